This design comes from an exercise in tuning for small area on the open sky130 flow, not from production work. At most, simulation tests tie the RTL to the original design; equivalence was not proved. Runs are listed by start time; runs that overlapped did not see each other's results, and the first one shown may already differ from the original design. The series may have gaps, and a smaller design here may also do less where the tests do not look. No functional check of the RTL was part of runs 1, 2 and 13.

**flow/config.mk**
```make
export PLATFORM = sky130hd
export DESIGN_NAME = rv_core
export DESIGN_NICKNAME = rv_core
export VERILOG_FILES = /design/flow/design.v
export SDC_FILE = /design/flow/constraint.sdc
export NUM_CORES = 8
export LEC_CHECK = 0
export CAP_MARGIN = 20
export CORE_MARGIN = 2
export CORE_UTILIZATION = 30
export SLEW_MARGIN = 20
```
**flow/constraint.sdc**
```tcl
create_clock -name core_clock -period 36.0 [get_ports {clk}]
set_input_delay 7.2000 -clock core_clock [delete_from_list [all_inputs] [get_ports {clk}]]
set_output_delay 7.2000 -clock core_clock [all_outputs]
set_load 0.01 [all_outputs]
```
**flow/design.v**
```verilog
 typedef logic [1:0]         u2_t;
 typedef logic [2:0]         u3_t;
 typedef logic signed [2:0]  s3_t;
 typedef logic [3:0]         u4_t;
 typedef logic signed [3:0]  s4_t;
 typedef logic [4:0]         u5_t;
 typedef logic [5:0]         u6_t;
 typedef logic [6:0]         u7_t;
 typedef logic [7:0]         u8_t;
 typedef logic signed [7:0]  s8_t;
 typedef logic [8:0]         u9_t;
 typedef logic signed [8:0]  s9_t;
 typedef logic [9:0]         u10_t;
 typedef logic signed [9:0]  s10_t;
 typedef logic [10:0]        u11_t;
 typedef logic signed [10:0] s11_t;
 typedef logic [11:0]        u12_t;
 typedef logic signed [11:0] s12_t;
 typedef logic [15:0]        u16_t;
 typedef logic signed [15:0] s16_t;
 typedef logic [16:0]        u17_t;
 typedef logic signed [16:0] s17_t;
 typedef logic [17:0]        u18_t;
 typedef logic signed [17:0] s18_t;
 typedef logic [19:0]        u20_t;
 typedef logic signed [19:0] s20_t;
 typedef logic [21:0]        u22_t;
 typedef logic signed [21:0] s22_t;
 typedef logic [22:0]        u23_t;
 typedef logic [23:0]        u24_t;
 typedef logic signed [23:0] s24_t;
 typedef logic [24:0]        u25_t;
 typedef logic [25:0]        u26_t;
 typedef logic [26:0]        u27_t;
 typedef logic [27:0]        u28_t;
 typedef logic signed [27:0] s28_t;
 typedef logic [28:0]        u29_t;
 typedef logic signed [28:0] s29_t;
 typedef logic [31:0]        u32_t;
 typedef logic signed [31:0] s32_t;
 typedef logic [32:0]        u33_t;
 typedef logic signed [32:0] s33_t;
 typedef logic [33:0]        u34_t;
 typedef logic signed [33:0] s34_t;
 typedef logic [39:0]        u40_t;
 typedef logic [47:0]        u48_t;
 typedef logic signed [47:0] s48_t;
 typedef logic [63:0]        u64_t;
 typedef logic signed [63:0] s64_t;
typedef enum logic [2:0] {
  type_U, type_UJ, type_I, type_SB, type_S, type_R, type_RF
} itype_t;
typedef enum logic [2:0] {
  ex_I, ex_M, ex_F, ex_E, ex_C, ex_R
} ex_t;
typedef enum logic [2:0] {
  SI, HI, QI, SHI, SQI
} wmode_t;
typedef enum logic [5:0] {
  A_NA, S2, ADD, SLT,  SLTU, XOR, OR, AND,  SLL, SRL, SRA, SUB,
  MUL, MULH, MULHSU, MULHU,  DIV, DIVU, REM, REMU, CSR,
  FADD, FSUB, FMUL, FDIV, FLOAT, FEQ, FLT, FLE, FIX, FSGNJ, FSGNJN, FSGNJX, FMIN, FMAX
} alu_t;
typedef enum logic [3:0] {
  R_NA, X0, RS1, RS2, RD, IMM, PC, WE, RE, MDR, ALU, INC, JMP, BRA, SHAMT
} regs_t;
typedef struct packed {
  itype_t itype;
  ex_t    ex;
  alu_t   alu;
  wmode_t mode;
  regs_t  mar;
  regs_t  ofs;
  regs_t  mwe;
  regs_t  rrd1;
  regs_t  rrd2;
  regs_t  rwa;
  regs_t  rwd;
  regs_t  pc;
  logic [4:0]    excyc;
} f_insn_t;
typedef enum logic [3:0] {
  type_CR, type_CI, type_CSS, type_CIW, type_CL, type_CS, type_CB, type_CJ
} citype_t;
typedef enum logic [3:0] {
  CX_NA, CX0, CX1, CX2, CRS1, CRS2, CRS1D, CRS2D, CRS2I
} cregs_t;
typedef enum logic [3:0] {
  CIMM_NA, CIMM0, CIMM1, CIMM2, CIMM3, CIMM4, CIMM5, CIMM6, CIMM7, CIMM8, CIMM9, CIMM10
} cimm_t;
typedef struct packed {
  citype_t itype;
  cimm_t   imm;
  cregs_t  rs2;
  cregs_t  rs1;
  cregs_t  rd;
  logic [6:0] func7;
  logic [2:0] func3;
  logic [6:0] opc;
} c_insn_t;
function logic [63:0] exp_cinsn (input logic [15:0] ir);
  logic [31:0] exir, c_imm;
  c_insn_t c_dec;
  casez (ir[15:0])
  16'b000???????????00 : c_dec = {type_CIW,   CIMM9,   CX_NA,     CX2,   CRS2D,    7'h0,    3'h0,   7'h13 };   
  16'b010???????????00 : c_dec = { type_CL,   CIMM8,   CX_NA,   CRS1D,   CRS2D,    7'h0,    3'h2,   7'h03 };   
  16'b011???????????00 : c_dec = { type_CL,   CIMM8,   CX_NA,   CRS1D,   CRS2D,    7'h0,    3'h2,   7'h07 };   
  16'b110???????????00 : c_dec = { type_CS,   CIMM8,   CRS2D,   CRS1D,   CX_NA,    7'h0,    3'h2,   7'h23 };   
  16'b111???????????00 : c_dec = { type_CS,   CIMM8,   CRS2D,   CRS1D,   CX_NA,    7'h0,    3'h2,   7'h27 };   
  16'b0000000000000001 : c_dec = { type_CR,   CIMM0,   CX_NA,     CX0,     CX0,    7'h0,    3'h0,   7'h13 };   
  16'b000???????????01 : c_dec = { type_CI,  CIMM10,   CX_NA,    CRS1,    CRS1,    7'h0,    3'h0,   7'h13 };   
  16'b001???????????01 : c_dec = { type_CJ,   CIMM5,   CX_NA,   CX_NA,     CX1,    7'h0,    3'h0,   7'h6F };   
  16'b010???????????01 : c_dec = { type_CI,  CIMM10,   CX_NA,     CX0,    CRS1,    7'h0,    3'h0,   7'h13 };   
  16'b011?00010?????01 : c_dec = { type_CI,   CIMM7,   CX_NA,     CX2,     CX2,    7'h0,    3'h0,   7'h13 };   
  16'b011???????????01 : c_dec = { type_CI,   CIMM6,   CX_NA,   CX_NA,    CRS1,    7'h0,    3'h0,   7'h37 };   
  16'b100?00????????01 : c_dec = { type_CI,   CIMM4,   CRS2I,   CRS1D,   CRS1D,   7'h00,    3'h5,   7'h13 };   
  16'b100?01????????01 : c_dec = { type_CI,   CIMM4,   CRS2I,   CRS1D,   CRS1D,   7'h20,    3'h5,   7'h13 };   
  16'b100?10????????01 : c_dec = { type_CI,  CIMM10,   CX_NA,   CRS1D,   CRS1D,    7'h0,    3'h7,   7'h13 };   
  16'b100011???00???01 : c_dec = { type_CL, CIMM_NA,   CRS2D,   CRS1D,   CRS1D,   7'h20,    3'h0,   7'h33 };   
  16'b100011???01???01 : c_dec = { type_CL, CIMM_NA,   CRS2D,   CRS1D,   CRS1D,   7'h00,    3'h4,   7'h33 };   
  16'b100011???10???01 : c_dec = { type_CL, CIMM_NA,   CRS2D,   CRS1D,   CRS1D,   7'h00,    3'h6,   7'h33 };   
  16'b100011???11???01 : c_dec = { type_CL, CIMM_NA,   CRS2D,   CRS1D,   CRS1D,   7'h00,    3'h7,   7'h33 };   
  16'b101???????????01 : c_dec = { type_CJ,   CIMM5,   CX_NA,   CX_NA,     CX0,    7'h0,    3'h0,   7'h6F };   
  16'b110???????????01 : c_dec = { type_CB,   CIMM3,   CX_NA,   CRS1D,     CX0,    7'h0,    3'h0,   7'h63 };   
  16'b111???????????01 : c_dec = { type_CB,   CIMM3,   CX_NA,   CRS1D,     CX0,    7'h0,    3'h1,   7'h63 };   
  16'b000???????????10 : c_dec = { type_CI,   CIMM4,   CRS2I,    CRS1,    CRS1,   7'h00,    3'h1,   7'h13 };   
  16'b010???????????10 : c_dec = { type_CI,   CIMM2,   CX_NA,     CX2,    CRS1,    7'h0,    3'h2,   7'h03 };   
  16'b011???????????10 : c_dec = { type_CI,   CIMM2,   CX_NA,     CX2,    CRS1,    7'h0,    3'h2,   7'h07 };   
  16'b1000?????0000010 : c_dec = { type_CI, CIMM_NA,   CX_NA,    CRS1,     CX0,    7'h0,    3'h0,   7'h67 };   
  16'b1000??????????10 : c_dec = { type_CR, CIMM_NA,    CRS2,     CX0,    CRS1,   7'h00,    3'h0,   7'h33 };   
  16'b1001000000000010 : c_dec = { type_CI, CIMM_NA,     CX1,   CX_NA,   CX_NA,    7'h0,    3'h0,   7'h73 };   
  16'b1001?????0000010 : c_dec = { type_CR,   CIMM0,   CX_NA,    CRS1,     CX1,    7'h0,    3'h0,   7'h67 };   
  16'b1001??????????10 : c_dec = { type_CR, CIMM_NA,    CRS2,    CRS1,    CRS1,   7'h00,    3'h0,   7'h33 };   
  16'b110???????????10 : c_dec = {type_CSS,   CIMM1,    CRS2,     CX2,   CX_NA,    7'h0,    3'h2,   7'h23 };   
  16'b111???????????10 : c_dec = {type_CSS,   CIMM1,    CRS2,     CX2,   CX_NA,    7'h0,    3'h2,   7'h27 };   
  default :              c_dec = {type_CR,  CIMM_NA,   CX_NA,   CX_NA,   CX_NA,    7'h0,    3'h0,   7'h00 };
  endcase
  case (c_dec.imm)
  CIMM0:  c_imm = 'h00000000;
  CIMM1:  c_imm = 32'({ir[8:7],ir[12:9],2'b0});
  CIMM2:  c_imm = 32'({ir[3:2],ir[12],ir[6:4],2'b0});
  CIMM3:  c_imm = 32'(signed'({ir[12],ir[6:5],ir[2],ir[11:10],ir[4:3],1'b0}));
  CIMM4:  c_imm = 32'({ir[12],ir[6:2]});
  CIMM5:  c_imm = 32'(signed'({ir[12],ir[8],ir[10:9],ir[6],ir[7],ir[2],ir[11],ir[5:3],1'b0}));
  CIMM6:  c_imm = 32'(signed'({ir[12],ir[6:2],12'b0}));
  CIMM7:  c_imm = 32'(signed'({ir[12],ir[4:3],ir[5],ir[2],ir[6],4'b0}));
  CIMM8:  c_imm = 32'({ir[5],ir[12:10],ir[6],2'b0});
  CIMM9:  c_imm = 32'({ir[10:7],ir[12],ir[11],ir[5],ir[6],2'b0});
  CIMM10: c_imm = 32'(signed'({ir[12],ir[6:2]}));
  default: c_imm = 'h00000000;
  endcase
  case (c_dec.rs1)
  CX0:   exir[19:15] = 5'h0;
  CX2:   exir[19:15] = 5'h2;
  CRS1D: exir[19:15] = {2'h1,ir[9:7]};
  CRS1:  exir[19:15] = ir[11:7];
  default: exir[19:15] = 5'h0;
  endcase
  case (c_dec.rs2)
  CX0:   exir[24:20] = 5'h0;
  CX1:   exir[24:20] = 5'h1;
  CX2:   exir[24:20] = 5'h2;
  CRS2D: exir[24:20] = {2'h1,ir[4:2]};
  CRS2:  exir[24:20] = ir[6:2];
  CRS2I: exir[24:20] = c_imm[4:0];
  default: exir[24:20] = 5'h0;
  endcase
  case (c_dec.rd)
  CX0:   exir[11:7] = 5'h0;
  CX1:   exir[11:7] = 5'h1;
  CX2:   exir[11:7] = 5'h2;
  CRS1:  exir[11:7] = ir[11:7];
  CRS1D: exir[11:7] = {2'h1,ir[9:7]};
  CRS2D: exir[11:7] = {2'h1,ir[4:2]};
  CRS2:  exir[11:7] = ir[11:7];
  default: exir[11:7] = 5'h0;
  endcase
  exir[31:25] = c_dec.func7;
  exir[14:12] = c_dec.func3;
  exir[6:0] = c_dec.opc;
  exp_cinsn = {exir, c_imm};
endfunction
function f_insn_t dec_insn(input logic [31:0] ir);
  f_insn_t f_dec;
  casez ({ir[31:25],ir[22:20],ir[14:12],ir[6:0]})
  20'b??????????0000000011 : f_dec = { type_I,   ex_I,   A_NA,    SQI,    RS1,    IMM,     RE,    RS1,   R_NA,     RD,    MDR,   R_NA,   5'd0 };  
  20'b??????????0010000011 : f_dec = { type_I,   ex_I,   A_NA,    SHI,    RS1,    IMM,     RE,    RS1,   R_NA,     RD,    MDR,   R_NA,   5'd0 };  
  20'b??????????0100000011 : f_dec = { type_I,   ex_I,   A_NA,     SI,    RS1,    IMM,     RE,    RS1,   R_NA,     RD,    MDR,   R_NA,   5'd0 };  
  20'b??????????1000000011 : f_dec = { type_I,   ex_I,   A_NA,     QI,    RS1,    IMM,     RE,    RS1,   R_NA,     RD,    MDR,   R_NA,   5'd0 };  
  20'b??????????1010000011 : f_dec = { type_I,   ex_I,   A_NA,     HI,    RS1,    IMM,     RE,    RS1,   R_NA,     RD,    MDR,   R_NA,   5'd0 };  
  20'b??????????0000001111 : f_dec = { type_I,   ex_I,   A_NA,     SI,   R_NA,   R_NA,   R_NA,   R_NA,   R_NA,   R_NA,   R_NA,   R_NA,   5'd0 };  
  20'b??????????0010001111 : f_dec = { type_I,   ex_I,   A_NA,     SI,   R_NA,   R_NA,   R_NA,   R_NA,   R_NA,   R_NA,   R_NA,   R_NA,   5'd0 };  
  20'b??????????0000010011 : f_dec = { type_I,   ex_I,    ADD,     SI,   R_NA,   R_NA,   R_NA,    RS1,    IMM,     RD,    ALU,   R_NA,   5'd0 };  
  20'b??????????0100010011 : f_dec = { type_I,   ex_I,    SLT,     SI,   R_NA,   R_NA,   R_NA,    RS1,    IMM,     RD,    ALU,   R_NA,   5'd0 };  
  20'b??????????0110010011 : f_dec = { type_I,   ex_I,   SLTU,     SI,   R_NA,   R_NA,   R_NA,    RS1,    IMM,     RD,    ALU,   R_NA,   5'd0 };  
  20'b??????????1000010011 : f_dec = { type_I,   ex_I,    XOR,     SI,   R_NA,   R_NA,   R_NA,    RS1,    IMM,     RD,    ALU,   R_NA,   5'd0 };  
  20'b??????????1100010011 : f_dec = { type_I,   ex_I,     OR,     SI,   R_NA,   R_NA,   R_NA,    RS1,    IMM,     RD,    ALU,   R_NA,   5'd0 };  
  20'b??????????1110010011 : f_dec = { type_I,   ex_I,    AND,     SI,   R_NA,   R_NA,   R_NA,    RS1,    IMM,     RD,    ALU,   R_NA,   5'd0 };  
  20'b0000000???0010010011 : f_dec = { type_R,   ex_I,    SLL,     SI,   R_NA,   R_NA,   R_NA,    RS1,  SHAMT,     RD,    ALU,   R_NA,   5'd0 };  
  20'b0000000???1010010011 : f_dec = { type_R,   ex_I,    SRL,     SI,   R_NA,   R_NA,   R_NA,    RS1,  SHAMT,     RD,    ALU,   R_NA,   5'd0 };  
  20'b0100000???1010010011 : f_dec = { type_R,   ex_I,    SRA,     SI,   R_NA,   R_NA,   R_NA,    RS1,  SHAMT,     RD,    ALU,   R_NA,   5'd0 };  
  20'b?????????????0010111 : f_dec = { type_U,   ex_I,    ADD,     SI,   R_NA,    IMM,   R_NA,     PC,    IMM,     RD,    ALU,   R_NA,   5'd0 };  
  20'b??????????0000100011 : f_dec = { type_S,   ex_I,   A_NA,     QI,    RS1,    IMM,     WE,    RS1,    RS2,   R_NA,   R_NA,   R_NA,   5'd0 };  
  20'b??????????0010100011 : f_dec = { type_S,   ex_I,   A_NA,     HI,    RS1,    IMM,     WE,    RS1,    RS2,   R_NA,   R_NA,   R_NA,   5'd0 };  
  20'b??????????0100100011 : f_dec = { type_S,   ex_I,   A_NA,     SI,    RS1,    IMM,     WE,    RS1,    RS2,   R_NA,   R_NA,   R_NA,   5'd0 };  
  20'b0000000???0000110011 : f_dec = { type_R,   ex_I,    ADD,     SI,   R_NA,   R_NA,   R_NA,    RS1,    RS2,     RD,    ALU,   R_NA,   5'd0 };  
  20'b0100000???0000110011 : f_dec = { type_R,   ex_I,    SUB,     SI,   R_NA,   R_NA,   R_NA,    RS1,    RS2,     RD,    ALU,   R_NA,   5'd0 };  
  20'b0000000???0010110011 : f_dec = { type_R,   ex_I,    SLL,     SI,   R_NA,   R_NA,   R_NA,    RS1,    RS2,     RD,    ALU,   R_NA,   5'd0 };  
  20'b0000000???0100110011 : f_dec = { type_R,   ex_I,    SLT,     SI,   R_NA,   R_NA,   R_NA,    RS1,    RS2,     RD,    ALU,   R_NA,   5'd0 };  
  20'b0000000???0110110011 : f_dec = { type_R,   ex_I,   SLTU,     SI,   R_NA,   R_NA,   R_NA,    RS1,    RS2,     RD,    ALU,   R_NA,   5'd0 };  
  20'b0000000???1000110011 : f_dec = { type_R,   ex_I,    XOR,     SI,   R_NA,   R_NA,   R_NA,    RS1,    RS2,     RD,    ALU,   R_NA,   5'd0 };  
  20'b0000000???1010110011 : f_dec = { type_R,   ex_I,    SRL,     SI,   R_NA,   R_NA,   R_NA,    RS1,    RS2,     RD,    ALU,   R_NA,   5'd0 };  
  20'b0100000???1010110011 : f_dec = { type_R,   ex_I,    SRA,     SI,   R_NA,   R_NA,   R_NA,    RS1,    RS2,     RD,    ALU,   R_NA,   5'd0 };  
  20'b0000000???1100110011 : f_dec = { type_R,   ex_I,     OR,     SI,   R_NA,   R_NA,   R_NA,    RS1,    RS2,     RD,    ALU,   R_NA,   5'd0 };  
  20'b0000000???1110110011 : f_dec = { type_R,   ex_I,    AND,     SI,   R_NA,   R_NA,   R_NA,    RS1,    RS2,     RD,    ALU,   R_NA,   5'd0 };  
  20'b0000001???0000110011 : f_dec = { type_R,   ex_M,    MUL,     SI,   R_NA,   R_NA,   R_NA,    RS1,    RS2,     RD,    ALU,   R_NA,   5'd0 };  
  20'b0000001???0010110011 : f_dec = { type_R,   ex_M,   MULH,     SI,   R_NA,   R_NA,   R_NA,    RS1,    RS2,     RD,    ALU,   R_NA,   5'd0 };  
  20'b0000001???0100110011 : f_dec = { type_R,   ex_M, MULHSU,     SI,   R_NA,   R_NA,   R_NA,    RS1,    RS2,     RD,    ALU,   R_NA,   5'd0 };  
  20'b0000001???0110110011 : f_dec = { type_R,   ex_M,  MULHU,     SI,   R_NA,   R_NA,   R_NA,    RS1,    RS2,     RD,    ALU,   R_NA,   5'd0 };  
  20'b0000001???1000110011 : f_dec = { type_R,   ex_M,    DIV,     SI,   R_NA,   R_NA,   R_NA,    RS1,    RS2,     RD,    ALU,   R_NA,  5'd16 };  
  20'b0000001???1010110011 : f_dec = { type_R,   ex_M,   DIVU,     SI,   R_NA,   R_NA,   R_NA,    RS1,    RS2,     RD,    ALU,   R_NA,  5'd16 };  
  20'b0000001???1100110011 : f_dec = { type_R,   ex_M,    REM,     SI,   R_NA,   R_NA,   R_NA,    RS1,    RS2,     RD,    ALU,   R_NA,  5'd16 };  
  20'b0000001???1110110011 : f_dec = { type_R,   ex_M,   REMU,     SI,   R_NA,   R_NA,   R_NA,    RS1,    RS2,     RD,    ALU,   R_NA,  5'd16 };  
  20'b?????????????0110111 : f_dec = { type_U,   ex_I,    ADD,     SI,   R_NA,    IMM,   R_NA,     X0,    IMM,     RD,    ALU,   R_NA,   5'd0 };  
  20'b0000000??????1010011 : f_dec = { type_R,   ex_M,   FADD,     SI,   R_NA,   R_NA,   R_NA,    RS1,    RS2,     RD,    ALU,   R_NA,   5'd1 };  
  20'b0000100??????1010011 : f_dec = { type_R,   ex_M,   FSUB,     SI,   R_NA,   R_NA,   R_NA,    RS1,    RS2,     RD,    ALU,   R_NA,   5'd1 };  
  20'b0001000??????1010011 : f_dec = { type_R,   ex_M,   FMUL,     SI,   R_NA,   R_NA,   R_NA,    RS1,    RS2,     RD,    ALU,   R_NA,   5'd0 };  
  20'b0001100??????1010011 : f_dec = { type_R,   ex_M,   FDIV,     SI,   R_NA,   R_NA,   R_NA,    RS1,    RS2,     RD,    ALU,   R_NA,  5'd16 };  
  20'b1100000??????1010011 : f_dec = { type_R,   ex_M,    FIX,     SI,   R_NA,   R_NA,   R_NA,    RS1,  SHAMT,     RD,    ALU,   R_NA,   5'd0 };  
  20'b1010000???0101010011 : f_dec = { type_R,   ex_M,    FEQ,     SI,   R_NA,   R_NA,   R_NA,    RS1,    RS2,     RD,    ALU,   R_NA,   5'd0 };  
  20'b1010000???0011010011 : f_dec = { type_R,   ex_M,    FLT,     SI,   R_NA,   R_NA,   R_NA,    RS1,    RS2,     RD,    ALU,   R_NA,   5'd0 };  
  20'b1010000???0001010011 : f_dec = { type_R,   ex_M,    FLE,     SI,   R_NA,   R_NA,   R_NA,    RS1,    RS2,     RD,    ALU,   R_NA,   5'd0 };  
  20'b1101000??????1010011 : f_dec = { type_R,   ex_M,  FLOAT,     SI,   R_NA,   R_NA,   R_NA,    RS1,  SHAMT,     RD,    ALU,   R_NA,   5'd0 };  
  20'b0010000???0001010011 : f_dec = { type_R,   ex_M,  FSGNJ,     SI,   R_NA,   R_NA,   R_NA,    RS1,    RS2,     RD,    ALU,   R_NA,   5'd0 };  
  20'b0010000???0011010011 : f_dec = { type_R,   ex_M, FSGNJN,     SI,   R_NA,   R_NA,   R_NA,    RS1,    RS2,     RD,    ALU,   R_NA,   5'd0 };  
  20'b0010000???0101010011 : f_dec = { type_R,   ex_M, FSGNJX,     SI,   R_NA,   R_NA,   R_NA,    RS1,    RS2,     RD,    ALU,   R_NA,   5'd0 };  
  20'b0010100???0001010011 : f_dec = { type_R,   ex_M,   FMIN,     SI,   R_NA,   R_NA,   R_NA,    RS1,    RS2,     RD,    ALU,   R_NA,   5'd0 };  
  20'b0010100???0011010011 : f_dec = { type_R,   ex_M,   FMAX,     SI,   R_NA,   R_NA,   R_NA,    RS1,    RS2,     RD,    ALU,   R_NA,   5'd0 };  
  20'b??????????0001100011 : f_dec = {type_SB,   ex_I,   A_NA,     SI,   R_NA,    IMM,   R_NA,    RS1,    RS2,   R_NA,   R_NA,    BRA,   5'd0 };  
  20'b??????????0011100011 : f_dec = {type_SB,   ex_I,   A_NA,     SI,   R_NA,    IMM,   R_NA,    RS1,    RS2,   R_NA,   R_NA,    BRA,   5'd0 };  
  20'b??????????1001100011 : f_dec = {type_SB,   ex_I,   A_NA,     SI,   R_NA,    IMM,   R_NA,    RS1,    RS2,   R_NA,   R_NA,    BRA,   5'd0 };  
  20'b??????????1011100011 : f_dec = {type_SB,   ex_I,   A_NA,     SI,   R_NA,    IMM,   R_NA,    RS1,    RS2,   R_NA,   R_NA,    BRA,   5'd0 };  
  20'b??????????1101100011 : f_dec = {type_SB,   ex_I,   A_NA,     SI,   R_NA,    IMM,   R_NA,    RS1,    RS2,   R_NA,   R_NA,    BRA,   5'd0 };  
  20'b??????????1111100011 : f_dec = {type_SB,   ex_I,   A_NA,     SI,   R_NA,    IMM,   R_NA,    RS1,    RS2,   R_NA,   R_NA,    BRA,   5'd0 };  
  20'b??????????0001100111 : f_dec = { type_I,   ex_I,     S2,     SI,   R_NA,    IMM,   R_NA,    RS1,    INC,     RD,    ALU,    JMP,   5'd0 };  
  20'b?????????????1101111 : f_dec = {type_UJ,   ex_I,     S2,     SI,   R_NA,    IMM,   R_NA,   R_NA,    INC,     RD,    ALU,    JMP,   5'd0 };  
  20'b00000000000001110011 : f_dec = { type_I,   ex_E,   A_NA,     SI,   R_NA,   R_NA,   R_NA,   R_NA,   R_NA,   R_NA,   R_NA,    JMP,   5'd0 };  
  20'b00000000010001110011 : f_dec = { type_I,   ex_E,   A_NA,     SI,   R_NA,   R_NA,   R_NA,   R_NA,   R_NA,   R_NA,   R_NA,    JMP,   5'd0 };  
  20'b00000000100001110011 : f_dec = { type_R,   ex_R,   A_NA,     SI,   R_NA,   R_NA,   R_NA,   R_NA,   R_NA,   R_NA,   R_NA,    JMP,   5'd0 };  
  20'b00010000100001110011 : f_dec = { type_R,   ex_R,   A_NA,     SI,   R_NA,   R_NA,   R_NA,   R_NA,   R_NA,   R_NA,   R_NA,    JMP,   5'd0 };  
  20'b00110000100001110011 : f_dec = { type_R,   ex_R,   A_NA,     SI,   R_NA,   R_NA,   R_NA,   R_NA,   R_NA,   R_NA,   R_NA,    JMP,   5'd0 };  
  20'b??????????0011110011 : f_dec = { type_I,   ex_C,    CSR,     SI,   R_NA,   R_NA,   R_NA,    RS1,   R_NA,     RD,    ALU,   R_NA,   5'd0 };  
  20'b??????????0101110011 : f_dec = { type_I,   ex_C,    CSR,     SI,   R_NA,   R_NA,   R_NA,    RS1,   R_NA,     RD,    ALU,   R_NA,   5'd0 };  
  20'b??????????0111110011 : f_dec = { type_I,   ex_C,    CSR,     SI,   R_NA,   R_NA,   R_NA,    RS1,   R_NA,     RD,    ALU,   R_NA,   5'd0 };  
  20'b??????????1011110011 : f_dec = { type_I,   ex_C,    CSR,     SI,   R_NA,   R_NA,   R_NA,  SHAMT,   R_NA,     RD,    ALU,   R_NA,   5'd0 };  
  20'b??????????1101110011 : f_dec = { type_I,   ex_C,    CSR,     SI,   R_NA,   R_NA,   R_NA,  SHAMT,   R_NA,     RD,    ALU,   R_NA,   5'd0 };  
  20'b??????????1111110011 : f_dec = { type_I,   ex_C,    CSR,     SI,   R_NA,   R_NA,   R_NA,  SHAMT,   R_NA,     RD,    ALU,   R_NA,   5'd0 };  
  default                  : f_dec = { type_I,   ex_I,   A_NA,     SI,   R_NA,   R_NA,   R_NA,   R_NA,   R_NA,   R_NA,   R_NA,   R_NA,   5'd0 };
  endcase
  dec_insn = f_dec;
endfunction
`timescale 1ns/1ns
module rv_regf 
  # (parameter Nregs = 16)
  (
  input  logic clk,
  input  u5_t  ars1,	 
  input  u5_t  ars2,	 
  output u32_t rs1,	 
  output u32_t rs2,	 
  input  u5_t  awd,	 
  input  logic we,	 
  input  u32_t wd	 
  );
  u32_t regf[Nregs];	 
  always @(posedge clk) begin
    if(awd > 0 && we)
      regf[awd] <= wd;
  end
  always_comb begin
    if(ars1 == 5'd0)
      rs1 <= 32'd0;
    else
      rs1 <= regf[ars1];
    if(ars2 == 5'd0)
      rs2 <= 32'd0;
    else
      rs2 <= regf[ars2];
  end
endmodule
module rv_muldiv (
  input  logic clk,
  input  logic xreset,
  input  logic rdy,
  input  alu_t alu,
  input  u32_t rrd1,
  input  u32_t rrd2,
  output u32_t rwdat,    
  output u32_t rwdatx,   
  output logic cmpl,
  output logic mulop   
  );
  typedef struct packed {
    u32_t A, B;
    u64_t R;
  } div_t;
  logic sgn, msgn;
  div_t Q;
  alu_t alu1;
  u64_t umul;
  s32_t smul, sumul;
  always_ff@(posedge clk) begin
    alu1 <= alu;
    umul[31:0]  <= 32'(rrd1 * rrd2);
    umul[63:32] <= 64'(rrd1 * rrd2) >>> 32;
    smul        <= 64'(signed'(rrd1) * signed'(rrd2)) >>> 32;         
    sumul       <= 64'(signed'(rrd1) * signed'({1'b0,rrd2})) >>> 32;  
  end
  always_comb begin
    case(alu)	 
    MUL,MULH,MULHSU,MULHU: mulop = 1'b1;
    default: mulop = 1'b0;
    endcase
    case(alu1)	 
    MUL:    rwdatx = umul[31:0];   
    MULH:   rwdatx = smul;         
    MULHSU: rwdatx = sumul;        
    MULHU:  rwdatx = umul[63:32];  
    default: rwdatx = 'd0;
    endcase
  end
  function div_t div_sub(div_t Q);
    div_t q;
    q = Q;
    for(int i = 0; i < 2; i++) begin
      q.R = {1'b0, q.R[63:1]};
      if((q.R[63:32] == 'd0) && (q.B >= q.R[31:0])) begin
        q.B = q.B - q.R[31:0];
        q.A = {q.A[30:0], 1'b1};
      end else begin
        q.A = {q.A[30:0], 1'b0};
      end
    end
    div_sub = q;
  endfunction
  typedef enum logic {Idle, Calc} state_t;
  state_t st;
  u5_t exc;
  div_t vQ;
  assign vQ = div_sub(Q);
  always_ff@(posedge clk) begin
    if(!xreset) begin
      st <= Idle;
      exc <= 'd0;
      cmpl <= 1'b0;
    end else begin
      if(rdy && st == Idle) begin
        exc <= 'd16;
        cmpl <= 1'b0;
        case (alu)
        DIV,REM : begin
            sgn <= rrd1[31] ^ rrd2[31];
            msgn <= rrd1[31];
            Q.R <= {32'((rrd2[31] ? (32'd0 - rrd2) : rrd2)), 32'd0};
            Q.B <= rrd1[31] ? (32'd0 - rrd1) : rrd1;
            Q.A <= 'd0;
            st <= Calc;
          end
        DIVU,REMU : begin
            sgn <= 1'b0;
            msgn <= 1'b0;
            Q.R <= {rrd2, 32'd0};
            Q.B <= rrd1;
            Q.A <= 'd0;
            st <= Calc;
          end
        default: begin
            st <= Idle;
          end
        endcase
      end else if(st == Calc) begin
        Q <= vQ;
        case(alu)	 
        DIV:    rwdat <= sgn ? 32'd0 - vQ.A : vQ.A;	 
        DIVU:   rwdat <= vQ.A;
        REM:    rwdat <= msgn ? 2'd0 - vQ.B : vQ.B;	 
        REMU:   rwdat <= vQ.B;
        default: rwdat <= 'd0;
        endcase
        exc <= exc - 'd1;
        if(exc == 0) begin
          st <= Idle;
        end
        cmpl <= exc == 2 ? 1'b1 : 1'b0;
      end
    end
  end
endmodule
`timescale 1ns/1ns
module rv_fpu #(parameter divfen = 1) (
    input logic clk,   
    input logic xreset,   
    input logic rdy,   
    input alu_t alu,   
    input u32_t rrd1,   
    input u32_t rrd2,   
    output u32_t rwdat,   
    output u32_t rwdatx,   
    output logic cmpl,
    output logic mulop   
    );
  logic sgns;  
  u9_t  exps;  
  u26_t sigs;  
  logic nan, inf, rfz;  
  u26_t R, A, B;  
  function logic is_nan(u32_t flt);
      is_nan = (flt[30:23] == 'd255) && (flt[22:0] != 'd0);
  endfunction
  function logic is_fzero(u32_t flt);
      is_fzero = (flt[30:23] == 'd0) && (flt[22:0] == 0);
  endfunction
  function logic is_inf(u32_t flt);
      is_inf = (flt[30:23] == 'd255) && (flt[22:0] == 'd0);
  endfunction
  function u8_t leadingzero(u32_t ud, int nb);
      u8_t zr;
      logic fnd;
      zr = 'd0;
      fnd = 1'b0;
      for(int i = 31;  i >= 0; i--) begin
          if(i < nb) begin
              if(ud[i]) fnd = 1'b1;
              if(!fnd) zr = zr + 'd1;
          end
      end
      leadingzero = zr;
  endfunction
  function u33_t sgned(u32_t rd);
  u33_t rv;
      rv = {rd[31], rd};
      if(rd[30:0] == 'd0) begin
          rv = 'd0;
      end else if(rd[31]) begin
          rv[30:0] = ~rv[30:0];
      end
      sgned = rv;
  endfunction
  function u3_t grsg(u26_t sig, int d);
    u3_t rv;
    rv = '0;
    if(d-1 >= 0) rv[2] = sig[d-1]; 
    if(d-2 >= 0) rv[1] = sig[d-2]; 
    if(d-3 >= 0) rv[0] = (sig & ((1'b1 << d-2) - 'd1)) != 'd0;
    grsg = rv;
  endfunction
  function u4_t rndup(u4_t d);
    logic ulp, g, r, s;
    {ulp,g,r,s} = d;
    rndup = g & (ulp|r|s) ? 4'b1000 : 4'b0000;
  endfunction
  typedef enum logic {Idle, Calc} state_t;
  state_t st;
  u5_t exc;
  logic nan1r, nan2r, inf1r, inf2r, fz1r, fz2r;    
  bit nan1, nan2, inf1, inf2, fz1, fz2;
  logic sgn1, sgn2, vsgns;
  u3_t grs1, grs2;
  u8_t exp1, exp2;  
  u8_t d	;  
  u9_t vexps ;  
  u26_t sig1, sig2 ;  
  u26_t vsigs;  
  u29_t sums, vsums;
  u32_t fsigs;  
  u48_t msigs;  
  u33_t rd	;  
  u32_t cc	; 
  u26_t vR, vA, vB;  
  always_comb begin
    case (alu)
    FLOAT,FMUL,FIX,FEQ,FLT,FLE,FMIN,FMAX,FSGNJ,FSGNJN,FSGNJX: mulop <= 1'b1;
    default:  mulop <= 1'b0;
    endcase
  end
  always_ff@(posedge clk) begin
    sgn1 = rrd1[31];
    sgn2 = rrd2[31];
    exp1 = rrd1[30:23];
    exp2 = rrd2[30:23];
    sig1 = {3'b001, rrd1[22:0]};
    sig2 = {3'b001, rrd2[22:0]};
    nan1 = is_nan(rrd1);
    fz1  = is_fzero(rrd1);
    inf1 = is_inf(rrd1);
    nan2 = is_nan(rrd2);
    fz2  = is_fzero(rrd2);
    inf2 = is_inf(rrd2);
    cc  = '0;
    if(!xreset) begin
    end else begin
      if(rdy) begin
        case (alu)
        FADD,FSUB : begin  
                nan <= nan1 | nan2 | inf1 | inf2;
                inf <= inf1 | inf2;
                if(alu == FSUB) begin  
                    sgn2 = ~sgn2;
                end
                grs1 = '0;
                grs2 = '0;
                if(exp1 > exp2) begin
                    d = exp1 - exp2;
                    vexps = {1'b0, exp1};
                    if(fz2 || d > 'd24) begin
                        sig2 = 'd0;
                    end else begin
                        grs2 = grsg(sig2, d);
                        sig2 = sig2 >> d;
                    end
                end else begin
                    d = exp2 - exp1;
                    vexps = {1'b0, exp2};
                    if(fz1 || d > 'd24) begin
                        sig1 = '0;
                    end else begin
                        if(d > 0) begin
                            grs1 = grsg(sig1, d);
                        end
                        sig1 = sig1 >> d;
                    end
                end
                if(sgn1 != sgn2) begin   
                    vsums = {sig1,grs1} - {sig2,grs2};
                end else begin   
                    vsums = {sig1,grs1} + {sig2,grs2};
                end
                if(vsums[28]) begin  
                    vsums = 'd0 - vsums;
                    vsgns = ~sgn1;
                end else begin
                    vsgns = sgn1;
                end
                sgns <= vsgns;
                exps <= vexps;
                sums <= vsums;
                vsgns = sgns;
                vexps = exps;
                vsums = sums;
                if(!vsums) begin
                    vexps = '0;
                end else if(vsums[27]) begin	 
                    vsums = {1'b0, vsums[28:1]};   
                    vexps = vexps + 'd1;
                end else begin
                    d = leadingzero(vsums, 29) - 'd2;
                    vexps = vexps - d;
                    vsums = vsums << d;
                    if(vexps[8]) begin	 
                        vexps = '0;
                        vsums = '0;
                    end
                end
                vsigs = (vsums + rndup(vsums[3:0])) >> 3;    
                if(nan) begin
                    vexps = 8'hff;
                end
                if(inf) begin
                    vsigs[22:0] = '0;
                end
                rwdat[31] <= vsgns;
                rwdat[30:23] <= vexps[7:0];
                rwdat[22:0] <= vsigs[22:0];
        end
        FDIV : begin	 
            if(divfen) begin
                vB = B;
                vA = A;
                vR = R;
                if(st == Idle) begin
                  vR = sig2;
                  vB = sig1;
                  vA = '0;
                  exps <= 'd254 + exp1 - exp2;
                  sgns <= sgn1 ^ sgn2;
                  nan1r <= nan1;
                  nan2r <= nan2;
                  inf1r <= inf1;
                  inf2r <= inf2;
                  fz1r <= fz1;
                  fz2r <= fz2; 
                end else if(exc > 'd3) begin
                    for(int i = 0; i < 2; i++) begin
                        if(vB >= vR) begin
                                vB = vB - vR;
                                vA = {vA[24:0], 1'b1};
                        end else begin
                                vA = {vA[24:0], 1'b0};
                        end
                        vB = {vB[24:0], 1'b0};
                    end
                end
                B <= vB;
                A <= vA;	 
                R <= vR;
                if(exc == 'd1) begin
                    if(A[25]) begin	 
                        vsigs = A[25:2] + A[1];
                        vexps = exps;
                    end else begin			 
                        vsigs = A[25:1] + A[0];
                        vexps = exps - 'd1;
                    end
                    if(vexps < 'd128) begin	 
                        vexps = '0;
                        vsigs[22:0] = 'd0;
                    end else if(vexps > 'd254+'d127) begin	 
                        vexps = 8'hff;
                        vsigs[22:0] = 'd0;
                    end else begin
                        vexps = vexps - 'd127;
                    end
                    if((fz2r && fz1r) || (inf1r && inf2r)) begin
                        vexps = 8'hff;	 
                        vsigs[22:0] = {1'b1, 22'd0};
                    end else if(fz1r || inf2r) begin
                        vexps = '0;	 
                        vsigs[22:0] = '0;
                    end else if(fz2r || inf1r) begin
                        vexps = 8'hff;	 
                        vsigs[22:0] = '0;
                    end
                    if(nan1r || nan2r) begin
                        vexps = 8'hff;
                        vsigs[22:0] = {1'b1, 22'd0};
                    end
                    rwdat[31] <= sgns;
                    rwdat[30:23] <= vexps[7:0];
                    rwdat[22:0] <= vsigs[22:0];
                end
            end
        end
        FLOAT : begin  
            fsigs = rrd1;
            vsgns = '0;
            if(rrd2 == '0) begin     
                if(rrd1[31]) begin
                    fsigs = 'd0 - rrd1;
                    vsgns = 1'b1;
                end
            end
            d = leadingzero(fsigs, 32);
            vexps = 9'('d127+'d31) - d;
            if(d < 9) begin
                d = 'd8 - d;	
                fsigs = (fsigs >> d);
            end else begin
                d = d - 'd8;
                fsigs = (fsigs << d);
            end
            if(fz1) begin
                vexps = '0;
            end
            rwdatx[31] <= vsgns;
            rwdatx[30:23] <= vexps[7:0];
            rwdatx[22:0] <= fsigs[22:0];
        end
        FMUL : begin   
            msigs = sig1[23:0] * sig2[23:0];
            if(msigs[47]) begin
                vsigs[22:0] = msigs[46:24] + msigs[23];
                vexps = {1'b0, exp1} + exp2 + 1;
            end else if(msigs[45:22] == 24'hffffff) begin	 
                vsigs[22:0] = '0;
                vexps = {1'b0, exp1} + exp2 + 'd1;
            end else begin
                vsigs[22:0] = msigs[45:23] + msigs[22];
                vexps = {1'b0, exp1} + exp2;
            end
            if(vexps < 128) begin	 
                vexps = '0;
            end else if(vexps > 'd254+'d127) begin	 
                vexps = 8'hff;
            end else begin
                vexps = vexps - 'd127;
            end
            vsgns = sgn1 ^ sgn2;
            if(fz1 || fz2) begin
                vexps = '0;
                vsigs[22:0] ='0;
            end
            if(inf1 || inf2) begin
                vsigs[22:0] = '0;
            end
            if(nan1 || nan2 || inf1 || inf2) begin
                vexps = 8'hff;
            end 
            rwdatx[31] <= vsgns;
            rwdatx[30:23] <= vexps[7:0];
            rwdatx[22:0] <= vsigs[22:0];
        end
        FIX : begin  
            fsigs = sig1;
            d = ('d23 + 'd127) - exp1;
            if(!d[7]) begin	 
                fsigs = (fsigs >> d);
            end else begin
                fsigs = fsigs << (0-d);
            end
            if(sgn1) begin
                    fsigs = 'd0 - fsigs;
            end
            rwdatx <= fsigs;
        end
        FEQ,FLT,FLE,FMIN,FMAX : begin  
            rd = sgned(rrd1) - sgned(rrd2);
            case(alu) 
            FEQ : cc = rd[31:0] == '0;   
            FLT : cc = rd[32];   
            FLE : cc = rd[32] || (rd[31:0] == '0);   
            FMIN: cc = rd[32] ? rrd1 : rrd2;
            FMAX: cc = rd[32] ? rrd2 : rrd1;
            default : cc = '0;
            endcase
            rwdatx <= cc;
        end
        FSGNJ,FSGNJN,FSGNJX: begin    
            cc = rrd1;
            case(alu)
            FSGNJ:  cc[31] = rrd2[31];
            FSGNJN: cc[31] = ~rrd2[31];
            FSGNJX: cc[31] = rrd1[31] ^ rrd2[31];
            default: ;
            endcase
            rwdatx <= cc;
        end
        default : begin
            rwdatx <= '0;
            rwdat <= '0;
        end
        endcase
      end
    end
    if(!xreset) begin
      st <= Idle;
      cmpl <= 1'b0;
      exc <= 'd0;
    end else if(rdy) begin
        if(st == Idle) begin
          case(alu)
          FADD,FSUB: begin
            st <= Calc;
            exc <= 'd1;
            cmpl <= 1'b1;
          end
          FDIV: begin
            st <= Calc;
            exc <= 'd16;
          end
          default: begin
            exc <= 'd0;
          end
          endcase
        end else begin   
          case(alu)
          FADD,FSUB: begin
            cmpl <= 1'b0;
          end
          FDIV: begin
            if(exc == 'd2) begin
              cmpl <= 1'b1;
            end else begin
              cmpl <= 1'b0;
            end
          end
          default: begin
            cmpl <= 1'b0;
          end
          endcase
          if(exc > 'd0) begin
            exc <= exc - 'd1;
          end else if(exc == '0) begin
            st <= Idle;
          end
        end
    end
  end
endmodule
module rv_alu #(parameter fpuen = 1) (
  input  logic clk,
  input  logic xreset,
  input  logic rdy,
  input  alu_t alu,
  input  u32_t rrd1,
  input  u32_t rrd2,
  input  u32_t csr_rd,
  output u32_t rwdat,
  output u32_t rwdatx,
  output logic cmpl,
  output logic mulop
  );
  u32_t rwd, rwdx;
  logic cmplm, mulopm;
  rv_muldiv u_rv_muldiv(	 
    .clk(clk),   .xreset(xreset), .rdy(rdy),
    .alu(alu),
    .rrd1(rrd1), .rrd2(rrd2),
    .rwdat(rwd), .rwdatx(rwdx),
    .cmpl(cmplm), .mulop(mulopm)
  );
  u32_t rwdatf, rwdatxf;
  logic cmplf, mulopf;
  generate
    if(fpuen) begin
      rv_fpu #(.divfen(1)) u_rv_fpu (
        .clk    (clk),     
        .xreset (xreset),  
        .rdy    (rdy),     
        .alu    (alu),     
        .rrd1   (rrd1),    
        .rrd2   (rrd2),    
        .rwdat  (rwdatf),  
        .rwdatx (rwdatxf),  
        .cmpl   (cmplf),   
        .mulop  (mulopf)   
        );
    end else begin
      assign rwdatf  = 'd0;
      assign rwdatxf = 'd0;
      assign cmplf  = 1'b0;
      assign mulopf = 1'b0;
    end
  endgenerate
  assign mulop = mulopm | mulopf;
  assign cmpl = cmplm | cmplf;
  assign rwdatx = rwdx | rwdatxf;
  always_comb begin
  case(alu)	 
  ADD:    rwdat = rrd1 + rrd2;  
  S2:     rwdat = rrd2;	
  SLT:    rwdat = $signed(rrd1) < $signed(rrd2);	
  SLTU:   rwdat = rrd1 < rrd2;	
  XOR:    rwdat = rrd1 ^ rrd2;	
  OR:     rwdat = rrd1 | rrd2;	
  AND:    rwdat = rrd1 & rrd2;	
  SLL:    rwdat = rrd1 << (rrd2 & 6'h3f);	
  SRL:    rwdat = rrd1 >> (rrd2 & 6'h3f);	
  SRA:    rwdat = $signed(rrd1) >>> (rrd2 & 6'h3f);	
  SUB:    rwdat = rrd1 - rrd2;	
  CSR:    rwdat = csr_rd;
  DIV:    rwdat = rwd;
  DIVU:   rwdat = rwd;
  REM:    rwdat = rwd;
  REMU:   rwdat = rwd;
  default: rwdat = rwdatf;
  endcase
  end
endmodule
`timescale 1ns/1ns
module rv_core #(parameter Nregs = 16,
                 parameter debug = 0,
                 parameter fpuen = 1 ) (
  input  logic clk,
  input  logic xreset,
  output u32_t i_adr,	 
  input  u32_t i_dr,	 
  output logic i_re,	 
  input  logic i_rdy,	 
  output u32_t d_adr,	 
  input  u32_t d_dr,	 
  output logic d_re,	 
  output u32_t d_dw,	 
  output u4_t  d_we,	 
  input  logic d_rdy,	 
  input  logic d_be,	 
  input  logic irq   
  );
function logic [63:0] exp_cinsn (input logic [15:0] ir);
  logic [31:0] exir, c_imm;
  c_insn_t c_dec;
  casez (ir[15:0])
  16'b000???????????00 : c_dec = {type_CIW,   CIMM9,   CX_NA,     CX2,   CRS2D,    7'h0,    3'h0,   7'h13 };   
  16'b010???????????00 : c_dec = { type_CL,   CIMM8,   CX_NA,   CRS1D,   CRS2D,    7'h0,    3'h2,   7'h03 };   
  16'b011???????????00 : c_dec = { type_CL,   CIMM8,   CX_NA,   CRS1D,   CRS2D,    7'h0,    3'h2,   7'h07 };   
  16'b110???????????00 : c_dec = { type_CS,   CIMM8,   CRS2D,   CRS1D,   CX_NA,    7'h0,    3'h2,   7'h23 };   
  16'b111???????????00 : c_dec = { type_CS,   CIMM8,   CRS2D,   CRS1D,   CX_NA,    7'h0,    3'h2,   7'h27 };   
  16'b0000000000000001 : c_dec = { type_CR,   CIMM0,   CX_NA,     CX0,     CX0,    7'h0,    3'h0,   7'h13 };   
  16'b000???????????01 : c_dec = { type_CI,  CIMM10,   CX_NA,    CRS1,    CRS1,    7'h0,    3'h0,   7'h13 };   
  16'b001???????????01 : c_dec = { type_CJ,   CIMM5,   CX_NA,   CX_NA,     CX1,    7'h0,    3'h0,   7'h6F };   
  16'b010???????????01 : c_dec = { type_CI,  CIMM10,   CX_NA,     CX0,    CRS1,    7'h0,    3'h0,   7'h13 };   
  16'b011?00010?????01 : c_dec = { type_CI,   CIMM7,   CX_NA,     CX2,     CX2,    7'h0,    3'h0,   7'h13 };   
  16'b011???????????01 : c_dec = { type_CI,   CIMM6,   CX_NA,   CX_NA,    CRS1,    7'h0,    3'h0,   7'h37 };   
  16'b100?00????????01 : c_dec = { type_CI,   CIMM4,   CRS2I,   CRS1D,   CRS1D,   7'h00,    3'h5,   7'h13 };   
  16'b100?01????????01 : c_dec = { type_CI,   CIMM4,   CRS2I,   CRS1D,   CRS1D,   7'h20,    3'h5,   7'h13 };   
  16'b100?10????????01 : c_dec = { type_CI,  CIMM10,   CX_NA,   CRS1D,   CRS1D,    7'h0,    3'h7,   7'h13 };   
  16'b100011???00???01 : c_dec = { type_CL, CIMM_NA,   CRS2D,   CRS1D,   CRS1D,   7'h20,    3'h0,   7'h33 };   
  16'b100011???01???01 : c_dec = { type_CL, CIMM_NA,   CRS2D,   CRS1D,   CRS1D,   7'h00,    3'h4,   7'h33 };   
  16'b100011???10???01 : c_dec = { type_CL, CIMM_NA,   CRS2D,   CRS1D,   CRS1D,   7'h00,    3'h6,   7'h33 };   
  16'b100011???11???01 : c_dec = { type_CL, CIMM_NA,   CRS2D,   CRS1D,   CRS1D,   7'h00,    3'h7,   7'h33 };   
  16'b101???????????01 : c_dec = { type_CJ,   CIMM5,   CX_NA,   CX_NA,     CX0,    7'h0,    3'h0,   7'h6F };   
  16'b110???????????01 : c_dec = { type_CB,   CIMM3,   CX_NA,   CRS1D,     CX0,    7'h0,    3'h0,   7'h63 };   
  16'b111???????????01 : c_dec = { type_CB,   CIMM3,   CX_NA,   CRS1D,     CX0,    7'h0,    3'h1,   7'h63 };   
  16'b000???????????10 : c_dec = { type_CI,   CIMM4,   CRS2I,    CRS1,    CRS1,   7'h00,    3'h1,   7'h13 };   
  16'b010???????????10 : c_dec = { type_CI,   CIMM2,   CX_NA,     CX2,    CRS1,    7'h0,    3'h2,   7'h03 };   
  16'b011???????????10 : c_dec = { type_CI,   CIMM2,   CX_NA,     CX2,    CRS1,    7'h0,    3'h2,   7'h07 };   
  16'b1000?????0000010 : c_dec = { type_CI, CIMM_NA,   CX_NA,    CRS1,     CX0,    7'h0,    3'h0,   7'h67 };   
  16'b1000??????????10 : c_dec = { type_CR, CIMM_NA,    CRS2,     CX0,    CRS1,   7'h00,    3'h0,   7'h33 };   
  16'b1001000000000010 : c_dec = { type_CI, CIMM_NA,     CX1,   CX_NA,   CX_NA,    7'h0,    3'h0,   7'h73 };   
  16'b1001?????0000010 : c_dec = { type_CR,   CIMM0,   CX_NA,    CRS1,     CX1,    7'h0,    3'h0,   7'h67 };   
  16'b1001??????????10 : c_dec = { type_CR, CIMM_NA,    CRS2,    CRS1,    CRS1,   7'h00,    3'h0,   7'h33 };   
  16'b110???????????10 : c_dec = {type_CSS,   CIMM1,    CRS2,     CX2,   CX_NA,    7'h0,    3'h2,   7'h23 };   
  16'b111???????????10 : c_dec = {type_CSS,   CIMM1,    CRS2,     CX2,   CX_NA,    7'h0,    3'h2,   7'h27 };   
  default :              c_dec = {type_CR,  CIMM_NA,   CX_NA,   CX_NA,   CX_NA,    7'h0,    3'h0,   7'h00 };
  endcase
  case (c_dec.imm)
  CIMM0:  c_imm = 'h00000000;
  CIMM1:  c_imm = 32'({ir[8:7],ir[12:9],2'b0});
  CIMM2:  c_imm = 32'({ir[3:2],ir[12],ir[6:4],2'b0});
  CIMM3:  c_imm = 32'(signed'({ir[12],ir[6:5],ir[2],ir[11:10],ir[4:3],1'b0}));
  CIMM4:  c_imm = 32'({ir[12],ir[6:2]});
  CIMM5:  c_imm = 32'(signed'({ir[12],ir[8],ir[10:9],ir[6],ir[7],ir[2],ir[11],ir[5:3],1'b0}));
  CIMM6:  c_imm = 32'(signed'({ir[12],ir[6:2],12'b0}));
  CIMM7:  c_imm = 32'(signed'({ir[12],ir[4:3],ir[5],ir[2],ir[6],4'b0}));
  CIMM8:  c_imm = 32'({ir[5],ir[12:10],ir[6],2'b0});
  CIMM9:  c_imm = 32'({ir[10:7],ir[12],ir[11],ir[5],ir[6],2'b0});
  CIMM10: c_imm = 32'(signed'({ir[12],ir[6:2]}));
  default: c_imm = 'h00000000;
  endcase
  case (c_dec.rs1)
  CX0:   exir[19:15] = 5'h0;
  CX2:   exir[19:15] = 5'h2;
  CRS1D: exir[19:15] = {2'h1,ir[9:7]};
  CRS1:  exir[19:15] = ir[11:7];
  default: exir[19:15] = 5'h0;
  endcase
  case (c_dec.rs2)
  CX0:   exir[24:20] = 5'h0;
  CX1:   exir[24:20] = 5'h1;
  CX2:   exir[24:20] = 5'h2;
  CRS2D: exir[24:20] = {2'h1,ir[4:2]};
  CRS2:  exir[24:20] = ir[6:2];
  CRS2I: exir[24:20] = c_imm[4:0];
  default: exir[24:20] = 5'h0;
  endcase
  case (c_dec.rd)
  CX0:   exir[11:7] = 5'h0;
  CX1:   exir[11:7] = 5'h1;
  CX2:   exir[11:7] = 5'h2;
  CRS1:  exir[11:7] = ir[11:7];
  CRS1D: exir[11:7] = {2'h1,ir[9:7]};
  CRS2D: exir[11:7] = {2'h1,ir[4:2]};
  CRS2:  exir[11:7] = ir[11:7];
  default: exir[11:7] = 5'h0;
  endcase
  exir[31:25] = c_dec.func7;
  exir[14:12] = c_dec.func3;
  exir[6:0] = c_dec.opc;
  exp_cinsn = {exir, c_imm};
endfunction
function f_insn_t dec_insn(input logic [31:0] ir);
  f_insn_t f_dec;
  casez ({ir[31:25],ir[22:20],ir[14:12],ir[6:0]})
  20'b??????????0000000011 : f_dec = { type_I,   ex_I,   A_NA,    SQI,    RS1,    IMM,     RE,    RS1,   R_NA,     RD,    MDR,   R_NA,   5'd0 };  
  20'b??????????0010000011 : f_dec = { type_I,   ex_I,   A_NA,    SHI,    RS1,    IMM,     RE,    RS1,   R_NA,     RD,    MDR,   R_NA,   5'd0 };  
  20'b??????????0100000011 : f_dec = { type_I,   ex_I,   A_NA,     SI,    RS1,    IMM,     RE,    RS1,   R_NA,     RD,    MDR,   R_NA,   5'd0 };  
  20'b??????????1000000011 : f_dec = { type_I,   ex_I,   A_NA,     QI,    RS1,    IMM,     RE,    RS1,   R_NA,     RD,    MDR,   R_NA,   5'd0 };  
  20'b??????????1010000011 : f_dec = { type_I,   ex_I,   A_NA,     HI,    RS1,    IMM,     RE,    RS1,   R_NA,     RD,    MDR,   R_NA,   5'd0 };  
  20'b??????????0000001111 : f_dec = { type_I,   ex_I,   A_NA,     SI,   R_NA,   R_NA,   R_NA,   R_NA,   R_NA,   R_NA,   R_NA,   R_NA,   5'd0 };  
  20'b??????????0010001111 : f_dec = { type_I,   ex_I,   A_NA,     SI,   R_NA,   R_NA,   R_NA,   R_NA,   R_NA,   R_NA,   R_NA,   R_NA,   5'd0 };  
  20'b??????????0000010011 : f_dec = { type_I,   ex_I,    ADD,     SI,   R_NA,   R_NA,   R_NA,    RS1,    IMM,     RD,    ALU,   R_NA,   5'd0 };  
  20'b??????????0100010011 : f_dec = { type_I,   ex_I,    SLT,     SI,   R_NA,   R_NA,   R_NA,    RS1,    IMM,     RD,    ALU,   R_NA,   5'd0 };  
  20'b??????????0110010011 : f_dec = { type_I,   ex_I,   SLTU,     SI,   R_NA,   R_NA,   R_NA,    RS1,    IMM,     RD,    ALU,   R_NA,   5'd0 };  
  20'b??????????1000010011 : f_dec = { type_I,   ex_I,    XOR,     SI,   R_NA,   R_NA,   R_NA,    RS1,    IMM,     RD,    ALU,   R_NA,   5'd0 };  
  20'b??????????1100010011 : f_dec = { type_I,   ex_I,     OR,     SI,   R_NA,   R_NA,   R_NA,    RS1,    IMM,     RD,    ALU,   R_NA,   5'd0 };  
  20'b??????????1110010011 : f_dec = { type_I,   ex_I,    AND,     SI,   R_NA,   R_NA,   R_NA,    RS1,    IMM,     RD,    ALU,   R_NA,   5'd0 };  
  20'b0000000???0010010011 : f_dec = { type_R,   ex_I,    SLL,     SI,   R_NA,   R_NA,   R_NA,    RS1,  SHAMT,     RD,    ALU,   R_NA,   5'd0 };  
  20'b0000000???1010010011 : f_dec = { type_R,   ex_I,    SRL,     SI,   R_NA,   R_NA,   R_NA,    RS1,  SHAMT,     RD,    ALU,   R_NA,   5'd0 };  
  20'b0100000???1010010011 : f_dec = { type_R,   ex_I,    SRA,     SI,   R_NA,   R_NA,   R_NA,    RS1,  SHAMT,     RD,    ALU,   R_NA,   5'd0 };  
  20'b?????????????0010111 : f_dec = { type_U,   ex_I,    ADD,     SI,   R_NA,    IMM,   R_NA,     PC,    IMM,     RD,    ALU,   R_NA,   5'd0 };  
  20'b??????????0000100011 : f_dec = { type_S,   ex_I,   A_NA,     QI,    RS1,    IMM,     WE,    RS1,    RS2,   R_NA,   R_NA,   R_NA,   5'd0 };  
  20'b??????????0010100011 : f_dec = { type_S,   ex_I,   A_NA,     HI,    RS1,    IMM,     WE,    RS1,    RS2,   R_NA,   R_NA,   R_NA,   5'd0 };  
  20'b??????????0100100011 : f_dec = { type_S,   ex_I,   A_NA,     SI,    RS1,    IMM,     WE,    RS1,    RS2,   R_NA,   R_NA,   R_NA,   5'd0 };  
  20'b0000000???0000110011 : f_dec = { type_R,   ex_I,    ADD,     SI,   R_NA,   R_NA,   R_NA,    RS1,    RS2,     RD,    ALU,   R_NA,   5'd0 };  
  20'b0100000???0000110011 : f_dec = { type_R,   ex_I,    SUB,     SI,   R_NA,   R_NA,   R_NA,    RS1,    RS2,     RD,    ALU,   R_NA,   5'd0 };  
  20'b0000000???0010110011 : f_dec = { type_R,   ex_I,    SLL,     SI,   R_NA,   R_NA,   R_NA,    RS1,    RS2,     RD,    ALU,   R_NA,   5'd0 };  
  20'b0000000???0100110011 : f_dec = { type_R,   ex_I,    SLT,     SI,   R_NA,   R_NA,   R_NA,    RS1,    RS2,     RD,    ALU,   R_NA,   5'd0 };  
  20'b0000000???0110110011 : f_dec = { type_R,   ex_I,   SLTU,     SI,   R_NA,   R_NA,   R_NA,    RS1,    RS2,     RD,    ALU,   R_NA,   5'd0 };  
  20'b0000000???1000110011 : f_dec = { type_R,   ex_I,    XOR,     SI,   R_NA,   R_NA,   R_NA,    RS1,    RS2,     RD,    ALU,   R_NA,   5'd0 };  
  20'b0000000???1010110011 : f_dec = { type_R,   ex_I,    SRL,     SI,   R_NA,   R_NA,   R_NA,    RS1,    RS2,     RD,    ALU,   R_NA,   5'd0 };  
  20'b0100000???1010110011 : f_dec = { type_R,   ex_I,    SRA,     SI,   R_NA,   R_NA,   R_NA,    RS1,    RS2,     RD,    ALU,   R_NA,   5'd0 };  
  20'b0000000???1100110011 : f_dec = { type_R,   ex_I,     OR,     SI,   R_NA,   R_NA,   R_NA,    RS1,    RS2,     RD,    ALU,   R_NA,   5'd0 };  
  20'b0000000???1110110011 : f_dec = { type_R,   ex_I,    AND,     SI,   R_NA,   R_NA,   R_NA,    RS1,    RS2,     RD,    ALU,   R_NA,   5'd0 };  
  20'b0000001???0000110011 : f_dec = { type_R,   ex_M,    MUL,     SI,   R_NA,   R_NA,   R_NA,    RS1,    RS2,     RD,    ALU,   R_NA,   5'd0 };  
  20'b0000001???0010110011 : f_dec = { type_R,   ex_M,   MULH,     SI,   R_NA,   R_NA,   R_NA,    RS1,    RS2,     RD,    ALU,   R_NA,   5'd0 };  
  20'b0000001???0100110011 : f_dec = { type_R,   ex_M, MULHSU,     SI,   R_NA,   R_NA,   R_NA,    RS1,    RS2,     RD,    ALU,   R_NA,   5'd0 };  
  20'b0000001???0110110011 : f_dec = { type_R,   ex_M,  MULHU,     SI,   R_NA,   R_NA,   R_NA,    RS1,    RS2,     RD,    ALU,   R_NA,   5'd0 };  
  20'b0000001???1000110011 : f_dec = { type_R,   ex_M,    DIV,     SI,   R_NA,   R_NA,   R_NA,    RS1,    RS2,     RD,    ALU,   R_NA,  5'd16 };  
  20'b0000001???1010110011 : f_dec = { type_R,   ex_M,   DIVU,     SI,   R_NA,   R_NA,   R_NA,    RS1,    RS2,     RD,    ALU,   R_NA,  5'd16 };  
  20'b0000001???1100110011 : f_dec = { type_R,   ex_M,    REM,     SI,   R_NA,   R_NA,   R_NA,    RS1,    RS2,     RD,    ALU,   R_NA,  5'd16 };  
  20'b0000001???1110110011 : f_dec = { type_R,   ex_M,   REMU,     SI,   R_NA,   R_NA,   R_NA,    RS1,    RS2,     RD,    ALU,   R_NA,  5'd16 };  
  20'b?????????????0110111 : f_dec = { type_U,   ex_I,    ADD,     SI,   R_NA,    IMM,   R_NA,     X0,    IMM,     RD,    ALU,   R_NA,   5'd0 };  
  20'b0000000??????1010011 : f_dec = { type_R,   ex_M,   FADD,     SI,   R_NA,   R_NA,   R_NA,    RS1,    RS2,     RD,    ALU,   R_NA,   5'd1 };  
  20'b0000100??????1010011 : f_dec = { type_R,   ex_M,   FSUB,     SI,   R_NA,   R_NA,   R_NA,    RS1,    RS2,     RD,    ALU,   R_NA,   5'd1 };  
  20'b0001000??????1010011 : f_dec = { type_R,   ex_M,   FMUL,     SI,   R_NA,   R_NA,   R_NA,    RS1,    RS2,     RD,    ALU,   R_NA,   5'd0 };  
  20'b0001100??????1010011 : f_dec = { type_R,   ex_M,   FDIV,     SI,   R_NA,   R_NA,   R_NA,    RS1,    RS2,     RD,    ALU,   R_NA,  5'd16 };  
  20'b1100000??????1010011 : f_dec = { type_R,   ex_M,    FIX,     SI,   R_NA,   R_NA,   R_NA,    RS1,  SHAMT,     RD,    ALU,   R_NA,   5'd0 };  
  20'b1010000???0101010011 : f_dec = { type_R,   ex_M,    FEQ,     SI,   R_NA,   R_NA,   R_NA,    RS1,    RS2,     RD,    ALU,   R_NA,   5'd0 };  
  20'b1010000???0011010011 : f_dec = { type_R,   ex_M,    FLT,     SI,   R_NA,   R_NA,   R_NA,    RS1,    RS2,     RD,    ALU,   R_NA,   5'd0 };  
  20'b1010000???0001010011 : f_dec = { type_R,   ex_M,    FLE,     SI,   R_NA,   R_NA,   R_NA,    RS1,    RS2,     RD,    ALU,   R_NA,   5'd0 };  
  20'b1101000??????1010011 : f_dec = { type_R,   ex_M,  FLOAT,     SI,   R_NA,   R_NA,   R_NA,    RS1,  SHAMT,     RD,    ALU,   R_NA,   5'd0 };  
  20'b0010000???0001010011 : f_dec = { type_R,   ex_M,  FSGNJ,     SI,   R_NA,   R_NA,   R_NA,    RS1,    RS2,     RD,    ALU,   R_NA,   5'd0 };  
  20'b0010000???0011010011 : f_dec = { type_R,   ex_M, FSGNJN,     SI,   R_NA,   R_NA,   R_NA,    RS1,    RS2,     RD,    ALU,   R_NA,   5'd0 };  
  20'b0010000???0101010011 : f_dec = { type_R,   ex_M, FSGNJX,     SI,   R_NA,   R_NA,   R_NA,    RS1,    RS2,     RD,    ALU,   R_NA,   5'd0 };  
  20'b0010100???0001010011 : f_dec = { type_R,   ex_M,   FMIN,     SI,   R_NA,   R_NA,   R_NA,    RS1,    RS2,     RD,    ALU,   R_NA,   5'd0 };  
  20'b0010100???0011010011 : f_dec = { type_R,   ex_M,   FMAX,     SI,   R_NA,   R_NA,   R_NA,    RS1,    RS2,     RD,    ALU,   R_NA,   5'd0 };  
  20'b??????????0001100011 : f_dec = {type_SB,   ex_I,   A_NA,     SI,   R_NA,    IMM,   R_NA,    RS1,    RS2,   R_NA,   R_NA,    BRA,   5'd0 };  
  20'b??????????0011100011 : f_dec = {type_SB,   ex_I,   A_NA,     SI,   R_NA,    IMM,   R_NA,    RS1,    RS2,   R_NA,   R_NA,    BRA,   5'd0 };  
  20'b??????????1001100011 : f_dec = {type_SB,   ex_I,   A_NA,     SI,   R_NA,    IMM,   R_NA,    RS1,    RS2,   R_NA,   R_NA,    BRA,   5'd0 };  
  20'b??????????1011100011 : f_dec = {type_SB,   ex_I,   A_NA,     SI,   R_NA,    IMM,   R_NA,    RS1,    RS2,   R_NA,   R_NA,    BRA,   5'd0 };  
  20'b??????????1101100011 : f_dec = {type_SB,   ex_I,   A_NA,     SI,   R_NA,    IMM,   R_NA,    RS1,    RS2,   R_NA,   R_NA,    BRA,   5'd0 };  
  20'b??????????1111100011 : f_dec = {type_SB,   ex_I,   A_NA,     SI,   R_NA,    IMM,   R_NA,    RS1,    RS2,   R_NA,   R_NA,    BRA,   5'd0 };  
  20'b??????????0001100111 : f_dec = { type_I,   ex_I,     S2,     SI,   R_NA,    IMM,   R_NA,    RS1,    INC,     RD,    ALU,    JMP,   5'd0 };  
  20'b?????????????1101111 : f_dec = {type_UJ,   ex_I,     S2,     SI,   R_NA,    IMM,   R_NA,   R_NA,    INC,     RD,    ALU,    JMP,   5'd0 };  
  20'b00000000000001110011 : f_dec = { type_I,   ex_E,   A_NA,     SI,   R_NA,   R_NA,   R_NA,   R_NA,   R_NA,   R_NA,   R_NA,    JMP,   5'd0 };  
  20'b00000000010001110011 : f_dec = { type_I,   ex_E,   A_NA,     SI,   R_NA,   R_NA,   R_NA,   R_NA,   R_NA,   R_NA,   R_NA,    JMP,   5'd0 };  
  20'b00000000100001110011 : f_dec = { type_R,   ex_R,   A_NA,     SI,   R_NA,   R_NA,   R_NA,   R_NA,   R_NA,   R_NA,   R_NA,    JMP,   5'd0 };  
  20'b00010000100001110011 : f_dec = { type_R,   ex_R,   A_NA,     SI,   R_NA,   R_NA,   R_NA,   R_NA,   R_NA,   R_NA,   R_NA,    JMP,   5'd0 };  
  20'b00110000100001110011 : f_dec = { type_R,   ex_R,   A_NA,     SI,   R_NA,   R_NA,   R_NA,   R_NA,   R_NA,   R_NA,   R_NA,    JMP,   5'd0 };  
  20'b??????????0011110011 : f_dec = { type_I,   ex_C,    CSR,     SI,   R_NA,   R_NA,   R_NA,    RS1,   R_NA,     RD,    ALU,   R_NA,   5'd0 };  
  20'b??????????0101110011 : f_dec = { type_I,   ex_C,    CSR,     SI,   R_NA,   R_NA,   R_NA,    RS1,   R_NA,     RD,    ALU,   R_NA,   5'd0 };  
  20'b??????????0111110011 : f_dec = { type_I,   ex_C,    CSR,     SI,   R_NA,   R_NA,   R_NA,    RS1,   R_NA,     RD,    ALU,   R_NA,   5'd0 };  
  20'b??????????1011110011 : f_dec = { type_I,   ex_C,    CSR,     SI,   R_NA,   R_NA,   R_NA,  SHAMT,   R_NA,     RD,    ALU,   R_NA,   5'd0 };  
  20'b??????????1101110011 : f_dec = { type_I,   ex_C,    CSR,     SI,   R_NA,   R_NA,   R_NA,  SHAMT,   R_NA,     RD,    ALU,   R_NA,   5'd0 };  
  20'b??????????1111110011 : f_dec = { type_I,   ex_C,    CSR,     SI,   R_NA,   R_NA,   R_NA,  SHAMT,   R_NA,     RD,    ALU,   R_NA,   5'd0 };  
  default                  : f_dec = { type_I,   ex_I,   A_NA,     SI,   R_NA,   R_NA,   R_NA,   R_NA,   R_NA,   R_NA,   R_NA,   R_NA,   5'd0 };
  endcase
  dec_insn = f_dec;
endfunction
function logic [32:0] bra_dest(logic bra_stall, f_insn_t f_dec, u3_t func3,
                               u32_t rs1, u32_t rs2, u32_t imm, u32_t bdst, u32_t pc, u4_t pcinc,
                               u32_t vec, u32_t epc);
  logic bra;
  u32_t pc_nxt;
  bra = 1'b0;
  if(bra_stall) begin
    pc_nxt = pc + pcinc;
    bra_dest = {bra,pc_nxt};
  end else if(f_dec.pc == BRA) begin
    case(func3)
    3'd0: if(rs1 == rs2) bra = 1'b1;    
    3'd1: if(rs1 != rs2) bra = 1'b1;    
    3'd4: if($signed(rs1) < $signed(rs2)) bra = 1'b1;   
    3'd5: if($signed(rs1) >= $signed(rs2)) bra = 1'b1;  
    3'd6: if(rs1 < rs2)  bra = 1'b1;    
    3'd7: if(rs1 >= rs2) bra = 1'b1;    
    endcase
    if(bra) begin
      pc_nxt = bdst;
    end else begin
      pc_nxt = pc + pcinc;
    end
  end else if(f_dec.pc == JMP) begin
    if(f_dec.ex == ex_E) begin   
      pc_nxt = vec;
    end else if(f_dec.ex == ex_R) begin  
      pc_nxt = epc;
    end else begin
      pc_nxt = f_dec.rrd1 == RS1 ? (rs1 + imm) : bdst;
    end
    bra = 1'b1;
  end else begin
    pc_nxt = pc + pcinc;
  end
  bra_dest = {bra,pc_nxt};         
endfunction
function logic [32:0] Reg_fwd(u5_t ix, u32_t rd, u32_t mdr,
                              u5_t rwa_0, u5_t rwa_1, u5_t rwa_2, regs_t rwd_0, regs_t rwd_1, regs_t rwd_2,
                              logic rwdx_0, u32_t rwdat_0, u32_t rwdat_1, u32_t rwdat_2);  
  logic d_stall;
  u32_t rdi;
  rdi = rd;
  d_stall = 1'b0;
  if(ix == 5'd0) rdi = 'd0;
  else if(rwa_0 == ix) begin
    if(rwd_0 == ALU && rwdx_0) d_stall = 1'b1;
    else if(rwd_0 == ALU) rdi = rwdat_0;
    else if(rwd_0 == MDR) d_stall = 1'b1;
  end else if(rwa_1 == ix) begin
    if(rwd_1 == ALU) rdi = rwdat_1;
    else if(rwd_1 == MDR) d_stall = 1'b1;
  end else if(rwa_2 == ix) begin
    if(rwd_2 == ALU) rdi = rwdat_2;
    else if(rwd_2 == MDR) rdi = mdr;
  end
  Reg_fwd = {d_stall,rdi};
endfunction
function u32_t dec_imm(f_insn_t f_dec, u32_t insn);
  u32_t f_imm;
  case (f_dec.itype)
  type_I  : f_imm = u32_t'(signed'(insn[31:20]));
  type_S  : f_imm = u32_t'(signed'({insn[31:25],insn[11:7]}));
  type_SB : f_imm = u32_t'(signed'({insn[31],insn[7],insn[30:25],insn[11:8],1'b0}));
  type_U  : f_imm = {insn[31:12],12'h0};
  type_UJ : f_imm = u32_t'(signed'({insn[31],insn[19:12],insn[20],insn[30:21],1'b0}));
  type_R  : f_imm = 'h00000000;
  type_RF : f_imm = 'h00000000;
  default : f_imm = 'h00000000;
  endcase
  dec_imm = f_imm;
endfunction
logic   rdy, cmpl, mulop;
logic   bstall, ds1, ds2;  
u3_t    issue_int;
assign rdy = i_rdy & d_rdy;
assign i_re = 1'b1;
  u5_t    ars1, ars2, awd;
  u32_t   wd, rs1, rs2;
  logic   we;
  rv_regf #(.Nregs(Nregs)) u_rv_regf (
    .clk   (clk),
    .ars1  (ars1),   .ars2  (ars2),  .rs1   (rs1),    .rs2   (rs2),
    .awd   (rwa[2]), .we    (we),    .wd    (wd)
  );
  u32_t   IR, ir, irh;	 
  u32_t   pc,  pca, pc1, bdst;
  u32_t   mar, mdr, mdr1, mdw;
  u2_t    mar1[2];
  wmode_t mmd, mmd1[2];	 
  regs_t  mwe, mwe1[2];	 
  u32_t   rrd1, rrd2;	 
  u5_t    rwa[3];	 
  regs_t  rwd[3];	 
  logic   rwdx_s0, rwdx_s1, rwdx_s2;	 
  u32_t   rwdat_s0, rwdat_s1, rwdat_s2;	 
  u32_t   rwdat1;	 
  u32_t   rwdatx;	 
  alu_t   alu;		 
  logic   bra_stall;	 
  logic   d_stall;	 
  logic   ex_stall;	 
  logic   stall;
  u32_t   mtvec, mepc;
  u16_t   mip, mie;
  u32_t   mcause;
  assign stall = bra_stall | d_stall | ex_stall;
  logic   rdy1;
  u4_t    pcinc, pcinca;
  u32_t   ira, irah;
  assign  ira = rdy1 ? i_dr : irah;
  assign  i_adr = pca;
  always_ff @ (posedge clk) begin
    if(!xreset) begin
      ir <= 'd0;
      irh <= 'd0;
    end else if(rdy) begin
      ir <= ira;
      if(!(ex_stall || d_stall))
        irh <= ir;
    end
    rdy1 <= rdy;
    if(rdy1) begin
      irah <= ira;
    end
  end
  assign IR = (ex_stall || d_stall) ? irh : ir;
  logic c_insn, c_insna;
  f_insn_t f_dec;
  u32_t c_imm, f_imm, imm;
  u32_t exir, eir;
  u3_t func3;
  parameter ECALL = 32'h00000073;
  assign c_insn = IR[1:0] != 2'b11;
  assign c_insna = ira[1:0] != 2'b11;
  assign pcinc = c_insn ? 'd2 : 'd4;
  assign pcinca = c_insna ? 'd2 : 'd4;
  assign {eir, c_imm} = exp_cinsn(IR[15:0]);
  assign f_imm = dec_imm(f_dec, IR);
  assign imm  = c_insn ? c_imm : f_imm;
  assign exir = issue_int ? ECALL : (c_insn ? eir : IR);  
  assign f_dec = dec_insn(exir);
  assign func3 = exir[14:12];
  assign ars1 = f_dec.rrd1 == RS1 ? exir[19:15] : 'd0;
  assign ars2 = f_dec.rrd2 == RS2 ? exir[24:20] : 'd0;
  assign awd  = exir[10:7];
  u32_t rrd1a, rrd2a, bdsta;
  u32_t rs1f, rs2f;
  assign {ds1,rs1f} = Reg_fwd(ars1, rs1, mdr, rwa[0], rwa[1], rwa[2], rwd[0], rwd[1], rwd[2], rwdx_s0, rwdat_s0, rwdat_s1, rwdat_s2) & ~{bra_stall, 32'd0};
  assign {ds2,rs2f} = Reg_fwd(ars2, rs2, mdr, rwa[0], rwa[1], rwa[2], rwd[0], rwd[1], rwd[2], rwdx_s0, rwdat_s0, rwdat_s1, rwdat_s2) & ~{bra_stall, 32'd0};
  assign rrd1a = f_dec.rrd1 == PC ? pc1 :
                (f_dec.rrd1 == X0 ? 'd0 :
                (f_dec.rrd1 == SHAMT ? exir[19:15] : rs1f));
  assign rrd2a = f_dec.rrd2 == IMM ? imm :
                (f_dec.rrd2 == INC ? pc1 + (d_stall ? 'd0 : pcinc) :   
                (f_dec.rrd2 == SHAMT ? exir[24:20] : rs2f));
  assign bdsta = d_stall ? bdst : pc1 + imm;
  assign {bstall,pca} = xreset ? 
          (ds1|ds2|(ex_stall&!cmpl) ? {1'b0,pc} : 
                  bra_dest(bra_stall, f_dec, func3, rs1f, rs2f, imm, bdsta, pc, pcinca, mtvec, mepc)) : 'd0;
  u32_t csr_rd;
  rv_alu #(.fpuen(fpuen)) u_rv_alu (
    .clk    (clk),
    .xreset (xreset),
    .rdy    (rdy),
    .alu    (alu),
    .rrd1   (rrd1),
    .rrd2   (rrd2),
    .csr_rd (csr_rd),
    .rwdat  (rwdat_s0),	 
    .rwdatx (rwdatx),	 
    .cmpl   (cmpl),	   
    .mulop  (mulop)	   
  );
parameter MTIME    = 32'hffff8000;
parameter MTIMECMP = 32'hffff8008;
  u64_t   mtime, mtimecmp;
  logic   mtirq;
  logic [1:0] irq_s;
  typedef enum logic [1:0] { RW, SET, CLR, NOP } csrmd_t;
  logic   csren;
  u12_t   csr_adr;
  csrmd_t csrmd;
  logic   mret;
  logic   zmip;
  function csrmd_t csr_mode(logic csren, u3_t func3);
    if(csren)
      case(func3)
      3'd1: csr_mode = RW;
      3'd2: csr_mode = SET;
      3'd3: csr_mode = CLR;
      3'd5: csr_mode = RW;
      3'd6: csr_mode = SET;
      3'd7: csr_mode = CLR;
      default: csr_mode = NOP;
      endcase
    else 
      csr_mode = NOP;
  endfunction
  function u32_t csr_wsc(csrmd_t csrmd, u32_t csr, u32_t rrd1);
    case(csrmd)
    RW:  csr_wsc = rrd1;
    SET: csr_wsc = csr | rrd1;
    CLR: csr_wsc = csr & ~rrd1;
    default: csr_wsc = csr;
    endcase
  endfunction
  function u32_t csr_rd_sel(csrmd_t md, u12_t adr);
    u32_t csr_rd;
    if(md != NOP)
      case(adr)
      12'h305: csr_rd = mtvec;
      12'h304: csr_rd = mie;
      12'h344: csr_rd = mip;
      12'h341: csr_rd = mepc;
      12'h342: csr_rd = mcause;
      12'hc01: csr_rd = mtime[31:0];   
      12'hc81: csr_rd = mtime[63:32];  
      default: csr_rd = 'd0;
      endcase
    else
      csr_rd = 'd0;
    csr_rd_sel = csr_rd;
  endfunction
  assign csren = f_dec.ex == ex_C;
  always_ff @ (posedge clk) begin
    if(!xreset) begin
      mtvec <= 'd0;
      mepc  <= 'd0;
      mie   <= 'd0;
      mip   <= 'd0;
      zmip  <= 1'b1;
      mcause<= 'd0;
    end else if(rdy) begin
      csrmd   <= csr_mode(csren, func3);
      csr_adr <= IR[31:20];
      csr_rd  <= csr_rd_sel(csr_mode(csren, func3), IR[31:20]);
      mtirq <= $signed(32'(mtimecmp - mtime)) < 0;   
      irq_s <= {irq_s[0], irq};
      mret  <= f_dec.ex == ex_R;
      if(csr_adr == 12'h304 && csrmd != NOP)   
        mie <= csr_wsc(csrmd, mie, rrd1) & 32'b100010001000;
      else begin
        mie[7] <= mie[7] & ~issue_int[1];
        mie[11] <= mie[11] & ~issue_int[2];
      end
      if(csr_adr == 12'h344 && csrmd != NOP) begin  
        mip <= csr_wsc(csrmd, mip, rrd1) & 32'b100010001000;
        zmip <= (csr_wsc(csrmd, mip, rrd1) & 32'b100010001000) == 'd0;
      end else begin
        mip[7] <= (mip[7] | issue_int[1]) & ~mret; 
        mip[11] <= (mip[11] | issue_int[2]) & ~mret; 
        zmip <= ~((mip[7] | issue_int[1]) & ~mret || (mip[11] | issue_int[2]) & ~mret);
      end
      if(csrmd != NOP) begin
        case(csr_adr)
        12'h305: mtvec <= csr_wsc(csrmd, mtvec, rrd1);
        12'h342: mcause<= csr_wsc(csrmd, mcause, rrd1);
        default: ;
        endcase
      end
      if(issue_int) mepc <= pc1;
    end
  end
  assign issue_int[0] = 1'b0;
  assign issue_int[1] = !mip && (mie[7]  && mtirq) && !stall;
  assign issue_int[2] = !mip && (mie[11] && irq_s[1]) && !stall;
  u32_t d_dr1;
  always_ff @ (posedge clk) begin
    if(!xreset) begin
      mtime     <= 'd0;
      mtimecmp  <= 'd0;
      d_dr1     <= 'd0;
    end else begin
      if(rdy && (d_we != 'd0)) begin
        case(d_adr)
        MTIME:        mtime[31:0]   <= d_dw;
        MTIME+'d4:    mtime[63:32]  <= d_dw;
        default:      mtime <= mtime + 'd1;
        endcase
        case(d_adr)
        MTIMECMP:     mtimecmp[31:0]  <= d_dw;
        MTIMECMP+'d4: mtimecmp[63:32] <= d_dw;
        endcase
      end else begin
        mtime <= mtime + 'd1;
      end
      if(rdy) begin
        if(d_re) begin
          case(d_adr)
          MTIME:        d_dr1 <= mtime[31:0];
          MTIME+'d4:    d_dr1 <= mtime[63:32];
          MTIMECMP:     d_dr1 <= mtimecmp[31:0];
          MTIMECMP+'d4: d_dr1 <= mtimecmp[63:32];
          default:      d_dr1 <= 'd0;
          endcase
        end else begin
          d_dr1 <= 'd0;
        end
      end
    end
  end
  logic d_be1[2];
  function u32_t mem_rdata(u32_t mrd, regs_t mwe, wmode_t mmd, u2_t ma, logic be);
    u32_t rd;
    u2_t mar;
    mar = be ? ~ma : ma;
    case(mmd)
    HI:  rd = u32_t'(mar[1] ? mrd[31:16] : mrd[15:0]);
    SHI: rd = u32_t'(signed'((mar[1] ? mrd[31:16] : mrd[15:0])));
    QI:
        case(mar)
        2'd0:  rd = u32_t'(mrd[7:0]);
        2'd1:  rd = u32_t'(mrd[15:8]);
        2'd2:  rd = u32_t'(mrd[23:16]);
        2'd3:  rd = u32_t'(mrd[31:24]);
        endcase
    SQI:
        case(mar)
        2'd0:  rd = u32_t'(signed'(mrd[7:0]));
        2'd1:  rd = u32_t'(signed'(mrd[15:8]));
        2'd2:  rd = u32_t'(signed'(mrd[23:16]));
        2'd3:  rd = u32_t'(signed'(mrd[31:24]));
        endcase
    default: rd = mrd;
    endcase
    mem_rdata = rd;
  endfunction
  function u32_t mem_wdata(u32_t mdw, regs_t mwe, wmode_t mmd, u2_t ma, logic be);
    u32_t wd;
    u2_t mar;
    mar = be ? ~ma : ma;
    case(mmd)
    HI:   wd = mar[1] ? {mdw[15:0], 16'd0} : {16'd0, mdw[15:0]};
    SHI:  wd = mar[1] ? {mdw[15:0], 16'd0} : {16'd0, mdw[15:0]};
    QI:   wd = mdw[7:0] << {mar,3'd0};
    SQI:  wd = mdw[7:0] << {mar,3'd0};
    SI:   wd = mdw;
    endcase
    mem_wdata = wd;
  endfunction
  function u4_t mem_we(regs_t mwe, wmode_t mmd, u2_t ma, logic be);
    u4_t we;
    u2_t mar;
    mar = be ? ~ma : ma;
    case(mmd)
    SI:   we = 4'b1111;
    HI:   we = mar[1] ? 4'b1100 : 4'b0011;
    SHI:  we = mar[1] ? 4'b1100 : 4'b0011;
    QI:   we = 4'b0001 << mar;
    SQI:  we = 4'b0001 << mar;
    endcase
    mem_we = mwe == WE ? we : 'd0;
  endfunction
  assign d_adr = mar;
  assign d_dw = mem_wdata(mdw, mwe, mmd, mar[1:0], d_be);
  assign mdr  = mem_rdata(mdr1, mwe1[1], mmd1[1], mar1[1], d_be1[1]);
  assign d_we = mem_we(mwe, mmd, mar[1:0], d_be);
  assign d_re = mwe == RE;
  always_comb begin
    case(rwd[2])	 
    ALU: begin
         we = 1'b1;
         wd = rwdat_s2;
         end
    MDR: begin
         we = 1'b1;
         wd = mdr;
         end
    default: begin
         we = 1'b0;
         wd = 'd0;
         end
    endcase
  end
  assign rwdat_s1 = rwdx_s1 ? rwdatx : rwdat1;
  assign rwdx_s0 = mulop;
  u32_t marp, mdwp, immp;
  always_ff @ (posedge clk) begin
    if(rdy1) begin
      mdr1 <= d_dr | d_dr1;
    end
    if(rdy || !xreset) begin
      bra_stall <= bra_stall ? 1'b0 : bstall;
      if(!xreset)
        ex_stall <= 1'b0;     
      else if(cmpl)
        ex_stall <= 1'b0;
      else if(!bra_stall && f_dec.excyc > 0)
        ex_stall <= 1'b1;
      d_stall <= (ds1 | ds2);
      if(f_dec.excyc == 0 || cmpl || bra_stall)
              pc  <= pca;
      pc1 <= pc;
      rwdat1   <= rwdat_s0;
      rwdat_s2 <= rwdat_s1;
      rwd[1]   <= rwd[0];
      rwd[2]   <= rwd[1];
      rwdx_s1  <= rwdx_s0;
      rwdx_s2  <= rwdx_s1;
      rwa[1]   <= rwa[0];
      rwa[2]   <= rwa[1];
      mmd1[0] <= mmd;
      mmd1[1] <= mmd1[0];
      mwe1[0] <= mwe;
      mwe1[1] <= mwe1[0];
      mar1[0] <= mar[1:0];
      mar1[1] <= mar1[0];
      d_be1[0] <= d_be;
      d_be1[1] <= d_be1[0];
      if(!(bra_stall)) begin
        if(!(ex_stall && !d_stall)) begin
            rrd1 <= rrd1a;
            rrd2 <= rrd2a;
        end
        bdst <= bdsta;
        mdw    <= (f_dec.mwe == WE ? rs2f : 'd0);
        marp   <= rs1f;
        immp   <= imm;
        rwa[0] <= ds1 | ds2 ? R_NA : (f_dec.rwa == RD ? awd : 'd0);
        mmd    <= ds1 | ds2 ? SI   : f_dec.mode;
        mwe    <= ds1 | ds2 ? R_NA : f_dec.mwe;
        rwd[0] <= ds1 | ds2 ? R_NA : f_dec.rwd;
        alu    <= ds1 | ds2 ? A_NA : f_dec.alu;
      end
    end
  end
  assign mar = marp + immp;
  function void debug_print(u32_t pc, u32_t ir, u32_t mar, u32_t mdr, u32_t rrd1, u32_t rrd2, u32_t rwdat);
    if(ir[1:0] == 2'd3)
      $display("%8h %8h  %8h %8h %8h %8h %8h", pc, ir, mar, mdr, rrd1, rrd2, rwdat);
    else
      $display("%8h     %4h  %8h %8h %8h %8h %8h", pc, ir[15:0], mar, mdr, rrd1, rrd2, rwdat);
  endfunction
  logic [1:0] bst;
  u32_t rrd1h, rrd2h;
  always@(posedge clk) begin
    if(rdy) begin
        bst <= {bst[0]|ex_stall,bra_stall};
        rrd1h <= ex_stall ? rrd1h : rrd1;
        rrd2h <= ex_stall ? rrd2h : rrd2;
        if(debug) debug_print(pc1, IR, mar, mdr, ex_stall?rrd1h:rrd1, ex_stall?rrd2h:rrd2, bst[1]?'d0:rwdat_s1);
    end
  end
endmodule
```
**flow/run.sh**
```bash
#!/bin/bash
# synth_recipe.tcl (not shown) runs the flow's synth.tcl, then flattens the netlist and writes it again
# the make line also repeats each setting of config.mk as NAME=value (left out here)
make -C /OpenROAD-flow-scripts/flow DESIGN_CONFIG=/design/flow/config.mk WORK_HOME=/design/flow/orfs CLKGATE_MAP_FILE= SYNTH_SCRIPT=/design/flow/synth_recipe.tcl finish
```
==> results.json, run 1 <==
{
  "mostFrequentLayoutCell": "inv_1",
  "cts_setup_buffers": 0,
  "numPortBuffers": 170,
  "ys_top_cells_by_area": "fa_1 24%, edfxtp_1 18%, ha_1 7.7%",
  "grt_pass1_vias": 198100,
  "met3_length_um": 150300,
  "cts_tree": "done",
  "die_x_um": 868.5,
  "crit_type": "reg2out",
  "fin_crit_ns": 27.08,
  "max_stage_delay_ns": 0.82,
  "ys_seq_elements": 1813,
  "clkSinkCount": 1813,
  "avgSynthCellArea_sq_um": 8.882,
  "period_share_pct": 75.22,
  "critPathSlowestCell": "nor2_1",
  "netlist_instances": 25250,
  "yosys_warnings": 17,
  "clk_path_buf_depth": 4,
  "cp-start-kind": "flop",
  "max_slew_margin_pct": 7.087,
  "grt_usage_pct": 30.69,
  "setup_tns_ns": 0,
  "final_net_count": 29380,
  "cts_inserted_buffers": 218,
  "rows": 317,
  "async_flop_share_pct": 0,
  "status": "finished clean",
  "synth_top_area_share_pct": 24.37,
  "ctsHoldBuffers": 0,
  "ys.flop_type": "edfxtp_1",
  "cts_resized": 0,
  "cp_num_buf_inv": 9,
  "fmax_ghz": 0.03693,
  "clk-insertion-delay-late_ns": 1.06,
  "endpoint_kind": "output port",
  "drc": 0,
  "wl_per_cell_um": 33.62,
  "core_sq_um": 744900,
  "layout_common_cells": "3870 x inv_1, 2727 x fa_1, 2424 x nor2_1",
  "die-area_sq_um": 754300,
  "fin_skew_ns": 0.1581,
  "synth.distinct_cells": 122,
  "grt_pass1_wl_um": 1623000,
  "worst_slew_pin_slew_ns": 1.394,
  "fill_cells": 76990,
  "vias": 205500,
  "drv_slew": 0,
  "drive_gt1_share_pct": 7.432,
  "wl_met2_um": 495400,
  "start_util_pct": 30.10,
  "critical_path.max_fanout": 54,
  "area_delta_synth_final_pct": 11.09,
  "ant_nets": 0,
  "m1WireLength_um": 455200,
  "io_pins": 172,
  "place_congestion": 1.091,
  "detailed_place_hpwl_um": 923200,
  "synth.largest_area_cell": "fa_1",
  "cp_common_cell": "a21oi_1",
  "cap_violations": 0,
  "crit_family": "compound AO/OA/AOI/OAI gates",
  "viasPerCell": 5.796,
  "clk_pin_slew_worst_paths_ns": 0.07,
  "hold_path.class": "reg2reg",
  "maxUsedRoutingLayer": "met5",
  "synth-seq-area-share_pct": 22.16,
  "cts_max_level": 4,
  "worst_slack_ns": 8.920,
  "rsz0062_at_grt": "false",
  "hold_violations": 0,
  "drt_wl_total_um": 1192000,
  "fp.dieH_um": 868.5,
  "first_iter_violations": 28550,
  "grt_max_degree": 107,
  "crit_required_ns": 28.80,
  "clock-root-buffer": "clkbuf_16",
  "synth.cell_area_sq_um": 224200,
  "drt_pass1_iterations": 14,
  "synth_edf_count": 1338,
  "antenna_found_initial": 201,
  "setup_viol": 0,
  "gr-total-overflow": 0,
  "dpl_worst_slack_ns": 10.79,
  "arrival_ns": 19.88
}
[flip-flops by register name (all words and copies together), names as in the netlist, 64 cells and up]
| signal | cells |
|---|---|
| mtime | 64 |
| mtimecmp | 64 |
| u_rv_alu.u_rv_muldiv.Q | 125 |
| u_rv_alu.u_rv_muldiv.umul | 64 |
| u_rv_regf.regf | 512 |
[layer usage]
layer / track usage (%) / up-vias
met3: 10.82 / 3100
li1: - / 85190
met1: 38.77 / 103200
met5: 0.2604 / -
met4: 19.32 / 80
met2: 44.55 / 13960
[metrics by stage]
stage,util [%],hold slack [ns],instance area [sq um],instances
after CTS,33.36,0.4219,248500,35270
after global placement,32.35,0.4031,241000,34860
after global routing,33.39,0.4347,248700,35310
final,33.44,0.4215,249100,35460
after floorplan,-,0.3462,224300,25280
after detailed placement,32.37,0.4071,241100,34870
[kinds of logic (layout without fill, tap and decap cells)]
logic type	Yosys count	count (layout)	share of synthesized area (%)
XOR/XNOR	1035	1035	4.228
adder cells (fa/ha/maj)	4116	4116	32.10
AND/OR/NAND/NOR	7065	7065	14.03
other	2	211	0.003349
multiplexers	611	611	3.334
AO/OA/AOI/OAI	5331	5331	15.30
buffers and inverters	5273	5386	8.846
flip-flops	1813	1813	22.16
[path summary, 6_finish.rpt]
kind                                 startpoint                                   to  slack (ns)  cells after the start
max                                     d_stall                            i_adr[28]        8.92                     60
min                                  mmd1[0][0]                           mmd1[1][0]        0.42                      0
max reg2reg  u_rv_alu.genblk1.u_rv_fpu.sums[26]  u_rv_alu.genblk1.u_rv_fpu.rwdat[22]       12.66                    113
min reg2reg                          mmd1[0][0]                           mmd1[1][0]        0.42                      0
[cells in the mapped netlist (all sizes together) (60+ instances only)]
cell type,instances
a21o,213
nor2b,151
o221ai,95
xnor2,682
a22o,69
clkbuf,1056
a21oi,1383
dfxtp,475
buf,290
o22ai,258
and3,164
or3,106
nand2b,158
o21a,117
nor4,114
a31oi,258
a22oi,181
nor3,418
mux2i,379
o21bai,115
and2,203
o211ai,176
inv,3905
a221o,71
ha,1380
mux4,95
a21boi,60
nand4,136
edfxtp,1338
a211oi,296
or2,93
nand2,2400
xor2,330
mux2,137
nand3,453
nor2,2475
fa,2729
o31ai,63
a221oi,223
o21ai,1247
[final cells by class]
cell class	instances	area [sq um]	area share [%]
multi-input combinational	18190	155900	62.60
antenna	178	445.4	0.1788
sequential	1813	49690	19.95
timing repair buffer	1054	8528	3.424
clock buffer	293	6148	2.468
inverter	3927	14760	5.925
clock inverter	112	1202	0.4827
tap	9889	12370	4.967
Power of run 1 is not shown: default switching activity piles up to over one toggle a cycle in this logic, so the estimate is an artifact.
==> run 2: too many edits to list; what changed since run 1 <==
flow/design.v: 1483 -> 3416 lines; modules unchanged: 2
  rv_muldiv: edited, 108 -> 103 lines
  rv_mul33: new, 1956 lines, shown in part
  rv_lzc32: new, 16 lines
  rv_fpu: edited, 389 -> 310 lines
  rv_add: new, 16 lines
  rv_inc: new, 15 lines
  rv_cneg: new, 13 lines
  rv_alu: edited, 70 -> 71 lines
==> module rv_muldiv as of run 2 <==
module rv_muldiv (
  input  logic clk,
  input  logic xreset,
  input  logic rdy,
  input  alu_t alu,
  input  u32_t rrd1,
  input  u32_t rrd2,
  input  u64_t prod,     
  output u32_t rwdat,    
  output u32_t rwdatx,   
  output logic cmpl,
  output logic mulop   
  );
  u32_t mres;
  always_ff@(posedge clk) begin
    case(alu)
    MUL:                 mres <= prod[31:0];
    MULH, MULHSU, MULHU: mres <= prod[63:32];
    default:             mres <= 'd0;
    endcase
  end
  assign rwdatx = mres;
  always_comb begin
    case(alu)	 
    MUL,MULH,MULHSU,MULHU: mulop = 1'b1;
    default: mulop = 1'b0;
    endcase
  end
  logic sgn, msgn;
  u32_t QA, QB;
  logic [63:1] QR;	 
  u32_t r1, r2, d1, d2, b1, b2;
  logic c1, c2, t1, t2;
  assign r1 = QR[32:1];
  rv_add #(32) u_sub1 (.a(QB), .b(~r1), .ci(1'b1), .s(d1), .co(c1));
  assign t1 = (QR[63:33] == 'd0) && c1;
  assign b1 = t1 ? d1 : QB;
  assign r2 = QR[33:2];
  rv_add #(32) u_sub2 (.a(b1), .b(~r2), .ci(1'b1), .s(d2), .co(c2));
  assign t2 = (QR[63:34] == 'd0) && c2;
  assign b2 = t2 ? d2 : b1;
  u32_t va, vb, nqa, nqb, nd2, nb1, ra, rb, xa, xb;
  assign va = {QA[29:0], t1, t2};
  assign vb = b2;
  rv_cneg #(32) u_nqa (.a(va), .neg(1'b1), .y(nqa));
  rv_cneg #(32) u_nd2 (.a(d2), .neg(1'b1), .y(nd2));
  rv_cneg #(32) u_nb1 (.a(b1), .neg(1'b1), .y(nb1));
  assign nqb = t2 ? nd2 : nb1;
  rv_cneg #(32) u_xa (.a(rrd1), .neg(rrd1[31]), .y(xa));
  rv_cneg #(32) u_xb (.a(rrd2), .neg(rrd2[31]), .y(xb));
  typedef enum logic {Idle, Calc} state_t;
  state_t st;
  u5_t exc;
  always_ff@(posedge clk) begin
    if(!xreset) begin
      st <= Idle;
      exc <= 'd0;
      cmpl <= 1'b0;
    end else begin
      if(rdy && st == Idle) begin
        exc <= 'd16;
        cmpl <= 1'b0;
        case (alu)
        DIV,REM : begin
            sgn <= rrd1[31] ^ rrd2[31];
            msgn <= rrd1[31];
            QR <= {xb, 31'd0};
            QB <= xa;
            QA <= 'd0;
            st <= Calc;
          end
        DIVU,REMU : begin
            sgn <= 1'b0;
            msgn <= 1'b0;
            QR <= {rrd2, 31'd0};
            QB <= rrd1;
            QA <= 'd0;
            st <= Calc;
          end
        default: begin
            st <= Idle;
          end
        endcase
      end else if(st == Calc) begin
        QA <= va;
        QB <= vb;
        QR <= {2'b00, QR[63:3]};
        case(alu)	 
        DIV:    rwdat <= sgn ? nqa : va;	 
        DIVU:   rwdat <= va;
        REM:    rwdat <= msgn ? nqb : vb;	 
        REMU:   rwdat <= vb;
        default: rwdat <= 'd0;
        endcase
        exc <= exc - 'd1;
        if(exc == 0) begin
          st <= Idle;
        end
        cmpl <= exc == 2 ? 1'b1 : 1'b0;
      end
    end
  end
endmodule
==> module rv_mul33 as of run 2, first 31 of 1956 lines <==
module rv_mul33 (input logic [32:0] a, input logic [32:0] b, output logic [63:0] p);
  wire one0 = b[0] ^ 1'b0;
  wire two0 = (b[1] & ~b[0] & ~1'b0) | (~b[1] & b[0] & 1'b0);
  wire neg0 = b[1];
  wire [34:0] x0;
  assign x0[0] = ((one0 & a[0]) | (two0 & 1'b0)) ^ neg0;
  assign x0[1] = ((one0 & a[1]) | (two0 & a[0])) ^ neg0;
  assign x0[2] = ((one0 & a[2]) | (two0 & a[1])) ^ neg0;
  assign x0[3] = ((one0 & a[3]) | (two0 & a[2])) ^ neg0;
  assign x0[4] = ((one0 & a[4]) | (two0 & a[3])) ^ neg0;
  assign x0[5] = ((one0 & a[5]) | (two0 & a[4])) ^ neg0;
  assign x0[6] = ((one0 & a[6]) | (two0 & a[5])) ^ neg0;
  assign x0[7] = ((one0 & a[7]) | (two0 & a[6])) ^ neg0;
  assign x0[8] = ((one0 & a[8]) | (two0 & a[7])) ^ neg0;
  assign x0[9] = ((one0 & a[9]) | (two0 & a[8])) ^ neg0;
  assign x0[10] = ((one0 & a[10]) | (two0 & a[9])) ^ neg0;
  assign x0[11] = ((one0 & a[11]) | (two0 & a[10])) ^ neg0;
  assign x0[12] = ((one0 & a[12]) | (two0 & a[11])) ^ neg0;
  assign x0[13] = ((one0 & a[13]) | (two0 & a[12])) ^ neg0;
  assign x0[14] = ((one0 & a[14]) | (two0 & a[13])) ^ neg0;
  assign x0[15] = ((one0 & a[15]) | (two0 & a[14])) ^ neg0;
  assign x0[16] = ((one0 & a[16]) | (two0 & a[15])) ^ neg0;
  assign x0[17] = ((one0 & a[17]) | (two0 & a[16])) ^ neg0;
  assign x0[18] = ((one0 & a[18]) | (two0 & a[17])) ^ neg0;
  assign x0[19] = ((one0 & a[19]) | (two0 & a[18])) ^ neg0;
  assign x0[20] = ((one0 & a[20]) | (two0 & a[19])) ^ neg0;
  assign x0[21] = ((one0 & a[21]) | (two0 & a[20])) ^ neg0;
  assign x0[22] = ((one0 & a[22]) | (two0 & a[21])) ^ neg0;
  assign x0[23] = ((one0 & a[23]) | (two0 & a[22])) ^ neg0;
  assign x0[24] = ((one0 & a[24]) | (two0 & a[23])) ^ neg0;
  assign x0[25] = ((one0 & a[25]) | (two0 & a[24])) ^ neg0;
==> module rv_lzc32 as of run 2 <==
module rv_lzc32 (
  input  logic [31:0] a,
  output logic [5:0]  n
  );
  always_comb begin
    logic found;
    n = 6'd32;
    found = 1'b0;
    for (int i = 31; i >= 0; i--) begin
      if (!found && a[i]) begin
        n = 6'(31 - i);
        found = 1'b1;
      end
    end
  end
endmodule
==> module rv_fpu as of run 2 <==
module rv_fpu (
    input logic clk,
    input logic xreset,
    input logic rdy,
    input alu_t alu,
    input u32_t rrd1,
    input u32_t rrd2,
    input logic [47:0] mprod,	 
    output u32_t rwdat,
    output u32_t rwdatx,   
    output logic cmpl,
    output logic mulop   
    );
  logic sgns;
  u9_t  exps;
  u29_t sums;
  logic nan, inf;
  u26_t R, A, B;	 
  typedef enum logic {Idle, Calc} state_t;
  state_t st;
  u5_t exc;
  logic nan1r, nan2r, inf1r, inf2r, fz1r, fz2r;
  always_comb begin
    case (alu)
    FLOAT,FMUL,FIX,FEQ,FLT,FLE,FMIN,FMAX,FSGNJ,FSGNJN,FSGNJX: mulop = 1'b1;
    default:  mulop = 1'b0;
    endcase
  end
  logic sgn1, sgn2;
  u8_t  exp1, exp2;
  logic e1max, e2max, e1z, e2z, f1z, f2z;
  logic nan1, nan2, inf1, inf2, fz1, fz2;
  assign sgn1 = rrd1[31];
  assign sgn2 = rrd2[31];
  assign exp1 = rrd1[30:23];
  assign exp2 = rrd2[30:23];
  assign e1max = &exp1;
  assign e2max = &exp2;
  assign e1z = ~|exp1;
  assign e2z = ~|exp2;
  assign f1z = ~|rrd1[22:0];
  assign f2z = ~|rrd2[22:0];
  assign nan1 = e1max & ~f1z;
  assign nan2 = e2max & ~f2z;
  assign inf1 = e1max & f1z;
  assign inf2 = e2max & f2z;
  assign fz1 = e1z & f1z;
  assign fz2 = e2z & f2z;
  logic isfadd, isfsub, isfix, isfloat, isfdiv;
  assign isfsub  = (alu == FSUB);
  assign isfadd  = (alu == FADD) | isfsub;
  assign isfix   = (alu == FIX);
  assign isfloat = (alu == FLOAT);
  assign isfdiv  = (alu == FDIV);
  u8_t  eb, ediff, dabs;
  logic ecy, gt, ege;
  assign eb = isfix ? 8'd150 : exp2;
  rv_add #(8) u_ediff (.a(exp1), .b(~eb), .ci(1'b1), .s(ediff), .co(ecy));    
  assign gt = ecy & (ediff != 8'd0);
  rv_cneg #(8) u_dabs (.a(ediff), .neg(~ecy), .y(dabs));
  logic [23:0] xsh, ylg;	 
  logic        zsh;		 
  logic [25:0] ext, shr;
  logic        stk;
  assign xsh = gt ? {1'b1, rrd2[22:0]} : {1'b1, rrd1[22:0]};
  assign ylg = gt ? {1'b1, rrd1[22:0]} : {1'b1, rrd2[22:0]};
  assign zsh = (gt ? fz2 : fz1) | (dabs > 8'd24);
  assign ext = {xsh, 2'b00};
  always_comb begin
    logic [25:0] t;
    logic s;
    t = ext;
    s = 1'b0;
    if (dabs[4]) begin s = s | (|t[15:0]); t = {16'd0, t[25:16]}; end
    if (dabs[3]) begin s = s | (|t[7:0]);  t = {8'd0,  t[25:8]};  end
    if (dabs[2]) begin s = s | (|t[3:0]);  t = {4'd0,  t[25:4]};  end
    if (dabs[1]) begin s = s | (|t[1:0]);  t = {2'd0,  t[25:2]};  end
    if (dabs[0]) begin s = s | t[0];       t = {1'd0,  t[25:1]};  end
    shr = zsh ? 26'd0 : t;
    stk = zsh ? 1'b0 : s;
  end
  logic        sub, dneg;
  logic [26:0] lop, sop, sopx, dsum;
  logic        dco;
  logic [27:0] dres, vsums1;
  logic        vsgns1;
  assign sub  = sgn1 ^ sgn2 ^ isfsub;
  assign lop  = {ylg, 3'b000};
  assign sop  = {shr, stk};
  assign sopx = sop ^ {27{sub}};
  rv_add #(27) u_fadd (.a(lop), .b(sopx), .ci(sub), .s(dsum), .co(dco));
  assign dres = {dco ^ sub, dsum};
  assign dneg = sub & ~dco;		 
  rv_cneg #(28) u_fneg (.a(dres), .neg(dneg), .y(vsums1));
  assign vsgns1 = sgn1 ^ (sub & ~gt & dco & (dsum != 27'd0));
  logic [31:0] fsrc, fneg, nin, nout;
  logic [5:0]  lz;
  logic        fsgn;
  assign fsgn = (rrd2 == 'd0) & rrd1[31];
  rv_cneg #(32) u_fltneg (.a(rrd1), .neg(fsgn), .y(fneg));
  assign nin = isfloat ? fneg : {sums[26:0], 5'd0};
  rv_lzc32 u_lzc (.a(nin), .n(lz));
  assign nout = nin << lz[4:0];
  logic [8:0]  vexps2, exps_p1, exps_mlz;
  logic        ecy2;
  logic [28:0] vsums2;
  logic [25:0] vsigs2;
  logic        rnd2;
  rv_inc #(9) u_expp1 (.a(exps), .ci(1'b1), .s(exps_p1), .co());
  rv_add #(9) u_expmlz (.a(exps), .b(~{3'd0, lz}), .ci(1'b1), .s(exps_mlz), .co(ecy2));
  always_comb begin
    if (sums == 'd0) begin
      vexps2 = '0;
      vsums2 = '0;
    end else if (sums[27]) begin
      vexps2 = exps_p1;
      vsums2 = {1'b0, sums[28:1]};
    end else if (exps_mlz[8]) begin    
      vexps2 = '0;
      vsums2 = '0;
    end else begin
      vexps2 = exps_mlz;
      vsums2 = {2'b00, nout[31:5]};
    end
  end
  assign rnd2 = vsums2[2] & (vsums2[3] | vsums2[1] | vsums2[0]);
  rv_inc #(26) u_rnd2 (.a(vsums2[28:3]), .ci(rnd2), .s(vsigs2), .co());
  u32_t fadd_res;
  assign fadd_res = {sgns, nan ? 8'hff : vexps2[7:0], inf ? 23'd0 : vsigs2[22:0]};
  u32_t float_res;
  logic [8:0] fexp;
  assign fexp = 9'd158 - {3'd0, lz};
  assign float_res = {fsgn, fz1 ? 8'd0 : fexp[7:0], nout[30:8]};
  u32_t fixu, fix_res;
  assign fixu = gt ? 32'd0 : {8'd0, shr[25:2]};
  rv_cneg #(32) u_fixneg (.a(fixu), .neg(sgn1), .y(fix_res));
  u32_t fmul_res;
  logic [23:0] mm;
  logic [22:0] msig;
  logic        mco;
  logic [8:0]  mexp, mexp2;
  assign mm = mprod[47] ? mprod[46:23] : mprod[45:22];
  rv_inc #(23) u_mrnd (.a(mm[23:1]), .ci(mm[0]), .s(msig), .co(mco));
  rv_add #(9) u_mexp (.a({1'b0, exp1}), .b({1'b0, exp2}), .ci(mprod[47] | mco), .s(mexp), .co());
  always_comb begin
    logic [7:0] e;
    logic [22:0] f;
    if (mexp < 9'd128) e = 8'd0;
    else if (mexp > 9'd381) e = 8'hff;
    else e = mexp[7:0] - 8'd127;
    f = msig;
    if (fz1 || fz2) begin e = 8'd0; f = 23'd0; end
    if (inf1 || inf2) f = 23'd0;
    if (nan1 || nan2 || inf1 || inf2) e = 8'hff;
    fmul_res = {sgn1 ^ sgn2, e, f};
  end
  u32_t cmp_res;
  logic [32:0] sa1, sb1, cd;
  logic        ccy;
  assign sa1 = (rrd1[30:0] == 'd0) ? 33'd0 : {rrd1[31], rrd1[31], rrd1[30:0] ^ {31{rrd1[31]}}};
  assign sb1 = (rrd2[30:0] == 'd0) ? 33'd0 : {rrd2[31], rrd2[31], rrd2[30:0] ^ {31{rrd2[31]}}};
  rv_add #(33) u_fcmp (.a(sa1), .b(~sb1), .ci(1'b1), .s(cd), .co(ccy));
  always_comb begin
    case (alu)
    FEQ : cmp_res = {31'd0, cd[31:0] == 'd0};
    FLT : cmp_res = {31'd0, cd[32]};
    FLE : cmp_res = {31'd0, cd[32] || (cd[31:0] == 'd0)};
    FMIN: cmp_res = cd[32] ? rrd1 : rrd2;
    default: cmp_res = cd[32] ? rrd2 : rrd1;	 
    endcase
  end
  u32_t sgnj_res;
  always_comb begin
    case (alu)
    FSGNJ:  sgnj_res = {rrd2[31], rrd1[30:0]};
    FSGNJN: sgnj_res = {~rrd2[31], rrd1[30:0]};
    default: sgnj_res = {rrd1[31] ^ rrd2[31], rrd1[30:0]};	 
    endcase
  end
  logic [25:0] q1d, q2d, vB1, vB2;
  logic        q1, q2, q1c, q2c;
  rv_add #(26) u_fdiv1 (.a(B), .b(~R), .ci(1'b1), .s(q1d), .co(q1c));
  assign q1 = q1c;
  assign vB1 = {(q1 ? q1d[24:0] : B[24:0]), 1'b0};
  rv_add #(26) u_fdiv2 (.a(vB1), .b(~R), .ci(1'b1), .s(q2d), .co(q2c));
  assign q2 = q2c;
  assign vB2 = {(q2 ? q2d[24:0] : vB1[24:0]), 1'b0};
  u32_t fdiv_res;
  logic [24:0] dm;
  logic [23:0] dsig;
  logic [8:0]  dexp, exps_m1, dexp0;
  logic [8:0]  fdexp;
  assign dm = A[25] ? A[25:1] : A[24:0];
  rv_inc #(24) u_drnd (.a(dm[24:1]), .ci(dm[0]), .s(dsig), .co());
  rv_add #(9) u_expm1 (.a(exps), .b(9'h1ff), .ci(1'b0), .s(exps_m1), .co());
  assign dexp = A[25] ? exps : exps_m1;
  rv_add #(9) u_fdexp (.a({1'b0, exp1}), .b(~{1'b0, exp2}), .ci(1'b0), .s(fdexp), .co());   
  always_comb begin
    logic [7:0] e;
    logic [22:0] f;
    if (dexp < 9'd128) begin
      e = 8'd0; f = 23'd0;
    end else if (dexp > 9'd381) begin
      e = 8'hff; f = 23'd0;
    end else begin
      e = dexp[7:0] - 8'd127; f = dsig[22:0];
    end
    if ((fz2r && fz1r) || (inf1r && inf2r)) begin
      e = 8'hff; f = {1'b1, 22'd0};
    end else if (fz1r || inf2r) begin
      e = 8'd0; f = 23'd0;
    end else if (fz2r || inf1r) begin
      e = 8'hff; f = 23'd0;
    end
    if (nan1r || nan2r) begin
      e = 8'hff; f = {1'b1, 22'd0};
    end
    fdiv_res = {sgns, e, f};
  end
  always_ff@(posedge clk) begin
    if(!xreset) begin
    end else begin
      if(rdy) begin
        case (alu)
        FADD,FSUB : begin
            nan <= nan1 | nan2 | inf1 | inf2;
            inf <= inf1 | inf2;
            sgns <= vsgns1;
            exps <= {1'b0, gt ? exp1 : exp2};
            sums <= {1'b0, vsums1};
            rwdat <= fadd_res;
        end
        FDIV : begin
            if(st == Idle) begin
              R <= {3'b001, rrd2[22:0]};
              B <= {3'b001, rrd1[22:0]};
              A <= '0;
              exps <= fdexp + 9'd255;
              sgns <= sgn1 ^ sgn2;
              nan1r <= nan1;
              nan2r <= nan2;
              inf1r <= inf1;
              inf2r <= inf2;
              fz1r <= fz1;
              fz2r <= fz2;
            end else if(exc > 'd3) begin
              B <= vB2;
              A <= {A[23:0], q1, q2};
            end
            if(exc == 'd1) begin
              rwdat <= fdiv_res;
            end
        end
        FLOAT : rwdatx <= float_res;
        FMUL  : rwdatx <= fmul_res;
        FIX   : rwdatx <= fix_res;
        FEQ,FLT,FLE,FMIN,FMAX : rwdatx <= cmp_res;
        FSGNJ,FSGNJN,FSGNJX : rwdatx <= sgnj_res;
        default : begin
            rwdatx <= '0;
            rwdat <= '0;
        end
        endcase
      end
    end
    if(!xreset) begin
      st <= Idle;
      cmpl <= 1'b0;
      exc <= 'd0;
    end else if(rdy) begin
        if(st == Idle) begin
          case(alu)
          FADD,FSUB: begin
            st <= Calc;
            exc <= 'd1;
            cmpl <= 1'b1;
          end
          FDIV: begin
            st <= Calc;
            exc <= 'd16;
          end
          default: begin
            exc <= 'd0;
          end
          endcase
        end else begin   
          case(alu)
          FADD,FSUB: begin
            cmpl <= 1'b0;
          end
          FDIV: begin
            if(exc == 'd2) begin
              cmpl <= 1'b1;
            end else begin
              cmpl <= 1'b0;
            end
          end
          default: begin
            cmpl <= 1'b0;
          end
          endcase
          if(exc > 'd0) begin
            exc <= exc - 'd1;
          end else if(exc == '0) begin
            st <= Idle;
          end
        end
    end
  end
endmodule
==> module rv_add as of run 2 <==
module rv_add #(parameter W = 32) (
  input  logic [W-1:0] a,
  input  logic [W-1:0] b,
  input  logic         ci,
  output logic [W-1:0] s,
  output logic         co
  );
  logic [W:0] c;
  assign c[0] = ci;
  genvar i;
  generate for (i = 0; i < W; i++) begin : g
    assign s[i]   = a[i] ^ b[i] ^ c[i];
    assign c[i+1] = (a[i] & b[i]) | (a[i] & c[i]) | (b[i] & c[i]);
  end endgenerate
  assign co = c[W];
endmodule
==> module rv_inc as of run 2 <==
module rv_inc #(parameter W = 32) (
  input  logic [W-1:0] a,
  input  logic         ci,
  output logic [W-1:0] s,
  output logic         co
  );
  logic [W:0] c;
  assign c[0] = ci;
  genvar i;
  generate for (i = 0; i < W; i++) begin : g
    assign s[i]   = a[i] ^ c[i];
    assign c[i+1] = a[i] & c[i];
  end endgenerate
  assign co = c[W];
endmodule
==> module rv_cneg as of run 2 <==
module rv_cneg #(parameter W = 32) (
  input  logic [W-1:0] a,
  input  logic         neg,
  output logic [W-1:0] y
  );
  logic [W:0] o;	 
  assign o[0] = 1'b0;
  genvar i;
  generate for (i = 0; i < W; i++) begin : g
    assign y[i]   = a[i] ^ (neg & o[i]);
    assign o[i+1] = o[i] | a[i];
  end endgenerate
endmodule
==> module rv_alu as of run 2 <==
module rv_alu #(parameter fpuen = 1) (
  input  logic clk,
  input  logic xreset,
  input  logic rdy,
  input  alu_t alu,
  input  u32_t rrd1,
  input  u32_t rrd2,
  input  u32_t csr_rd,
  output u32_t rwdat,
  output u32_t rwdatx,
  output logic cmpl,
  output logic mulop
  );
  logic fm, sa, sb;
  logic [32:0] ma, mb;
  logic [63:0] prod;
  assign fm = (alu == FMUL);
  assign sa = rrd1[31] & (alu == MULH || alu == MULHSU);
  assign sb = rrd2[31] & (alu == MULH);
  assign ma = {sa, rrd1[31:24] & {8{~fm}}, rrd1[23] | fm, rrd1[22:0]};
  assign mb = {sb, rrd2[31:24] & {8{~fm}}, rrd2[23] | fm, rrd2[22:0]};
  rv_mul33 u_rv_mul33 (.a(ma), .b(mb), .p(prod));
  u32_t rwd, rwdx;
  logic cmplm, mulopm;
  rv_muldiv u_rv_muldiv(	 
    .clk(clk),   .xreset(xreset), .rdy(rdy),
    .alu(alu),
    .rrd1(rrd1), .rrd2(rrd2), .prod(prod),
    .rwdat(rwd), .rwdatx(rwdx),
    .cmpl(cmplm), .mulop(mulopm)
  );
  u32_t rwdatf, rwdatxf;
  logic cmplf, mulopf;
  rv_fpu u_rv_fpu (
    .clk    (clk),
    .xreset (xreset),
    .rdy    (rdy),
    .alu    (alu),
    .rrd1   (rrd1),
    .rrd2   (rrd2),
    .mprod  (prod[47:0]),
    .rwdat  (rwdatf),
    .rwdatx (rwdatxf),
    .cmpl   (cmplf),
    .mulop  (mulopf)
    );
  assign mulop = mulopm | mulopf;
  assign cmpl = cmplm | cmplf;
  assign rwdatx = rwdx | rwdatxf;
  always_comb begin
  case(alu)	 
  ADD:    rwdat = rrd1 + rrd2;
  S2:     rwdat = rrd2;
  SLT:    rwdat = $signed(rrd1) < $signed(rrd2);
  SLTU:   rwdat = rrd1 < rrd2;
  XOR:    rwdat = rrd1 ^ rrd2;
  OR:     rwdat = rrd1 | rrd2;
  AND:    rwdat = rrd1 & rrd2;
  SLL:    rwdat = rrd1 << (rrd2 & 6'h3f);
  SRL:    rwdat = rrd1 >> (rrd2 & 6'h3f);
  SRA:    rwdat = $signed(rrd1) >>> (rrd2 & 6'h3f);
  SUB:    rwdat = rrd1 - rrd2;
  CSR:    rwdat = csr_rd;
  DIV:    rwdat = rwd;
  DIVU:   rwdat = rwd;
  REM:    rwdat = rwd;
  REMU:   rwdat = rwd;
  default: rwdat = rwdatf;
  endcase
  end
endmodule
--- a/flow/config.mk
+++ b/flow/config.mk
@@ -7,5 +7,6 @@
 export LEC_CHECK = 0
+export ABC_AREA = 1
 export CAP_MARGIN = 20
 export CORE_MARGIN = 2
-export CORE_UTILIZATION = 30
+export CORE_UTILIZATION = 40
 export SLEW_MARGIN = 20
==> results.json, run 2 <==
{
  "wl_per_cell_um": 33.88,
  "setup_tns_ns": 0,
  "io_pins": 172,
  "die_x_um": 605.9,
  "gr-usage-met2_pct": 59.39,
  "critPathSlowestCell": "fa_1",
  "fin_crit_ns": 35.10,
  "synth.distinct_cells": 90,
  "fill_cells": 36350,
  "endpoint_kind": "flop",
  "ys_seq_elements": 1710,
  "mostFrequentLayoutCell": "nand2_1",
  "numPortBuffers": 170,
  "hold_path.class": "reg2reg",
  "status": "finished clean",
  "area_delta_synth_final_pct": 10.52,
  "drive_gt1_share_pct": 7.520,
  "clock-root-buffer": "clkbuf_16",
  "cp_common_cell": "fa_2",
  "period_share_pct": 97.49,
  "clk-insertion-delay-late_ns": 0.99,
  "layout_common_cells": "3654 x nand2_1, 2083 x inv_1, 1555 x o21ai_0",
  "clk_path_buf_depth": 4,
  "yosys_warnings": 18,
  "antenna_found_initial": 85,
  "cts_max_level": 4,
  "synth.cell_area_sq_um": 144900,
  "grt_busiest_layer": "met2",
  "synth.largest_area_cell": "edfxtp_1",
  "arrival_ns": 35.73,
  "cts_inserted_buffers": 208,
  "cts_setup_buffers": 0,
  "fmax_ghz": 0.02849,
  "ys_top_cells_by_area": "edfxtp_1 28%, fa_1 10%, nand2_1 9.5%",
  "setup_viol": 0,
  "r2r_cells": 107,
  "synth_common_cells": "3666 x nand2_1, 2112 x inv_1, 1578 x o21ai_0",
  "synth_top_area_share_pct": 27.71,
  "viasPerCell": 6.270,
  "met3_usage_pct": 13.35,
  "async_flop_share_pct": 0,
  "drc": 0,
  "first_iter_violations": 21840,
  "drv_slew": 0,
  "die-area_sq_um": 367100,
  "max_stage_delay_ns": 0.48,
  "detailed_place_hpwl_um": 574000,
  "netlist_instances": 18460,
  "start_util_pct": 40.09,
  "grt_max_degree": 92,
  "critical_path.max_fanout": 3,
  "synth_edf_count": 1337,
  "drt_pass1_iterations": 9,
  "cap_violations": 0,
  "grt_use_met1_pct": 51.95,
  "yosysMostFrequentCell": "nand2_1",
  "fin_skew_ns": 0.1115,
  "rows": 221,
  "crit_type": "reg2reg",
  "clk_pin_slew_worst_paths_ns": 0.06,
  "grt_pass1_wl_um": 1073000,
  "avgSynthCellArea_sq_um": 7.848,
  "hold_depth": 0,
  "worst_slew_pin_slew_ns": 1.323,
  "final_net_count": 19570,
  "grt_pass1_vias": 132800,
  "place_congestion": 1.077,
  "synth-seq-area-share_pct": 32.86,
  "crit_required_ns": 36.63,
  "fp.dieH_um": 605.9,
  "gr-total-overflow": 0,
  "vias": 145800,
  "cp-start-kind": "flop",
  "seq_area_sq_um": 47620,
  "multi_input_area_sq_um": 84950,
  "core_sq_um": 361400,
  "hold_violations": 0,
  "grt_usage_pct": 41.72,
  "cts_tree": "done",
  "ant_nets": 0,
  "rsz0062_at_grt": "false",
  "largest_reg_flops": 512,
  "drt_wl_total_um": 787900,
  "clkSinkCount": 1710,
  "ys.flop_type": "edfxtp_1",
  "max_slew_margin_pct": 10.89
}
run 2: cell types whose count changed after synthesis, moves of 315 or more:
cell     delta
nand2_1  +1268
ha_1      -848
fa_1     -2005
nor2_1   -1136
mux2i_1   -338
nand3_1   +464
inv_1    -1782
o22ai_1   +399
a21oi_1   -315
xor2_1    +434
xnor2_1   -612
o21ai_0   +361
run 2: path summary, 6_finish.rpt:
check	start	end	slack (ns)
worst max-delay path	u_rv_alu.u_rv_muldiv.QB[0]	u_rv_alu.u_rv_muldiv.rwdat[31]	0.90
worst min-delay path	mmd1[0][1]	mmd1[1][1]	0.42
worst max register to register	u_rv_alu.u_rv_muldiv.QB[0]	u_rv_alu.u_rv_muldiv.rwdat[31]	0.90
worst min register to register	mmd1[0][1]	mmd1[1][1]	0.42
run 2: logic make-up (layout without fill, tap and decap cells):
| kind of cell | count (synthesis) | in the layout | synth area share (%) |
|---|---|---|---|
| AOI/OAI and AO/OA | 4550 | 4550 | 18.68 |
| xor gates and xnor gates | 824 | 824 | 4.981 |
| adders and majority gates | 1259 | 1259 | 14.62 |
| buffers and inverters | 3419 | 3342 | 9.174 |
| DFF | 1710 | 1710 | 32.86 |
| muxes | 41 | 41 | 0.2832 |
| other | 2 | 78 | 0.005183 |
| and+or+nand+nor | 6658 | 6658 | 19.40 |
run 2: cell type report:
class / count / area share [%]
clock buffers: 274 / 3.569
diodes: 45 / 0.07032
flip-flops and latches: 1710 / 29.74
well taps: 4794 / 3.745
repair buffers: 745 / 3.785
multi-input cells: 13370 / 53.05
clock inverters: 114 / 0.8586
inverters: 2209 / 5.189
run 2: critical path: cells and delay by family (launching register included):
kind,cells,cell delay [ns]
compound gates,3,0.34
xor+xnor,1,0.13
fa+ha+maj,94,32.97
buf+inv,2,0.13
flops,1,0.39
simple gates,7,0.88
run 2: metrics by stage:
step / instances / hold slack (ns) / cell area, sq um / setup WS, ns / util [%]
2_1_floorplan: 18490 / 0.4003 / 145000 / 0.1707 / -
3_3_place_gp: 22820 / 0.4024 / 152700 / -1.631 / 42.25
3_5_place_dp: 22820 / 0.4052 / 152700 / -1.643 / 42.26
4_1_cts: 23210 / 0.4204 / 159900 / 0.02510 / 44.25
5_1_grt: 23210 / 0.4277 / 160000 / 0.03120 / 44.28
6_report: 23260 / 0.4192 / 160100 / 0.9030 / 44.31
run 2: what timing repair did:
action	in CTS	in global routing
gates resized for setup	29	12
hold buffers	0	0
pin swaps	1	0
endpoints found under the setup margin	9	4
run 2: metal layers:
metal  wire length, um  up-vias
met5               514        -
met4             75850       60
met3            102100     2511
met2            320700    10320
met1            288700    70440
li1                  -    62470
Power of run 2 is left out for the same reason.
==> run 3, diff against run 2 <==
--- a/flow/design.v
+++ b/flow/design.v
@@ -274,16 +274,16 @@
   );
-  u32_t regf[Nregs];	 
+  u32_t regf[1:Nregs-1];
   always @(posedge clk) begin
-    if(awd > 0 && we)
-      regf[awd] <= wd;
+    if(awd[3:0] != 'd0 && we)
+      regf[awd[3:0]] <= wd;
   end
   always_comb begin
-    if(ars1 == 5'd0)
-      rs1 <= 32'd0;
+    if(ars1[3:0] == 'd0)
+      rs1 = 32'd0;
     else
-      rs1 <= regf[ars1];
-    if(ars2 == 5'd0)
-      rs2 <= 32'd0;
+      rs1 = regf[ars1[3:0]];
+    if(ars2[3:0] == 'd0)
+      rs2 = 32'd0;
     else
-      rs2 <= regf[ars2];
+      rs2 = regf[ars2[3:0]];
   end
@@ -2459,3 +2459,6 @@
   assign dneg = sub & ~dco;		 
-  rv_cneg #(28) u_fneg (.a(dres), .neg(dneg), .y(vsums1));
+  logic [31:0] ngin, ngout;
+  logic        ngneg;
+  rv_cneg #(32) u_neg (.a(ngin), .neg(ngneg), .y(ngout));
+  assign vsums1 = ngout[27:0];
   assign vsgns1 = sgn1 ^ (sub & ~gt & dco & (dsum != 27'd0));
@@ -2465,3 +2468,3 @@
   assign fsgn = (rrd2 == 'd0) & rrd1[31];
-  rv_cneg #(32) u_fltneg (.a(rrd1), .neg(fsgn), .y(fneg));
+  assign fneg = ngout;
   assign nin = isfloat ? fneg : {sums[26:0], 5'd0};
@@ -2501,3 +2504,5 @@
   assign fixu = gt ? 32'd0 : {8'd0, shr[25:2]};
-  rv_cneg #(32) u_fixneg (.a(fixu), .neg(sgn1), .y(fix_res));
+  assign fix_res = ngout;
+  assign ngin  = isfloat ? rrd1 : isfix ? fixu : {4'd0, dres};
+  assign ngneg = isfloat ? fsgn : isfix ? sgn1 : dneg;
   u32_t fmul_res;
@@ -2720,2 +2725,12 @@
 endmodule
+module rv_pcadd (
+  input  logic [31:0] a,
+  input  logic [1:0]  inc,
+  output logic [31:0] s
+  );
+  logic c;
+  rv_add #(2)  u_lo (.a(a[2:1]), .b(inc), .ci(1'b0), .s(s[2:1]), .co(c));
+  rv_inc #(29) u_hi (.a(a[31:3]), .ci(c), .s(s[31:3]), .co());
+  assign s[0] = a[0];
+endmodule
 module rv_alu #(parameter fpuen = 1) (
@@ -2769,8 +2784,25 @@
   assign rwdatx = rwdx | rwdatxf;
+  logic isub, aco, ltu, lts;
+  u32_t asum;
+  assign isub = (alu == SUB) || (alu == SLT) || (alu == SLTU);
+  rv_add #(32) u_add (.a(rrd1), .b(rrd2 ^ {32{isub}}), .ci(isub), .s(asum), .co(aco));
+  assign ltu = ~aco;
+  assign lts = ltu ^ rrd1[31] ^ rrd2[31];
+  logic sleft, sfill;
+  u32_t sin, sout, srev;
+  logic [32:0] sext;
+  always_comb begin
+    sleft = (alu == SLL);
+    sfill = (alu == SRA) & rrd1[31];
+    for (int i = 0; i < 32; i++) sin[i] = sleft ? rrd1[31-i] : rrd1[i];
+    sext = $signed({sfill, sin}) >>> rrd2[4:0];
+    srev = rrd2[5] ? {32{sfill}} : sext[31:0];
+    for (int i = 0; i < 32; i++) sout[i] = sleft ? srev[31-i] : srev[i];
+  end
   always_comb begin
   case(alu)	 
-  ADD:    rwdat = rrd1 + rrd2;
+  ADD:    rwdat = asum;
   S2:     rwdat = rrd2;
-  SLT:    rwdat = $signed(rrd1) < $signed(rrd2);
-  SLTU:   rwdat = rrd1 < rrd2;
+  SLT:    rwdat = {31'd0, lts};
+  SLTU:   rwdat = {31'd0, ltu};
   XOR:    rwdat = rrd1 ^ rrd2;
@@ -2778,6 +2810,6 @@
   AND:    rwdat = rrd1 & rrd2;
-  SLL:    rwdat = rrd1 << (rrd2 & 6'h3f);
-  SRL:    rwdat = rrd1 >> (rrd2 & 6'h3f);
-  SRA:    rwdat = $signed(rrd1) >>> (rrd2 & 6'h3f);
-  SUB:    rwdat = rrd1 - rrd2;
+  SLL:    rwdat = sout;
+  SRL:    rwdat = sout;
+  SRA:    rwdat = sout;
+  SUB:    rwdat = asum;
   CSR:    rwdat = csr_rd;
@@ -2972,3 +3004,3 @@
 function logic [32:0] bra_dest(logic bra_stall, f_insn_t f_dec, u3_t func3,
-                               u32_t rs1, u32_t rs2, u32_t imm, u32_t bdst, u32_t pc, u4_t pcinc,
+                               logic beq, logic blt, logic bltu, u32_t jtgt, u32_t bdst, u32_t pc_inc,
                                u32_t vec, u32_t epc);
@@ -2978,3 +3010,3 @@
   if(bra_stall) begin
-    pc_nxt = pc + pcinc;
+    pc_nxt = pc_inc;
     bra_dest = {bra,pc_nxt};
@@ -2982,8 +3014,8 @@
     case(func3)
-    3'd0: if(rs1 == rs2) bra = 1'b1;    
-    3'd1: if(rs1 != rs2) bra = 1'b1;    
-    3'd4: if($signed(rs1) < $signed(rs2)) bra = 1'b1;   
-    3'd5: if($signed(rs1) >= $signed(rs2)) bra = 1'b1;  
-    3'd6: if(rs1 < rs2)  bra = 1'b1;    
-    3'd7: if(rs1 >= rs2) bra = 1'b1;    
+    3'd0: if(beq) bra = 1'b1;    
+    3'd1: if(!beq) bra = 1'b1;    
+    3'd4: if(blt) bra = 1'b1;   
+    3'd5: if(!blt) bra = 1'b1;  
+    3'd6: if(bltu)  bra = 1'b1;    
+    3'd7: if(!bltu) bra = 1'b1;    
     endcase
@@ -2992,3 +3024,3 @@
     end else begin
-      pc_nxt = pc + pcinc;
+      pc_nxt = pc_inc;
     end
@@ -3000,3 +3032,3 @@
     end else begin
-      pc_nxt = f_dec.rrd1 == RS1 ? (rs1 + imm) : bdst;
+      pc_nxt = f_dec.rrd1 == RS1 ? jtgt : bdst;
     end
@@ -3004,3 +3036,3 @@
   end else begin
-    pc_nxt = pc + pcinc;
+    pc_nxt = pc_inc;
   end
@@ -3058,3 +3090,3 @@
   u32_t   pc,  pca, pc1, bdst;
-  u32_t   mar, mdr, mdr1, mdw;
+  u32_t   mar, mdr, mdr1;
   u2_t    mar1[2];
@@ -3080,4 +3112,4 @@
   u4_t    pcinc, pcinca;
-  u32_t   ira, irah;
-  assign  ira = rdy1 ? i_dr : irah;
+  u32_t   ira;
+  assign  ira = i_dr;
   assign  i_adr = pca;
@@ -3093,5 +3125,2 @@
     rdy1 <= rdy;
-    if(rdy1) begin
-      irah <= ira;
-    end
   end
@@ -3124,9 +3153,21 @@
                 (f_dec.rrd1 == SHAMT ? exir[19:15] : rs1f));
+  u32_t mara;
+  rv_add #(32) u_mara (.a(rs1f), .b(imm), .ci(1'b0), .s(mara), .co());
+  u32_t pc1inc, pcinc2, pc1imm, jtgt;
+  logic bcy, beq, blt, bltu;
+  rv_pcadd u_pc1inc (.a(pc1), .inc(d_stall ? 2'd0 : pcinc[2:1]), .s(pc1inc));
+  rv_pcadd u_pcinc2 (.a(pc), .inc(pcinca[2:1]), .s(pcinc2));
+  rv_add #(32) u_pc1imm (.a(pc1), .b(imm), .ci(1'b0), .s(pc1imm), .co());
+  assign jtgt = mara;	 
+  rv_add #(32) u_bcmp (.a(rs1f), .b(~rs2f), .ci(1'b1), .s(), .co(bcy));
+  assign beq  = (rs1f == rs2f);
+  assign bltu = ~bcy;
+  assign blt  = bltu ^ rs1f[31] ^ rs2f[31];
   assign rrd2a = f_dec.rrd2 == IMM ? imm :
-                (f_dec.rrd2 == INC ? pc1 + (d_stall ? 'd0 : pcinc) :   
+                (f_dec.rrd2 == INC ? pc1inc :   
                 (f_dec.rrd2 == SHAMT ? exir[24:20] : rs2f));
-  assign bdsta = d_stall ? bdst : pc1 + imm;
+  assign bdsta = d_stall ? bdst : pc1imm;
   assign {bstall,pca} = xreset ? 
           (ds1|ds2|(ex_stall&!cmpl) ? {1'b0,pc} : 
-                  bra_dest(bra_stall, f_dec, func3, rs1f, rs2f, imm, bdsta, pc, pcinca, mtvec, mepc)) : 'd0;
+                  bra_dest(bra_stall, f_dec, func3, beq, blt, bltu, jtgt, bdsta, pcinc2, mtvec, mepc)) : 'd0;
   u32_t csr_rd;
@@ -3148,2 +3189,6 @@
   u64_t   mtime, mtimecmp;
+  u64_t mtime_p1;
+  rv_inc #(64) u_mtinc (.a(mtime), .ci(1'b1), .s(mtime_p1), .co());
+  u32_t tdiff;
+  rv_add #(32) u_tdiff (.a(mtimecmp[31:0]), .b(~mtime[31:0]), .ci(1'b1), .s(tdiff), .co());
   logic   mtirq;
@@ -3204,2 +3249,3 @@
       mcause<= 'd0;
+      csrmd <= NOP;	 
     end else if(rdy) begin
@@ -3208,3 +3254,3 @@
       csr_rd  <= csr_rd_sel(csr_mode(csren, func3), IR[31:20]);
-      mtirq <= $signed(32'(mtimecmp - mtime)) < 0;   
+      mtirq <= tdiff[31];   
       irq_s <= {irq_s[0], irq};
@@ -3249,3 +3295,3 @@
         MTIME+'d4:    mtime[63:32]  <= d_dw;
-        default:      mtime <= mtime + 'd1;
+        default:      mtime <= mtime_p1;
         endcase
@@ -3256,3 +3302,3 @@
       end else begin
-        mtime <= mtime + 'd1;
+        mtime <= mtime_p1;
       end
@@ -3326,3 +3372,3 @@
   assign d_adr = mar;
-  assign d_dw = mem_wdata(mdw, mwe, mmd, mar[1:0], d_be);
+  assign d_dw = mem_wdata(rrd2, mwe, mmd, mar[1:0], d_be);
   assign mdr  = mem_rdata(mdr1, mwe1[1], mmd1[1], mar1[1], d_be1[1]);
@@ -3348,3 +3394,2 @@
   assign rwdx_s0 = mulop;
-  u32_t marp, mdwp, immp;
   always_ff @ (posedge clk) begin
@@ -3387,5 +3432,3 @@
         bdst <= bdsta;
-        mdw    <= (f_dec.mwe == WE ? rs2f : 'd0);
-        marp   <= rs1f;
-        immp   <= imm;
+        mar    <= mara;
         rwa[0] <= ds1 | ds2 ? R_NA : (f_dec.rwa == RD ? awd : 'd0);
@@ -3398,3 +3441,2 @@
   end
-  assign mar = marp + immp;
   function void debug_print(u32_t pc, u32_t ir, u32_t mar, u32_t mdr, u32_t rrd1, u32_t rrd2, u32_t rwdat);
--- a/flow/config.mk
+++ b/flow/config.mk
@@ -10,3 +10,3 @@
 export CORE_MARGIN = 2
-export CORE_UTILIZATION = 40
+export CORE_UTILIZATION = 45
 export SLEW_MARGIN = 20
==> results.json, run 3 <==
{
  "fin_crit_ns": 35.32,
  "cp_common_cell": "fa_1",
  "cap_violations": 0,
  "cp-start-kind": "flop",
  "synth-seq-area-share_pct": 33.06,
  "ant_nets": 0,
  "viasPerCell": 6.464,
  "ys_seq_elements": 1582,
  "critical_path.max_fanout": 3,
  "vias": 129300,
  "clk_pin_slew_worst_paths_ns": 0.06,
  "fin_skew_ns": 0.07199,
  "final_net_count": 17270,
  "synth.cell_area_sq_um": 132300,
  "synth_top_area_share_pct": 27.39,
  "drt_pass1_iterations": 9,
  "dpl_worst_slack_ns": -0.8275,
  "critPathSlowestCell": "fa_1",
  "synth_edf_count": 1207,
  "hold_start": "mar1[0][1]",
  "hold_depth": 0,
  "hold_path.class": "reg2reg",
  "drt_wl_total_um": 639200,
  "grt_usage_pct": 41.31,
  "crit_required_ns": 28.80,
  "clk-insertion-delay-late_ns": 0.92,
  "synth.distinct_cells": 80,
  "yosysMostFrequentCell": "nand2_1",
  "wl_per_cell_um": 31.94,
  "cts_tree": "done",
  "fill_cells": 28680,
  "hold_slack_ns": 0.4153,
  "max_slew_margin_pct": 8.280,
  "cts_inserted_buffers": 186,
  "layout_common_cells": "2917 x nand2_1, 1754 x inv_1, 1378 x o21ai_0",
  "r2r_cells": 111,
  "async_flop_share_pct": 0,
  "ctsHoldBuffers": 0,
  "detailed_place_hpwl_um": 454100,
  "yosys_warnings": 18,
  "grt_max_degree": 90,
  "arrival_ns": 28.12,
  "hold_violations": 0,
  "ys_top_cells_by_area": "edfxtp_1 27%, fa_1 12%, nand2_1 8.3%",
  "r2r_end": "u_rv_alu.u_rv_muldiv.rwdat[31]",
  "die-area_sq_um": 298400,
  "rrSetupSlack_ns": 1.12,
  "drc": 0,
  "clkSinkCount": 1582,
  "largest_reg_flops": 480,
  "design_area_sq_um": 145300,
  "synth_common_cells": "2923 x nand2_1, 1789 x inv_1, 1387 x o21ai_0",
  "fin_util_pct": 49.52,
  "fp.dieH_um": 546.3,
  "rsz0062_at_grt": "true",
  "io_pins": 172,
  "numPortBuffers": 170,
  "die_x_um": 546.3,
  "status": "finished clean",
  "period_share_pct": 98.10,
  "antenna_found_initial": 57,
  "setup_viol": 0,
  "core_sq_um": 293300,
  "worst_slew_pin_slew_ns": 1.363,
  "max_stage_delay_ns": 0.42,
  "drv_slew": 0,
  "cts_max_level": 4,
  "gr-total-overflow": 0,
  "first_iter_violations": 21340,
  "grt_pass1_wl_um": 889100,
  "synth.largest_area_cell": "edfxtp_1",
  "endpoint_kind": "output port",
  "postPlaceCellArea_sq_um": 139000,
  "area_delta_synth_final_pct": 9.771,
  "rows": 199,
  "avgSynthCellArea_sq_um": 8.195,
  "crit_type": "reg2out",
  "worst_slack_ns": 0.6847,
  "drive_gt1_share_pct": 7.697,
  "rr_startpoint": "u_rv_alu.u_rv_muldiv.QB[0]",
  "fmax_ghz": 0.02832,
  "clk_path_buf_depth": 4,
  "netlist_instances": 16150,
  "whs_endpoint": "mar1[1][1]",
  "grt_pass1_vias": 117000,
  "start_util_pct": 45.11,
  "mostFrequentLayoutCell": "nand2_1",
  "ys.flop_type": "edfxtp_1",
  "clock-root-buffer": "clkbuf_16",
  "place_congestion": 1.073
}
run 3: how the worst max path moves through the flow:
stage | from | endpoint | slack (ns) | cells after the start
2_1_floorplan | u_rv_alu.u_rv_muldiv.QB[0] | u_rv_alu.u_rv_muldiv.rwdat[30] | 0.42 | 110
3_3_place_gp | u_rv_alu.u_rv_muldiv.QB[0] | u_rv_alu.u_rv_muldiv.rwdat[31] | -0.91 | 111
3_5_place_dp | u_rv_alu.u_rv_muldiv.QB[0] | u_rv_alu.u_rv_muldiv.rwdat[31] | -0.83 | 111
4_1_cts | alu[2] | i_adr[31] | 0.01 | 93
5_1_grt | alu[2] | i_adr[31] | -0.03 | 93
6_report | alu[2] | i_adr[31] | 0.68 | 93
run 3: worst max-delay path: cells and delay by family (launching register included):
kind	cells	cell delay, ns
adder cells (fa/ha/maj)	62	23.07
AO/OA/AOI/OAI	11	1.41
AND/OR/NAND/NOR	11	1.09
XOR/XNOR	4	0.64
buffers and inverters	5	0.59
flip-flops	1	0.41
run 3: layer usage:
layer	vias up	wire length [um]	GRT usage, %
met5	-	373	0.06410
met4	48	46660	24.22
met3	2028	102600	17.34
met2	9954	245300	54.66
met1	62160	244300	55.64
li1	55160	-	-
run 3: final cells by class:
cell class,instances,area (sq um),area share (%)
Tap cell,3919,4903,3.376
Antenna cell,47,117.6,0.08097
Clock buffer,243,5067,3.489
Timing Repair Buffer,712,5787,3.984
Inverter,1882,7081,4.875
Sequential cell,1582,43750,30.12
Multi-Input combinational cell,11530,77760,53.53
Clock inverter,94,782.0,0.5384
run 3: kinds of logic (layout without fill, tap and decap cells):
group,Yosys count,in the layout,synth area share (%)
AOI/OAI and AO/OA,4265,4265,19.72
xor gates and xnor gates,705,705,4.666
adders and majority gates,1308,1308,16.96
buffers and inverters,3032,2931,8.819
DFF,1582,1582,33.06
muxes,61,61,0.4614
other,1,48,0.002834
and+or+nand+nor,5193,5193,16.31
run 3: repair_timing:
| item | CTS | global route |
|---|---|---|
| pin swaps | 4 | 7 |
| buffers inserted | 1 | 2 |
| endpoints found under the setup margin | 9 | 10 |
| gates resized for setup | 35 | 39 |
run 3: stage by stage:
step,instances,setup TNS (ns)
2_1_floorplan,16150,0
3_3_place_gp,19620,-2.996
3_5_place_dp,19620,-2.761
4_1_cts,19960,0
5_1_grt,19970,-0.04823
6_report,20010,0
Power of run 3 is left out for the same reason.
==> run 4, diff against run 3 <==
==> flow/flow/run.sh (new file) <==
#!/bin/bash
set -uo pipefail
W=$(pwd)
R=orfs/results/${FLOW_PLATFORM}/rv_core/base
M=orfs_mine/results/${FLOW_PLATFORM}/rv_core/base

echo "== reference synthesis"
bash standard.sh synth > log_synth_reference.txt 2>&1 || { echo "reference synthesis failed"; exit 1; }

echo "== area-oriented synthesis"
rm -rf myscripts orfs_mine
cp -r "$FLOW_HOME/scripts" myscripts
cp flow/abc.script myscripts/abc_area.script
sed -e "s#WORK_HOME=[^ ]*#WORK_HOME=$W/orfs_mine SCRIPTS_DIR=$W/myscripts ABC_AREA=1#" standard.sh > mine_synth.sh
use_mine=0
if bash mine_synth.sh synth > log_synth_area.txt 2>&1; then
  if python3 flow/regcheck.py "$R/1_2_yosys.v" "$M/1_2_yosys.v" > log_regcheck.txt 2>&1; then
    use_mine=1
  fi
fi
echo "use area-oriented netlist: $use_mine"
if [[ $use_mine == 1 ]]; then
  cp "$M/1_2_yosys.v" "$R/1_2_yosys.v"
fi

echo "== layout"
bash standard.sh finish > log_layout.txt 2>&1 || { echo "layout failed"; tail -20 log_layout.txt; exit 1; }
ls -la out/
==> flow/flow/abc.script (new file) <==
strash
dch -f
amap
strash
dch -f
amap
topo
stime -c
buffer -c
upsize -c
dnsize -c
==> flow/flow/regcheck.py (new file) <==
#!/usr/bin/env python3
"""Exit 0 if two flat netlists hold the same registers: same instance names, same cell family."""
import re, sys
SEQ = re.compile(r'^sky130_fd_sc_hd__(e?dfx|df[rsb]|sdf|sedf|dl[xrc]|sdl|lpflow_inputiso)')
def regs(fn):
    out = {}
    for m in re.finditer(r'^\s*(sky130_fd_sc_hd__\w+)\s+(\S+)\s*\(', open(fn).read(), re.M):
        if SEQ.match(m.group(1)):
            out[m.group(2).lstrip('\\')] = re.sub(r'_\d+$', '', m.group(1))
    return out
a, b = regs(sys.argv[1]), regs(sys.argv[2])
diff = sorted(k for k in set(a) | set(b) if a.get(k) != b.get(k))
print(f"reference {len(a)} registers, area netlist {len(b)}, differing {len(diff)}")
for k in diff[:20]:
    print(" ", k, a.get(k), b.get(k))
sys.exit(0 if a and not diff else 1)
==> flow/standard.sh (new file) <==
#!/bin/bash
# synth_recipe.tcl (not shown) runs the flow's synth.tcl, then flattens the netlist and writes it again
# the make line also repeats each setting of config.mk as NAME=value (left out here)
make -C /OpenROAD-flow-scripts/flow DESIGN_CONFIG=/design/flow/config.mk WORK_HOME=/design/flow/orfs CLKGATE_MAP_FILE= SYNTH_SCRIPT=/design/flow/synth_recipe.tcl "${@:-finish}"
removed: flow/run.sh
==> results.json, run 4 <==
{
  "status": "finished clean",
  "rrSetupSlack_ns": 1.25,
  "netlist_instances": 13930,
  "period_share_pct": 98.75,
  "crit_type": "reg2out",
  "layout_common_cells": "1619 x nor2_1, 1361 x o22ai_1, 1305 x inv_1",
  "setup_tns_ns": 0,
  "synth.cell_area_sq_um": 126300,
  "grt_usage_pct": 45.95,
  "r2r_cells": 107,
  "die-area_sq_um": 284800,
  "numPortBuffers": 170,
  "avgSynthCellArea_sq_um": 9.066,
  "vias": 127800,
  "hold_depth": 0,
  "wl_per_cell_um": 38.62,
  "worst_slew_pin_slew_ns": 1.389,
  "place_congestion": 1.079,
  "grt_max_degree": 174,
  "hold_violations": 0,
  "area_delta_synth_final_pct": 10.98,
  "clkSinkCount": 1582,
  "endpoint_kind": "output port",
  "largest_reg_flops": 480,
  "hold_path.class": "reg2reg",
  "clk_path_buf_depth": 4,
  "fmax_ghz": 0.02813,
  "cp_num_buf_inv": 3,
  "crit_required_ns": 28.80,
  "hold_start": "mmd1[0][2]",
  "drive_gt1_share_pct": 11.46,
  "drt_wl_total_um": 681200,
  "cp-start-kind": "flop",
  "clk-insertion-delay-late_ns": 0.94,
  "gr-total-overflow": 0,
  "cts_tree": "done",
  "cp_common_cell": "fa_2",
  "arrival_ns": 28.35,
  "max_slew_margin_pct": 7.389,
  "critical_path.max_fanout": 3,
  "clk_pin_slew_worst_paths_ns": 0.06,
  "whs_endpoint": "mmd1[1][2]",
  "io_pins": 172,
  "first_iter_violations": 24420,
  "mostFrequentLayoutCell": "nor2_1",
  "detailed_place_hpwl_um": 484200,
  "die_x_um": 533.7,
  "yosys_warnings": 18,
  "antenna_found_initial": 74,
  "grt_pass1_vias": 116800,
  "viasPerCell": 7.247,
  "critPathSlowestCell": "fa_1",
  "rsz0062_at_grt": "false",
  "rows": 194,
  "cts_inserted_buffers": 189,
  "fill_cells": 25930,
  "fin_skew_ns": 0.08662,
  "core_sq_um": 279100,
  "drt_pass1_iterations": 13,
  "drv_slew": 0,
  "cts_max_level": 4,
  "multi_input_area_sq_um": 73350,
  "fin_crit_ns": 35.55,
  "finalNonFillerCells": 17640,
  "crit_family": "adder cells",
  "start_util_pct": 45.23,
  "seq_area_sq_um": 43750,
  "drc": 0,
  "setup_viol": 0,
  "fp.dieH_um": 533.7,
  "ant_nets": 0,
  "clock-root-buffer": "clkbuf_16",
  "r2r_end": "u_rv_alu.u_rv_muldiv.rwdat[31]",
  "final_net_count": 15070,
  "ctsHoldBuffers": 0,
  "grt_pass1_wl_um": 930800,
  "dp_cells": 17220,
  "cap_violations": 0,
  "max_stage_delay_ns": 0.42,
  "rr_startpoint": "u_rv_alu.u_rv_muldiv.QB[0]"
}
## run 4: changes by cell type in the layout (fill, tap and decap cells not counted), moves of 326 or more
| cell | before | now |
|---|---|---|
| xor2_1 | 667 | 1 |
| nand3_1 | 643 | 76 |
| o22ai_1 | 687 | 1361 |
| inv_1 | 1754 | 1305 |
| o22a_1 | 1 | 327 |
| nand2_1 | 2917 | 802 |
| o21ai_0 | 1378 | 830 |
| nor2_1 | 1090 | 1619 |
## run 4: how the worst max path moves through the flow
stage                                from                             end  cells after the start  slack (ns)
2_1_floorplan  u_rv_alu.u_rv_muldiv.QB[0]  u_rv_alu.u_rv_muldiv.rwdat[31]                    110        0.23
3_3_place_gp   u_rv_alu.u_rv_muldiv.QB[0]  u_rv_alu.u_rv_muldiv.rwdat[31]                    107       -1.01
3_5_place_dp   u_rv_alu.u_rv_muldiv.QB[0]  u_rv_alu.u_rv_muldiv.rwdat[31]                    107       -0.91
4_1_cts        u_rv_alu.u_rv_muldiv.QB[0]  u_rv_alu.u_rv_muldiv.rwdat[31]                    107       -0.22
5_1_grt        u_rv_alu.u_rv_muldiv.QB[0]  u_rv_alu.u_rv_muldiv.rwdat[31]                    107        0.02
6_report                           alu[5]                       i_adr[31]                     88        0.45
## run 4: final cells by class
class / instances / area share [%]
timing repair buffer: 806 / 4.685
clock inverter: 106 / 0.8286
multi-input combinational: 9688 / 52.34
sequential: 1582 / 31.22
clock buffer: 243 / 3.645
inverter: 1424 / 3.830
antenna: 66 / 0.1179
tap: 3724 / 3.325
## run 4: per-stage QoR
step | hold WS (ns) | instance area [sq um] | setup slack [ns] | util, %
5_1_grt | 0.4361 | 140000 | 0.02001 | 50.14
3_3_place_gp | 0.4036 | 133200 | -1.010 | 47.73
4_1_cts | 0.4164 | 139700 | -0.2179 | 50.04
6_report | 0.4185 | 140100 | 0.4484 | 50.20
2_1_floorplan | 0.4003 | 126300 | 0.2313 | -
3_5_place_dp | 0.4045 | 133300 | -0.9123 | 47.75
## run 4: routing by layer
layer	track usage [%]	wire length, um	vias up
li1	-	-	51520
met2	60.80	262600	11300
met1	61.52	258500	62680
met3	19.82	109300	2285
met5	0.3831	612	-
met4	27.18	50210	56
## run 4: timing repair
item | CTS | global route
resized for setup | 49 | 51
setup buffers | 1 | 1
endpoints found under the setup margin | 12 | 12
endpoints found under the hold margin | 0 | 0
pin swaps | 9 | 10
Power of run 4 is not shown: the default activity estimate is doubtful for this run.
--- run 5: outline of the changes from run 4 ---
flow/design.v: 3458 -> 2996 lines; modules unchanged: 6
  rv_muldiv: edited, 103 -> 109 lines
  rv_mul33: edited, 1956 -> 1451 lines, shown in part
  rv_fpu: edited, 315 -> 335 lines
  rv_addcs: new, 15 lines
  rv_alu: edited, 88 -> 88 lines
  rv_core: edited, 634 -> 636 lines
==> module rv_muldiv, changes in run 5 <==
@@ -44,3 +44,9 @@
   assign vb = b2;
-  rv_cneg #(32) u_nqa (.a(va), .neg(1'b1), .y(nqa));
+  logic [29:0] nqh;
+  rv_cneg #(30) u_nqa (.a(QA[29:0]), .neg(1'b1), .y(nqh));
+  assign nqa[0] = t2;
+  assign nqa[1] = t1 ^ t2;
+  generate for (genvar i = 2; i < 32; i++) begin : g_nqa
+    assign nqa[i] = (t1 | t2) ? ~QA[i-2] : nqh[i-2];
+  end endgenerate
   rv_cneg #(32) u_nd2 (.a(d2), .neg(1'b1), .y(nd2));
==> module rv_mul33 as of run 5, first 33 of 1451 lines <==
module rv_mul33 (input logic [32:0] a, input logic [32:0] b, output logic [63:0] p);
  wire [35:0] ax = {{3{a[32]}}, a};
  wire [35:0] a3;
  wire [36:0] c3;
  assign c3[0] = 1'b0;
  assign a3[0] = ax[0] ^ 1'b0 ^ c3[0];
  assign c3[1] = (ax[0] & 1'b0) | (ax[0] & c3[0]) | (1'b0 & c3[0]);
  assign a3[1] = ax[1] ^ ax[0] ^ c3[1];
  assign c3[2] = (ax[1] & ax[0]) | (ax[1] & c3[1]) | (ax[0] & c3[1]);
  assign a3[2] = ax[2] ^ ax[1] ^ c3[2];
  assign c3[3] = (ax[2] & ax[1]) | (ax[2] & c3[2]) | (ax[1] & c3[2]);
  assign a3[3] = ax[3] ^ ax[2] ^ c3[3];
  assign c3[4] = (ax[3] & ax[2]) | (ax[3] & c3[3]) | (ax[2] & c3[3]);
  assign a3[4] = ax[4] ^ ax[3] ^ c3[4];
  assign c3[5] = (ax[4] & ax[3]) | (ax[4] & c3[4]) | (ax[3] & c3[4]);
  assign a3[5] = ax[5] ^ ax[4] ^ c3[5];
  assign c3[6] = (ax[5] & ax[4]) | (ax[5] & c3[5]) | (ax[4] & c3[5]);
  assign a3[6] = ax[6] ^ ax[5] ^ c3[6];
  assign c3[7] = (ax[6] & ax[5]) | (ax[6] & c3[6]) | (ax[5] & c3[6]);
  assign a3[7] = ax[7] ^ ax[6] ^ c3[7];
  assign c3[8] = (ax[7] & ax[6]) | (ax[7] & c3[7]) | (ax[6] & c3[7]);
  assign a3[8] = ax[8] ^ ax[7] ^ c3[8];
  assign c3[9] = (ax[8] & ax[7]) | (ax[8] & c3[8]) | (ax[7] & c3[8]);
  assign a3[9] = ax[9] ^ ax[8] ^ c3[9];
  assign c3[10] = (ax[9] & ax[8]) | (ax[9] & c3[9]) | (ax[8] & c3[9]);
  assign a3[10] = ax[10] ^ ax[9] ^ c3[10];
  assign c3[11] = (ax[10] & ax[9]) | (ax[10] & c3[10]) | (ax[9] & c3[10]);
  assign a3[11] = ax[11] ^ ax[10] ^ c3[11];
  assign c3[12] = (ax[11] & ax[10]) | (ax[11] & c3[11]) | (ax[10] & c3[11]);
  assign a3[12] = ax[12] ^ ax[11] ^ c3[12];
  assign c3[13] = (ax[12] & ax[11]) | (ax[12] & c3[12]) | (ax[11] & c3[12]);
  assign a3[13] = ax[13] ^ ax[12] ^ c3[13];
  assign c3[14] = (ax[13] & ax[12]) | (ax[13] & c3[13]) | (ax[12] & c3[13]);
==> module rv_fpu, changes in run 5 <==
@@ -129,3 +129,6 @@
   assign rnd2 = vsums2[2] & (vsums2[3] | vsums2[1] | vsums2[0]);
-  rv_inc #(26) u_rnd2 (.a(vsums2[28:3]), .ci(rnd2), .s(vsigs2), .co());
+  logic [25:0] rin, rout;
+  logic        rci, rco;
+  rv_inc #(26) u_rnd (.a(rin), .ci(rci), .s(rout), .co(rco));
+  assign vsigs2 = rout;
   u32_t fadd_res;
@@ -147,3 +150,4 @@
   assign mm = mprod[47] ? mprod[46:23] : mprod[45:22];
-  rv_inc #(23) u_mrnd (.a(mm[23:1]), .ci(mm[0]), .s(msig), .co(mco));
+  assign msig = rout[22:0];
+  assign mco  = &mm;		 
   rv_add #(9) u_mexp (.a({1'b0, exp1}), .b({1'b0, exp2}), .ci(mprod[47] | mco), .s(mexp), .co());
@@ -162,14 +166,26 @@
   u32_t cmp_res;
-  logic [32:0] sa1, sb1, cd;
-  logic        ccy;
-  assign sa1 = (rrd1[30:0] == 'd0) ? 33'd0 : {rrd1[31], rrd1[31], rrd1[30:0] ^ {31{rrd1[31]}}};
-  assign sb1 = (rrd2[30:0] == 'd0) ? 33'd0 : {rrd2[31], rrd2[31], rrd2[30:0] ^ {31{rrd2[31]}}};
-  rv_add #(33) u_fcmp (.a(sa1), .b(~sb1), .ci(1'b1), .s(cd), .co(ccy));
+  logic mlt, meq, mz1, mz2, clt, ceq;
+  logic [30:0] mdiff;
+  logic cmco;
+  rv_add #(31) u_fcmp (.a(rrd1[30:0]), .b(~rrd2[30:0]), .ci(1'b1), .s(mdiff), .co(cmco));
+  assign mlt = ~cmco;				 
+  assign meq = (rrd1[30:0] == rrd2[30:0]);
+  assign mz1 = (rrd1[30:0] == 31'd0);
+  assign mz2 = (rrd2[30:0] == 31'd0);
+  always_comb begin
+    case ({sgn1, sgn2})
+    2'b00:   clt = mlt;
+    2'b11:   clt = ~mlt & ~meq;
+    2'b10:   clt = ~mz1 | ~mz2;
+    default: clt = 1'b0;
+    endcase
+  end
+  assign ceq = (mz1 & mz2) | ((sgn1 == sgn2) & meq);
   always_comb begin
     case (alu)
-    FEQ : cmp_res = {31'd0, cd[31:0] == 'd0};
-    FLT : cmp_res = {31'd0, cd[32]};
-    FLE : cmp_res = {31'd0, cd[32] || (cd[31:0] == 'd0)};
-    FMIN: cmp_res = cd[32] ? rrd1 : rrd2;
-    default: cmp_res = cd[32] ? rrd2 : rrd1;	 
+    FEQ : cmp_res = {31'd0, ceq};
+    FLT : cmp_res = {31'd0, clt};
+    FLE : cmp_res = {31'd0, clt | ceq};
+    FMIN: cmp_res = clt ? rrd1 : rrd2;
+    default: cmp_res = clt ? rrd2 : rrd1;	 
     endcase
@@ -198,3 +214,5 @@
   assign dm = A[25] ? A[25:1] : A[24:0];
-  rv_inc #(24) u_drnd (.a(dm[24:1]), .ci(dm[0]), .s(dsig), .co());
+  assign dsig = rout[23:0];
+  assign rin = isfadd ? vsums2[28:3] : (alu == FMUL) ? {3'd0, mm[23:1]} : {2'd0, dm[24:1]};
+  assign rci = isfadd ? rnd2 : (alu == FMUL) ? mm[0] : dm[0];
   rv_add #(9) u_expm1 (.a(exps), .b(9'h1ff), .ci(1'b0), .s(exps_m1), .co());
@@ -202,2 +220,4 @@
   rv_add #(9) u_fdexp (.a({1'b0, exp1}), .b(~{1'b0, exp2}), .ci(1'b0), .s(fdexp), .co());   
+  logic [8:0] fdexps;
+  rv_add #(9) u_fdexps (.a(fdexp), .b(9'd255), .ci(1'b0), .s(fdexps), .co());   
   always_comb begin
@@ -242,3 +262,3 @@
               A <= '0;
-              exps <= fdexp + 9'd255;
+              exps <= fdexps;
               sgns <= sgn1 ^ sgn2;
==> module rv_addcs as of run 5 <==
module rv_addcs #(parameter W = 32, parameter L = 16) (
  input  logic [W-1:0] a,
  input  logic [W-1:0] b,
  input  logic         ci,
  output logic [W-1:0] s,
  output logic         co
  );
  logic cl, c0, c1;
  logic [W-L-1:0] s0, s1;
  rv_add #(L)   u_lo (.a(a[L-1:0]), .b(b[L-1:0]), .ci(ci),   .s(s[L-1:0]), .co(cl));
  rv_add #(W-L) u_h0 (.a(a[W-1:L]), .b(b[W-1:L]), .ci(1'b0), .s(s0), .co(c0));
  rv_add #(W-L) u_h1 (.a(a[W-1:L]), .b(b[W-1:L]), .ci(1'b1), .s(s1), .co(c1));
  assign s[W-1:L] = cl ? s1 : s0;
  assign co = cl ? c1 : c0;
endmodule
==> module rv_alu, changes in run 5 <==
@@ -52,3 +52,3 @@
   assign isub = (alu == SUB) || (alu == SLT) || (alu == SLTU);
-  rv_add #(32) u_add (.a(rrd1), .b(rrd2 ^ {32{isub}}), .ci(isub), .s(asum), .co(aco));
+  rv_addcs #(32, 16) u_add (.a(rrd1), .b(rrd2 ^ {32{isub}}), .ci(isub), .s(asum), .co(aco));
   assign ltu = ~aco;
==> module rv_core, changes in run 5 <==
@@ -330,3 +330,5 @@
   u32_t mara;
-  rv_add #(32) u_mara (.a(rs1f), .b(imm), .ci(1'b0), .s(mara), .co());
+  logic usepc;
+  assign usepc = (f_dec.pc == BRA) || (f_dec.pc == JMP && f_dec.rrd1 != RS1);
+  rv_add #(32) u_mara (.a(usepc ? pc1 : rs1f), .b(imm), .ci(1'b0), .s(mara), .co());
   u32_t pc1inc, pcinc2, pc1imm, jtgt;
@@ -335,3 +337,3 @@
   rv_pcadd u_pcinc2 (.a(pc), .inc(pcinca[2:1]), .s(pcinc2));
-  rv_add #(32) u_pc1imm (.a(pc1), .b(imm), .ci(1'b0), .s(pc1imm), .co());
+  assign pc1imm = mara;
   assign jtgt = mara;	 
@@ -373,3 +375,3 @@
   logic   csren;
-  u12_t   csr_adr;
+  logic   csa_mie, csa_mip, csa_mtvec, csa_mcause;	 
   csrmd_t csrmd;
@@ -428,3 +430,6 @@
       csrmd   <= csr_mode(csren, func3);
-      csr_adr <= IR[31:20];
+      csa_mie    <= IR[31:20] == 12'h304;
+      csa_mip    <= IR[31:20] == 12'h344;
+      csa_mtvec  <= IR[31:20] == 12'h305;
+      csa_mcause <= IR[31:20] == 12'h342;
       csr_rd  <= csr_rd_sel(csr_mode(csren, func3), IR[31:20]);
@@ -433,3 +438,3 @@
       mret  <= f_dec.ex == ex_R;
-      if(csr_adr == 12'h304 && csrmd != NOP)   
+      if(csa_mie && csrmd != NOP)   
         mie <= csr_wsc(csrmd, mie, rrd1) & 32'b100010001000;
@@ -439,3 +444,3 @@
       end
-      if(csr_adr == 12'h344 && csrmd != NOP) begin  
+      if(csa_mip && csrmd != NOP) begin  
         mip <= csr_wsc(csrmd, mip, rrd1) & 32'b100010001000;
@@ -448,7 +453,4 @@
       if(csrmd != NOP) begin
-        case(csr_adr)
-        12'h305: mtvec <= csr_wsc(csrmd, mtvec, rrd1);
-        12'h342: mcause<= csr_wsc(csrmd, mcause, rrd1);
-        default: ;
-        endcase
+        if(csa_mtvec)  mtvec <= csr_wsc(csrmd, mtvec, rrd1);
+        if(csa_mcause) mcause<= csr_wsc(csrmd, mcause, rrd1);
       end
==> flow/flow/run.sh (replaced) <==
#!/bin/bash
# Own layout flow = the standard ORFS flow with a re-mapped synthesis netlist.
#  2. fapol.py: choose the polarity of each full adder so that fewer inverters are needed
#  3. resynthesis: all combinational cells except full/half adders are dissolved into logic
#     and mapped again by ABC with an area-oriented script (flow/abc.script); registers,
#     adders and tie cells are kept as they are
#  5. the standard layout flow (bash standard.sh finish) on the chosen netlist, with the make
#     settings listed in flow/extra.txt (clock tree options, port buffer cell)
# Each tool writes its full output to a log file of its own in this folder (log_*.txt).
set -uo pipefail
W=$(pwd)
F=$W/flow
R=orfs/results/${FLOW_PLATFORM}/rv_core/base
export PATH="$FLOW_HOME/../tools/install/yosys/bin:$FLOW_HOME/../tools/install/OpenROAD/bin:$PATH"

echo "== reference synthesis"
bash standard.sh synth > log_synth_reference.txt 2>&1 || { echo "reference synthesis failed"; exit 1; }
cp "$R/1_2_yosys.v" ref.v

LIB=$(make -s -C "$FLOW_HOME" DESIGN_CONFIG="$W/config.mk" WORK_HOME="$W/orfs" print-LIB_FILES 2>/dev/null | sed -n 's/^LIB_FILES: *//p' | awk '{print $1}')
DU=$(make -s -C "$FLOW_HOME" DESIGN_CONFIG="$W/config.mk" WORK_HOME="$W/orfs" print-DONT_USE_CELLS 2>/dev/null | sed -n 's/^DONT_USE_CELLS: *//p')
DUA=""; for c in $DU; do DUA="$DUA -dont_use $c"; done
printf 'set_driving_cell sky130_fd_sc_hd__buf_1\nset_load 5\n' > abc.constr

resyn() {  # $1 in.v  $2 out.v  $3 tag
  python3 "$F/fapol.py" "$1" "pol_$3.v" > "log_fapol_$3.txt" 2>&1 || return 1
  cat > "resyn_$3.ys" <<EOY
read_liberty -ignore_miss_func $LIB
read_verilog pol_$3.v
hierarchy -top ${FLOW_TOP}
setattr -mod -set keep_hierarchy 1 sky130_fd_sc_hd__fa_* sky130_fd_sc_hd__ha_* sky130_fd_sc_hd__*df* sky130_fd_sc_hd__conb_*
flatten
delete t:\$scopeinfo
opt_clean -purge
abc -script $F/abc.script -liberty $LIB $DUA -constr $W/abc.constr -D $(awk "BEGIN{print ${FLOW_PERIOD_NS}*1000}")
opt_clean -purge
setundef -zero
hilomap -singleton -hicell sky130_fd_sc_hd__conb_1 HI -locell sky130_fd_sc_hd__conb_1 LO
splitnets
opt_clean -purge
insbuf -buf sky130_fd_sc_hd__buf_4 A X
select ${FLOW_TOP}
tee -o stat_$3.txt stat -liberty $LIB
write_verilog -noattr -nohex -nodec -selected $2
EOY
  yosys -s "resyn_$3.ys" > "log_resyn_$3.txt" 2>&1 || return 1
}

use=ref.v
echo "== resynthesis"
if resyn ref.v mine1.v 1 && resyn mine1.v mine2.v 2 && resyn mine2.v mine3.v 3; then
  # candidates from the smallest area to the largest
  cands=$(for i in 1 2 3; do echo "$(sed -n "s/.*Chip area for module .*: //p" stat_$i.txt) mine$i.v"; done | sort -g | awk '{print $2}')
  for cand in $cands; do
    if python3 "$F/regcheck.py" ref.v $cand > log_regcheck_$cand.txt 2>&1 && \
       bash "$F/cec.sh" "$LIB" ref.v $cand > log_cec_$cand.txt 2>&1 && \
       grep -q "Networks are equivalent" log_cec_$cand.txt; then
      use=$cand; break
    fi
  done
fi
echo "netlist used: $use"
grep -i "chip area" orfs/reports/${FLOW_PLATFORM}/rv_core/base/synth_stat.txt stat_*.txt 2>/dev/null
if [[ $use != ref.v ]]; then
  cp $use "$R/1_2_yosys.v"
fi

echo "== layout"
# extra make variables for the layout steps (one assignment per line), e.g. CTS options
EXTRA=()
if [[ -f "$F/extra.txt" ]]; then
  while IFS= read -r line; do [[ -n "$line" && "$line" != \#* ]] && EXTRA+=("$line"); done < "$F/extra.txt"
fi
echo "extra layout settings: ${EXTRA[*]:-none}"
bash standard.sh "${EXTRA[@]}" finish > log_layout.txt 2>&1 || { echo "layout failed"; tail -20 log_layout.txt; exit 1; }
ls -la out/
==> flow/flow/abc.script (replaced) <==
strash
ifraig
dch -f
amap
strash
dch -f
amap
strash
dch -f
amap
topo
stime -c
==> flow/flow/cec.sh (new file) <==
#!/bin/bash
# usage: cec.sh LIB a.v b.v  -- combinational equivalence of two flat netlists, registers cut by name
LIB=$1; A=$2; B=$3; D=cec_work; rm -rf $D; mkdir -p $D
H=$(dirname $0)
for x in a b; do
  f=$A; [[ $x == b ]] && f=$B
  python3 $H/cutflops.py $f $D/$x.v || exit 2
  yosys -q -p "read_liberty -ignore_miss_func $LIB; read_verilog $D/$x.v; hierarchy -top ${FLOW_TOP:-rv_core}; flatten; opt_clean; setundef -zero; aigmap; write_aiger $D/$x.aig" > $D/$x.log 2>&1 || { tail $D/$x.log; exit 2; }
done
yosys-abc -c "cec $D/a.aig $D/b.aig" 2>&1 | tail -2
==> flow/flow/cutflops.py (new file) <==
#!/usr/bin/env python3
"""Turn a flat sky130hd netlist into a purely combinational one for equivalence checking:
every flip-flop instance is removed; its Q net becomes an input port and its D/DE nets output
ports, named after the instance.  Ports are listed in sorted order so that two netlists with the
same registers get the same port order.   usage: cutflops.py IN.v OUT.v"""
import re, sys
src = open(sys.argv[1]).read()
m = re.search(r"^module\s+(\S+)\s*\((.*?)\);", src, re.M | re.S)
top = m.group(1)
body = src[m.end():src.rindex("endmodule")]
SEQ = re.compile(r"^sky130_fd_sc_hd__(e?dfx|df[rsb]|sdf|sedf)")
decls, cells = [], []
ins, outs = {}, {}
for part in re.finditer(r".*?;", body, re.S):
    t = part.group(0)
    c = re.match(r"^\s*(sky130_fd_sc_hd__\w+)\s+(\S+)\s*\((.*?)\);\s*$", t, re.S)
    if c and SEQ.match(c.group(1)):
        name = re.sub(r"[^A-Za-z0-9_]", "_", c.group(2))
        pins = dict((p, n.strip()) for p, n in re.findall(r"\.(\w+)\(\s*(.*?)\s*\)\s*(?:,|$)", c.group(3), re.S))
        def fmt(n): return n + " " if n.startswith("\\") else n
        if pins.get("Q"):
            ins[f"cut_q_{name}"] = fmt(pins["Q"])
        for p in ("D", "DE", "SCD", "SCE", "RESET_B", "SET_B"):
            if p in pins and pins[p]:
                outs[f"cut_{p.lower()}_{name}"] = fmt(pins[p])
        continue
    d = re.match(r"^\s*(input|output)\s+(?:\[(\d+):(\d+)\]\s*)?(\S+?)\s*;", t)
    if d:
        kind, hi, lo, nm = d.groups()
        if hi:
            for i in range(int(lo), int(hi) + 1):
                (ins if kind == "input" else outs)[f"port_{nm}_{i}"] = f"{nm}[{i}]"
        else:
            (ins if kind == "input" else outs)[f"port_{nm}"] = nm
        decls.append(t.replace(kind, "wire", 1))
        continue
    decls.append(t)
names = sorted(ins) + sorted(outs)
o = [f"module {top}({', '.join(names)});"]
for n in sorted(ins): o.append(f"  input {n};")
for n in sorted(outs): o.append(f"  output {n};")
o.extend(decls)
for n in sorted(ins): o.append(f"  assign {ins[n]} = {n};")
for n in sorted(outs): o.append(f"  assign {n} = {outs[n]};")
o.append("endmodule")
open(sys.argv[2], "w").write("\n".join(o) + "\n")
==> flow/flow/extra.txt (new file) <==
CTS_ARGS=-sink_clustering_enable -repair_clock_nets -dont_use_dummy_load -sink_clustering_size 15 -sink_clustering_max_diameter 100
BUFFER_PORTS_ARGS=-buffer_cell sky130_fd_sc_hd__buf_1
==> flow/flow/fapol.py (new file) <==
#!/usr/bin/env python3
"""Inverter clean-up around full adders in a flat sky130hd netlist written by Yosys.

A full adder is self-dual: FA(~a,~b,~c) = (~sum, ~cout).  Synthesis leaves many inverters between
full adders (sum/carry of one adder inverted into the next).  This script chooses for every
fa_* cell whether to use it 'flipped' (inputs and outputs complemented), so that as few inverters
as possible remain.  All inverters are first dissolved into (net, polarity) pairs and then
re-created: at most one per net whose complement is needed (reusing an original inverter's cell
type and instance name where there was one).  The logic function of every register input and
output port is unchanged; registers are untouched.

usage: fapol.py IN.v OUT.v
"""
import re
import sys
from collections import defaultdict

OUT_PINS = {"X", "Y", "Q", "Q_N", "SUM", "COUT", "HI", "LO", "GCLK"}
INV = re.compile(r"^sky130_fd_sc_hd__(clk)?inv_\d+$")
FA = re.compile(r"^sky130_fd_sc_hd__fa_\d+$")

src = open(sys.argv[1]).read()
m = re.search(r"^module\s+(\S+)\s*\((.*?)\);", src, re.M | re.S)
mod_start = m.start()
body_start = m.end()
end = src.rindex("endmodule")

# ---- parse statements of the module body
stmts = []  # ('text', str) or ('cell', type, name, [(pin, net)])
cell_re = re.compile(r"^\s*(sky130_fd_sc_hd__\w+)\s+(\S+)\s*\((.*?)\);\s*$", re.S)
pin_re = re.compile(r"\.(\w+)\(\s*(.*?)\s*\)\s*(?:,|$)", re.S)
pos = body_start
for part in re.finditer(r".*?;", src[body_start:end], re.S):
    text = part.group(0)
    c = cell_re.match(text)
    if c:
        pins = [(p, n.strip()) for p, n in pin_re.findall(c.group(3))]
        stmts.append(("cell", c.group(1), c.group(2), pins))
    else:
        stmts.append(("text", text))
tail = src[body_start:end][sum(len(s[1]) if s[0] == "text" else 0 for s in stmts):]  # unused

cells = [s for s in stmts if s[0] == "cell"]
for s in stmts:
    if s[0] == "text" and re.search(r"\bassign\b", s[1]):
        sys.exit("assign statements are not handled")

def fmt(n):
    return n + " " if n.startswith("\\") else n

def is_const(n):
    return re.fullmatch(r"\d+'[hbd][0-9a-fA-FxzXZ]+", n) is not None

# driver of each net
driver = {}
for _, typ, name, pins in cells:
    for p, n in pins:
        if p in OUT_PINS and n:
            driver[n] = (typ, name, p)

# inverter map: output net -> input net
inv_of = {}
inv_cells = {}
for _, typ, name, pins in cells:
    if INV.match(typ):
        d = dict(pins)
        if d.get("Y") and d.get("A") is not None:
            inv_of[d["Y"]] = d["A"]
            inv_cells[name] = (typ, d["A"], d["Y"])

def base(n):
    """(base net, polarity): n == base ^ pol, following inverter chains."""
    pol = 0
    seen = 0
    while n in inv_of and seen < 100:
        n = inv_of[n]
        pol ^= 1
        seen += 1
    return n, pol

# loads: every non-inverter cell input pin, on its base net
# ports (outputs) are loads too: find output port nets
port_decl = re.findall(r"^\s*output\s+(?:\[(\d+):(\d+)\]\s*)?(\S+?)\s*;", src[body_start:end], re.M)
out_port_nets = set()
for hi, lo, nm in port_decl:
    if hi:
        for i in range(int(lo), int(hi) + 1):
            out_port_nets.add(f"{nm}[{i}]")
        out_port_nets.add(nm)
    else:
        out_port_nets.add(nm)

fa_names = [name for _, typ, name, _ in cells if FA.match(typ)]
fa_index = {n: i for i, n in enumerate(fa_names)}
flip = [0] * len(fa_names)

# load list per base net: (fa index or -1, need_pol)   need_pol relative to base signal
loads = defaultdict(list)
fa_inputs = {}   # fa index -> list of base nets (for delta evaluation)
for _, typ, name, pins in cells:
    if INV.match(typ):
        continue
    fi = fa_index.get(name, -1)
    ins = []
    for p, n in pins:
        if p in OUT_PINS or not n:
            continue
        if is_const(n):
            continue
        b, pol = base(n)
        loads[b].append((fi, pol))
        ins.append(b)
    if fi >= 0:
        fa_inputs[fi] = ins
# output ports read nets
port_loads = 0
for n in out_port_nets:
    if n in driver and INV.match(driver[n][0]):
        # port driven by an inverter: keep that inverter as it is (treat as load of base with pol)
        pass
fa_out = defaultdict(list)  # fa index -> its output base nets
net_fa = {}                 # base net -> fa index driving it
for _, typ, name, pins in cells:
    if FA.match(typ):
        fi = fa_index[name]
        for p, n in pins:
            if p in OUT_PINS and n:
                fa_out[fi].append(n)
                net_fa[n] = fi
locked = set()
inv_driven_ports = set()
for n in out_port_nets:
    b, pol = base(n) if n in inv_of else (n, 0)
    if b in net_fa:
        locked.add(net_fa[b])
    if n in inv_of:
        inv_driven_ports.add(n)

def net_cost(b):
    f = flip[net_fa[b]] if b in net_fa else 0
    for fi, pol in loads.get(b, ()):
        if pol ^ (flip[fi] if fi >= 0 else 0) ^ f:
            return 1
    return 0

def fa_nets(fi):
    return set(fa_out[fi]) | set(fa_inputs.get(fi, []))

initial = sum(net_cost(b) for b in loads)
changed = True
rounds = 0
while changed and rounds < 50:
    changed = False
    rounds += 1
    for fi in range(len(fa_names)):
        if fi in locked:
            continue
        nets = fa_nets(fi)
        before = sum(net_cost(b) for b in nets)
        flip[fi] ^= 1
        after = sum(net_cost(b) for b in nets)
        if after < before:
            changed = True
        else:
            flip[fi] ^= 1
final = sum(net_cost(b) for b in loads)

# ---- rebuild
# inverter to use for base net b (its complement)
inv_name_for = {}
orig_inv_for_base = {}
for name, (typ, a, y) in inv_cells.items():
    b, pol = base(a)
    if y in inv_driven_ports or y in out_port_nets:
        continue
    if pol == 0 and b not in orig_inv_for_base:
        orig_inv_for_base[b] = (typ, name)
new_cells = []
new_wires = []
used_names = set(n for _, _, n, _ in cells)
cnt = [0]

def complement_net(b):
    if b not in inv_name_for:
        typ, name = orig_inv_for_base.get(b, ("sky130_fd_sc_hd__inv_1", None))
        if name is None or name in inv_name_for.values():
            cnt[0] += 1
            name = f"_fapol_inv_{cnt[0]}_"
        out = f"_fapol_n_{len(new_wires)}_"
        new_wires.append(out)
        new_cells.append((typ, name, [("A", b), ("Y", out)]))
        inv_name_for[b] = name
        inv_out[b] = out
    return inv_out[b]

inv_out = {}

def phys(b):
    return flip[net_fa[b]] if b in net_fa else 0

out = []
for s in stmts:
    if s[0] == "text":
        out.append(s[1])
        continue
    _, typ, name, pins = s
    if INV.match(typ):
        a, y = inv_cells[name][1], inv_cells[name][2]
        if y in inv_driven_ports or y in out_port_nets:
            # keep inverters that drive ports as they are, fed with the right polarity
            b, pol = base(a)
            want = pol  # port net = ~a = ~(b^pol); input needed = b^pol
            net = b if (want ^ phys(b)) == 0 else complement_net(b)
            out.append(f"  {typ} {name} (\n    .A({fmt(net)}),\n    .Y({y})\n  );")
        continue
    fi = fa_index.get(name, -1)
    f = flip[fi] if fi >= 0 else 0
    newpins = []
    for p, n in pins:
        if p in OUT_PINS or not n:
            newpins.append((p, n))
            continue
        if is_const(n):
            if f:
                n = {"1'h0": "1'h1", "1'h1": "1'h0"}.get(n, n)
            newpins.append((p, n))
            continue
        b, pol = base(n)
        need = pol ^ f
        newpins.append((p, b if (need ^ phys(b)) == 0 else complement_net(b)))
    out.append(f"  {typ} {name} (\n" + ",\n".join(f"    .{p}({n})" for p, n in newpins) + "\n  );")

out = [re.sub(r"\.(\w+)\((\\[^()]*?)\)", lambda mm: f".{mm.group(1)}({fmt(mm.group(2).strip())})", o) for o in out]
wires = "".join(f"  wire {w};\n" for w in new_wires)
invs = "".join(f"  {t} {n} (\n    .A({fmt(a[0][1])}),\n    .Y({a[1][1]})\n  );\n" for t, n, a in new_cells)
result = src[:body_start] + "\n" + wires + "\n".join(out) + "\n" + invs + src[end:]
open(sys.argv[2], "w").write(result)
sys.stderr.write(
    f"fapol: {len(fa_names)} full adders, {sum(flip)} flipped, {len(locked)} locked; "
    f"inverters {len(inv_cells)} -> {len(new_cells) + len(inv_driven_ports)} "
    f"(needed complements {initial} -> {final})\n"
)
--- a/flow/config.mk
+++ b/flow/config.mk
@@ -8,5 +8,8 @@
 export ABC_AREA = 1
-export CAP_MARGIN = 20
+export CAP_MARGIN = 30
 export CORE_MARGIN = 2
-export CORE_UTILIZATION = 45
+export CORE_UTILIZATION = 40
+export CTS_CLUSTER_DIAMETER = 100
+export CTS_CLUSTER_SIZE = 15
+export SETUP_SLACK_MARGIN = 0.1
 export SLEW_MARGIN = 20
==> results.json, run 5 <==
{
  "status": "finished clean",
  "hold_path.class": "reg2reg",
  "rsz0062_at_grt": "false",
  "endpoint_kind": "output port",
  "r2r_cells": 177,
  "place_congestion": 1.138,
  "netlist_instances": 12670,
  "cap_violations": 0,
  "fmax_ghz": 0.02875,
  "wl_per_cell_um": 39.84,
  "r2r_end": "u_rv_alu.u_rv_fpu.rwdatx[21]",
  "hold_slack_ns": 0.3875,
  "worst_slew_pin_slew_ns": 1.237,
  "gr-total-overflow": 0,
  "finalNonFillerCells": 17440,
  "fill_cells": 28390,
  "clk-insertion-delay-late_ns": 0.90,
  "critPathSlowestCell": "edfxtp_1",
  "vias": 126900,
  "avgSynthCellArea_sq_um": 9.128,
  "synth.cell_area_sq_um": 115600,
  "maxUsedRoutingLayer": "met5",
  "clk_path_buf_depth": 4,
  "setup_viol": 0,
  "cts_max_level": 4,
  "cp_common_cell": "fa_1",
  "drv_slew": 0,
  "whs_endpoint": "mmd1[1][0]",
  "grt_pass1_vias": 114400,
  "viasPerCell": 7.275,
  "dp_cells": 17230,
  "critical_path.max_fanout": 31,
  "first_iter_violations": 25130,
  "largest_reg_flops": 480,
  "core_sq_um": 287900,
  "drt_wl_total_um": 694700,
  "cts_inserted_buffers": 139,
  "yosys_warnings": 18,
  "drc": 0,
  "max_stage_delay_ns": 0.50,
  "m1WireLength_um": 255800,
  "cts_tree": "done",
  "ctsHoldBuffers": 0,
  "clock-root-buffer": "clkbuf_16",
  "numPortBuffers": 170,
  "fin_crit_ns": 34.79,
  "ant_nets": 0,
  "period_share_pct": 96.63,
  "grt_pass1_wl_um": 941800,
  "clkSinkCount": 1574,
  "antenna_found_initial": 89,
  "fin_util_pct": 45.30,
  "max_slew_margin_pct": 17.38,
  "hold_violations": 0,
  "drt_pass1_iterations": 10,
  "rr_startpoint": "alu[1]",
  "arrival_ns": 27.59,
  "start_util_pct": 40.17,
  "io_pins": 172,
  "grt_max_degree": 104,
  "area_delta_synth_final_pct": 12.78,
  "grt_usage_pct": 45.60,
  "fin_skew_ns": 0.1267,
  "die_x_um": 541.7,
  "met3_length_um": 119200,
  "detailed_place_hpwl_um": 496900,
  "final_net_count": 14770,
  "mostFrequentLayoutCell": "nor2_1",
  "fp.dieH_um": 541.7,
  "hold_start": "mmd1[0][0]",
  "die-area_sq_um": 293400,
  "drive_gt1_share_pct": 7.241,
  "crit_type": "reg2out",
  "rrSetupSlack_ns": 2.12,
  "rows": 197,
  "hold_depth": 0,
  "setup_tns_ns": 0,
  "wl_met2_um": 261700,
  "crit_required_ns": 28.80,
  "layout_common_cells": "1934 x nor2_1, 1410 x o22ai_1, 1211 x clkinv_1",
  "cp-start-kind": "flop",
  "clk_pin_slew_worst_paths_ns": 0.07
}
## run 5: worst max-delay path by stage
stage                 from                      endpoint  slack (ns)  cells past startpoint
finish              alu[4]                     i_adr[31]        1.21                     93
global route        alu[1]  u_rv_alu.u_rv_fpu.rwdatx[21]        0.16                    176
CTS                 alu[1]  u_rv_alu.u_rv_fpu.rwdatx[21]        0.86                    176
detailed placement  alu[1]  u_rv_alu.u_rv_fpu.rwdatx[21]        0.91                    176
global placement    alu[1]  u_rv_alu.u_rv_fpu.rwdatx[21]        0.80                    176
floorplan           alu[1]  u_rv_alu.u_rv_fpu.rwdatx[21]        0.22                    170
## run 5: cell type report
class / instances / area (sq um) / share of cell area (%)
repair buffers: 841 / 5823 / 4.465
multi-input cells: 9820 / 68090 / 52.21
diodes: 39 / 97.59 / 0.07483
inverters: 1243 / 4693 / 3.598
clock buffers: 139 / 3478 / 2.667
well taps: 3781 / 4731 / 3.627
flip-flops and latches: 1574 / 43510 / 33.36
## run 5: stage by stage
stage | worst slack (ns) | instance area (sq um)
finish | 1.214 | 130400
global route | 0.1569 | 130300
CTS | 0.8551 | 129900
floorplan | 0.2223 | 115700
global placement | 0.8012 | 126200
detailed placement | 0.9056 | 126500
## run 5: layer usage
layer / vias to the layer above / GRT usage (%)
met2: 11450 / 59.92
met3: 2720 / 21.88
met5: - / 1.858
li1: 51270 / -
met1: 61330 / 58.86
met4: 83 / 28.96
## run 5: timing repair
item | CTS | global route
resized for setup | 0 | 20
setup buffers | 0 | 5
endpoints found under the setup margin | 0 | 28
## run 5: worst max-delay path, delay by kind of cell, from the launching register on
kind / cells / cell delay [ns]
AND/OR/NAND/NOR: 28 / 4.41
flip-flops: 1 / 0.50
AO/OA/AOI/OAI: 17 / 3.58
adder cells (fa/ha/maj): 45 / 17.47
buffers and inverters: 3 / 0.72
Power of run 5 is not shown: the default activity estimate is doubtful for this run.
==> run 6, diff against run 5 <==
==> flow/run.sh (new file) <==
#!/bin/bash
# synth_recipe.tcl (not shown) runs the flow's synth.tcl, then flattens the netlist and writes it again
# the make line also repeats each setting of config.mk as NAME=value (left out here)
make -C /OpenROAD-flow-scripts/flow DESIGN_CONFIG=/design/flow/config.mk WORK_HOME=/design/flow/orfs CLKGATE_MAP_FILE= SYNTH_SCRIPT=/design/flow/synth_recipe.tcl finish
--- a/flow/config.mk
+++ b/flow/config.mk
@@ -8,8 +8,7 @@
 export ABC_AREA = 1
-export CAP_MARGIN = 30
+export CAP_MARGIN = 25
 export CORE_MARGIN = 2
-export CORE_UTILIZATION = 40
+export CORE_UTILIZATION = 45
 export CTS_CLUSTER_DIAMETER = 100
 export CTS_CLUSTER_SIZE = 15
-export SETUP_SLACK_MARGIN = 0.1
 export SLEW_MARGIN = 20
removed: flow/flow/run.sh
removed: flow/flow/abc.script
removed: flow/flow/cec.sh
removed: flow/flow/cutflops.py
removed: flow/flow/extra.txt
removed: flow/flow/fapol.py
removed: flow/flow/regcheck.py
removed: flow/standard.sh
==> results.json, run 6 <==
{
  "synth.cell_area_sq_um": 131100,
  "fill_cells": 28730,
  "io_pins": 172,
  "clk_path_buf_depth": 4,
  "max_slew_margin_pct": 13.57,
  "ant_nets": 0,
  "max_stage_delay_ns": 0.70,
  "synth-seq-area-share_pct": 33.19,
  "crit_type": "reg2out",
  "viasPerCell": 6.668,
  "rsz0062_at_grt": "false",
  "start_util_pct": 45.16,
  "hold_violations": 0,
  "synth.largest_area_cell": "edfxtp_1",
  "drv_slew": 0,
  "postPlaceCellArea_sq_um": 137900,
  "area_delta_synth_final_pct": 8.370,
  "cts_max_level": 4,
  "fin_crit_ns": 32.77,
  "drive_gt1_share_pct": 7.026,
  "crit_required_ns": 28.80,
  "hold_path.class": "reg2reg",
  "synth_common_cells": "3274 x nand2_1, 1820 x inv_1, 1739 x o21ai_0",
  "wl_per_cell_um": 33.70,
  "yosysMostFrequentCell": "nand2_1",
  "critPathSlowestCell": "fa_1",
  "grt_max_degree": 162,
  "fin_skew_ns": 0.08719,
  "die-area_sq_um": 295700,
  "cp_common_cell": "fa_1",
  "layout_common_cells": "3267 x nand2_1, 1797 x inv_1, 1720 x o21ai_0",
  "design_area_sq_um": 142100,
  "detailed_place_hpwl_um": 492400,
  "async_flop_share_pct": 0,
  "rrSetupSlack_ns": 4.10,
  "status": "finished clean",
  "clock-root-buffer": "clkbuf_16",
  "ctsHoldBuffers": 0,
  "hold_slack_ns": 0.4206,
  "cp-start-kind": "flop",
  "path_depth": 83,
  "gr-total-overflow": 0,
  "r2r_end": "u_rv_alu.u_rv_muldiv.rwdat[26]",
  "endpoint_kind": "output port",
  "rr_startpoint": "u_rv_alu.u_rv_muldiv.QB[0]",
  "crit_start": "alu[4]",
  "mostFrequentLayoutCell": "nand2_1",
  "die_x_um": 543.8,
  "cap_violations": 0,
  "setup_viol": 0,
  "grt_usage_pct": 45.20,
  "synth_edf_count": 1199,
  "seq_area_sq_um": 43510,
  "cts_tree": "done",
  "cts_inserted_buffers": 135,
  "cts_setup_buffers": 0,
  "worst_slew_pin_slew_ns": 1.283,
  "clkSinkCount": 1574,
  "cp-endpoint": "i_adr[31]",
  "multi_input_area_sq_um": 76130,
  "crit_family": "adder cells",
  "first_iter_violations": 25530,
  "numPortBuffers": 170,
  "place_congestion": 1.140,
  "grt_pass1_wl_um": 949600,
  "drc": 0,
  "synth_top_area_share_pct": 27.46,
  "ys_top_cells_by_area": "edfxtp_1 27%, nand2_1 9.4%, fa_1 8.7%",
  "core_sq_um": 290300,
  "rows": 198,
  "cp_num_buf_inv": 7,
  "period_share_pct": 91.02,
  "final_net_count": 17650,
  "cts_resized": 0,
  "clk_pin_slew_worst_paths_ns": 0.08,
  "ys_seq_elements": 1574,
  "ys.flop_type": "edfxtp_1",
  "drt_wl_total_um": 692200,
  "synth.distinct_cells": 84,
  "fmax_ghz": 0.03052,
  "setup_tns_ns": 0,
  "antenna_found_initial": 82,
  "fp.dieH_um": 543.8,
  "vias": 137000,
  "yosys_warnings": 18,
  "clk-insertion-delay-late_ns": 0.91,
  "critical_path.max_fanout": 32,
  "r2r_cells": 82,
  "avgSynthCellArea_sq_um": 7.806,
  "grt_pass1_vias": 121500,
  "netlist_instances": 16800,
  "drt_pass1_iterations": 10,
  "largest_reg_flops": 480,
  "arrival_ns": 25.57
}
[run 6: per-stage QoR]
step	util, %	instances	setup slack, ns
2_1_floorplan	-	16800	5.633
5_1_grt	48.88	20480	2.306
3_5_place_dp	47.48	20260	4.028
6_report	48.94	20540	3.233
3_3_place_gp	47.43	20240	4.213
4_1_cts	48.85	20460	3.563
[run 6: worst min path at each step]
stage	start	cells after the start	slack (ns)	to
detailed placement	d_be1[0]	0	0.40	d_be1[1]
finish	d_be1[0]	0	0.42	d_be1[1]
floorplan	d_be1[0]	0	0.40	d_be1[1]
CTS	d_be1[0]	0	0.42	d_be1[1]
global placement	mmd1[0][1]	0	0.40	mmd1[1][1]
global route	d_be1[0]	0	0.42	d_be1[1]
[run 6: layout make-up]
cell class	instances	share of cell area [%]
multi-input combinational	12100	53.58
sequential	1574	30.62
inverter	1941	5.137
timing repair buffer	746	4.305
tap	3900	3.434
clock buffer	180	2.571
clock inverter	24	0.2184
antenna	73	0.1286
[run 6: worst register-to-register path: cells and delay by family, from the launching register on]
family	cells	cell delay, ns
flip-flops	1	0.39
adder cells (fa/ha/maj)	65	28.64
buffers and inverters	6	1.35
AO/OA/AOI/OAI	4	0.61
AND/OR/NAND/NOR	7	0.66
[run 6: cell families (layout without fill, tap and decap cells)]
logic type	count (synthesis)	after routing	share of synthesized area, %
buffers and inverters	3122	2891	9.151
flip-flops	1574	1574	33.19
other	1	74	0.002860
multiplexers	51	51	0.3903
AND/OR/NAND/NOR	5722	5722	18.29
XOR/XNOR	579	579	3.868
AO/OA/AOI/OAI	4665	4665	21.52
adder cells (fa/ha/maj)	1083	1083	13.59
[run 6: metal layers]
layer,part of all wire [%],vias up,GRT usage (%)
li1,-,57270,-
met1,38,65330,60.04
met2,38,11670,59.36
met3,17,2638,20.51
met4,7.6,58,26.43
met5,0.14,-,1.623
Power of run 6 is not shown: default switching activity piles up to over one toggle a cycle in this logic, so the estimate is an artifact.
==> run 7, diff against run 6 <==
==> flow/flow/run.sh (new file) <==
#!/bin/bash
# Own layout flow = the standard ORFS flow with a re-mapped synthesis netlist.
#  2. fapol.py: choose the polarity of each full adder so that fewer inverters are needed
#  3. resynthesis: all combinational cells except full/half adders are dissolved into logic
#     and mapped again by ABC with an area-oriented script (flow/abc.script); registers,
#     adders and tie cells are kept as they are
#  5. the standard layout flow (bash standard.sh finish) on the chosen netlist, with the make
#     settings listed in flow/extra.txt (clock tree options, port buffer cell, buf_4 left out of timing repair)
# Each tool writes its full output to a log file of its own in this folder (log_*.txt).
set -uo pipefail
W=$(pwd)
F=$W/flow
R=orfs/results/${FLOW_PLATFORM}/rv_core/base
export PATH="$FLOW_HOME/../tools/install/yosys/bin:$FLOW_HOME/../tools/install/OpenROAD/bin:$PATH"

echo "== reference synthesis"
bash standard.sh synth > log_synth_reference.txt 2>&1 || { echo "reference synthesis failed"; exit 1; }
cp "$R/1_2_yosys.v" ref.v

LIB=$(make -s -C "$FLOW_HOME" DESIGN_CONFIG="$W/config.mk" WORK_HOME="$W/orfs" print-LIB_FILES 2>/dev/null | sed -n 's/^LIB_FILES: *//p' | awk '{print $1}')
DU=$(make -s -C "$FLOW_HOME" DESIGN_CONFIG="$W/config.mk" WORK_HOME="$W/orfs" print-DONT_USE_CELLS 2>/dev/null | sed -n 's/^DONT_USE_CELLS: *//p')
DUA=""; for c in $DU; do DUA="$DUA -dont_use $c"; done
printf 'set_driving_cell sky130_fd_sc_hd__buf_1\nset_load 5\n' > abc.constr

resyn() {  # $1 in.v  $2 out.v  $3 tag
  python3 "$F/fapol.py" "$1" "pol_$3.v" > "log_fapol_$3.txt" 2>&1 || return 1
  cat > "resyn_$3.ys" <<EOY
read_liberty -ignore_miss_func $LIB
read_verilog pol_$3.v
hierarchy -top ${FLOW_TOP}
setattr -mod -set keep_hierarchy 1 sky130_fd_sc_hd__fa_* sky130_fd_sc_hd__ha_* sky130_fd_sc_hd__*df* sky130_fd_sc_hd__conb_*
flatten
delete t:\$scopeinfo
opt_clean -purge
abc -script $F/abc.script -liberty $LIB $DUA -constr $W/abc.constr -D $(awk "BEGIN{print ${FLOW_PERIOD_NS}*1000}")
opt_clean -purge
setundef -zero
hilomap -singleton -hicell sky130_fd_sc_hd__conb_1 HI -locell sky130_fd_sc_hd__conb_1 LO
splitnets
opt_clean -purge
insbuf -buf sky130_fd_sc_hd__buf_4 A X
select ${FLOW_TOP}
tee -o stat_$3.txt stat -liberty $LIB
write_verilog -noattr -nohex -nodec -selected $2
EOY
  yosys -s "resyn_$3.ys" > "log_resyn_$3.txt" 2>&1 || return 1
}

use=ref.v
echo "== resynthesis"
if resyn ref.v mine1.v 1 && resyn mine1.v mine2.v 2 && resyn mine2.v mine3.v 3; then
  # candidates from the smallest area to the largest
  cands=$(for i in 1 2 3; do echo "$(sed -n "s/.*Chip area for module .*: //p" stat_$i.txt) mine$i.v"; done | sort -g | awk '{print $2}')
  for cand in $cands; do
    if python3 "$F/regcheck.py" ref.v $cand > log_regcheck_$cand.txt 2>&1 && \
       bash "$F/cec.sh" "$LIB" ref.v $cand > log_cec_$cand.txt 2>&1 && \
       grep -q "Networks are equivalent" log_cec_$cand.txt; then
      use=$cand; break
    fi
  done
fi
echo "netlist used: $use"
grep -i "chip area" orfs/reports/${FLOW_PLATFORM}/rv_core/base/synth_stat.txt stat_*.txt 2>/dev/null
if [[ $use != ref.v ]]; then
  cp $use "$R/1_2_yosys.v"
fi

echo "== layout"
# extra make variables for the layout steps (one assignment per line), e.g. CTS options
EXTRA=()
if [[ -f "$F/extra.txt" ]]; then
  while IFS= read -r line; do [[ -n "$line" && "$line" != \#* ]] && EXTRA+=("$line"); done < "$F/extra.txt"
fi
echo "extra layout settings: ${EXTRA[*]:-none}"
bash standard.sh "${EXTRA[@]}" finish > log_layout.txt 2>&1 || { echo "layout failed"; tail -20 log_layout.txt; exit 1; }
ls -la out/
==> flow/flow/abc.script (new file) <==
strash
ifraig
dch -f
amap
strash
dch -f
amap
strash
dch -f
amap
topo
stime -c
==> flow/flow/cec.sh (new file) <==
#!/bin/bash
# usage: cec.sh LIB a.v b.v  -- combinational equivalence of two flat netlists, registers cut by name
LIB=$1; A=$2; B=$3; D=cec_work; rm -rf $D; mkdir -p $D
H=$(dirname $0)
for x in a b; do
  f=$A; [[ $x == b ]] && f=$B
  python3 $H/cutflops.py $f $D/$x.v || exit 2
  yosys -q -p "read_liberty -ignore_miss_func $LIB; read_verilog $D/$x.v; hierarchy -top ${FLOW_TOP:-rv_core}; flatten; opt_clean; setundef -zero; aigmap; write_aiger $D/$x.aig" > $D/$x.log 2>&1 || { tail $D/$x.log; exit 2; }
done
yosys-abc -c "cec $D/a.aig $D/b.aig" 2>&1 | tail -2
==> flow/flow/cutflops.py (new file) <==
#!/usr/bin/env python3
"""Turn a flat sky130hd netlist into a purely combinational one for equivalence checking:
every flip-flop instance is removed; its Q net becomes an input port and its D/DE nets output
ports, named after the instance.  Ports are listed in sorted order so that two netlists with the
same registers get the same port order.   usage: cutflops.py IN.v OUT.v"""
import re, sys
src = open(sys.argv[1]).read()
m = re.search(r"^module\s+(\S+)\s*\((.*?)\);", src, re.M | re.S)
top = m.group(1)
body = src[m.end():src.rindex("endmodule")]
SEQ = re.compile(r"^sky130_fd_sc_hd__(e?dfx|df[rsb]|sdf|sedf)")
decls, cells = [], []
ins, outs = {}, {}
for part in re.finditer(r".*?;", body, re.S):
    t = part.group(0)
    c = re.match(r"^\s*(sky130_fd_sc_hd__\w+)\s+(\S+)\s*\((.*?)\);\s*$", t, re.S)
    if c and SEQ.match(c.group(1)):
        name = re.sub(r"[^A-Za-z0-9_]", "_", c.group(2))
        pins = dict((p, n.strip()) for p, n in re.findall(r"\.(\w+)\(\s*(.*?)\s*\)\s*(?:,|$)", c.group(3), re.S))
        def fmt(n): return n + " " if n.startswith("\\") else n
        if pins.get("Q"):
            ins[f"cut_q_{name}"] = fmt(pins["Q"])
        for p in ("D", "DE", "SCD", "SCE", "RESET_B", "SET_B"):
            if p in pins and pins[p]:
                outs[f"cut_{p.lower()}_{name}"] = fmt(pins[p])
        continue
    d = re.match(r"^\s*(input|output)\s+(?:\[(\d+):(\d+)\]\s*)?(\S+?)\s*;", t)
    if d:
        kind, hi, lo, nm = d.groups()
        if hi:
            for i in range(int(lo), int(hi) + 1):
                (ins if kind == "input" else outs)[f"port_{nm}_{i}"] = f"{nm}[{i}]"
        else:
            (ins if kind == "input" else outs)[f"port_{nm}"] = nm
        decls.append(t.replace(kind, "wire", 1))
        continue
    decls.append(t)
names = sorted(ins) + sorted(outs)
o = [f"module {top}({', '.join(names)});"]
for n in sorted(ins): o.append(f"  input {n};")
for n in sorted(outs): o.append(f"  output {n};")
o.extend(decls)
for n in sorted(ins): o.append(f"  assign {ins[n]} = {n};")
for n in sorted(outs): o.append(f"  assign {n} = {outs[n]};")
o.append("endmodule")
open(sys.argv[2], "w").write("\n".join(o) + "\n")
==> flow/flow/extra.txt (new file) <==
CTS_ARGS=-sink_clustering_enable -repair_clock_nets -dont_use_dummy_load -sink_clustering_size 15 -sink_clustering_max_diameter 100
BUFFER_PORTS_ARGS=-buffer_cell sky130_fd_sc_hd__buf_1
DONT_USE_CELLS=sky130_fd_sc_hd__probe_p_8 sky130_fd_sc_hd__probec_p_8 sky130_fd_sc_hd__lpflow_bleeder_1 sky130_fd_sc_hd__lpflow_clkbufkapwr_1 sky130_fd_sc_hd__lpflow_clkbufkapwr_16 sky130_fd_sc_hd__lpflow_clkbufkapwr_2 sky130_fd_sc_hd__lpflow_clkbufkapwr_4 sky130_fd_sc_hd__lpflow_clkbufkapwr_8 sky130_fd_sc_hd__lpflow_clkinvkapwr_1 sky130_fd_sc_hd__lpflow_clkinvkapwr_16 sky130_fd_sc_hd__lpflow_clkinvkapwr_2 sky130_fd_sc_hd__lpflow_clkinvkapwr_4 sky130_fd_sc_hd__lpflow_clkinvkapwr_8 sky130_fd_sc_hd__lpflow_decapkapwr_12 sky130_fd_sc_hd__lpflow_decapkapwr_3 sky130_fd_sc_hd__lpflow_decapkapwr_4 sky130_fd_sc_hd__lpflow_decapkapwr_6 sky130_fd_sc_hd__lpflow_decapkapwr_8 sky130_fd_sc_hd__lpflow_inputiso0n_1 sky130_fd_sc_hd__lpflow_inputiso0p_1 sky130_fd_sc_hd__lpflow_inputiso1n_1 sky130_fd_sc_hd__lpflow_inputiso1p_1 sky130_fd_sc_hd__lpflow_inputisolatch_1 sky130_fd_sc_hd__lpflow_isobufsrc_1 sky130_fd_sc_hd__lpflow_isobufsrc_16 sky130_fd_sc_hd__lpflow_isobufsrc_2 sky130_fd_sc_hd__lpflow_isobufsrc_4 sky130_fd_sc_hd__lpflow_isobufsrc_8 sky130_fd_sc_hd__lpflow_isobufsrckapwr_16 sky130_fd_sc_hd__lpflow_lsbuf_lh_hl_isowell_tap_1 sky130_fd_sc_hd__lpflow_lsbuf_lh_hl_isowell_tap_2 sky130_fd_sc_hd__lpflow_lsbuf_lh_hl_isowell_tap_4 sky130_fd_sc_hd__lpflow_lsbuf_lh_isowell_4 sky130_fd_sc_hd__lpflow_lsbuf_lh_isowell_tap_1 sky130_fd_sc_hd__lpflow_lsbuf_lh_isowell_tap_2 sky130_fd_sc_hd__lpflow_lsbuf_lh_isowell_tap_4 sky130_fd_sc_hd__buf_4
==> flow/flow/fapol.py: back to that of run 5 <==
==> flow/flow/regcheck.py (new file) <==
#!/usr/bin/env python3
"""Exit 0 if two flat netlists hold the same registers: same instance names, same cell family."""
import re, sys
SEQ = re.compile(r'^sky130_fd_sc_hd__(e?dfx|df[rsb]|sdf|sedf|dl[xrc]|sdl|lpflow_inputiso)')
def regs(fn):
    out = {}
    for m in re.finditer(r'^\s*(sky130_fd_sc_hd__\w+)\s+(\S+)\s*\(', open(fn).read(), re.M):
        if SEQ.match(m.group(1)):
            out[m.group(2).lstrip('\\')] = re.sub(r'_\d+$', '', m.group(1))
    return out
a, b = regs(sys.argv[1]), regs(sys.argv[2])
diff = sorted(k for k in set(a) | set(b) if a.get(k) != b.get(k))
print(f"reference {len(a)} registers, area netlist {len(b)}, differing {len(diff)}")
for k in diff[:20]:
    print(" ", k, a.get(k), b.get(k))
sys.exit(0 if a and not diff else 1)
==> flow/standard.sh (new file) <==
#!/bin/bash
# synth_recipe.tcl (not shown) runs the flow's synth.tcl, then flattens the netlist and writes it again
# the make line also repeats each setting of config.mk as NAME=value (left out here)
make -C /OpenROAD-flow-scripts/flow DESIGN_CONFIG=/design/flow/config.mk WORK_HOME=/design/flow/orfs CLKGATE_MAP_FILE= SYNTH_SCRIPT=/design/flow/synth_recipe.tcl "${@:-finish}"
--- a/flow/config.mk
+++ b/flow/config.mk
@@ -8,7 +8,8 @@
 export ABC_AREA = 1
-export CAP_MARGIN = 25
+export CAP_MARGIN = 30
 export CORE_MARGIN = 2
-export CORE_UTILIZATION = 45
+export CORE_UTILIZATION = 40
 export CTS_CLUSTER_DIAMETER = 100
 export CTS_CLUSTER_SIZE = 15
+export SETUP_SLACK_MARGIN = 0.1
 export SLEW_MARGIN = 20
removed: flow/run.sh
==> results.json, run 7 <==
{
  "cap_violations": 0,
  "first_iter_violations": 25040,
  "period_share_pct": 96.21,
  "viasPerCell": 7.302,
  "status": "finished clean",
  "wl_per_cell_um": 40.91,
  "max_slew_margin_pct": 15.75,
  "worst_slew_pin_slew_ns": 1.264,
  "setup_viol": 0,
  "cp_num_buf_inv": 4,
  "endpoint_kind": "output port",
  "drt_pass1_iterations": 12,
  "core_sq_um": 287900,
  "crit_family": "adder cells",
  "numPortBuffers": 170,
  "max_stage_delay_ns": 0.50,
  "maxUsedRoutingLayer": "met5",
  "yosys_warnings": 18,
  "rsz0062_at_grt": "false",
  "hold_violations": 0,
  "arrival_ns": 27.44,
  "crit_type": "reg2out",
  "path_depth": 94,
  "start_util_pct": 40.17,
  "critical_path.max_fanout": 7,
  "cts_inserted_buffers": 135,
  "die-area_sq_um": 293400,
  "antenna_found_initial": 87,
  "multi_input_area_sq_um": 68060,
  "detailed_place_hpwl_um": 540600,
  "rows": 197,
  "grt_pass1_vias": 114700,
  "cts_tree": "done",
  "cts_max_level": 4,
  "place_congestion": 1.143,
  "fill_cells": 28570,
  "largest_reg_flops": 480,
  "wl_met2_um": 273000,
  "area_delta_synth_final_pct": 12.27,
  "layout_common_cells": "1937 x nor2_1, 1412 x o22ai_1, 1212 x clkinv_1",
  "fmax_ghz": 0.02887,
  "setup_tns_ns": 0,
  "drt_wl_total_um": 720500,
  "avgSynthCellArea_sq_um": 9.128,
  "mostFrequentLayoutCell": "nor2_1",
  "whs_endpoint": "mmd1[1][1]",
  "clk-insertion-delay-late_ns": 0.91,
  "crit_required_ns": 28.80,
  "hold_depth": 0,
  "hold_path.class": "reg2reg",
  "grt_max_degree": 144,
  "gr-total-overflow": 0,
  "rrSetupSlack_ns": 2.25,
  "synth.cell_area_sq_um": 115600,
  "fin_crit_ns": 34.64,
  "cp-start-kind": "flop",
  "r2r_cells": 168,
  "seq_area_sq_um": 43510,
  "r2r_end": "u_rv_alu.u_rv_fpu.rwdatx[21]",
  "clk_path_buf_depth": 4,
  "m1WireLength_um": 273000,
  "die_x_um": 541.7,
  "critPathSlowestCell": "fa_1",
  "netlist_instances": 12670,
  "ant_nets": 0,
  "clk_pin_slew_worst_paths_ns": 0.09,
  "grt_usage_pct": 47.29,
  "ctsHoldBuffers": 0,
  "fp.dieH_um": 541.7,
  "cp_common_cell": "fa_1",
  "fin_skew_ns": 0.1188,
  "vias": 128600,
  "grt_pass1_wl_um": 969500,
  "final_net_count": 14920,
  "rr_startpoint": "alu[1]",
  "drive_gt1_share_pct": 8.160,
  "hold_start": "mmd1[0][1]",
  "clock-root-buffer": "clkbuf_16",
  "met3_length_um": 120100,
  "drc": 0,
  "drv_slew": 0,
  "io_pins": 172,
  "clkSinkCount": 1574
}
## run 7: repair_timing
item,4_1_cts,5_1_grt
buffers inserted,0,1
resized for setup,0,11
endpoints found under the setup margin,0,15
## run 7: routing by layer
| metal | up-vias | track usage, % |
|---|---|---|
| met3 | 2549 | 22.24 |
| met4 | 47 | 27.83 |
| met1 | 62770 | 62.37 |
| met2 | 11630 | 62.01 |
| met5 | - | 0.9042 |
| li1 | 51610 | - |
## run 7: cell type report
type | instances | area share [%]
Antenna cell | 69 | 0.1330
Clock buffer | 135 | 2.602
Inverter | 1243 | 3.615
Multi-Input combinational cell | 9820 | 52.42
Sequential cell | 1574 | 33.51
Tap cell | 3781 | 3.644
Timing Repair Buffer | 990 | 4.073
## run 7: worst max path at each step
stage / from / end / slack (ns)
global placement: alu[1] / u_rv_alu.u_rv_fpu.rwdatx[21] / 2.05
finish: alu[4] / i_adr[30] / 1.36
global route: alu[1] / u_rv_alu.u_rv_fpu.rwdatx[21] / 0.11
floorplan: alu[1] / u_rv_alu.u_rv_fpu.rwdatx[21] / 0.22
detailed placement: alu[4] / i_adr[31] / 1.76
CTS: alu[4] / i_adr[31] / 1.12
## run 7: through the flow
| step | setup slack [ns] | instances | utilization (%) | cell area [sq um] | hold WS [ns] |
|---|---|---|---|---|---|
| after floorplan | 0.2223 | 12670 | - | 115700 | 0.4003 |
| after global placement | 2.046 | 17340 | 43.56 | 125400 | 0.4007 |
| after detailed placement | 1.764 | 17380 | 43.72 | 125900 | 0.4045 |
| after CTS | 1.118 | 17510 | 44.89 | 129200 | 0.4131 |
| after global routing | 0.1057 | 17550 | 45.04 | 129700 | 0.4268 |
| final | 1.363 | 17610 | 45.10 | 129800 | 0.4102 |
Power of run 7 is not shown: the default activity estimate is doubtful for this run.
==> run 8, diff against run 7 <==
--- a/flow/config.mk
+++ b/flow/config.mk
@@ -10,6 +10,5 @@
 export CORE_MARGIN = 2
-export CORE_UTILIZATION = 40
+export CORE_UTILIZATION = 45
 export CTS_CLUSTER_DIAMETER = 100
 export CTS_CLUSTER_SIZE = 15
-export SETUP_SLACK_MARGIN = 0.1
 export SLEW_MARGIN = 20
==> results.json, run 8 <==
{
  "cts_max_level": 4,
  "wl_per_cell_um": 41.73,
  "layout_common_cells": "1935 x nor2_1, 1415 x o22ai_1, 1223 x clkinv_1",
  "final_net_count": 14940,
  "yosys_warnings": 18,
  "clkSinkCount": 1574,
  "cap_violations": 0,
  "grt_pass1_wl_um": 972100,
  "drt_wl_total_um": 720600,
  "start_util_pct": 45.13,
  "clk_pin_slew_worst_paths_ns": 0.07,
  "arrival_ns": 27.85,
  "viasPerCell": 7.674,
  "rows": 186,
  "dp_cells": 16980,
  "rsz0062_at_grt": "false",
  "drc": 0,
  "period_share_pct": 97.37,
  "clk-insertion-delay-late_ns": 0.90,
  "die_x_um": 510.9,
  "fin_skew_ns": 0.1624,
  "setup_viol": 0,
  "cp_common_cell": "fa_1",
  "crit_required_ns": 28.80,
  "die-area_sq_um": 261100,
  "hold_path.class": "reg2reg",
  "area_delta_synth_final_pct": 12.04,
  "numPortBuffers": 170,
  "finalNonFillerCells": 17270,
  "synth.cell_area_sq_um": 115600,
  "first_iter_violations": 30490,
  "grt_usage_pct": 52.95,
  "drt_pass1_iterations": 19,
  "max_slew_margin_pct": 17.23,
  "critPathSlowestCell": "fa_1",
  "setup_tns_ns": 0,
  "m1WireLength_um": 253800,
  "clock-root-buffer": "clkbuf_16",
  "cts_tree": "done",
  "core_sq_um": 256200,
  "fmax_ghz": 0.02853,
  "ant_nets": 0,
  "mostFrequentLayoutCell": "nor2_1",
  "clk_path_buf_depth": 3,
  "vias": 132500,
  "avgSynthCellArea_sq_um": 9.128,
  "fp.dieH_um": 510.9,
  "drive_gt1_share_pct": 8.237,
  "cts_inserted_buffers": 134,
  "wl_met2_um": 264800,
  "io_pins": 172,
  "met3_length_um": 132300,
  "gr-total-overflow": 0,
  "grt_pass1_vias": 118300,
  "maxUsedRoutingLayer": "met5",
  "critical_path.max_fanout": 7,
  "max_stage_delay_ns": 0.50,
  "fill_cells": 24050,
  "grt_max_degree": 120,
  "largest_reg_flops": 480,
  "place_congestion": 1.221,
  "status": "finished clean",
  "crit_type": "reg2out",
  "endpoint_kind": "output port",
  "netlist_instances": 12670,
  "cp-start-kind": "flop",
  "fin_crit_ns": 35.05,
  "drv_slew": 0,
  "hold_slack_ns": 0.3716,
  "worst_slew_pin_slew_ns": 1.237,
  "detailed_place_hpwl_um": 532700,
  "hold_violations": 0,
  "antenna_found_initial": 106
}
## run 8: what timing repair did
| item | in CTS | in global routing |
|---|---|---|
| setup endpoints to repair | 0 | 3 |
| hold buffers | 0 | 0 |
| gates resized for setup | 0 | 8 |
| setup buffers | 0 | 9 |
## run 8: path summary, 6_finish.rpt
| path | start | endpoint | slack [ns] | cells past startpoint |
|---|---|---|---|---|
| worst min register to register | irq_s[0] | irq_s[1] | 0.37 | 0 |
| worst max-delay path | alu[4] | i_adr[30] | 0.95 | 95 |
| worst min-delay path | irq_s[0] | irq_s[1] | 0.37 | 0 |
| worst max register to register | rrd1[3] | u_rv_alu.u_rv_fpu.rwdatx[26] | 2.29 | 80 |
## run 8: area by class of cell
cell class	instances	area [sq um]	share of cell area, %
Antenna cell	103	257.7	0.1989
Clock buffer	134	3353	2.588
Inverter	1243	4692	3.621
Multi-Input combinational cell	9820	68080	52.54
Sequential cell	1574	43510	33.58
Tap cell	3384	4234	3.268
Timing Repair Buffer	1009	5441	4.200
## run 8: through the flow
stage	worst slack, ns	instance area [sq um]	utilization (%)
floorplan	0.01562	115700	-
global placement	1.496	124900	48.74
detailed placement	1.546	125400	48.94
CTS	0.8525	128800	50.25
global route	0.06077	129400	50.49
finish	0.9456	129600	50.57
## run 8: worst max-delay path, delay by kind of cell (launching register included)
kind | cells | cell delay, ns
compound gates | 15 | 3.24
fa+ha+maj | 46 | 18.18
buf+inv | 5 | 0.77
flops | 1 | 0.47
simple gates | 29 | 4.30
## run 8: layer usage
metal  track usage [%]  vias to the layer above
li1                  -                    51700
met1             66.44                    63170
met2             67.77                    13870
met3             29.01                     3684
met4             36.32                       86
met5             5.242                        -
Power of run 8 is left out: the tool's default activity adds up to more than one toggle a clock period on the data nets, which glitch-free logic cannot reach.
==> run 9, diff against run 8 <==
--- a/flow/design.v
+++ b/flow/design.v
@@ -1875,2 +1875,6 @@
     input logic [47:0] mprod,	 
+    output logic [31:0] nin,	 
+    output logic [5:0]  lz,
+    input  logic [31:0] nout,
+    input  logic        mlt_in,	 
     output u32_t rwdat,
@@ -1965,4 +1969,3 @@
   assign vsgns1 = sgn1 ^ (sub & ~gt & dco & (dsum != 27'd0));
-  logic [31:0] fsrc, fneg, nin, nout;
-  logic [5:0]  lz;
+  logic [31:0] fsrc, fneg;
   logic        fsgn;
@@ -1972,3 +1975,2 @@
   rv_lzc32 u_lzc (.a(nin), .n(lz));
-  assign nout = nin << lz[4:0];
   logic [8:0]  vexps2, exps_p1, exps_mlz;
@@ -2034,6 +2036,3 @@
   logic mlt, meq, mz1, mz2, clt, ceq;
-  logic [30:0] mdiff;
-  logic cmco;
-  rv_add #(31) u_fcmp (.a(rrd1[30:0]), .b(~rrd2[30:0]), .ci(1'b1), .s(mdiff), .co(cmco));
-  assign mlt = ~cmco;				 
+  assign mlt = mlt_in;				 
   assign meq = (rrd1[30:0] == rrd2[30:0]);
@@ -2303,2 +2302,5 @@
   u32_t rwdatf, rwdatxf;
+  logic [31:0] fnin, fnout;
+  logic [5:0]  flz;
+  logic        flt30;
   logic cmplf, mulopf;
@@ -2312,2 +2314,6 @@
     .mprod  (prod[47:0]),
+    .nin    (fnin),
+    .lz     (flz),
+    .nout   (fnout),
+    .mlt_in (flt30),
     .rwdat  (rwdatf),
@@ -2322,3 +2328,5 @@
   u32_t asum;
-  assign isub = (alu == SUB) || (alu == SLT) || (alu == SLTU);
+  assign isub = (alu == SUB) || (alu == SLT) || (alu == SLTU) ||
+                (alu == FEQ) || (alu == FLT) || (alu == FLE) || (alu == FMIN) || (alu == FMAX);
+  assign flt30 = ~(asum[31] ^ rrd1[31] ^ ~rrd2[31]);
   rv_addcs #(32, 16) u_add (.a(rrd1), .b(rrd2 ^ {32{isub}}), .ci(isub), .s(asum), .co(aco));
@@ -2337,2 +2345,3 @@
   end
+  assign fnout = fnin << flz[4:0];	 
   always_comb begin
--- a/flow/config.mk
+++ b/flow/config.mk
@@ -10,5 +10,6 @@
 export CORE_MARGIN = 2
-export CORE_UTILIZATION = 45
+export CORE_UTILIZATION = 40
 export CTS_CLUSTER_DIAMETER = 100
 export CTS_CLUSTER_SIZE = 15
+export SETUP_SLACK_MARGIN = 0.1
 export SLEW_MARGIN = 20
==> results.json, run 9 <==
{
  "hold_path.class": "reg2reg",
  "clk-insertion-delay-late_ns": 0.98,
  "clkSinkCount": 1574,
  "crit_start": "alu[1]",
  "ctsHoldBuffers": 0,
  "fmax_ghz": 0.02871,
  "rsz0062_at_grt": "true",
  "rr_startpoint": "alu[3]",
  "drt_pass1_iterations": 13,
  "grt_pass1_vias": 113900,
  "max_stage_delay_ns": 0.50,
  "crit_type": "reg2out",
  "layout_common_cells": "1955 x nor2_1, 1434 x o22ai_1, 1199 x edfxtp_1",
  "hold_start": "mmd1[0][0]",
  "r2r_end": "u_rv_alu.u_rv_fpu.rwdatx[20]",
  "gr-usage-met2_pct": 62.08,
  "setup_viol": 0,
  "cts_tree": "done",
  "cp-endpoint": "i_adr[30]",
  "die_x_um": 539.4,
  "drv_slew": 0,
  "drc": 0,
  "r2r_cells": 163,
  "worst_slew_pin_slew_ns": 1.270,
  "fp.dieH_um": 539.4,
  "clk_path_buf_depth": 4,
  "fin_crit_ns": 34.83,
  "largest_reg_flops": 480,
  "arrival_ns": 27.63,
  "netlist_instances": 12460,
  "area_delta_synth_final_pct": 12.03,
  "first_iter_violations": 25010,
  "mostFrequentLayoutCell": "nor2_1",
  "synth.cell_area_sq_um": 114700,
  "crit_required_ns": 28.80,
  "die-area_sq_um": 291000,
  "max_slew_margin_pct": 15.14,
  "drt_wl_total_um": 697600,
  "hold_slack_ns": 0.4253,
  "vias": 127000,
  "detailed_place_hpwl_um": 518300,
  "hold_violations": 0,
  "period_share_pct": 96.74,
  "viasPerCell": 7.307,
  "grt_busiest_layer": "met2",
  "cp_num_buf_inv": 5,
  "path_depth": 103,
  "core_sq_um": 285200,
  "grt_max_degree": 109,
  "status": "finished clean",
  "cap_violations": 0,
  "gr-total-overflow": 0,
  "cts_inserted_buffers": 125,
  "endpoint_kind": "output port",
  "ant_nets": 0,
  "grt_usage_pct": 46.02,
  "place_congestion": 1.158,
  "clk_pin_slew_worst_paths_ns": 0.08,
  "cp_common_cell": "fa_1",
  "crit_family": "adder cells",
  "dpl_worst_slack_ns": 0.4912,
  "drive_gt1_share_pct": 8.391,
  "start_util_pct": 40.21,
  "yosys_warnings": 18,
  "antenna_found_initial": 66,
  "critPathSlowestCell": "fa_1",
  "rows": 196,
  "grt_use_met1_pct": 59.00,
  "avgSynthCellArea_sq_um": 9.202,
  "io_pins": 172,
  "critical_path.max_fanout": 5,
  "wl_per_cell_um": 40.14,
  "met3_usage_pct": 20.96,
  "cp-start-kind": "flop",
  "fin_skew_ns": 0.1456,
  "grt_pass1_wl_um": 942900,
  "numPortBuffers": 170,
  "fin_util_pct": 45.05,
  "clock-root-buffer": "clkbuf_16",
  "cts_max_level": 3,
  "setup_tns_ns": 0,
  "worst_slack_ns": 1.174,
  "final_net_count": 14680,
  "rrSetupSlack_ns": 2.13
}
==> run 9: routing by layer <==
metal,vias up,wire [um]
met5,-,1265
met4,58,56250
met3,2809,117400
met2,11700,268500
met1,61350,254200
li1,51080,-
==> run 9: stage by stage <==
| stage | cells | cell area (sq um) |
|---|---|---|
| floorplan | 12460 | 114800 |
| global placement | 17120 | 124400 |
| detailed placement | 17150 | 124700 |
| CTS | 17280 | 127900 |
| global route | 17320 | 128300 |
| finish | 17380 | 128500 |
==> run 9: worst min-delay path by stage <==
| stage | endpoint | slack [ns] | depth (start not counted) |
|---|---|---|---|
| CTS | mar1[1][1] | 0.42 | 0 |
| floorplan | d_be1[1] | 0.40 | 0 |
| detailed placement | mar1[1][1] | 0.41 | 0 |
| global placement | mar1[1][1] | 0.40 | 0 |
| global route | d_be1[1] | 0.44 | 0 |
| finish | mmd1[1][0] | 0.43 | 0 |
==> run 9: repair_timing <==
item,in CTS,in global routing
endpoints found under the setup margin,2,16
hold endpoints to repair,0,0
resized for setup,5,42
pin swaps,0,9
buffers inserted,0,13
==> run 9: layout make-up <==
cell class,instances,area (sq um)
Fill cell,28060,156700
Multi-Input combinational cell,9668,67390
Sequential cell,1574,43510
Timing Repair Buffer,995,5096
Tap cell,3762,4707
Inverter,1188,4483
Clock buffer,125,3128
Antenna cell,67,167.7
Power of run 9 is not shown: the default activity estimate is doubtful for this run.
==> run 10, diff against run 9 <==
--- a/flow/flow/extra.txt
+++ b/flow/flow/extra.txt
@@ -1,2 +1,2 @@
-CTS_ARGS=-sink_clustering_enable -repair_clock_nets -dont_use_dummy_load -sink_clustering_size 15 -sink_clustering_max_diameter 100
+CTS_ARGS=-sink_clustering_enable -repair_clock_nets -dont_use_dummy_load -sink_clustering_size 20 -sink_clustering_max_diameter 100
 BUFFER_PORTS_ARGS=-buffer_cell sky130_fd_sc_hd__buf_1
--- a/flow/config.mk
+++ b/flow/config.mk
@@ -12,4 +12,3 @@
 export CTS_CLUSTER_DIAMETER = 100
-export CTS_CLUSTER_SIZE = 15
-export SETUP_SLACK_MARGIN = 0.1
+export CTS_CLUSTER_SIZE = 20
 export SLEW_MARGIN = 20
==> results.json, run 10 <==
{
  "core_sq_um": 285200,
  "ant_nets": 0,
  "dp_cells": 17190,
  "yosys_warnings": 18,
  "wl_per_cell_um": 41.63,
  "start_util_pct": 40.21,
  "grt_pass1_vias": 113700,
  "synth.cell_area_sq_um": 114700,
  "critical_path.max_fanout": 8,
  "critPathSlowestCell": "edfxtp_1",
  "worst_slew_pin_slew_ns": 1.237,
  "arrival_ns": 27.59,
  "clk_pin_slew_worst_paths_ns": 0.09,
  "rows": 196,
  "max_stage_delay_ns": 0.44,
  "gr-total-overflow": 0,
  "fp.dieH_um": 539.4,
  "viasPerCell": 7.329,
  "endpoint_kind": "output port",
  "fill_cells": 28270,
  "max_slew_margin_pct": 17.52,
  "drc": 0,
  "fin_skew_ns": 0.1537,
  "dpl_worst_slack_ns": 0.2633,
  "cts_inserted_buffers": 102,
  "clk_path_buf_depth": 4,
  "cap_violations": 0,
  "drv_slew": 0,
  "ctsHoldBuffers": 0,
  "io_pins": 172,
  "first_iter_violations": 24740,
  "setup_viol": 0,
  "final_net_count": 14690,
  "grt_usage_pct": 47.94,
  "clock-root-buffer": "clkbuf_16",
  "crit_required_ns": 28.80,
  "layout_common_cells": "1950 x nor2_1, 1433 x o22ai_1, 1199 x edfxtp_1",
  "grt_max_degree": 85,
  "place_congestion": 1.129,
  "largest_reg_flops": 480,
  "die_x_um": 539.4,
  "detailed_place_hpwl_um": 546100,
  "fin_util_pct": 44.97,
  "clk-insertion-delay-late_ns": 0.94,
  "area_delta_synth_final_pct": 11.83,
  "cts_tree": "done",
  "hold_path.class": "reg2reg",
  "vias": 127500,
  "cp-start-kind": "flop",
  "crit_type": "reg2out",
  "finalNonFillerCells": 17400,
  "cp_common_cell": "fa_1",
  "drt_pass1_iterations": 14,
  "netlist_instances": 12460,
  "fin_crit_ns": 34.79,
  "drive_gt1_share_pct": 8.586,
  "worst_slack_ns": 1.206,
  "avgSynthCellArea_sq_um": 9.202,
  "clkSinkCount": 1574,
  "numPortBuffers": 170,
  "fmax_ghz": 0.02874,
  "cts_max_level": 3,
  "period_share_pct": 96.65,
  "drt_wl_total_um": 724300,
  "grt_pass1_wl_um": 973800,
  "antenna_found_initial": 78,
  "hold_violations": 0,
  "die-area_sq_um": 291000,
  "mostFrequentLayoutCell": "nor2_1",
  "status": "finished clean"
}
-- run 10: changes by cell type in the layout (fill, tap and decap cells not counted), sizes merged --
cell	previous run	this run
diode	67	68
clkinv	1160	1156
clkbuf	138	122
clkdlybuf4s18	0	1
buf	980	1015
clkdlybuf4s15	2	1
inv	27	31
-- run 10: final timing paths --
path | from | end | slack, ns | depth (start not counted)
max | alu[5] | i_adr[31] | 1.21 | 105
min | mar1[0][0] | mar1[1][0] | 0.43 | 0
max reg2reg | alu[5] | u_rv_alu.u_rv_fpu.rwdatx[20] | 2.15 | 162
min reg2reg | mar1[0][0] | mar1[1][0] | 0.43 | 0
-- run 10: layout make-up --
cell class	instances	area (sq um)	share of cell area, %
flip-flops and latches	1574	43510	33.93
inverters	1188	4484	3.496
well taps	3762	4707	3.670
multi-input cells	9668	67440	52.58
repair buffers	1037	5386	4.200
diodes	68	170.2	0.1327
clock buffers	102	2552	1.990
-- run 10: what timing repair did --
| item | in CTS | in global routing |
|---|---|---|
| pin swaps | 1 | 8 |
| buffers inserted | 1 | 13 |
| gates resized for setup | 6 | 45 |
| setup endpoints to repair | 2 | 14 |
-- run 10: worst max-delay path: cells and delay by family, from the launching register on --
| family | cells | cell delay [ns] |
|---|---|---|
| AOI/OAI and AO/OA | 16 | 2.88 |
| adders and majority gates | 46 | 18.38 |
| buffers and inverters | 6 | 0.82 |
| DFF | 1 | 0.44 |
| and+or+nand+nor | 37 | 4.21 |
-- run 10: metrics by stage --
stage	cell area, sq um	hold WS (ns)	setup TNS (ns)
after floorplan	114700	0.4003	-0.07531
after global placement	124500	0.4010	0
after detailed placement	125000	0.4080	0
after CTS	127600	0.4279	0
after global routing	128100	0.4347	-0.01471
final	128300	0.4306	0
-- run 10: metal layers --
layer | vias to the layer above | global-route usage [%] | part of all wire (%)
met5 | - | 1.775 | 0.14
met4 | 68 | 27.62 | 7.3
met3 | 2625 | 22.84 | 17
met2 | 11440 | 63.14 | 38
met1 | 62240 | 62.98 | 38
li1 | 51150 | - | -
Power of run 10 is not shown: the default activity estimate is doubtful for this run.
==> run 11, diff against run 10 <==
--- a/flow/design.v
+++ b/flow/design.v
@@ -349,2 +349,19 @@
   u5_t exc;
+  logic dstart;
+  assign dstart = xreset && rdy && st == Idle;
+  always_ff@(posedge clk) begin
+    if(dstart && (alu == DIV || alu == REM)) begin
+      QR <= {xb, 31'd0};
+      QB <= xa;
+      QA <= 'd0;
+    end else if(dstart && (alu == DIVU || alu == REMU)) begin
+      QR <= {rrd2, 31'd0};
+      QB <= rrd1;
+      QA <= 'd0;
+    end else begin
+      QA <= va;
+      QB <= vb;
+      QR <= {2'b00, QR[63:3]};
+    end
+  end
   always_ff@(posedge clk) begin
@@ -362,5 +379,2 @@
             msgn <= rrd1[31];
-            QR <= {xb, 31'd0};
-            QB <= xa;
-            QA <= 'd0;
             st <= Calc;
@@ -370,5 +384,2 @@
             msgn <= 1'b0;
-            QR <= {rrd2, 31'd0};
-            QB <= rrd1;
-            QA <= 'd0;
             st <= Calc;
@@ -380,5 +391,2 @@
       end else if(st == Calc) begin
-        QA <= va;
-        QB <= vb;
-        QR <= {2'b00, QR[63:3]};
         case(alu)	 
@@ -2655,3 +2663,2 @@
   assign stall = bra_stall | d_stall | ex_stall;
-  logic   rdy1;
   u4_t    pcinc, pcinca;
@@ -2669,3 +2676,2 @@
     end
-    rdy1 <= rdy;
   end
@@ -2942,5 +2948,6 @@
   always_ff @ (posedge clk) begin
-    if(rdy1) begin
+    begin	 
       mdr1 <= d_dr | d_dr1;
     end
+    bdst <= bdsta;
     if(rdy || !xreset) begin
@@ -2978,3 +2985,2 @@
         end
-        bdst <= bdsta;
         mar    <= mara;
==> results.json, run 11 <==
{
  "fin_crit_ns": 34.77,
  "drv_slew": 0,
  "cts_inserted_buffers": 99,
  "r2r_end": "u_rv_alu.u_rv_fpu.rwdatx[21]",
  "clk_pin_slew_worst_paths_ns": 0.08,
  "ctsHoldBuffers": 0,
  "drive_gt1_share_pct": 7.892,
  "netlist_instances": 12420,
  "cap_violations": 0,
  "cp_num_buf_inv": 5,
  "layout_common_cells": "2040 x nor2_1, 1320 x o22ai_1, 1125 x clkinv_1",
  "hold_depth": 1,
  "grt_usage_pct": 46.73,
  "final_net_count": 14580,
  "hold_path.class": "reg2reg",
  "drc": 0,
  "hold_start": "d_dr1[30]",
  "rsz0062_at_grt": "false",
  "crit_required_ns": 28.80,
  "critPathSlowestCell": "edfxtp_1",
  "grt_pass1_wl_um": 938700,
  "numPortBuffers": 170,
  "fin_util_pct": 44.95,
  "cp_common_cell": "fa_1",
  "max_slew_margin_pct": 9.003,
  "yosys_warnings": 18,
  "clk_path_buf_depth": 3,
  "gr-total-overflow": 0,
  "io_pins": 172,
  "rows": 194,
  "die-area_sq_um": 286000,
  "critical_path.max_fanout": 32,
  "grt_max_degree": 85,
  "core_sq_um": 279900,
  "period_share_pct": 96.57,
  "place_congestion": 1.152,
  "max_stage_delay_ns": 0.47,
  "cp-start-kind": "flop",
  "endpoint_kind": "output port",
  "drt_pass1_iterations": 17,
  "arrival_ns": 27.57,
  "first_iter_violations": 25630,
  "rr_startpoint": "alu[3]",
  "status": "finished clean",
  "mostFrequentLayoutCell": "nor2_1",
  "clock-root-buffer": "clkbuf_16",
  "cts_max_level": 3,
  "setup_viol": 0,
  "clk-insertion-delay-late_ns": 0.84,
  "crit_type": "reg2out",
  "start_util_pct": 40.27,
  "whs_endpoint": "mdr1[30]",
  "synth.cell_area_sq_um": 112700,
  "fp.dieH_um": 534.8,
  "detailed_place_hpwl_um": 515200,
  "avgSynthCellArea_sq_um": 9.073,
  "vias": 127300,
  "cts_tree": "done",
  "r2r_cells": 148,
  "ant_nets": 0,
  "hold_violations": 0,
  "antenna_found_initial": 69,
  "crit_start": "alu[1]",
  "fmax_ghz": 0.02876,
  "fin_skew_ns": 0.1260,
  "grt_pass1_vias": 113400,
  "crit_family": "adder cells",
  "rrSetupSlack_ns": 2.27,
  "fill_cells": 27810,
  "area_delta_synth_final_pct": 11.61,
  "viasPerCell": 7.372,
  "wl_per_cell_um": 40.28,
  "setup_tns_ns": 0,
  "largest_reg_flops": 480,
  "die_x_um": 534.8,
  "clkSinkCount": 1573,
  "drt_wl_total_um": 695600,
  "worst_slew_pin_slew_ns": 1.365
}
-- run 11: worst max path at each step --
| stage | depth (start not counted) | endpoint | slack, ns |
|---|---|---|---|
| 6_report | 97 | i_adr[30] | 1.23 |
| 5_1_grt | 150 | u_rv_alu.u_rv_fpu.rwdatx[21] | 0.03 |
| 4_1_cts | 99 | i_adr[31] | 0.41 |
| 3_5_place_dp | 99 | i_adr[31] | 1.06 |
| 3_3_place_gp | 99 | i_adr[31] | 1.27 |
| 2_1_floorplan | 62 | i_adr[31] | 0.18 |
-- run 11: layout make-up --
type | instances | area, sq um | share of cell area (%)
Antenna cell | 87 | 217.7 | 0.1731
Clock buffer | 99 | 2477 | 1.969
Inverter | 1153 | 4355 | 3.462
Multi-Input combinational cell | 9665 | 67350 | 53.54
Sequential cell | 1573 | 41600 | 33.07
Tap cell | 3724 | 4659 | 3.704
Timing Repair Buffer | 965 | 5134 | 4.081
Timing Repair inverter | 1 | 5.005 | 0.003978
-- run 11: stage by stage --
stage,setup WS [ns],hold slack (ns),std cells,instance area [sq um]
detailed placement,1.064,0.4054,17040,122500
CTS,0.4064,0.4069,17140,125000
global placement,1.266,0.4024,17010,122200
global route,0.03214,0.4272,17200,125600
finish,1.235,0.4036,17270,125800
floorplan,0.1820,0.4003,12420,112700
-- run 11: what timing repair did --
item	CTS	global route
setup endpoints to repair	0	16
gates resized for setup	0	20
buffers inserted	0	1
endpoints found under the hold margin	0	0
-- run 11: metal layers --
| metal | part of all wire, % | global-route usage [%] | vias to the layer above |
|---|---|---|---|
| met3 | 17 | 22.15 | 3288 |
| met5 | 0.17 | 2.482 | - |
| met2 | 37 | 61.23 | 12250 |
| met1 | 36 | 59.89 | 61130 |
| li1 | - | - | 50560 |
| met4 | 9.1 | 31.67 | 61 |
Power of run 11 is not shown: default switching activity piles up to over one toggle a cycle in this logic, so the estimate is an artifact.
==> run 12, diff against run 11 <==
--- a/flow/config.mk
+++ b/flow/config.mk
@@ -8,3 +8,3 @@
 export ABC_AREA = 1
-export CAP_MARGIN = 30
+export CAP_MARGIN = 20
 export CORE_MARGIN = 2
@@ -13,2 +13,2 @@
 export CTS_CLUSTER_SIZE = 20
-export SLEW_MARGIN = 20
+export SLEW_MARGIN = 10
==> results.json, run 12 <==
{
  "rsz0062_at_grt": "false",
  "drt_pass1_iterations": 14,
  "final_net_count": 14540,
  "synth.cell_area_sq_um": 112700,
  "wl_per_cell_um": 40.41,
  "grt_max_degree": 85,
  "fmax_ghz": 0.02865,
  "vias": 126700,
  "detailed_place_hpwl_um": 514300,
  "clkSinkCount": 1573,
  "hold_violations": 0,
  "core_sq_um": 279900,
  "setup_viol": 0,
  "netlist_instances": 12420,
  "cp-start-kind": "flop",
  "grt_pass1_wl_um": 938500,
  "mostFrequentLayoutCell": "nor2_1",
  "critPathSlowestCell": "edfxtp_1",
  "numPortBuffers": 170,
  "design_area_sq_um": 125200,
  "yosys_warnings": 18,
  "io_pins": 172,
  "crit_type": "reg2out",
  "cap_violations": 0,
  "fin_skew_ns": 0.1471,
  "postPlaceCellArea_sq_um": 122200,
  "place_congestion": 1.152,
  "gr-total-overflow": 0,
  "first_iter_violations": 24920,
  "max_stage_delay_ns": 0.47,
  "avgSynthCellArea_sq_um": 9.073,
  "drc": 0,
  "largest_reg_flops": 480,
  "endpoint_kind": "output port",
  "clk_pin_slew_worst_paths_ns": 0.08,
  "crit_required_ns": 28.80,
  "hold_path.class": "reg2reg",
  "cp_common_cell": "fa_1",
  "area_delta_synth_final_pct": 11.06,
  "ant_nets": 0,
  "clk_path_buf_depth": 3,
  "die-area_sq_um": 286000,
  "fin_crit_ns": 34.90,
  "ctsHoldBuffers": 0,
  "max_slew_margin_pct": 3.935,
  "status": "finished clean",
  "die_x_um": 534.8,
  "clk-insertion-delay-late_ns": 0.85,
  "worst_slack_ns": 1.098,
  "viasPerCell": 7.365,
  "grt_pass1_vias": 113400,
  "start_util_pct": 40.27,
  "fp.dieH_um": 534.8,
  "layout_common_cells": "2042 x nor2_1, 1321 x o22ai_1, 1124 x clkinv_1",
  "worst_slew_pin_slew_ns": 1.441,
  "antenna_found_initial": 76,
  "rows": 194,
  "cts_tree": "done",
  "drv_slew": 0,
  "setup_tns_ns": 0,
  "hold_slack_ns": 0.3838,
  "period_share_pct": 96.95,
  "dpl_worst_slack_ns": 0.9733,
  "critical_path.max_fanout": 32,
  "cts_max_level": 3,
  "arrival_ns": 27.70,
  "drt_wl_total_um": 695400,
  "grt_usage_pct": 46.73,
  "cts_inserted_buffers": 100,
  "clock-root-buffer": "clkbuf_16",
  "drive_gt1_share_pct": 7.590
}
[run 12: area by class of cell]
class / count / area [sq um]
Timing Repair Buffer: 921 / 4559
Timing Repair inverter: 1 / 5.005
Multi-Input combinational cell: 9665 / 67320
Tap cell: 3724 / 4659
Inverter: 1153 / 4359
Antenna cell: 71 / 177.7
Sequential cell: 1573 / 41600
Fill cell: 27850 / 154700
Clock buffer: 100 / 2502
[run 12: worst max-delay path: cells and delay by family, from the launching register on]
kind                     cells  cell delay [ns]
AO/OA/AOI/OAI               13             2.80
adder cells (fa/ha/maj)     46            18.19
buffers and inverters        5             1.03
flip-flops                   1             0.47
AND/OR/NAND/NOR             33             4.44
[run 12: routing by layer]
metal	up-vias	routed length [um]	GRT usage, %
met5	-	1667	2.265
met4	71	62530	31.50
met3	3226	120000	23.03
met2	12060	260100	61.31
met1	60900	251100	59.34
li1	50470	-	-
[run 12: final timing paths]
check,slack (ns),to,cells past startpoint,startpoint
max,1.10,i_adr[30],97,alu[1]
min,0.38,mmd1[1][2],0,mmd1[0][2]
max reg2reg,2.22,u_rv_alu.u_rv_fpu.rwdatx[21],144,alu[3]
min reg2reg,0.38,mmd1[1][2],0,mmd1[0][2]
[run 12: what timing repair did]
action                                  CTS  global route
endpoints found under the setup margin    0            16
gates resized for setup                   0            19
setup buffers                             0             2
[run 12: metrics by stage]
| step | instances | utilization [%] |
|---|---|---|
| after floorplan | 12420 | - |
| after global placement | 17010 | 43.65 |
| after detailed placement | 17010 | 43.66 |
| after CTS | 17110 | 44.56 |
| after global routing | 17140 | 44.67 |
| final | 17210 | 44.73 |
Power of run 12 is left out for the same reason.
==> run 13, diff against run 12 <==
--- a/flow/design.v
+++ b/flow/design.v
@@ -2339,3 +2339,3 @@
   assign flt30 = ~(asum[31] ^ rrd1[31] ^ ~rrd2[31]);
-  rv_addcs #(32, 16) u_add (.a(rrd1), .b(rrd2 ^ {32{isub}}), .ci(isub), .s(asum), .co(aco));
+  rv_add #(32) u_add (.a(rrd1), .b(rrd2 ^ {32{isub}}), .ci(isub), .s(asum), .co(aco));
   assign ltu = ~aco;
==> results.json, run 13 <==
{
  "r2r_cells": 142,
  "die-area_sq_um": 288100,
  "grt_pass1_vias": 114200,
  "hold_violations": 0,
  "endpoint_kind": "output port",
  "cts_tree": "done",
  "hold_path.class": "reg2reg",
  "cts_max_level": 3,
  "critPathSlowestCell": "fa_2",
  "cp-start-kind": "flop",
  "vias": 127600,
  "clock-root-buffer": "clkbuf_16",
  "antenna_found_initial": 91,
  "clk_pin_slew_worst_paths_ns": 0.08,
  "rr_startpoint": "alu[1]",
  "drt_wl_total_um": 720200,
  "avgSynthCellArea_sq_um": 9.014,
  "numPortBuffers": 170,
  "clkSinkCount": 1573,
  "detailed_place_hpwl_um": 539800,
  "synth.cell_area_sq_um": 113500,
  "r2r_end": "u_rv_alu.u_rv_fpu.rwdatx[21]",
  "rsz0062_at_grt": "false",
  "arrival_ns": 28.17,
  "critical_path.max_fanout": 4,
  "dpl_worst_slack_ns": -0.9276,
  "crit_type": "reg2out",
  "max_slew_margin_pct": 6.036,
  "layout_common_cells": "1937 x nor2_1, 1353 x o22ai_1, 1171 x clkinv_1",
  "crit_family": "adder cells",
  "fp.dieH_um": 536.8,
  "ctsHoldBuffers": 0,
  "cp_num_buf_inv": 8,
  "period_share_pct": 98.24,
  "grt_usage_pct": 48.16,
  "clk-insertion-delay-late_ns": 0.84,
  "max_stage_delay_ns": 0.55,
  "die_x_um": 536.8,
  "cts_inserted_buffers": 103,
  "fin_crit_ns": 35.37,
  "worst_slew_pin_slew_ns": 1.395,
  "netlist_instances": 12600,
  "fmax_ghz": 0.02827,
  "cap_violations": 0,
  "start_util_pct": 40.22,
  "viasPerCell": 7.286,
  "final_net_count": 14840,
  "clk_path_buf_depth": 3,
  "drive_gt1_share_pct": 8.875,
  "core_sq_um": 282300,
  "setup_viol": 0,
  "drv_slew": 0,
  "first_iter_violations": 24440,
  "crit_required_ns": 28.80,
  "mostFrequentLayoutCell": "nor2_1",
  "drc": 0,
  "status": "finished clean",
  "gr-total-overflow": 0,
  "yosys_warnings": 18,
  "rows": 195,
  "grt_pass1_wl_um": 966500,
  "fill_cells": 28200,
  "hold_start": "mmd1[0][1]",
  "largest_reg_flops": 480,
  "cp_common_cell": "fa_2",
  "ant_nets": 0,
  "fin_skew_ns": 0.1225,
  "crit_start": "alu[5]",
  "area_delta_synth_final_pct": 11.88,
  "io_pins": 172,
  "worst_slack_ns": 0.6327,
  "whs_endpoint": "mmd1[1][1]",
  "hold_depth": 0,
  "wl_per_cell_um": 41.12,
  "rrSetupSlack_ns": 1.87,
  "place_congestion": 1.135,
  "drt_pass1_iterations": 14,
  "grt_max_degree": 160
}
run 13: cell types whose count changed in the layout (fill, tap and decap cells not counted), moves of 47 or more:
cell | before | now
a221oi_1 | 440 | 310
a22oi_1 | 155 | 244
buf_2 | 727 | 852
clkinv_1 | 1124 | 1171
nor2_1 | 2042 | 1937
o21ai_0 | 873 | 950
o221a_1 | 75 | 21
or3_1 | 80 | 161
run 13: area by class of cell:
| class | instances | area, sq um | area share, % |
|---|---|---|---|
| multi-input cells | 9788 | 68230 | 53.72 |
| inverters | 1203 | 4543 | 3.577 |
| flip-flops and latches | 1573 | 41600 | 32.75 |
| clock buffers | 103 | 2577 | 2.029 |
| well taps | 3743 | 4683 | 3.687 |
| diodes | 61 | 152.6 | 0.1202 |
| repair buffers | 1045 | 5233 | 4.119 |
run 13: worst max-delay path by stage:
stage / endpoint / slack, ns / cells past startpoint
2_1_floorplan: i_adr[31] / -0.01 / 73
3_3_place_gp: i_adr[31] / -0.67 / 92
3_5_place_dp: i_adr[31] / -0.93 / 92
4_1_cts: i_adr[31] / 0.003 / 91
5_1_grt: i_adr[30] / 0.05 / 92
6_report: i_adr[30] / 0.63 / 92
run 13: per-stage QoR:
| stage | area [sq um] | TNS (ns) | instances | hold slack [ns] | utilization (%) |
|---|---|---|---|---|---|
| 6_report | 127000 | 0 | 17520 | 0.4189 | 45.00 |
| 5_1_grt | 126900 | 0 | 17470 | 0.4253 | 44.95 |
| 4_1_cts | 126500 | 0 | 17430 | 0.4166 | 44.82 |
| 3_5_place_dp | 123800 | -2.241 | 17320 | 0.4045 | 43.85 |
| 3_3_place_gp | 123800 | -1.254 | 17320 | 0.4015 | 43.85 |
| 2_1_floorplan | 113600 | -0.01260 | 12600 | 0.4003 | - |
run 13: what timing repair did:
| action | CTS | global route |
|---|---|---|
| endpoints found under the setup margin | 5 | 4 |
| pin swaps | 16 | 11 |
| buffers inserted | 5 | 2 |
| resized for setup | 43 | 25 |
run 13: per-layer routing:
| layer | part of all wire [%] | track usage (%) | vias to the layer above |
|---|---|---|---|
| li1 | - | - | 51280 |
| met1 | 38 | 62.94 | 62270 |
| met2 | 38 | 63.42 | 11340 |
| met3 | 17 | 23.87 | 2670 |
| met4 | 7.4 | 27.04 | 72 |
| met5 | 0.19 | 2.171 | - |
run 13: worst register-to-register path, delay by kind of cell (launching register included):
family,cells,cell delay [ns]
AND/OR/NAND/NOR,32,5.38
adder cells (fa/ha/maj),55,15.99
AO/OA/AOI/OAI,36,6.88
buffers and inverters,19,5.24
flip-flops,1,0.45
Power of run 13 is not shown: the default activity estimate is doubtful for this run.
==> run 14, diff against run 13 <==
--- a/flow/design.v
+++ b/flow/design.v
@@ -2339,3 +2339,3 @@
   assign flt30 = ~(asum[31] ^ rrd1[31] ^ ~rrd2[31]);
-  rv_add #(32) u_add (.a(rrd1), .b(rrd2 ^ {32{isub}}), .ci(isub), .s(asum), .co(aco));
+  rv_addcs #(32, 16) u_add (.a(rrd1), .b(rrd2 ^ {32{isub}}), .ci(isub), .s(asum), .co(aco));
   assign ltu = ~aco;
--- a/flow/flow/extra.txt
+++ b/flow/flow/extra.txt
@@ -1,2 +1,2 @@
-CTS_ARGS=-sink_clustering_enable -repair_clock_nets -dont_use_dummy_load -sink_clustering_size 20 -sink_clustering_max_diameter 100
+CTS_ARGS=-sink_clustering_enable -repair_clock_nets -dont_use_dummy_load -sink_clustering_size 12 -sink_clustering_max_diameter 80 -buf_list {sky130_fd_sc_hd__clkbuf_8}
 BUFFER_PORTS_ARGS=-buffer_cell sky130_fd_sc_hd__buf_1
--- a/flow/config.mk
+++ b/flow/config.mk
@@ -11,4 +11,5 @@
 export CORE_UTILIZATION = 40
-export CTS_CLUSTER_DIAMETER = 100
-export CTS_CLUSTER_SIZE = 20
+export CTS_BUF_LIST = sky130_fd_sc_hd__clkbuf_8
+export CTS_CLUSTER_DIAMETER = 80
+export CTS_CLUSTER_SIZE = 12
 export SLEW_MARGIN = 10
==> results.json, run 14 <==
{
  "status": "finished clean",
  "gr-usage-met2_pct": 61.19,
  "grt_use_met1_pct": 59.64,
  "max_slew_margin_pct": 1.008,
  "rows": 194,
  "met3_usage_pct": 22.70,
  "rrSetupSlack_ns": 2.10,
  "area_delta_synth_final_pct": 10.94,
  "crit_start": "alu[0]",
  "critical_path.max_fanout": 32,
  "grt_busiest_layer": "met2",
  "core_sq_um": 279900,
  "fill_cells": 27920,
  "cts_tree": "done",
  "final_net_count": 14610,
  "grt_pass1_vias": 113800,
  "drc": 0,
  "detailed_place_hpwl_um": 514300,
  "numPortBuffers": 170,
  "viasPerCell": 7.401,
  "cts_max_level": 4,
  "fp.dieH_um": 534.8,
  "ctsHoldBuffers": 0,
  "endpoint_kind": "output port",
  "cp-start-kind": "flop",
  "layout_common_cells": "2042 x nor2_1, 1321 x o22ai_1, 1124 x clkinv_1",
  "gr-total-overflow": 0,
  "cp_common_cell": "fa_1",
  "die-area_sq_um": 286000,
  "hold_path.class": "reg2reg",
  "clock-root-buffer": "clkbuf_8",
  "fin_crit_ns": 34.91,
  "io_pins": 172,
  "first_iter_violations": 25810,
  "start_util_pct": 40.27,
  "mostFrequentLayoutCell": "nor2_1",
  "max_stage_delay_ns": 0.45,
  "r2r_cells": 147,
  "arrival_ns": 27.71,
  "setup_tns_ns": 0,
  "setup_viol": 0,
  "cts_inserted_buffers": 170,
  "fmax_ghz": 0.02864,
  "period_share_pct": 96.98,
  "clk-insertion-delay-late_ns": 1.08,
  "ant_nets": 0,
  "grt_usage_pct": 46.80,
  "drt_pass1_iterations": 15,
  "fin_util_pct": 44.68,
  "hold_violations": 0,
  "grt_pass1_wl_um": 940500,
  "drive_gt1_share_pct": 8.056,
  "wl_per_cell_um": 40.30,
  "synth.cell_area_sq_um": 112700,
  "worst_slew_pin_slew_ns": 1.485,
  "critPathSlowestCell": "edfxtp_1",
  "crit_required_ns": 28.80,
  "grt_max_degree": 85,
  "hold_depth": 0,
  "drt_wl_total_um": 697200,
  "rsz0062_at_grt": "false",
  "netlist_instances": 12420,
  "vias": 128000,
  "yosys_warnings": 18,
  "hold_start": "mar1[0][0]",
  "cp-endpoint": "i_adr[31]",
  "clk_pin_slew_worst_paths_ns": 0.09,
  "clk_path_buf_depth": 4,
  "drv_slew": 0,
  "fin_skew_ns": 0.1456,
  "antenna_found_initial": 70,
  "crit_type": "reg2out",
  "avgSynthCellArea_sq_um": 9.073,
  "die_x_um": 534.8,
  "clkSinkCount": 1573,
  "cap_violations": 0,
  "place_congestion": 1.152,
  "rr_startpoint": "alu[3]",
  "largest_reg_flops": 480,
  "r2r_end": "u_rv_alu.u_rv_fpu.rwdatx[21]"
}
[run 14: worst min path at each step]
stage                      end  slack [ns]
floorplan             d_be1[1]        0.40
global placement    mar1[1][0]        0.40
detailed placement  mar1[1][0]        0.41
CTS                 mar1[1][0]        0.42
global route        mar1[1][0]        0.44
finish              mar1[1][0]        0.43
[run 14: layer usage]
layer | vias to the layer above | wire length (um)
li1 | 50590 | -
met1 | 61700 | 253100
met2 | 12380 | 260900
met3 | 3301 | 118900
met4 | 61 | 62920
met5 | - | 1458
[run 14: area by class of cell]
class,instances,area [sq um],area share (%)
multi-input combinational,9665,67320,53.84
sequential,1573,41600,33.27
antenna,94,235.2,0.1881
clock buffer,170,2340,1.871
timing repair buffer,919,4528,3.621
timing repair inverter,1,5.005,0.004002
inverter,1153,4359,3.486
tap,3724,4659,3.726
[run 14: critical path, delay by kind of cell (launching register included)]
family	cells	cell delay (ns)
fa+ha+maj	46	18.08
simple gates	34	4.45
compound gates	13	2.74
buf+inv	5	0.96
flops	1	0.45
[run 14: timing repair]
action | in CTS | in global routing
buffers inserted | 0 | 5
setup endpoints to repair | 0 | 19
gates resized for setup | 0 | 22
[run 14: metrics by stage]
step | hold slack, ns | setup WS (ns) | cell area [sq um] | instances
2_1_floorplan | 0.4003 | 0.1820 | 112700 | 12420
4_1_cts | 0.4235 | 0.1296 | 124500 | 17180
5_1_grt | 0.4389 | 0.03116 | 124800 | 17220
3_3_place_gp | 0.4024 | 1.266 | 122200 | 17010
3_5_place_dp | 0.4054 | 0.9733 | 122200 | 17010
6_report | 0.4293 | 1.086 | 125000 | 17300
Power of run 14 is left out: the tool's default activity adds up to more than one toggle a clock period on the data nets, which glitch-free logic cannot reach.

## re-timing with driven ports
The flow's constraints put no driver on any port. The routed layouts listed below were extracted and timed again, unchanged, in two steps.
Step 1, drivers: a clkbuf_16 drives clk and a buf_2 each remaining input, both assumed.
Step 2, shift: input delay + t, output delay - t, t = (earliest + latest rising clock arrival at the registers) / 2. This alone moves slack from input paths to output paths.
Slacks: no drivers / after step 1 / after step 2; pairs: no drivers / after step 1.
run	t (ns)	setup WS [ns]	hold WS [ns]	slew at the worst register clock pin (ns)
run 1	1.113	8.919 / 8.784 / 9.897	0.421 / 0.421 / 0.421	0.08 / 0.08
run 2	1.054	0.903 / 0.903 / 0.903	0.419 / 0.419 / 0.419	0.07 / 0.07
run 3	0.993	0.685 / 0.572 / 1.121	0.415 / 0.415 / 0.415	0.07 / 0.07
run 4	1.002	0.448 / 0.342 / 1.250	0.419 / 0.419 / 0.419	0.07 / 0.07
run 5	0.945	1.214 / 1.106 / 2.050	0.388 / 0.388 / 0.388	0.09 / 0.09
run 6	0.978	3.233 / 3.123 / 4.096	0.421 / 0.421 / 0.421	0.09 / 0.09
run 7	0.967	1.363 / 1.246 / 2.213	0.410 / 0.410 / 0.410	0.09 / 0.09
run 8	0.926	0.946 / 0.835 / 1.761	0.372 / 0.372 / 0.372	0.09 / 0.09
run 9	1.011	1.174 / 1.056 / 2.067	0.425 / 0.425 / 0.425	0.09 / 0.09
run 10	0.982	1.206 / 1.090 / 2.071	0.431 / 0.431 / 0.431	0.10 / 0.10
run 11	0.875	1.235 / 1.127 / 2.002	0.404 / 0.404 / 0.404	0.10 / 0.10
run 12	0.873	1.098 / 0.988 / 1.860	0.384 / 0.384 / 0.384	0.10 / 0.10
run 13	0.873	0.633 / 0.532 / 1.405	0.419 / 0.419 / 0.419	0.10 / 0.10
run 14	1.130	1.085 / 0.961 / 2.091	0.429 / 0.429 / 0.429	0.10 / 0.10
After both steps every run listed still meets setup and hold.
